What follows belongs to an exercise in optimizing a design on an open flow for small area; a production flow would make more cautious choices.
At most, simulation tests tie the RTL to the original design; equivalence was not proved.
Order is by start time. A run may have started before the one above it ended, and the first run may already hold edits.
Some runs may be left out. An edit can pass the tests and still lose a function that they never use.
For runs 6 and 7, only the layout was checked, not whether the RTL still works.
No activity file was given, so power comes from the tool's default toggle rates.

<file path="flow/config.mk">
export PLATFORM = sky130hd
export DESIGN_NAME = platformer_top
export DESIGN_NICKNAME = platformer_top
export VERILOG_FILES = /design/flow/design.v
export SDC_FILE = /design/flow/constraint.sdc
export NUM_CORES = 4
export LEC_CHECK = 0
export CAP_MARGIN = 20
export CORE_MARGIN = 2
export CORE_UTILIZATION = 40
export SLEW_MARGIN = 20
</file>
<file path="flow/constraint.sdc">
create_clock -name core_clock -period 20.0 [get_ports {CLOCK_50}]
set_input_delay 4.0000 -clock core_clock [delete_from_list [all_inputs] [get_ports {CLOCK_50}]]
set_output_delay 4.0000 -clock core_clock [all_outputs]
set_load 0.01 [all_outputs]
</file>
<file path="flow/design.v">
module vga_driver(
    input  clk,
    input  rst,
    output reg vga_clk,
    output reg hsync,
    output reg vsync,
    output reg active_pixels,
    output reg [9:0] xPixel,
    output reg [9:0] yPixel,
    output reg VGA_BLANK_N,
    output reg VGA_SYNC_N
);
parameter HA_END = 10'd639;            
parameter HS_STA = HA_END + 10'd16;    
parameter HS_END = HS_STA + 10'd96;    
parameter WIDTH  = 10'd799;            
parameter VA_END = 10'd479;            
parameter VS_STA = VA_END + 10'd10;    
parameter VS_END = VS_STA + 10'd2;     
parameter HEIGHT = 10'd524;            
always @(*) begin
    hsync         = ~((xPixel >= HS_STA) && (xPixel < HS_END));
    vsync         = ~((yPixel >= VS_STA) && (yPixel < VS_END));
    active_pixels = (xPixel <= HA_END && yPixel <= VA_END);
    VGA_BLANK_N   = active_pixels;
    VGA_SYNC_N    = 1'b1;
end
always @(posedge clk or negedge rst) begin
    if (!rst) begin
        vga_clk <= 1'b0;
        xPixel  <= 10'd0;
        yPixel  <= 10'd0;
    end else begin
        vga_clk <= ~vga_clk;
        if (vga_clk) begin
            if (xPixel == WIDTH) begin
                xPixel <= 10'd0;
                if (yPixel == HEIGHT)
                    yPixel <= 10'd0;
                else
                    yPixel <= yPixel + 10'd1;
            end else begin
                xPixel <= xPixel + 10'd1;
            end
        end
    end
end
endmodule
module platform_collision (
    input  wire [9:0] player_x,
    input  wire [9:0] player_y,
    input  wire [1:0] level,
    input  wire [9:0] lava_height,
	 input  wire 		 hit_lava_wall,
    output wire       on_ground,
    output wire [9:0] support_y,
    output wire       hit_ceiling,
    output wire       hit_left_wall,
    output wire       hit_right_wall,
    output wire       at_goal_region,
    output wire       in_lava
);
    localparam PLAYER_W = 10'd16;
    localparam PLAYER_H = 10'd16;
    localparam LAVA_Y   = 10'd380;
    localparam LANDING_TOL = 10'd8;
    localparam CEILING_TOL = 10'd12;
    localparam SCREEN_HEIGHT = 10'd480;
    localparam LAVA_X_START  = 270;
    localparam LAVA_WIDTH    = 40;
    reg [9:0] PX_MIN [0:11];
    reg [9:0] PX_MAX [0:11];
    reg [9:0] PY_TOP [0:11];
    reg [9:0] PY_BOT [0:11];
    reg [9:0] PG_X_MIN, PG_X_MAX, PG_Y_TOP, PG_Y_BOT;
    integer i;
    always @(*) begin
        for (i = 0; i < 12; i = i + 1) begin
            PX_MIN[i] = 10'd0;
            PX_MAX[i] = 10'd0;
            PY_TOP[i] = 10'd0;
            PY_BOT[i] = 10'd0;
        end
        if (level == 2'd0) begin
            PX_MIN[0]  = 0;   PX_MAX[0]  = 60;  PY_TOP[0]  = 360; PY_BOT[0]  = 380;
            PX_MIN[1]  = 90;  PX_MAX[1]  = 270; PY_TOP[1]  = 360; PY_BOT[1]  = 380;
            PX_MIN[2]  = 130; PX_MAX[2]  = 200; PY_TOP[2]  = 295; PY_BOT[2]  = 310;
            PX_MIN[3]  = 175; PX_MAX[3]  = 210; PY_TOP[3]  = 240; PY_BOT[3]  = 255;
            PX_MIN[4]  = 240; PX_MAX[4]  = 270; PY_TOP[4]  = 220; PY_BOT[4]  = 380;
            PX_MIN[5]  = 330; PX_MAX[5]  = 380; PY_TOP[5]  = 360; PY_BOT[5]  = 380;
            PX_MIN[6]  = 380; PX_MAX[6]  = 430; PY_TOP[6]  = 295; PY_BOT[6]  = 310;
            PX_MIN[7]  = 345; PX_MAX[7]  = 380; PY_TOP[7]  = 230; PY_BOT[7]  = 245;
            PX_MIN[8]  = 370; PX_MAX[8]  = 430; PY_TOP[8]  = 165; PY_BOT[8]  = 180;
            PX_MIN[9]  = 475; PX_MAX[9]  = 550; PY_TOP[9]  = 190; PY_BOT[9]  = 240;
            PX_MIN[10] = 540; PX_MAX[10] = 639; PY_TOP[10] = 360; PY_BOT[10] = 380;
            PG_X_MIN = 580; PG_X_MAX = 630; PG_Y_TOP = 355; PG_Y_BOT = 360;
        end else begin
            PX_MIN[0] = 0;   PX_MAX[0] = 100; PY_TOP[0] = 400; PY_BOT[0] = 480;
            PX_MIN[1] = 200; PX_MAX[1] = 300; PY_TOP[1] = 400; PY_BOT[1] = 480;
            PX_MIN[2] = 400; PX_MAX[2] = 500; PY_TOP[2] = 400; PY_BOT[2] = 480;
            PX_MIN[3] = 550; PX_MAX[3] = 639; PY_TOP[3] = 400; PY_BOT[3] = 480;
            PX_MIN[4] = 120; PX_MAX[4] = 180; PY_TOP[4] = 370; PY_BOT[4] = 385;
            PX_MIN[5] = 350; PX_MAX[5] = 400; PY_TOP[5] = 350; PY_BOT[5] = 365;
            PX_MIN[6] = 550; PX_MAX[6] = 639; PY_TOP[6] = 50;  PY_BOT[6] = 65;
            PG_X_MIN = 10; PG_X_MAX = 60; PG_Y_TOP = 395; PG_Y_BOT = 400;
        end
    end
    wire [9:0] feet_y   = player_y + PLAYER_H;
    wire [9:0] head_y   = player_y;
    wire [9:0] px_left  = player_x;
    wire [9:0] px_right = player_x + PLAYER_W - 1;
    wire [9:0] lava_band_y_min = SCREEN_HEIGHT - lava_height;
    wire [9:0] lava_band_y_max = SCREEN_HEIGHT - 1;
    reg       r_has_support;
    reg [9:0] r_support_y;
    reg       r_hit_left;
    reg       r_hit_right;
    reg       r_hit_ceiling;
    function overlap_x;
        input [9:0] a_min, a_max, b_min, b_max;
        begin
            overlap_x = (a_max >= b_min) && (a_min <= b_max);
        end
    endfunction
    function overlap_y;
        input [9:0] a_min, a_max, b_min, b_max;
        begin
            overlap_y = (a_max >= b_min) && (a_min <= b_max);
        end
    endfunction
    always @(*) begin
        r_has_support = 1'b0;
        r_support_y   = 10'd0;
        r_hit_left    = 1'b0;
        r_hit_right   = 1'b0;
        r_hit_ceiling = 1'b0;
        for (i = 0; i < 12; i = i + 1) begin
            if (overlap_x(px_left, px_right, PX_MIN[i], PX_MAX[i])) begin
                if (feet_y >= PY_TOP[i] && feet_y <= PY_TOP[i] + LANDING_TOL) begin
                    if (!r_has_support || (PY_TOP[i] > r_support_y)) begin
                        r_has_support = 1'b1;
                        r_support_y   = PY_TOP[i];
                    end
                end
                if ( head_y <= PY_BOT[i] &&
                     head_y >= (PY_BOT[i] - CEILING_TOL) &&
                     overlap_y(head_y, feet_y, PY_TOP[i], PY_BOT[i]) ) begin
                    r_hit_ceiling = 1'b1;
                end
            end
            if (overlap_y(head_y, feet_y, PY_TOP[i], PY_BOT[i])) begin
                if (px_left  <= PX_MAX[i] && px_left  >= PX_MAX[i] - 2) r_hit_left  = 1'b1;
                if (px_right >= PX_MIN[i] && px_right <= PX_MIN[i] + 2) r_hit_right = 1'b1;
            end
        end
    end
    assign support_y = r_support_y;
    assign on_ground =
        r_has_support &&
        (feet_y >= r_support_y) &&
        (feet_y <= r_support_y + LANDING_TOL);
    assign hit_ceiling   = r_hit_ceiling;
    assign hit_left_wall = r_hit_left;
    assign hit_right_wall= r_hit_right;
    assign at_goal_region =
        overlap_x(px_left, px_right, PG_X_MIN, PG_X_MAX) &&
        overlap_y(head_y, feet_y, PG_Y_TOP, PG_Y_BOT);
    wire rising_lava_hit =
        (level == 2'd0) && (lava_height != 10'd0) &&
        overlap_x(px_left, px_right, LAVA_X_START, LAVA_X_START + LAVA_WIDTH - 1) &&
        overlap_y(head_y, feet_y, lava_band_y_min, lava_band_y_max);
    wire in_water_l2 =
        (feet_y >= 10'd400) && (
            (px_left >= 10'd101 && px_right < 10'd200) ||
            (px_left >= 10'd301 && px_right < 10'd400) ||
            (px_left >= 10'd501 && px_right < 10'd550)
        );
    reg r_in_lava;
    always @(*) begin
        case (level)
            2'd0: r_in_lava = ((feet_y >= LAVA_Y) && !on_ground) || rising_lava_hit || hit_lava_wall;
            2'd1: r_in_lava = in_water_l2;
            default: r_in_lava = 1'b0;
        endcase
    end
    assign in_lava = r_in_lava;
endmodule
module player_physics (
    input  wire       clk,
    input  wire       rst,
    input  wire       game_tick,
    input  wire       move_left,
    input  wire       move_right,
    input  wire       jump,
    input  wire       on_ground,
    input  wire [9:0] support_y,
    input  wire       hit_ceiling,
    input  wire       hit_left_wall,
    input  wire       hit_right_wall,
    input  wire       freeze,
    input  wire [9:0] reset_x,    
    input  wire [9:0] reset_y,    
    input  wire       reset_player,  
    output reg  [9:0] player_x,
    output reg  [9:0] player_y,
    output reg        jump_landed_pulse
);
    localparam SCREEN_W = 10'd640;
    localparam PLAYER_W = 10'd16;
    localparam PLAYER_H = 10'd16;
    localparam H_SPEED    = 10'd3;
    localparam signed [7:0] GRAVITY      = 8'sd1;
    localparam signed [7:0] JUMP_VEL     = -8'sd11;
    localparam signed [7:0] MAX_FALL_VEL = 8'sd8;
    localparam START_X  = 10'd20;
    localparam START_Y  = 10'd360 - PLAYER_H;
    reg signed [7:0] vy;
    reg signed [7:0] vy_next;
    reg        was_in_air;
    reg [9:0] next_x;
    reg [9:0] next_y;
    always @(posedge clk or negedge rst) begin
        if (!rst) begin
            player_x          <= START_X;
            player_y          <= START_Y;
            vy                <= 8'sd0;
            vy_next           <= 8'sd0;
            was_in_air        <= 1'b0;
            jump_landed_pulse <= 1'b0;
        end else if (game_tick) begin
            jump_landed_pulse <= 1'b0;
            if (!freeze) begin
                if (reset_player) begin
                    player_x <= reset_x;
                    player_y <= reset_y;
                    vy       <= 8'sd0;
                    vy_next  <= 8'sd0;
                    was_in_air <= 1'b0;
                end else begin
                    next_x = player_x;
                    if (move_left && !move_right) begin
                        if (!hit_left_wall && player_x > H_SPEED)
                            next_x = player_x - H_SPEED;
                    end
                    else if (move_right && !move_left) begin
                        if (!hit_right_wall && player_x < SCREEN_W - PLAYER_W - H_SPEED)
                            next_x = player_x + H_SPEED;
                    end
                    player_x <= next_x;
                    next_y  = player_y;
                    vy_next = vy;
                    if (jump && on_ground) begin
                        vy_next   = JUMP_VEL;
                        next_y    = player_y + {{2{vy_next[7]}}, vy_next};
                        was_in_air <= 1'b1;
                    end
                    else begin
                        if (!on_ground) begin
                            vy_next = vy + GRAVITY;
                            if (vy_next > MAX_FALL_VEL) vy_next = MAX_FALL_VEL;
                            next_y = player_y + {{2{vy_next[7]}}, vy_next};
                            if (hit_ceiling && vy_next < 0) begin
                                vy_next = 0;
                                next_y  = player_y;
                            end
                        end
                        else begin
                            next_y  = support_y - PLAYER_H;
                            vy_next = 0;
                            if (was_in_air) begin
                                jump_landed_pulse <= 1'b1;
                                was_in_air        <= 1'b0;
                            end
                        end
                    end
                    player_y <= next_y;
                    vy       <= vy_next;
                end
            end
        end
    end
endmodule
module lava_controller (
    input  wire       clk,
    input  wire       rst,
    input  wire       game_tick,
    input  wire       any_input_level,
    input  wire       speed_boost_pulse,
    input  wire       freeze,
    input  wire [9:0] player_x,
    input  wire [1:0] level,
    output reg  [9:0] lava_wall_x,
    output reg        hit_lava_wall
);
    localparam SCREEN_W       = 10'd640;
    localparam LAVA_WALL_WIDTH= 10'd10;
    localparam LAVA_DELAY_TICKS = 9'd120;
    reg [7:0] lava_speed;
    reg       lava_enabled;
    reg       first_move_done;
    reg [8:0] delay_cnt;
    always @(posedge clk or negedge rst) begin
        if (!rst) begin
            lava_wall_x     <= 10'd0;
            lava_speed      <= 8'd1; 
            lava_enabled    <= 1'b0;
            first_move_done <= 1'b0;
            delay_cnt       <= 9'd0;
            hit_lava_wall   <= 1'b0;
        end else if (game_tick) begin
            hit_lava_wall <= 1'b0;
            if (level == 2'd0) begin
                if (freeze) begin
                end else begin
                    if (!first_move_done && any_input_level)
                        first_move_done <= 1'b1;
                    if (first_move_done && !lava_enabled) begin
                        if (delay_cnt < LAVA_DELAY_TICKS)
                            delay_cnt <= delay_cnt + 1'b1;
                        else
                            lava_enabled <= 1'b1;
                    end
                    if (speed_boost_pulse)
                        lava_speed <= lava_speed;
                    if (lava_enabled) begin
                        if (lava_wall_x + LAVA_WALL_WIDTH < SCREEN_W)
                            lava_wall_x <= lava_wall_x + lava_speed;
                    end
                    if (lava_wall_x + LAVA_WALL_WIDTH >= player_x)
                        hit_lava_wall <= 1'b1;
                end
            end else begin
                lava_wall_x   <= 10'd0;
                hit_lava_wall <= 1'b0;
            end
        end
    end
endmodule
module enemy_controller (
    input  wire       clk,
    input  wire       rst,
    input  wire       game_tick,
    input  wire       freeze,
    input  wire [1:0] level,
    input  wire [9:0] player_x,
    input  wire [9:0] player_y,
    output reg  [9:0] enemy_x,
    output reg  [9:0] enemy_y,
    output reg  [9:0] proj0_x,
    output reg  [9:0] proj0_y,
    output reg        proj0_active,
    output reg  [9:0] proj1_x,
    output reg  [9:0] proj1_y,
    output reg        proj1_active,
    output reg  [9:0] proj2_x,
    output reg  [9:0] proj2_y,
    output reg        proj2_active,
    output reg  [9:0] proj3_x,
    output reg  [9:0] proj3_y,
    output reg        proj3_active,
    output wire       hit_enemy
);
    localparam SCREEN_H  = 10'd480;
    localparam PLAYER_W  = 10'd16;
    localparam PLAYER_H  = 10'd16;
    localparam ENEMY_W   = 10'd16;
    localparam ENEMY_H   = 10'd16;
    localparam PROJ_W    = 10'd5;  
    localparam PROJ_H    = 10'd12;  
    localparam NUM_PROJ  = 4;
    localparam ENEMY_Y_CONST    = 10'd120;
    localparam PATROL_X_MIN     = 10'd120;
    localparam PATROL_X_MAX     = 10'd580;
    localparam ENEMY_SPEED      = 10'd3;
    localparam PROJ_SPEED       = 10'd6;
    localparam SHOOT_PERIOD_TCK = 8'd20;
    reg        dir_left;
    reg [7:0]  shoot_timer;
    reg [9:0] proj_x   [0:NUM_PROJ-1];
    reg [9:0] proj_y   [0:NUM_PROJ-1];
    reg       proj_act [0:NUM_PROJ-1];
    integer i;
    always @(posedge clk or negedge rst) begin
        if (!rst) begin
            enemy_x     <= PATROL_X_MIN;
            enemy_y     <= ENEMY_Y_CONST;
            dir_left    <= 1'b0;
            for (i = 0; i < NUM_PROJ; i = i + 1) begin
                proj_x[i]   <= 10'd0;
                proj_y[i]   <= 10'd0;
                proj_act[i] <= 1'b0;
            end
            shoot_timer <= SHOOT_PERIOD_TCK;
        end else if (game_tick) begin
            if (level != 2'd1) begin
                enemy_x     <= PATROL_X_MIN;
                enemy_y     <= ENEMY_Y_CONST;
                dir_left    <= 1'b0;
                for (i = 0; i < NUM_PROJ; i = i + 1) begin
                    proj_x[i]   <= 10'd0;
                    proj_y[i]   <= 10'd0;
                    proj_act[i] <= 1'b0;
                end
                shoot_timer <= SHOOT_PERIOD_TCK;
            end else if (!freeze) begin
                if (!dir_left) begin
                    if (enemy_x + ENEMY_W + ENEMY_SPEED <= PATROL_X_MAX)
                        enemy_x <= enemy_x + ENEMY_SPEED;
                    else begin
                        enemy_x  <= PATROL_X_MAX - ENEMY_W;
                        dir_left <= 1'b1;
                    end
                end else begin
                    if (enemy_x >= PATROL_X_MIN + ENEMY_SPEED)
                        enemy_x <= enemy_x - ENEMY_SPEED;
                    else begin
                        enemy_x  <= PATROL_X_MIN;
                        dir_left <= 1'b0;
                    end
                end
                enemy_y <= ENEMY_Y_CONST;
                if (shoot_timer > 0) begin
                    shoot_timer <= shoot_timer - 1'b1;
                end else begin
                    integer slot;
                    slot = -1;
                    for (i = 0; i < NUM_PROJ; i = i + 1) begin
                        if (!proj_act[i] && slot == -1)
                            slot = i;
                    end
                    if (slot != -1) begin
                        proj_act[slot] <= 1'b1;
                        proj_x[slot]   <= enemy_x + (ENEMY_W >> 1) - (PROJ_W >> 1);
                        proj_y[slot]   <= enemy_y + ENEMY_H;
                    end
                    shoot_timer <= SHOOT_PERIOD_TCK;
                end
                for (i = 0; i < NUM_PROJ; i = i + 1) begin
                    if (proj_act[i]) begin
                        if (proj_y[i] + PROJ_H + PROJ_SPEED < SCREEN_H) begin
                            proj_y[i] <= proj_y[i] + PROJ_SPEED;
                        end else begin
                            proj_act[i] <= 1'b0;  
                        end
                    end
                end
            end
        end
    end
    always @(*) begin
        proj0_x      = proj_x[0];
        proj0_y      = proj_y[0];
        proj0_active = proj_act[0];
        proj1_x      = proj_x[1];
        proj1_y      = proj_y[1];
        proj1_active = proj_act[1];
        proj2_x      = proj_x[2];
        proj2_y      = proj_y[2];
        proj2_active = proj_act[2];
        proj3_x      = proj_x[3];
        proj3_y      = proj_y[3];
        proj3_active = proj_act[3];
    end
    function automatic overlap_1d;
        input [9:0] a_min, a_max, b_min, b_max;
        begin
            overlap_1d = (a_max >= b_min) && (a_min <= b_max);
        end
    endfunction
    wire [9:0] player_x_min = player_x;
    wire [9:0] player_x_max = player_x + PLAYER_W - 1;
    wire [9:0] player_y_min = player_y;
    wire [9:0] player_y_max = player_y + PLAYER_H - 1;
    wire [9:0] enemy_x_min  = enemy_x;
    wire [9:0] enemy_x_max  = enemy_x + ENEMY_W - 1;
    wire [9:0] enemy_y_min  = enemy_y;
    wire [9:0] enemy_y_max  = enemy_y + ENEMY_H - 1;
    wire enemy_overlap =
        overlap_1d(player_x_min, player_x_max, enemy_x_min, enemy_x_max) &&
        overlap_1d(player_y_min, player_y_max, enemy_y_min, enemy_y_max);
    reg proj_overlap_any;
    always @(*) begin
        proj_overlap_any = 1'b0;
        for (i = 0; i < NUM_PROJ; i = i + 1) begin
            if (proj_act[i]) begin
                if ( overlap_1d(player_x_min, player_x_max,
                                proj_x[i], proj_x[i] + PROJ_W - 1) &&
                     overlap_1d(player_y_min, player_y_max,
                                proj_y[i], proj_y[i] + PROJ_H - 1) ) begin
                    proj_overlap_any = 1'b1;
                end
            end
        end
    end
    assign hit_enemy = (level == 2'd1) && (enemy_overlap || proj_overlap_any);
endmodule
module vga_driver_memory (
    input  wire [9:0] x,
    input  wire [9:0] y,
    input  wire       active_pixels,
    input  wire [9:0] player_x,
    input  wire [9:0] player_y,
    input  wire [9:0] lava_wall_x,
    input  wire [9:0] lava_height,
    input  wire [2:0] game_state,
    input  wire [1:0] level,
    input  wire [9:0] enemy_x,
    input  wire [9:0] enemy_y,
    input  wire [9:0] proj0_x,
    input  wire [9:0] proj0_y,
    input  wire       proj0_active,
    input  wire [9:0] proj1_x,
    input  wire [9:0] proj1_y,
    input  wire       proj1_active,
    input  wire [9:0] proj2_x,
    input  wire [9:0] proj2_y,
    input  wire       proj2_active,
    input  wire [9:0] proj3_x,
    input  wire [9:0] proj3_y,
    input  wire       proj3_active,
    output reg  [7:0] VGA_R,
    output reg  [7:0] VGA_G,
    output reg  [7:0] VGA_B
);
    localparam S_RUNNING   = 3'd0;
    localparam S_GAME_OVER = 3'd1;
    localparam S_WIN       = 3'd2;
    localparam LIGHT_GRAY      = 24'hC0C0C0;
    localparam DARK_GRAY       = 24'h505050;
    localparam LAVA_RED        = 24'hFF4500;
    localparam GOLD            = 24'hFFD700;
    localparam PLAYER_COLOR    = 24'h0000FF;
    localparam LAVA_WALL_COLOR = 24'hFF6600;
    localparam BROWN           = 24'h964B00;
    localparam GRASS_GREEN     = 24'h3CB043;
    localparam WATER_BLUE      = 24'h00AFFF;
    localparam ENEMY_COLOR     = 24'hFF00FF;
    localparam PROJ_COLOR      = 24'hFFFFFF;
    localparam SCREEN_HEIGHT = 10'd480;
    localparam LAVA_Y        = 10'd380;
    localparam LAVA_X_START  = 270;
    localparam LAVA_WIDTH    = 40;
    reg [23:0] base_color;
    reg [23:0] vga_color;
    reg        draw_player;
    always @(*) begin : render
        integer px;
        integer py;
        px = 0;
        py = 0;
        draw_player = 1'b0;
        base_color = LIGHT_GRAY;
        if (y < 75)
            base_color = DARK_GRAY;
        if (level == 2'd0 && y >= LAVA_Y)
            base_color = LAVA_RED;
        if (level == 2'd0 &&
            (x >= LAVA_X_START && x < LAVA_X_START + LAVA_WIDTH) &&
            (y >= (SCREEN_HEIGHT - lava_height)))
            base_color = LAVA_RED;
        case (level)
            2'd0: begin
                if (x >= 0   && x <= 60  && y >= 360 && y <= 380) base_color = DARK_GRAY;
                if (x >= 90  && x <= 270 && y >= 360 && y <= 380) base_color = DARK_GRAY;
                if (x >= 130 && x <= 200 && y >= 295 && y <= 310) base_color = DARK_GRAY;
                if (x >= 175 && x <= 210 && y >= 240 && y <= 255) base_color = DARK_GRAY;
                if (x >= 240 && x <= 270 && y >= 220 && y <= 380) base_color = DARK_GRAY;
                if (x >= 330 && x <= 380 && y >= 360 && y <= 380) base_color = DARK_GRAY;
                if (x >= 380 && x <= 430 && y >= 295 && y <= 310) base_color = DARK_GRAY;
                if (x >= 345 && x <= 380 && y >= 230 && y <= 245) base_color = DARK_GRAY;
                if (x >= 370 && x <= 430 && y >= 165 && y <= 180) base_color = DARK_GRAY;
                if (x >= 475 && x <= 550 && y >= 190 && y <= 240) base_color = DARK_GRAY;
                if (x >= 540 &&          y >= 360 && y <= 380)     base_color = DARK_GRAY;
            end
            2'd1: begin
                if (x >= 0   && x <= 100 && y >= 400) base_color = GRASS_GREEN;
                if (x >= 200 && x <= 300 && y >= 400) base_color = GRASS_GREEN;
                if (x >= 400 && x <= 500 && y >= 400) base_color = GRASS_GREEN;
                if (x >= 550 && x <= 639 && y >= 400) base_color = GRASS_GREEN;
                if (x >= 120 && x <= 180 && y >= 370 && y <= 385) base_color = BROWN;
                if (x >= 350 && x <= 400 && y >= 350 && y <= 365) base_color = BROWN;
                if (y >= 400) begin
                    if (x > 100 && x < 200) base_color = WATER_BLUE;
                    if (x > 300 && x < 400) base_color = WATER_BLUE;
                    if (x > 500 && x < 550) base_color = WATER_BLUE;
                end
                if (x >= enemy_x && x < enemy_x + 16 &&
                    y >= enemy_y && y < enemy_y + 16)
                    base_color = ENEMY_COLOR;
                if (proj0_active &&
                    x >= proj0_x && x < proj0_x + 5 &&
                    y >= proj0_y && y < proj0_y + 12)
                    base_color = PROJ_COLOR;
                if (proj1_active &&
                    x >= proj1_x && x < proj1_x + 5 &&
                    y >= proj1_y && y < proj1_y + 12)
                    base_color = PROJ_COLOR;
                if (proj2_active &&
                    x >= proj2_x && x < proj2_x + 5 &&
                    y >= proj2_y && y < proj2_y + 12)
                    base_color = PROJ_COLOR;
                if (proj3_active &&
                    x >= proj3_x && x < proj3_x + 5 &&
                    y >= proj3_y && y < proj3_y + 12)
                    base_color = PROJ_COLOR;
            end
        endcase
        if (level == 2'd0 && x >= 580 && x <= 630 && y >= 355 && y <= 360)
            base_color = GOLD;
        if (level == 2'd1 && x >= 10 && x <= 60 && y >= 395 && y <= 400)
            base_color = GOLD;
        if (level == 2'd0 && x >= lava_wall_x && x < lava_wall_x + 10)
            base_color = LAVA_WALL_COLOR;
        if (x >= player_x && x < player_x + 16 &&
            y >= player_y && y < player_y + 16) begin
            px = x - player_x;
            py = y - player_y;
            draw_player = 1'b0;
            if (px >= 5 && px <= 10 && py <= 5) draw_player = 1'b1;
            if (px >= 7 && px <= 8 && py >= 6 && py <= 12) draw_player = 1'b1;
            if ((py >= 8 && py <= 12) && (px == 7 - (py - 8))) draw_player = 1'b1;
            if ((py >= 8 && py <= 12) && (px == 8 + (py - 8))) draw_player = 1'b1;
            if ((py >= 13 && py <= 15) && (px == 7 - (py - 13))) draw_player = 1'b1;
            if ((py >= 13 && py <= 15) && (px == 8 + (py - 13))) draw_player = 1'b1;
            if (draw_player)
                base_color = PLAYER_COLOR;
        end
        vga_color = base_color;
        if (active_pixels) begin
            if (game_state == S_GAME_OVER) begin
                vga_color[23:16] = base_color[23:16] | 8'h60;
                vga_color[15:8]  = base_color[15:8]  >> 1;
                vga_color[7:0]   = base_color[7:0]   >> 1;
            end else if (game_state == S_WIN) begin
                vga_color = base_color | 24'h302000;
            end
        end
    end
    always @(*) begin
        VGA_R = vga_color[23:16];
        VGA_G = vga_color[15:8];
        VGA_B = vga_color[7:0];
    end
endmodule
module platformer_top (
    input        CLOCK_50,
    input  [3:0] KEY,
    input  [9:0] SW,
    output [9:0] LEDR,
    output [6:0] HEX0,
    output [6:0] HEX1,
    output [6:0] HEX2,
    output [6:0] HEX3,
    output       VGA_BLANK_N,
    output [7:0] VGA_R,
    output [7:0] VGA_G,
    output [7:0] VGA_B,
    output       VGA_CLK,
    output       VGA_HS,
    output       VGA_VS,
    output       VGA_SYNC_N
);
    wire clk = CLOCK_50;
    wire rst = SW[0]; 
    wire       active_pixels;
    wire [9:0] x;
    wire [9:0] y;
    vga_driver the_vga(
        .clk          (clk),
        .rst          (rst),
        .vga_clk      (VGA_CLK),
        .hsync        (VGA_HS),
        .vsync        (VGA_VS),
        .active_pixels(active_pixels),
        .xPixel       (x),
        .yPixel       (y),
        .VGA_BLANK_N  (VGA_BLANK_N),
        .VGA_SYNC_N   (VGA_SYNC_N)
    );
    localparam TICK_DIV_MAX = 20'd1023;
    reg [19:0] tick_counter;
    reg        game_tick;
    always @(posedge clk or negedge rst) begin
        if (!rst) begin
            tick_counter <= 20'd0;
            game_tick    <= 1'b0;
        end else begin
            if (tick_counter == TICK_DIV_MAX) begin
                tick_counter <= 20'd0;
                game_tick    <= 1'b1;
            end else begin
                tick_counter <= tick_counter + 1'b1;
                game_tick    <= 1'b0;
            end
        end
    end
    wire raw_move_right = ~KEY[0];
    wire raw_jump       = ~KEY[1];
    wire raw_move_left  = ~KEY[2];
    wire move_left  = raw_move_left;
    wire move_right = raw_move_right;
    wire jump       = raw_jump;
    wire any_input_level = raw_move_left | raw_move_right | raw_jump;
    wire level_skip = SW[1];
    wire [9:0] player_x;
    wire [9:0] player_y;
    wire       on_ground;
    wire [9:0] support_y;
    wire       hit_ceiling;
    wire       hit_left_wall;
    wire       hit_right_wall;
    wire       at_goal_region;
    wire       in_lava;
	reg [1:0] level;  
    reg [9:0] lava_height;
    reg       lava_rise;
    platform_collision collision (
        .player_x     (player_x),
        .player_y     (player_y),
        .level        (level),
        .lava_height  (lava_height),
		  .hit_lava_wall(hit_lava_wall),
        .on_ground    (on_ground),
        .support_y    (support_y),
        .hit_ceiling  (hit_ceiling),
        .hit_left_wall(hit_left_wall),
        .hit_right_wall(hit_right_wall),
        .at_goal_region(at_goal_region),
        .in_lava      (in_lava)
    );
    localparam S_RUNNING   = 3'd0;
    localparam S_GAME_OVER = 3'd1;
    localparam S_WIN       = 3'd2;
    reg [2:0] game_state;
    reg       freeze;
    reg [15:0] score;
    reg        lava_speed_boost_pulse;
    reg [9:0] player_x_reset;
    reg [9:0] player_y_reset;
    localparam LAVA_TOP    = 10'd380;
    localparam LAVA_BOTTOM = 10'd0;
    localparam LAVA_SPEED  = 3;
    wire jump_landed_pulse;
    wire hit_enemy;
    always @(posedge clk or negedge rst) begin
        if (!rst) begin
            game_state  <= S_RUNNING;
            freeze      <= 1'b0;
            score       <= 16'd0;
            level       <= 2'd0;
            lava_height <= 10'd0;
            lava_rise   <= 1'b1;
            player_x_reset <= 10'd20;
            player_y_reset <= 10'd360 - 10'd16;
        end else if (game_tick) begin
            lava_speed_boost_pulse <= 1'b0;
            case (game_state)
                S_RUNNING: begin
                    freeze <= 1'b0;
                    if (jump_landed_pulse) begin
                        score <= score + 1;
                        lava_speed_boost_pulse <= 1'b1;
                    end
                    if (in_lava || hit_enemy) begin
                        game_state <= S_GAME_OVER;
                        freeze     <= 1'b1;
                    end else if (at_goal_region || level_skip) begin
                        game_state <= S_WIN;
                        freeze     <= 1'b1;
                    end
                    if (level == 2'd0) begin
                        if (lava_rise) begin
                            if (lava_height + LAVA_SPEED < LAVA_TOP)
                                lava_height <= lava_height + LAVA_SPEED;
                            else begin
                                lava_height <= LAVA_TOP;
                                lava_rise   <= 1'b0;
                            end
                        end else begin
                            if (lava_height >= LAVA_SPEED)
                                lava_height <= lava_height - LAVA_SPEED;
                            else begin
                                lava_height <= LAVA_BOTTOM;
                                lava_rise   <= 1'b1;
                            end
                        end
                    end else begin
                        lava_height <= LAVA_BOTTOM;
                        lava_rise   <= 1'b1;
                    end
                end
                S_GAME_OVER: begin
                    freeze     <= 1'b1;
                    game_state <= S_GAME_OVER;
                    if (level == 2'd0) begin
                        player_x_reset <= 10'd20;
                        player_y_reset <= 10'd360 - 10'd16;
                    end else begin
                        player_x_reset <= 10'd20;
                        player_y_reset <= 10'd380 - 10'd16;
                    end
                end
                S_WIN: begin
                    if (level < 2'd1) begin
                        player_x_reset <= 10'd20;
                        player_y_reset <= 10'd380 - 10'd16;
                        lava_height <= 10'd0;
                        lava_rise   <= 1'b1;
                        game_state  <= S_RUNNING;
                        freeze      <= 1'b0;
                        level       <= level + 1'b1;
                    end else begin
                        level      <= 2'd1;
                        game_state <= S_WIN;
                        freeze     <= 1'b1;
                    end
                end
            endcase
        end
    end
    wire reset_player = 1'b0; 
    player_physics player (
        .clk              (clk),
        .rst              (rst),
        .game_tick        (game_tick),
        .move_left        (move_left),
        .move_right       (move_right),
        .jump             (jump),
        .on_ground        (on_ground),
        .support_y        (support_y),
        .hit_ceiling      (hit_ceiling),
        .hit_left_wall    (hit_left_wall),
        .hit_right_wall   (hit_right_wall),
        .freeze           (freeze),
        .reset_x          (player_x_reset),
        .reset_y          (player_y_reset),
        .reset_player     (reset_player),
        .player_x         (player_x),
        .player_y         (player_y),
        .jump_landed_pulse(jump_landed_pulse)
    );
    wire [9:0] lava_wall_x;
    wire       hit_lava_wall;
    lava_controller lava (
        .clk              (clk),
        .rst              (rst),
        .game_tick        (game_tick),
        .any_input_level  (any_input_level),
        .speed_boost_pulse(lava_speed_boost_pulse),
        .freeze           (freeze),
        .player_x         (player_x),
        .level            (level),
        .lava_wall_x      (lava_wall_x),
        .hit_lava_wall    (hit_lava_wall)
    );
    wire [9:0] enemy_x;
    wire [9:0] enemy_y;
    wire [9:0] proj0_x, proj0_y;
    wire       proj0_active;
    wire [9:0] proj1_x, proj1_y;
    wire       proj1_active;
    wire [9:0] proj2_x, proj2_y;
    wire       proj2_active;
    wire [9:0] proj3_x, proj3_y;
    wire       proj3_active;
    enemy_controller enemy_ctrl (
        .clk         (clk),
        .rst         (rst),
        .game_tick   (game_tick),
        .freeze      (freeze),
        .level       (level),
        .player_x    (player_x),
        .player_y    (player_y),
        .enemy_x     (enemy_x),
        .enemy_y     (enemy_y),
        .proj0_x     (proj0_x),
        .proj0_y     (proj0_y),
        .proj0_active(proj0_active),
        .proj1_x     (proj1_x),
        .proj1_y     (proj1_y),
        .proj1_active(proj1_active),
        .proj2_x     (proj2_x),
        .proj2_y     (proj2_y),
        .proj2_active(proj2_active),
        .proj3_x     (proj3_x),
        .proj3_y     (proj3_y),
        .proj3_active(proj3_active),
        .hit_enemy   (hit_enemy)
    );
    vga_driver_memory the_renderer(
        .x             (x),
        .y             (y),
        .active_pixels (active_pixels),
        .player_x      (player_x),
        .player_y      (player_y),
        .lava_wall_x   (lava_wall_x),
        .lava_height   (lava_height),
        .game_state    (game_state),
        .level         (level),
        .enemy_x       (enemy_x),
        .enemy_y       (enemy_y),
        .proj0_x       (proj0_x),
        .proj0_y       (proj0_y),
        .proj0_active  (proj0_active),
        .proj1_x       (proj1_x),
        .proj1_y       (proj1_y),
        .proj1_active  (proj1_active),
        .proj2_x       (proj2_x),
        .proj2_y       (proj2_y),
        .proj2_active  (proj2_active),
        .proj3_x       (proj3_x),
        .proj3_y       (proj3_y),
        .proj3_active  (proj3_active),
        .VGA_R         (VGA_R),
        .VGA_G         (VGA_G),
        .VGA_B         (VGA_B)
    );
    function [6:0] seg7;
        input [3:0] d;
        begin
            case (d)
                4'h0: seg7 = 7'b1000000;
                4'h1: seg7 = 7'b1111001;
                4'h2: seg7 = 7'b0100100;
                4'h3: seg7 = 7'b0110000;
                4'h4: seg7 = 7'b0011001;
                4'h5: seg7 = 7'b0010010;
                4'h6: seg7 = 7'b0000010;
                4'h7: seg7 = 7'b1111000;
                4'h8: seg7 = 7'b0000000;
                4'h9: seg7 = 7'b0010000;
                4'hA: seg7 = 7'b0001000;
                4'hB: seg7 = 7'b0000011;
                4'hC: seg7 = 7'b1000110;
                4'hD: seg7 = 7'b0100001;
                4'hE: seg7 = 7'b0000110;
                default: seg7 = 7'b0001110;
            endcase
        end
    endfunction
    assign HEX0 = seg7(score[3:0]);
    assign HEX1 = seg7(score[7:4]);
    assign HEX2 = seg7(score[11:8]);
    assign HEX3 = seg7(score[15:12]);
    assign LEDR = player_x;
endmodule
</file>
<file path="flow/run.sh">
#!/bin/bash
# synth_recipe.tcl (not shown) runs the flow's synth.tcl, then flattens the netlist and writes it again
# the make line also repeats each setting of config.mk as NAME=value (left out here)
make -C /OpenROAD-flow-scripts/flow DESIGN_CONFIG=/design/flow/config.mk WORK_HOME=/design/flow/orfs CLKGATE_MAP_FILE= SYNTH_SCRIPT=/design/flow/synth_recipe.tcl finish
</file>
==> results.json, run 1 <==
{
  "firstDrtPassIters": 5,
  "root_buffer": "clkbuf_16",
  "critPathMaxFanout": 32,
  "crit_start": "player.player_x[3]$_DFFE_PN0P_",
  "yosysSeqAreaShare": 0.1466,
  "die_h_um": 317.1,
  "clock.fmax_ghz": 0.05945,
  "postCtsHoldBufs": 0,
  "drv_cap": 0,
  "drv_slew": 0,
  "synthCells": 5303,
  "wl_met1_um": 62810,
  "grt_pass1_wl_um": 220800,
  "layout-drive-gt1-share": 0.05423,
  "cts.path.max_buffers": 3,
  "r2r-start": "player.player_x[3]$_DFFE_PN0P_",
  "row_count": 114,
  "post-route-period-util": 0.8411,
  "slew_headroom": 0.1949,
  "via_count": 40470,
  "yosys_register_bits": 229,
  "clk_latency_ns": 0.62,
  "dieArea_mm2": 0.1006,
  "wl_met3_um": 11040,
  "avgSynthCellArea_um2": 7.394,
  "outcome": "no timing/DRC/antenna violations",
  "async_reset_ff_frac": 1.000,
  "clock_skew_ns": 0.01969,
  "viasPerCell": 6.178,
  "hp-start": "lava.delay_cnt[8]$_DFFE_PN0P_",
  "yosysTopAreaCell": "ha_1",
  "remaining_drc_errors": 0,
  "finalHoldViolations": 0,
  "grt_pass1_vias": 37480,
  "required_ns": 20.51,
  "start_util": 0.4043,
  "finalNonFillerCells": 6550,
  "synth_flop_cell": "dfrtp_1",
  "route.met2.wl_um": 62660,
  "fin_crit_ns": 16.82,
  "nets": 5934,
  "die_width_um": 317.1,
  "antenna_found_initial": 1,
  "cts_buffers": 30,
  "grt_overflow": 0,
  "synth_warnings": 14,
  "antenna_left": 0,
  "post-place-cells": 6494,
  "final_util": 0.4368,
  "fillers": 9869,
  "fin_setup_tns_ns": 0,
  "gr-usage-all-layers": 0.2768,
  "cts_resized": 0,
  "antenna_cells": 0,
  "core_mm2": 0.09699,
  "min_path_cells": 0,
  "synth_fp_nets": 5987,
  "area_growth_pct": 8.044,
  "htreeDepth": 1,
  "cts_setup_buffers": 0,
  "cp-start-kind": "flip-flop",
  "synth_top_area_frac": 0.2125,
  "setup_viol": 0,
  "cp.arrival_ns": 17.33,
  "ios": 82,
  "worst_pin_slew_ns": 1.199,
  "io_buffers": 71,
  "grt_max_degree": 86,
  "top_layer": "met5",
  "slowest_stage": "nor2_1",
  "worstHoldPathType": "reg -> reg",
  "cp_slowest_stage_delay_ns": 0.69,
  "cts.clk_slew.worst_paths_ns": 0.08,
  "cpMostUsedCell": "ha_1",
  "drtIter0Drc": 4198,
  "synth_edf_count": 0,
  "syn_area_mm2": 0.03921,
  "ys_types": 112,
  "clock-sinks": 229,
  "synth_area_leaders": "ha_1, dfrtp_1, xnor2_1, o21ai_0, a21oi_1",
  "rrSetupSlack_ns": 3.18,
  "dpl.hpwl_um": 104700,
  "path_class": "reg -> reg",
  "cts_tree": "yes",
  "drt_wl_total_um": 143500,
  "wire_per_inst_um": 21.91,
  "critPathCaptureType": "flip-flop",
  "rsz0062_at_grt": "no",
  "place_congestion": 1.024,
  "r2r_cells": 65
}
[through the flow]
stage	hold slack [ns]	setup slack [ns]	area, um2
final	0.3799	3.178	42370
after global routing	0.3903	1.958	42370
after CTS	0.3838	3.517	42370
after detailed placement	0.3670	3.587	41280
after global placement	0.3679	3.636	41280
after floorplan	0.4301	5.554	39210
[cell usage in the layout, fill, tap and decap left out, types with 39 or more instances in the layout]
cell | Yosys | final
a21o_1 | 81 | 81
a21oi_1 | 433 | 432
a31oi_1 | 90 | 90
and2_1 | 40 | 40
and3_1 | 45 | 45
buf_4 | 4 | 90
clkdlybuf4s50_1 | 0 | 70
dfrtp_1 | 216 | 215
ha_1 | 666 | 664
inv_1 | 265 | 263
mux2_2 | 42 | 42
nand2_1 | 468 | 468
nand2b_1 | 158 | 158
nand3_1 | 176 | 176
nand4_1 | 88 | 88
nor2_1 | 424 | 424
nor2b_1 | 156 | 156
nor3_1 | 155 | 154
nor4_1 | 78 | 78
o21ai_0 | 439 | 439
or3_1 | 39 | 39
xnor2_1 | 275 | 274
xor2_1 | 66 | 66
[worst paths after layout]
check	endpoint
max in group asynchronous	player.player_x[9]$_DFFE_PN0P_
min	lava.delay_cnt[8]$_DFFE_PN0P_
max reg2reg	freeze$_DFFE_PN0P_
min in group asynchronous	tick_counter[5]$_DFF_PN0_
min reg2reg	lava.delay_cnt[8]$_DFFE_PN0P_
max	freeze$_DFFE_PN0P_
[layout make-up]
| class | count | area, um2 | area share |
|---|---|---|---|
| Sequential cell | 229 | 5748 | 0.1357 |
| Multi-Input combinational cell | 4544 | 31480 | 0.7429 |
| Inverter | 284 | 1069 | 0.02522 |
| Clock inverter | 15 | 245.2 | 0.005788 |
| Clock buffer | 41 | 842.1 | 0.01988 |
| Timing Repair Buffer | 161 | 1391 | 0.03284 |
| Tap cell | 1276 | 1597 | 0.03768 |
[cell usage after synthesis, drive strengths merged, types with 45 or more instances]
cell,count
inv,275
xor2,67
nor2b,156
buf,50
nor4,79
dfrtp,216
ha,666
a21o,81
clkbuf,196
nand3,177
nand4,88
o21ai,458
a21oi,435
a31oi,90
nor2,426
and3,45
nand2,469
nor3,157
nand2b,158
xnor2,275
[sequential cells by signal (all words and copies together), names as in the netlist, 8 cells and up]
signal                  count
score                      16
player.player_y            10
player.player_x            10
lava_height                10
enemy_ctrl.enemy_x         10
tick_counter               20
the_vga.yPixel             10
enemy_ctrl.proj_y          40
player.vy                   8
the_vga.xPixel             10
lava.delay_cnt              9
enemy_ctrl.proj_x          40
lava.lava_wall_x           10
enemy_ctrl.shoot_timer      8
[cell families (layout without fill, tap and decap cells)]
| kind of cell | count (synthesis) | after routing | share of synthesized area |
|---|---|---|---|
| flops | 229 | 229 | 0.1466 |
| compound gates | 1496 | 1496 | 0.2366 |
| buf+inv | 530 | 501 | 0.05217 |
| xor+xnor | 344 | 344 | 0.07773 |
| mux | 69 | 69 | 0.01991 |
| simple gates | 1965 | 1965 | 0.2529 |
| fa+ha+maj | 669 | 669 | 0.2140 |
| other cells | 1 | 1 | 0.00009563 |
[routing by layer]
metal  vias up  global-route usage
li1      19170                   -
met1     19120              0.3811
met2      1853              0.4396
met3       324             0.02876
met4         2              0.1174
met5         -                   0
[critical path, delay by kind of cell (launching register included)]
family / cells / cell delay, ns
AOI/OAI and AO/OA: 28 / 6.28
and+or+nand+nor: 22 / 5.62
adders and majority gates: 7 / 2.26
buffers and inverters: 5 / 1.16
xor gates and xnor gates: 1 / 0.54
muxes: 2 / 0.44
DFF: 1 / 0.36
Power of run 1 is not shown: the default activity estimate is doubtful for this run.
==> inputs of run 2 (changes only) <==
==> flow/design.v (replaced) <==
module vga_driver(
    input            clk,
    input            rst,
    input            vga_clk,
    output reg [9:0] xPixel,
    output reg [9:0] yPixel,
    output           hsync,
    output           vsync,
    output           active_pixels
);
    function ge;
        input [9:0] a, b;
        integer i;
        reg r;
        begin
            r = 1'b1;
            for (i = 0; i < 10; i = i + 1)
                r = (a[i] & ~b[i]) | (~(a[i] ^ b[i]) & r);
            ge = r;
        end
    endfunction
    function [9:0] inc10;
        input [9:0] a;
        integer i;
        reg c;
        begin
            c = 1'b1;
            for (i = 0; i < 10; i = i + 1) begin
                inc10[i] = a[i] ^ c;
                c = a[i] & c;
            end
        end
    endfunction
    wire x_end = (xPixel == 10'd799);
    wire y_end = (yPixel == 10'd524);
    assign hsync = ~(ge(xPixel, 10'd655) && !ge(xPixel, 10'd751));
    assign vsync = ~(yPixel == 10'd489 || yPixel == 10'd490);
    assign active_pixels = !ge(xPixel, 10'd640) && !ge(yPixel, 10'd480);
    always @(posedge clk or negedge rst) begin
        if (!rst) begin
            xPixel <= 10'd0;
            yPixel <= 10'd0;
        end else if (vga_clk) begin
            if (x_end) begin
                xPixel <= 10'd0;
                yPixel <= y_end ? 10'd0 : inc10(yPixel);
            end else begin
                xPixel <= inc10(xPixel);
            end
        end
    end
endmodule
module platform_collision (
    input  wire [9:0] player_x,
    input  wire [9:0] player_y,
    input  wire       level,
    input  wire [9:0] lava_top,       
    input  wire       lava_on,        
    input  wire       hit_lava_wall,
    output wire       on_ground,
    output wire [9:0] land_y,         
    output wire       hit_ceiling,
    output wire       hit_left_wall,
    output wire       hit_right_wall,
    output wire       at_goal_region,
    output wire       in_lava
);
    function ge;
        input [9:0] a, b;
        integer i;
        reg r;
        begin
            r = 1'b1;
            for (i = 0; i < 10; i = i + 1)
                r = (a[i] & ~b[i]) | (~(a[i] ^ b[i]) & r);
            ge = r;
        end
    endfunction
    function inr;
        input [9:0] v, lo, hi;
        begin
            inr = ge(v, lo) && ge(hi, v);
        end
    endfunction
    wire [9:0] x = player_x;
    wire [9:0] y = player_y;
    function [4:0] plat;  
        input [9:0] x, y;
        input integer xmin, xmax, ytop, ybot;
        reg ox, oy;
        begin
            ox = inr(x, (xmin >= 15) ? xmin - 15 : 0, xmax);
            oy = inr(y, ytop - 16, ybot);
            plat[4] = ox && inr(y, ytop - 16, ytop - 8);
            plat[3] = ox && inr(y, ybot - 12, ybot);
            plat[2] = oy && (xmax < 639) && inr(x, xmax - 2, xmax);
            plat[1] = oy && (xmin > 0) && inr(x, (xmin >= 15) ? xmin - 15 : 0, (xmin >= 13) ? xmin - 13 : 0);
            plat[0] = ox;
        end
    endfunction
    wire [4:0] a0  = plat(x, y,   0,  60, 360, 380);
    wire [4:0] a1  = plat(x, y,  90, 270, 360, 380);
    wire [4:0] a2  = plat(x, y, 130, 200, 295, 310);
    wire [4:0] a3  = plat(x, y, 175, 210, 240, 255);
    wire [4:0] a4  = plat(x, y, 240, 270, 220, 380);
    wire [4:0] a5  = plat(x, y, 330, 380, 360, 380);
    wire [4:0] a6  = plat(x, y, 380, 430, 295, 310);
    wire [4:0] a7  = plat(x, y, 345, 380, 230, 245);
    wire [4:0] a8  = plat(x, y, 370, 430, 165, 180);
    wire [4:0] a9  = plat(x, y, 475, 550, 190, 240);
    wire [4:0] a10 = plat(x, y, 540, 639, 360, 380);
    wire [4:0] b0  = plat(x, y,   0, 100, 400, 480);
    wire [4:0] b1  = plat(x, y, 200, 300, 400, 480);
    wire [4:0] b2  = plat(x, y, 400, 500, 400, 480);
    wire [4:0] b3  = plat(x, y, 550, 639, 400, 480);
    wire [4:0] b4  = plat(x, y, 120, 180, 370, 385);
    wire [4:0] b5  = plat(x, y, 350, 400, 350, 365);
    wire [4:0] b6  = plat(x, y, 550, 639,  50,  65);
    wire [4:0] oa = a0 | a1 | a2 | a3 | a4 | a5 | a6 | a7 | a8 | a9 | a10;
    wire [4:0] ob = b0 | b1 | b2 | b3 | b4 | b5 | b6;
    wire [4:0] o  = level ? ob : oa;
    assign on_ground      = o[4];
    assign hit_ceiling    = o[3];
    assign hit_left_wall  = o[2];
    assign hit_right_wall = o[1];
    reg [9:0] ly;
    always @(*) begin
        ly = 10'd0;
        if (!level) begin
            if (inr(y, 344, 352)) ly = ly | 10'd344;
            if (inr(y, 279, 287)) ly = ly | 10'd279;
            if (inr(y, 224, 232)) ly = ly | 10'd224;
            if (inr(y, 204, 212)) ly = ly | 10'd204;
            if (inr(y, 214, 222)) ly = ly | 10'd214;
            if (inr(y, 149, 157)) ly = ly | 10'd149;
            if (inr(y, 174, 182)) ly = ly | 10'd174;
        end else begin
            if (inr(y, 384, 392)) ly = ly | 10'd384;
            if (inr(y, 354, 362)) ly = ly | 10'd354;
            if (inr(y, 334, 342)) ly = ly | 10'd334;
            if (inr(y,  34,  42)) ly = ly | 10'd34;
        end
    end
    assign land_y = ly;
    assign at_goal_region = level ? (ge(10'd60, x) && inr(y, 379, 400))
                                  : (inr(x, 565, 630) && inr(y, 339, 360));
    function [5:0] inc6;
        input [5:0] a;
        integer i;
        reg c;
        begin
            c = 1'b1;
            for (i = 0; i < 6; i = i + 1) begin
                inc6[i] = a[i] ^ c;
                c = a[i] & c;
            end
        end
    endfunction
    wire [9:0] feet = {inc6(y[9:4]), y[3:0]};
    wire rising_lava_hit = lava_on && inr(x, 255, 309) &&
                           ge(feet, lava_top) && ge(10'd479, y);
    wire in_water = ge(y, 10'd384) &&
                    (inr(x, 101, 184) || inr(x, 301, 384) || inr(x, 501, 534));
    assign in_lava = level ? in_water
                           : ((ge(y, 10'd364) && !on_ground) || rising_lava_hit || hit_lava_wall);
endmodule
module player_physics (
    input  wire       clk,
    input  wire       rst,
    input  wire       game_tick,
    input  wire       freeze,
    input  wire       move_left,
    input  wire       move_right,
    input  wire       jump,
    input  wire       on_ground,
    input  wire [9:0] land_y,
    input  wire       hit_ceiling,
    input  wire       hit_left_wall,
    input  wire       hit_right_wall,
    output reg  [9:0] player_x,
    output reg  [9:0] player_y,
    output reg        jump_landed_pulse
);
    function ge;
        input [9:0] a, b;
        integer i;
        reg r;
        begin
            r = 1'b1;
            for (i = 0; i < 10; i = i + 1)
                r = (a[i] & ~b[i]) | (~(a[i] ^ b[i]) & r);
            ge = r;
        end
    endfunction
    function [9:0] add10;
        input [9:0] a, b;
        integer i;
        reg c;
        begin
            c = 1'b0;
            for (i = 0; i < 10; i = i + 1) begin
                add10[i] = a[i] ^ b[i] ^ c;
                c = (a[i] & b[i]) | (c & (a[i] ^ b[i]));
            end
        end
    endfunction
    reg [4:0] vy;           
    reg       was_in_air;
    wire go_left  = move_left && !move_right && !hit_left_wall && ge(player_x, 10'd4);
    wire go_right = move_right && !move_left && !hit_right_wall && !ge(player_x, 10'd621);
    wire [9:0] x_step = go_left ? 10'h3FD : 10'd3;
    wire       jumping = jump && on_ground;
    wire [4:0] vy_inc  = vy + 5'd1;
    wire [4:0] vy_fall = (vy_inc == 5'd9) ? 5'd8 : vy_inc;
    wire       stop_up = hit_ceiling && vy_fall[4];
    wire [4:0] dy      = jumping ? 5'b10101 : vy_fall;    
    wire [9:0] y_move  = add10(player_y, {{5{dy[4]}}, dy});
    always @(posedge clk or negedge rst) begin
        if (!rst) begin
            player_x          <= 10'd20;
            player_y          <= 10'd344;
            vy                <= 5'd0;
            was_in_air        <= 1'b0;
            jump_landed_pulse <= 1'b0;
        end else if (game_tick) begin
            jump_landed_pulse <= 1'b0;
            if (!freeze) begin
                if (go_left || go_right)
                    player_x <= add10(player_x, x_step);
                if (jumping) begin
                    vy         <= 5'b10101;
                    player_y   <= y_move;
                    was_in_air <= 1'b1;
                end else if (!on_ground) begin
                    if (stop_up) begin
                        vy <= 5'd0;
                    end else begin
                        vy       <= vy_fall;
                        player_y <= y_move;
                    end
                end else begin
                    player_y <= land_y;
                    vy       <= 5'd0;
                    if (was_in_air) begin
                        jump_landed_pulse <= 1'b1;
                        was_in_air        <= 1'b0;
                    end
                end
            end
        end
    end
endmodule
module lava_controller (
    input  wire       clk,
    input  wire       rst,
    input  wire       game_tick,
    input  wire       freeze,
    input  wire       any_input_level,
    input  wire [9:0] player_x,
    output wire [9:0] lava_wall_x,
    output reg        hit_lava_wall
);
    function ge;
        input [9:0] a, b;
        integer i;
        reg r;
        begin
            r = 1'b1;
            for (i = 0; i < 10; i = i + 1)
                r = (a[i] & ~b[i]) | (~(a[i] ^ b[i]) & r);
            ge = r;
        end
    endfunction
    function [9:0] add10;
        input [9:0] a, b;
        integer i;
        reg c;
        begin
            c = 1'b0;
            for (i = 0; i < 10; i = i + 1) begin
                add10[i] = a[i] ^ b[i] ^ c;
                c = (a[i] & b[i]) | (c & (a[i] ^ b[i]));
            end
        end
    endfunction
    reg [9:0] w;
    wire waiting = &w[9:7];
    assign lava_wall_x = waiting ? 10'd0 : w;
    wire step = (w != 10'd630) && ((w != 10'd902) || any_input_level);
    always @(posedge clk or negedge rst) begin
        if (!rst) begin
            w             <= 10'd902;
            hit_lava_wall <= 1'b0;
        end else if (game_tick) begin
            hit_lava_wall <= ge(add10(lava_wall_x, 10'd10), player_x);
            if (!freeze && step)
                w <= add10(w, 10'd1);
        end
    end
endmodule
module enemy_controller (
    input  wire       clk,
    input  wire       rst,
    input  wire       game_tick,
    input  wire       freeze,
    input  wire       level,
    input  wire [9:0] player_x,
    input  wire [9:0] player_y,
    output reg  [9:0] enemy_x,
    output reg  [9:0] proj0_x,      
    output reg  [9:0] proj1_x,
    output reg  [9:0] proj2_x,      
    output wire       proj0_active,
    output wire       proj1_active,
    output wire       proj2_active,
    output reg  [5:0] q3,           
    output wire       hit_enemy
);
    function ge;
        input [9:0] a, b;
        integer i;
        reg r;
        begin
            r = 1'b1;
            for (i = 0; i < 10; i = i + 1)
                r = (a[i] & ~b[i]) | (~(a[i] ^ b[i]) & r);
            ge = r;
        end
    endfunction
    function [9:0] addc;
        input [9:0] a, b;
        input       cin;
        integer i;
        reg c;
        begin
            c = cin;
            for (i = 0; i < 10; i = i + 1) begin
                addc[i] = a[i] ^ b[i] ^ c;
                c = (a[i] & b[i]) | (c & (a[i] ^ b[i]));
            end
        end
    endfunction
    reg       dir_left;
    reg [1:0] fired;    
    wire fire = (q3 == 6'd60);
    assign proj0_active = (fired != 2'd0);
    assign proj1_active = fired[1];
    assign proj2_active = (fired == 2'd3) && !ge({4'd0, q3}, 10'd40);
    wire at_right = ge(enemy_x, 10'd562);
    wire at_left  = !ge(enemy_x, 10'd123);
    wire [9:0] ex_step = addc(enemy_x, dir_left ? 10'h3FD : 10'd3, 1'b0);
    always @(posedge clk or negedge rst) begin
        if (!rst) begin
            enemy_x  <= 10'd120;
            dir_left <= 1'b0;
            q3       <= 6'd0;
            fired    <= 2'd0;
        end else if (game_tick) begin
            if (!level) begin
                enemy_x  <= 10'd120;
                dir_left <= 1'b0;
                q3       <= 6'd0;
                fired    <= 2'd0;
            end else if (!freeze) begin
                if (!dir_left) begin
                    if (!at_right)
                        enemy_x <= ex_step;
                    else begin
                        enemy_x  <= 10'd564;
                        dir_left <= 1'b1;
                    end
                end else begin
                    if (!at_left)
                        enemy_x <= ex_step;
                    else begin
                        enemy_x  <= 10'd120;
                        dir_left <= 1'b0;
                    end
                end
                if (fire) begin
                    q3 <= 6'd0;
                    if (fired != 2'd3)
                        fired <= fired + 2'd1;
                end else begin
                    q3 <= q3 + 6'd3;
                end
            end
        end
    end
    always @(posedge clk) begin
        if (game_tick && level && !freeze && fire) begin
            proj2_x <= proj1_x;
            proj1_x <= proj0_x;
            proj0_x <= addc(enemy_x, 10'd6, 1'b0);
        end
    end
    wire [9:0] px15 = addc(player_x, 10'd15, 1'b0);
    wire [9:0] te = addc(px15, ~enemy_x, 1'b1);    
    wire [9:0] t0 = addc(px15, ~proj0_x, 1'b1);
    wire [9:0] t1 = addc(px15, ~proj1_x, 1'b1);
    wire [9:0] t2 = addc(px15, ~proj2_x, 1'b1);
    wire [9:0] u  = addc(addc(player_y, 10'd903, 1'b0), ~{3'd0, q3, 1'b0}, 1'b1);
    wire enemy_overlap = ge(10'd30, te) && ge(player_y, 10'd105) && ge(10'd135, player_y);
    wire h0 = proj0_active && ge(10'd19, t0) && ge(10'd26, u);
    wire h1 = proj1_active && ge(10'd19, t1) && ge(u, 10'd126) && ge(10'd152, u);
    wire h2 = proj2_active && ge(10'd19, t2) && ge(u, 10'd252) && ge(10'd278, u);
    assign hit_enemy = level && (enemy_overlap || h0 || h1 || h2);
endmodule
module vga_driver_memory (
    input  wire [9:0] x,
    input  wire [9:0] y,
    input  wire [9:0] player_x,
    input  wire [9:0] player_y,
    input  wire [9:0] lava_wall_x,
    input  wire [9:0] lava_top,      
    input  wire       game_over,
    input  wire       game_win,
    input  wire       level,
    input  wire [9:0] enemy_x,
    input  wire [9:0] proj0_x,
    input  wire [9:0] proj1_x,
    input  wire [9:0] proj2_x,
    input  wire       proj0_active,
    input  wire       proj1_active,
    input  wire       proj2_active,
    input  wire [5:0] q3,
    output wire [7:0] VGA_R,
    output wire [7:0] VGA_G,
    output wire [7:0] VGA_B
);
    function ge;
        input [9:0] a, b;
        integer i;
        reg r;
        begin
            r = 1'b1;
            for (i = 0; i < 10; i = i + 1)
                r = (a[i] & ~b[i]) | (~(a[i] ^ b[i]) & r);
            ge = r;
        end
    endfunction
    function inr;
        input [9:0] v, lo, hi;
        begin
            inr = ge(v, lo) && ge(hi, v);
        end
    endfunction
    function [9:0] addc;
        input [9:0] a, b;
        input       cin;
        integer i;
        reg c;
        begin
            c = cin;
            for (i = 0; i < 10; i = i + 1) begin
                addc[i] = a[i] ^ b[i] ^ c;
                c = (a[i] & b[i]) | (c & (a[i] ^ b[i]));
            end
        end
    endfunction
    localparam LIGHT_GRAY      = 24'hC0C0C0;
    localparam DARK_GRAY       = 24'h505050;
    localparam LAVA_RED        = 24'hFF4500;
    localparam GOLD            = 24'hFFD700;
    localparam PLAYER_COLOR    = 24'h0000FF;
    localparam LAVA_WALL_COLOR = 24'hFF6600;
    localparam BROWN           = 24'h964B00;
    localparam GRASS_GREEN     = 24'h3CB043;
    localparam WATER_BLUE      = 24'h00AFFF;
    localparam ENEMY_COLOR     = 24'hFF00FF;
    localparam PROJ_COLOR      = 24'hFFFFFF;
    wire [9:0] dpx = addc(x, ~player_x, 1'b1);
    wire [9:0] dpy = addc(y, ~player_y, 1'b1);
    wire [9:0] dwx = addc(x, ~lava_wall_x, 1'b1);
    wire [9:0] dex = addc(x, ~enemy_x, 1'b1);
    wire [9:0] d0x = addc(x, ~proj0_x, 1'b1);
    wire [9:0] d1x = addc(x, ~proj1_x, 1'b1);
    wire [9:0] d2x = addc(x, ~proj2_x, 1'b1);
    wire [9:0] dqy = addc(addc(y, 10'd888, 1'b0), ~{3'd0, q3, 1'b0}, 1'b1);
    wire in_player = (dpx[9:4] == 6'd0) && (dpy[9:4] == 6'd0);
    wire [3:0] sx = dpx[3:0];
    wire [3:0] sy = dpy[3:0];
    wire figure =
        (sx >= 4'd5 && sx <= 4'd10 && sy <= 4'd5) ||
        (sx >= 4'd7 && sx <= 4'd8 && sy >= 4'd6 && sy <= 4'd12) ||
        (sy >= 4'd8 && sy <= 4'd12 && (sx == 4'd15 - sy || sx == sy)) ||
        (sy >= 4'd13 && (sx == 4'd4 - sy || sx == sy - 4'd5));
    wire in_wall  = ge(10'd9, dwx);
    wire in_enemy = (dex[9:4] == 6'd0) && inr(y, 10'd120, 10'd135);
    wire in_proj  = (proj0_active && ge(10'd4, d0x) && ge(10'd11, dqy)) ||
                    (proj1_active && ge(10'd4, d1x) && inr(dqy, 10'd126, 10'd137)) ||
                    (proj2_active && ge(10'd4, d2x) && inr(dqy, 10'd252, 10'd263));
    reg [23:0] c;
    reg [23:0] t;
    always @(*) begin
        c = LIGHT_GRAY;
        if (!ge(y, 10'd75)) c = DARK_GRAY;
        if (!level) begin
            if (ge(y, 10'd380)) c = LAVA_RED;
            if (inr(x, 10'd270, 10'd309) && ge(y, lava_top)) c = LAVA_RED;
            if ((inr(x,   0,  60) && inr(y, 360, 380)) ||
                (inr(x,  90, 270) && inr(y, 360, 380)) ||
                (inr(x, 130, 200) && inr(y, 295, 310)) ||
                (inr(x, 175, 210) && inr(y, 240, 255)) ||
                (inr(x, 240, 270) && inr(y, 220, 380)) ||
                (inr(x, 330, 380) && inr(y, 360, 380)) ||
                (inr(x, 380, 430) && inr(y, 295, 310)) ||
                (inr(x, 345, 380) && inr(y, 230, 245)) ||
                (inr(x, 370, 430) && inr(y, 165, 180)) ||
                (inr(x, 475, 550) && inr(y, 190, 240)) ||
                (ge(x, 540)       && inr(y, 360, 380)))
                c = DARK_GRAY;
            if (inr(x, 580, 630) && inr(y, 355, 360)) c = GOLD;
            if (in_wall) c = LAVA_WALL_COLOR;
        end else begin
            if (ge(y, 400) && (ge(10'd100, x) || inr(x, 200, 300) || inr(x, 400, 500) || ge(x, 550)))
                c = GRASS_GREEN;
            if ((inr(x, 120, 180) && inr(y, 370, 385)) ||
                (inr(x, 350, 400) && inr(y, 350, 365)))
                c = BROWN;
            if (ge(y, 400) && (inr(x, 101, 199) || inr(x, 301, 399) || inr(x, 501, 549)))
                c = WATER_BLUE;
            if (in_enemy) c = ENEMY_COLOR;
            if (in_proj) c = PROJ_COLOR;
            if (inr(x, 10, 60) && inr(y, 395, 400)) c = GOLD;
        end
        if (in_player && figure) c = PLAYER_COLOR;
        t = c;
        if (game_over) begin
            t[23:16] = c[23:16] | 8'h60;
            t[15:8]  = c[15:8] >> 1;
            t[7:0]   = c[7:0] >> 1;
        end else if (game_win) begin
            t = c | 24'h302000;
        end
    end
    assign VGA_R = t[23:16];
    assign VGA_G = t[15:8];
    assign VGA_B = t[7:0];
endmodule
module platformer_top (
    input        CLOCK_50,
    input  [3:0] KEY,
    input  [9:0] SW,
    output [9:0] LEDR,
    output [6:0] HEX0,
    output [6:0] HEX1,
    output [6:0] HEX2,
    output [6:0] HEX3,
    output       VGA_BLANK_N,
    output [7:0] VGA_R,
    output [7:0] VGA_G,
    output [7:0] VGA_B,
    output       VGA_CLK,
    output       VGA_HS,
    output       VGA_VS,
    output       VGA_SYNC_N
);
    wire clk = CLOCK_50;
    wire rst = SW[0];
    function ge;
        input [9:0] a, b;
        integer i;
        reg r;
        begin
            r = 1'b1;
            for (i = 0; i < 10; i = i + 1)
                r = (a[i] & ~b[i]) | (~(a[i] ^ b[i]) & r);
            ge = r;
        end
    endfunction
    function [9:0] addc;
        input [9:0] a, b;
        input       cin;
        integer i;
        reg c;
        begin
            c = cin;
            for (i = 0; i < 10; i = i + 1) begin
                addc[i] = a[i] ^ b[i] ^ c;
                c = (a[i] & b[i]) | (c & (a[i] ^ b[i]));
            end
        end
    endfunction
    reg [9:0] tick_counter;
    reg       game_tick;
    always @(posedge clk or negedge rst) begin
        if (!rst) begin
            tick_counter <= 10'd0;
            game_tick    <= 1'b0;
        end else begin
            tick_counter <= addc(tick_counter, 10'd0, 1'b1);
            game_tick    <= &tick_counter;
        end
    end
    assign VGA_CLK    = tick_counter[0];
    assign VGA_SYNC_N = 1'b1;
    wire [9:0] x;
    wire [9:0] y;
    wire       active_pixels;
    vga_driver the_vga (
        .clk          (clk),
        .rst          (rst),
        .vga_clk      (tick_counter[0]),
        .xPixel       (x),
        .yPixel       (y),
        .hsync        (VGA_HS),
        .vsync        (VGA_VS),
        .active_pixels(active_pixels)
    );
    assign VGA_BLANK_N = active_pixels;
    wire move_right = ~KEY[0];
    wire jump       = ~KEY[1];
    wire move_left  = ~KEY[2];
    wire any_input  = move_right | jump | move_left;
    wire level_skip = SW[1];
    reg game_over;
    reg game_win;
    reg level;            
    wire freeze = game_over | game_win;
    reg [15:0] score;
    reg  [9:0] lava_top;    
    reg        lava_rise;
    wire [9:0] player_x;
    wire [9:0] player_y;
    wire       on_ground;
    wire [9:0] land_y;
    wire       hit_ceiling;
    wire       hit_left_wall;
    wire       hit_right_wall;
    wire       at_goal_region;
    wire       in_lava;
    wire       hit_lava_wall;
    wire       hit_enemy;
    wire       jump_landed_pulse;
    platform_collision collision (
        .player_x      (player_x),
        .player_y      (player_y),
        .level         (level),
        .lava_top      (lava_top),
        .lava_on       (lava_top != 10'd480),
        .hit_lava_wall (hit_lava_wall),
        .on_ground     (on_ground),
        .land_y        (land_y),
        .hit_ceiling   (hit_ceiling),
        .hit_left_wall (hit_left_wall),
        .hit_right_wall(hit_right_wall),
        .at_goal_region(at_goal_region),
        .in_lava       (in_lava)
    );
    always @(posedge clk or negedge rst) begin
        if (!rst) begin
            game_over <= 1'b0;
            game_win  <= 1'b0;
            level     <= 1'b0;
            score     <= 16'd0;
            lava_top  <= 10'd480;
            lava_rise <= 1'b1;
        end else if (game_tick) begin
            if (!freeze) begin
                if (jump_landed_pulse)
                    score <= score + 16'd1;
                if (in_lava || hit_enemy)
                    game_over <= 1'b1;
                else if (at_goal_region || level_skip)
                    game_win <= 1'b1;
                if (!level) begin
                    if (lava_rise) begin
                        if (ge(lava_top, 10'd104))
                            lava_top <= addc(lava_top, 10'h3FD, 1'b0);
                        else begin
                            lava_top  <= 10'd100;
                            lava_rise <= 1'b0;
                        end
                    end else begin
                        if (ge(10'd477, lava_top))
                            lava_top <= addc(lava_top, 10'd3, 1'b0);
                        else begin
                            lava_top  <= 10'd480;
                            lava_rise <= 1'b1;
                        end
                    end
                end
            end else if (game_win && !level) begin
                game_win <= 1'b0;
                level    <= 1'b1;
            end
        end
    end
    player_physics player (
        .clk              (clk),
        .rst              (rst),
        .game_tick        (game_tick),
        .freeze           (freeze),
        .move_left        (move_left),
        .move_right       (move_right),
        .jump             (jump),
        .on_ground        (on_ground),
        .land_y           (land_y),
        .hit_ceiling      (hit_ceiling),
        .hit_left_wall    (hit_left_wall),
        .hit_right_wall   (hit_right_wall),
        .player_x         (player_x),
        .player_y         (player_y),
        .jump_landed_pulse(jump_landed_pulse)
    );
    wire [9:0] lava_wall_x;
    lava_controller lava (
        .clk            (clk),
        .rst            (rst),
        .game_tick      (game_tick),
        .freeze         (freeze),
        .any_input_level(any_input),
        .player_x       (player_x),
        .lava_wall_x    (lava_wall_x),
        .hit_lava_wall  (hit_lava_wall)
    );
    wire [9:0] enemy_x;
    wire [9:0] proj0_x, proj1_x, proj2_x;
    wire       proj0_active, proj1_active, proj2_active;
    wire [5:0] q3;
    enemy_controller enemy_ctrl (
        .clk         (clk),
        .rst         (rst),
        .game_tick   (game_tick),
        .freeze      (freeze),
        .level       (level),
        .player_x    (player_x),
        .player_y    (player_y),
        .enemy_x     (enemy_x),
        .proj0_x     (proj0_x),
        .proj1_x     (proj1_x),
        .proj2_x     (proj2_x),
        .proj0_active(proj0_active),
        .proj1_active(proj1_active),
        .proj2_active(proj2_active),
        .q3          (q3),
        .hit_enemy   (hit_enemy)
    );
    vga_driver_memory the_renderer (
        .x           (x),
        .y           (y),
        .player_x    (player_x),
        .player_y    (player_y),
        .lava_wall_x (lava_wall_x),
        .lava_top    (lava_top),
        .game_over   (game_over),
        .game_win    (game_win),
        .level       (level),
        .enemy_x     (enemy_x),
        .proj0_x     (proj0_x),
        .proj1_x     (proj1_x),
        .proj2_x     (proj2_x),
        .proj0_active(proj0_active),
        .proj1_active(proj1_active),
        .proj2_active(proj2_active),
        .q3          (q3),
        .VGA_R       (VGA_R),
        .VGA_G       (VGA_G),
        .VGA_B       (VGA_B)
    );
    function [6:0] seg7;
        input [3:0] d;
        begin
            case (d)
                4'h0: seg7 = 7'b1000000;
                4'h1: seg7 = 7'b1111001;
                4'h2: seg7 = 7'b0100100;
                4'h3: seg7 = 7'b0110000;
                4'h4: seg7 = 7'b0011001;
                4'h5: seg7 = 7'b0010010;
                4'h6: seg7 = 7'b0000010;
                4'h7: seg7 = 7'b1111000;
                4'h8: seg7 = 7'b0000000;
                4'h9: seg7 = 7'b0010000;
                4'hA: seg7 = 7'b0001000;
                4'hB: seg7 = 7'b0000011;
                4'hC: seg7 = 7'b1000110;
                4'hD: seg7 = 7'b0100001;
                4'hE: seg7 = 7'b0000110;
                default: seg7 = 7'b0001110;
            endcase
        end
    endfunction
    assign HEX0 = seg7(score[3:0]);
    assign HEX1 = seg7(score[7:4]);
    assign HEX2 = seg7(score[11:8]);
    assign HEX3 = seg7(score[15:12]);
    assign LEDR = player_x;
endmodule
==> run 2 against run 1 <==
Effect of this change: still clean on timing, DRC and antenna; synthesized cell count shrank 64%; maximum frequency is 38% higher; sequential cell count down 81; clock skew fell by 0.0064 ns; wire length down 64%; design area shrank 55%; die area decreased by 56%; synthesized area fell by 56%; register-to-register slack better by 9.4 ns; setup slack gained 4.6 ns; core utilization is 0.57 points higher; critical endpoint is now VGA_G[0].
==> results.json, run 2 <==
{
  "outcome": "no timing/DRC/antenna violations",
  "grt_pass1_wl_um": 82580,
  "slew_headroom": 0.2314,
  "antenna_cells": 0,
  "wire_per_inst_um": 20.71,
  "finalNonFillerCells": 2493,
  "clock_skew_ns": 0.01333,
  "cp.arrival_ns": 8.19,
  "clock-sinks": 148,
  "cts_buffers": 17,
  "power_density_mw_per_mm2": 35.17,
  "die_h_um": 211.5,
  "grt_overflow": 0,
  "setup_viol": 0,
  "synth_flop_cell": "dfrtp_1",
  "internal_power_w": 0.0004851,
  "fin_setup_tns_ns": 0,
  "p_switching_w": 0.0001809,
  "crit_start": "the_vga.xPixel[1]$_DFFE_PN0P_",
  "synth_top_family_by_area": "adder cells",
  "worst_pin_slew_ns": 1.142,
  "synth_edf_count": 30,
  "worstHoldPathType": "reg -> reg",
  "nets": 2261,
  "r2r_cells": 26,
  "ys_types": 101,
  "drt_wl_total_um": 51640,
  "root_buffer": "clkbuf_16",
  "cts_tree": "yes",
  "mostFrequentLayoutCells": "ha_1, inv_1, nand2_1, nor2_1, fa_1",
  "start_util": 0.4025,
  "r2r-start": "player.player_x[1]$_DFFE_PN0P_",
  "synth_top_area_frac": 0.1424,
  "fillers": 4155,
  "netlist_top_cells_count": "ha_1, inv_1, nand2_1",
  "top_register": "score",
  "rsz0062_at_grt": "no",
  "endpoint": "VGA_G[0]",
  "finalHoldViolations": 0,
  "via_count": 14960,
  "place_congestion": 0.9822,
  "drv_slew": 0,
  "cts.clk_slew.worst_paths_ns": 0.07,
  "dpl.hpwl_um": 38960,
  "clk_latency_ns": 0.45,
  "rrSetupSlack_ns": 12.54,
  "seqPwrFrac": 0.469,
  "critPathCaptureType": "output port",
  "viasPerCell": 6.000,
  "ios": 82,
  "path_class": "reg -> out",
  "layout_commonest_cell": "ha_1",
  "seqCellArea_mm2": 0.003879,
  "drtIter0Drc": 1520,
  "dieArea_mm2": 0.04474,
  "vdd_drop_max_mv": 0.06208,
  "cp_slowest_stage_delay_ns": 0.82,
  "avgSynthCellArea_um2": 8.999,
  "synth_fp_nets": 2241,
  "post-place-cells": 2461,
  "yosys.area_share.simple": 0.1828,
  "firstDrtPassIters": 5,
  "gr-usage-all-layers": 0.2362,
  "multi_input_area_mm2": 0.01228,
  "synth_compound_area_frac": 0.1881,
  "path_cells": "inv_1 > fa_1 > fa_1 > fa_1 > fa_1 > fa_1 > fa_1 > fa_1 > fa_1 > and4_1 > nand4_1 > a2111o_1 > a31oi_1 > nand3b_1 > o31ai_1 > a311oi_1 > clkdlybuf4s50_1",
  "htreeDepth": 4,
  "yosysMostFrequentCell": "ha_1",
  "syn_area_mm2": 0.01722,
  "synth_warnings": 7,
  "comb_power_share": 0.066,
  "leakage_nw": 7.959,
  "slowest_stage": "a31oi_1",
  "die_width_um": 211.5,
  "critPathMaxFanout": 10,
  "synth_xor_xnor_area_share": 0.03247,
  "min_path_cells": 1,
  "cts_setup_buffers": 0,
  "postCtsHoldBufs": 0,
  "area_growth_pct": 9.930,
  "largest_reg_flops": 16,
  "cpMostUsedCell": "fa_1",
  "post-route-period-util": 0.6094,
  "io_buffers": 71,
  "synth_area_leaders": "dfrtp_1, ha_1, fa_1, edfxtp_1, inv_1",
  "fin_crit_ns": 12.19,
  "synthAdderAreaFrac": 0.2772,
  "yosys_register_bits": 148,
  "synthCells": 1914,
  "antenna_left": 0,
  "layout-drive-gt1-share": 0.06934,
  "yosysTopAreaCell": "dfrtp_1",
  "clock.fmax_ghz": 0.08205,
  "async_reset_ff_frac": 0.7973,
  "remaining_drc_errors": 0,
  "grt_max_degree": 44,
  "yosysSeqAreaShare": 0.2252,
  "grt_pass1_vias": 14590,
  "synth_mux_area_frac": 0.03131,
  "antenna_found_initial": 0,
  "p_clk_frac": 0.465,
  "cts_resized": 0,
  "drv_cap": 0,
  "swShare": 0.2716,
  "row_count": 76,
  "cp-start-kind": "flip-flop",
  "cts.path.max_buffers": 2,
  "required_ns": 16.00,
  "timing.rr.end": "player.player_y[9]$_DFFE_PN0P_",
  "core_mm2": 0.04279
}
[run 2: cell count changes in the layout (fill, tap and decap cells not counted), sizes merged, moves of 118 or more]
cell and delta:
a21oi -349, dfrtp -118, ha -470, nand2 -331
nand2b -132, nand3 -128, nor2 -309, nor2b -134
o21ai -351, xnor2 -229
[run 2: layer usage]
metal | wire length (um) | up-vias | GRT usage | part of all wire
met5 | 0 | - | 0 | 0
met3 | 2905 | 100 | 0.03026 | 0.056
met2 | 23830 | 542 | 0.3748 | 0.46
met1 | 23380 | 7339 | 0.3320 | 0.45
li1 | - | 6976 | - | -
met4 | 1522 | 0 | 0.08208 | 0.029
[run 2: final cells by class]
cell class / instances / area share
multi-input cells: 1493 / 0.6487
flip-flops and latches: 148 / 0.2049
repair buffers: 91 / 0.04533
inverters: 183 / 0.03628
well taps: 546 / 0.03608
clock buffers: 17 / 0.02247
clock inverters: 15 / 0.006278
[run 2: how the worst min path moves through the flow]
stage	startpoint	to	slack (ns)
5_1_grt	enemy_ctrl.proj0_x[0]$_DFFE_PP_	enemy_ctrl.proj1_x[0]$_DFFE_PP_	0.50
3_5_place_dp	tick_counter[1]$_DFF_PN0_	tick_counter[1]$_DFF_PN0_	0.46
4_1_cts	tick_counter[1]$_DFF_PN0_	tick_counter[1]$_DFF_PN0_	0.47
3_3_place_gp	tick_counter[1]$_DFF_PN0_	tick_counter[1]$_DFF_PN0_	0.45
2_1_floorplan	tick_counter[9]$_DFF_PN0_	tick_counter[9]$_DFF_PN0_	0.44
6_report	tick_counter[1]$_DFF_PN0_	tick_counter[1]$_DFF_PN0_	0.47
[run 2: cells by family after synthesis]
family,count (synthesis)
adders and majority gates,312
and+or+nand+nor,598
xor gates and xnor gates,63
other,1
DFF,148
buffers and inverters,273
muxes,47
AOI/OAI and AO/OA,472
[run 2: through the flow]
| step | power, W | hold slack, ns | instance area, um2 | setup slack (ns) | utilization |
|---|---|---|---|---|---|
| 2_1_floorplan | 0.0003439 | 0.4415 | 17220 | 9.964 | - |
| 3_3_place_gp | 0.0003612 | 0.4533 | 18380 | 8.364 | 0.4296 |
| 3_5_place_dp | 0.0003622 | 0.4611 | 18380 | 8.311 | 0.4296 |
| 4_1_cts | 0.0006746 | 0.4745 | 18930 | 7.824 | 0.4423 |
| 5_1_grt | 0.0006920 | 0.5032 | 18930 | 7.567 | 0.4425 |
| 6_report | 0.0006660 | 0.4747 | 18930 | 7.813 | 0.4425 |
[run 2: critical path: cells and delay by family, from the launching register on]
kind | cells | cell delay, ns
adder cells (fa/ha/maj) | 8 | 3.83
AO/OA/AOI/OAI | 4 | 1.62
AND/OR/NAND/NOR | 3 | 0.60
flip-flops | 1 | 0.71
buffers and inverters | 2 | 1.00
[run 2: power groups by stage]
| stage | sequential (W) | clock [W] | combinational [W] |
|---|---|---|---|
| 2_1_floorplan | 0.000315 | 0 | 0.0000287 |
| 3_3_place_gp | 0.000318 | 0 | 0.0000433 |
| 3_5_place_dp | 0.000318 | 0 | 0.0000444 |
| 4_1_cts | 0.000312 | 0.000318 | 0.0000446 |
| 5_1_grt | 0.000312 | 0.000329 | 0.0000505 |
| 6_report | 0.000312 | 0.000310 | 0.0000441 |
==> inputs of run 3 (changes only) <==
--- a/flow/design.v
+++ b/flow/design.v
@@ -21,18 +21,19 @@
     endfunction
     function [9:0] inc10;
         input [9:0] a;
+        input       c;
         integer i;
-        reg c;
+        reg k;
         begin
-            c = 1'b1;
+            k = c;
             for (i = 0; i < 10; i = i + 1) begin
-                inc10[i] = a[i] ^ c;
-                c = a[i] & c;
+                inc10[i] = a[i] ^ k;
+                k = a[i] & k;
             end
         end
     endfunction
-    wire x_end = (xPixel == 10'd799);
-    wire y_end = (yPixel == 10'd524);
+    wire x_wrap = vga_clk && (xPixel == 10'd799);
+    wire y_wrap = x_wrap && (yPixel == 10'd524);
     assign hsync = ~(ge(xPixel, 10'd655) && !ge(xPixel, 10'd751));
     assign vsync = ~(yPixel == 10'd489 || yPixel == 10'd490);
     assign active_pixels = !ge(xPixel, 10'd640) && !ge(yPixel, 10'd480);
@@ -40,13 +41,9 @@
         if (!rst) begin
             xPixel <= 10'd0;
             yPixel <= 10'd0;
-        end else if (vga_clk) begin
-            if (x_end) begin
-                xPixel <= 10'd0;
-                yPixel <= y_end ? 10'd0 : inc10(yPixel);
-            end else begin
-                xPixel <= inc10(xPixel);
-            end
+        end else begin
+            xPixel <= inc10(xPixel, vga_clk) & {10{~x_wrap}};
+            yPixel <= inc10(yPixel, x_wrap) & {10{~y_wrap}};
         end
     end
 endmodule
@@ -84,38 +81,50 @@
     endfunction
     wire [9:0] x = player_x;
     wire [9:0] y = player_y;
+    function gei;
+        input [9:0] x;
+        input integer t;
+        begin
+            if (t <= 0)
+                gei = 1'b1;
+            else if (t >= 1024)
+                gei = 1'b0;
+            else
+                gei = ge(x, t);
+        end
+    endfunction
     function [4:0] plat;  
         input [9:0] x, y;
-        input integer xmin, xmax, ytop, ybot;
+        input integer ox0, ox1, lw0, lw1, rw0, rw1, ytop, ybot;
         reg ox, oy;
         begin
-            ox = inr(x, (xmin >= 15) ? xmin - 15 : 0, xmax);
+            ox = gei(x, ox0) && !gei(x, ox1);
             oy = inr(y, ytop - 16, ybot);
             plat[4] = ox && inr(y, ytop - 16, ytop - 8);
             plat[3] = ox && inr(y, ybot - 12, ybot);
-            plat[2] = oy && (xmax < 639) && inr(x, xmax - 2, xmax);
-            plat[1] = oy && (xmin > 0) && inr(x, (xmin >= 15) ? xmin - 15 : 0, (xmin >= 13) ? xmin - 13 : 0);
+            plat[2] = oy && gei(x, lw0) && !gei(x, lw1);
+            plat[1] = oy && gei(x, rw0) && !gei(x, rw1);
             plat[0] = ox;
         end
     endfunction
-    wire [4:0] a0  = plat(x, y,   0,  60, 360, 380);
-    wire [4:0] a1  = plat(x, y,  90, 270, 360, 380);
-    wire [4:0] a2  = plat(x, y, 130, 200, 295, 310);
-    wire [4:0] a3  = plat(x, y, 175, 210, 240, 255);
-    wire [4:0] a4  = plat(x, y, 240, 270, 220, 380);
-    wire [4:0] a5  = plat(x, y, 330, 380, 360, 380);
-    wire [4:0] a6  = plat(x, y, 380, 430, 295, 310);
-    wire [4:0] a7  = plat(x, y, 345, 380, 230, 245);
-    wire [4:0] a8  = plat(x, y, 370, 430, 165, 180);
-    wire [4:0] a9  = plat(x, y, 475, 550, 190, 240);
-    wire [4:0] a10 = plat(x, y, 540, 639, 360, 380);
-    wire [4:0] b0  = plat(x, y,   0, 100, 400, 480);
-    wire [4:0] b1  = plat(x, y, 200, 300, 400, 480);
-    wire [4:0] b2  = plat(x, y, 400, 500, 400, 480);
-    wire [4:0] b3  = plat(x, y, 550, 639, 400, 480);
-    wire [4:0] b4  = plat(x, y, 120, 180, 370, 385);
-    wire [4:0] b5  = plat(x, y, 350, 400, 350, 365);
-    wire [4:0] b6  = plat(x, y, 550, 639,  50,  65);
+    wire [4:0] a0  = plat(x, y,   0,   60,   58,   60,   0,   0, 360, 380);   
+    wire [4:0] a1  = plat(x, y,  76,  272,  268,  272,  76,  80, 360, 380);   
+    wire [4:0] a2  = plat(x, y, 116,  202,  200,  202, 116, 118, 295, 310);   
+    wire [4:0] a3  = plat(x, y, 160,  212,  208,  212, 160, 164, 240, 255);   
+    wire [4:0] a4  = plat(x, y, 226,  272,  268,  272, 226, 228, 220, 380);   
+    wire [4:0] a5  = plat(x, y, 316,  382,  380,  382, 316, 320, 360, 380);   
+    wire [4:0] a6  = plat(x, y, 364,  430,  428,  430, 364, 368, 295, 310);   
+    wire [4:0] a7  = plat(x, y, 332,  382,  380,  382, 332, 334, 230, 245);   
+    wire [4:0] a8  = plat(x, y, 356,  430,  428,  430, 356, 358, 165, 180);   
+    wire [4:0] a9  = plat(x, y, 460,  550,  548,  550, 460, 464, 190, 240);   
+    wire [4:0] a10 = plat(x, y, 526, 1024, 1024, 1024, 526, 528, 360, 380);   
+    wire [4:0] b0  = plat(x, y,   0,  100,   96,  100,   0,   0, 400, 480);   
+    wire [4:0] b1  = plat(x, y, 184,  300,  298,  300, 184, 188, 400, 480);   
+    wire [4:0] b2  = plat(x, y, 384,  502,  500,  502, 384, 388, 400, 480);   
+    wire [4:0] b3  = plat(x, y, 536, 1024, 1024, 1024, 536, 538, 400, 480);   
+    wire [4:0] b4  = plat(x, y, 106,  180,  178,  180, 106, 108, 370, 385);   
+    wire [4:0] b5  = plat(x, y, 334,  400,  396,  400, 334, 336, 350, 365);   
+    wire [4:0] b6  = plat(x, y, 536, 1024, 1024, 1024, 536, 538,  50,  65);   
     wire [4:0] oa = a0 | a1 | a2 | a3 | a4 | a5 | a6 | a7 | a8 | a9 | a10;
     wire [4:0] ob = b0 | b1 | b2 | b3 | b4 | b5 | b6;
     wire [4:0] o  = level ? ob : oa;
@@ -142,8 +151,8 @@
         end
     end
     assign land_y = ly;
-    assign at_goal_region = level ? (ge(10'd60, x) && inr(y, 379, 400))
-                                  : (inr(x, 565, 630) && inr(y, 339, 360));
+    assign at_goal_region = level ? (!ge(x, 10'd60) && inr(y, 379, 400))
+                                  : (ge(x, 10'd564) && inr(y, 339, 360));
     function [5:0] inc6;
         input [5:0] a;
         integer i;
@@ -157,10 +166,10 @@
         end
     endfunction
     wire [9:0] feet = {inc6(y[9:4]), y[3:0]};
-    wire rising_lava_hit = lava_on && inr(x, 255, 309) &&
+    wire rising_lava_hit = lava_on && ge(x, 10'd256) && !ge(x, 10'd310) &&
                            ge(feet, lava_top) && ge(10'd479, y);
     wire in_water = ge(y, 10'd384) &&
-                    (inr(x, 101, 184) || inr(x, 301, 384) || inr(x, 501, 534));
+                    ((ge(x, 10'd100) && !ge(x, 10'd184)) || (ge(x, 10'd300) && !ge(x, 10'd384)) || (ge(x, 10'd502) && !ge(x, 10'd536)));
     assign in_lava = level ? in_water
                            : ((ge(y, 10'd364) && !on_ground) || rising_lava_hit || hit_lava_wall);
 endmodule
@@ -206,15 +215,18 @@
     endfunction
     reg [4:0] vy;           
     reg       was_in_air;
+    wire run      = game_tick && !freeze;
     wire go_left  = move_left && !move_right && !hit_left_wall && ge(player_x, 10'd4);
-    wire go_right = move_right && !move_left && !hit_right_wall && !ge(player_x, 10'd621);
-    wire [9:0] x_step = go_left ? 10'h3FD : 10'd3;
+    wire go_right = move_right && !move_left && !hit_right_wall && !ge(player_x, 10'd622);
+    wire [9:0] x_step = (run && go_left) ? 10'h3FD : (run && go_right) ? 10'd3 : 10'd0;
     wire       jumping = jump && on_ground;
-    wire [4:0] vy_inc  = vy + 5'd1;
+    wire       landing = on_ground && !jumping;
+    wire [4:0] vy_inc  = {vy[4] ^ (&vy[3:0]), vy[3] ^ (&vy[2:0]), vy[2] ^ (&vy[1:0]), vy[1] ^ vy[0], ~vy[0]};
     wire [4:0] vy_fall = (vy_inc == 5'd9) ? 5'd8 : vy_inc;
-    wire       stop_up = hit_ceiling && vy_fall[4];
+    wire       stop_up = !on_ground && hit_ceiling && vy_fall[4];
     wire [4:0] dy      = jumping ? 5'b10101 : vy_fall;    
-    wire [9:0] y_move  = add10(player_y, {{5{dy[4]}}, dy});
+    wire       y_moves = run && !landing && !stop_up;
+    wire [9:0] y_move  = add10(player_y, y_moves ? {{5{dy[4]}}, dy} : 10'd0);
     always @(posedge clk or negedge rst) begin
         if (!rst) begin
             player_x          <= 10'd20;
@@ -222,29 +234,17 @@
             vy                <= 5'd0;
             was_in_air        <= 1'b0;
             jump_landed_pulse <= 1'b0;
-        end else if (game_tick) begin
-            jump_landed_pulse <= 1'b0;
-            if (!freeze) begin
-                if (go_left || go_right)
-                    player_x <= add10(player_x, x_step);
-                if (jumping) begin
-                    vy         <= 5'b10101;
-                    player_y   <= y_move;
-                    was_in_air <= 1'b1;
-                end else if (!on_ground) begin
-                    if (stop_up) begin
-                        vy <= 5'd0;
-                    end else begin
-                        vy       <= vy_fall;
-                        player_y <= y_move;
-                    end
-                end else begin
-                    player_y <= land_y;
-                    vy       <= 5'd0;
-                    if (was_in_air) begin
-                        jump_landed_pulse <= 1'b1;
-                        was_in_air        <= 1'b0;
-                    end
+        end else begin
+            player_x <= add10(player_x, x_step);
+            player_y <= (run && landing) ? land_y : y_move;
+            if (game_tick) begin
+                jump_landed_pulse <= run && landing && was_in_air;
+                if (!freeze) begin
+                    vy <= y_moves ? dy : 5'd0;
+                    if (jumping)
+                        was_in_air <= 1'b1;
+                    else if (landing)
+                        was_in_air <= 1'b0;
                 end
             end
         end
@@ -256,46 +256,31 @@
     input  wire       game_tick,
     input  wire       freeze,
     input  wire       any_input_level,
-    input  wire [9:0] player_x,
-    output wire [9:0] lava_wall_x,
-    output reg        hit_lava_wall
+    output wire [9:0] lava_wall_x
 );
-    function ge;
-        input [9:0] a, b;
-        integer i;
-        reg r;
-        begin
-            r = 1'b1;
-            for (i = 0; i < 10; i = i + 1)
-                r = (a[i] & ~b[i]) | (~(a[i] ^ b[i]) & r);
-            ge = r;
-        end
-    endfunction
-    function [9:0] add10;
-        input [9:0] a, b;
+    function [9:0] inc10;
+        input [9:0] a;
+        input       c;
         integer i;
-        reg c;
+        reg k;
         begin
-            c = 1'b0;
+            k = c;
             for (i = 0; i < 10; i = i + 1) begin
-                add10[i] = a[i] ^ b[i] ^ c;
-                c = (a[i] & b[i]) | (c & (a[i] ^ b[i]));
+                inc10[i] = a[i] ^ k;
+                k = a[i] & k;
             end
         end
     endfunction
     reg [9:0] w;
     wire waiting = &w[9:7];
     assign lava_wall_x = waiting ? 10'd0 : w;
-    wire step = (w != 10'd630) && ((w != 10'd902) || any_input_level);
+    wire step = game_tick && !freeze && (w != 10'd630) &&
+                ((w != 10'd902) || any_input_level);
     always @(posedge clk or negedge rst) begin
-        if (!rst) begin
-            w             <= 10'd902;
-            hit_lava_wall <= 1'b0;
-        end else if (game_tick) begin
-            hit_lava_wall <= ge(add10(lava_wall_x, 10'd10), player_x);
-            if (!freeze && step)
-                w <= add10(w, 10'd1);
-        end
+        if (!rst)
+            w <= 10'd902;
+        else
+            w <= inc10(w, step);
     end
 endmodule
 module enemy_controller (
@@ -306,6 +291,7 @@
     input  wire       level,
     input  wire [9:0] player_x,
     input  wire [9:0] player_y,
+    input  wire [9:0] lava_wall_x,
     output reg  [9:0] enemy_x,
     output reg  [9:0] proj0_x,      
     output reg  [9:0] proj1_x,
@@ -314,7 +300,8 @@
     output wire       proj1_active,
     output wire       proj2_active,
     output reg  [5:0] q3,           
-    output wire       hit_enemy
+    output wire       hit_enemy,
+    output wire       near_lava_wall   
 );
     function ge;
         input [9:0] a, b;
@@ -327,7 +314,7 @@
             ge = r;
         end
     endfunction
-    function [9:0] addc;
+    function [10:0] addc;
         input [9:0] a, b;
         input       cin;
         integer i;
@@ -338,6 +325,7 @@
                 addc[i] = a[i] ^ b[i] ^ c;
                 c = (a[i] & b[i]) | (c & (a[i] ^ b[i]));
             end
+            addc[10] = c;
         end
     endfunction
     reg       dir_left;
@@ -346,65 +334,63 @@
     assign proj0_active = (fired != 2'd0);
     assign proj1_active = fired[1];
     assign proj2_active = (fired == 2'd3) && !ge({4'd0, q3}, 10'd40);
-    wire at_right = ge(enemy_x, 10'd562);
-    wire at_left  = !ge(enemy_x, 10'd123);
-    wire [9:0] ex_step = addc(enemy_x, dir_left ? 10'h3FD : 10'd3, 1'b0);
+    wire run   = game_tick && level && !freeze;
+    wire clear = game_tick && !level;
+    wire at_end = dir_left ? !ge(enemy_x, 10'd123) : ge(enemy_x, 10'd562);
+    wire move   = run && !at_end;
+    wire [9:0] ex_next = addc(enemy_x, move ? (dir_left ? 10'h3FD : 10'd3) : 10'd0, 1'b0);
+    wire [9:0] q3_sum = addc({4'd0, q3}, 10'd3, 1'b0);
+    wire [5:0] q3_next = q3_sum[5:0];
     always @(posedge clk or negedge rst) begin
         if (!rst) begin
             enemy_x  <= 10'd120;
             dir_left <= 1'b0;
             q3       <= 6'd0;
             fired    <= 2'd0;
-        end else if (game_tick) begin
-            if (!level) begin
-                enemy_x  <= 10'd120;
+        end else begin
+            enemy_x  <= clear ? 10'd120 : ex_next;
+            if (clear)
                 dir_left <= 1'b0;
-                q3       <= 6'd0;
-                fired    <= 2'd0;
-            end else if (!freeze) begin
-                if (!dir_left) begin
-                    if (!at_right)
-                        enemy_x <= ex_step;
-                    else begin
-                        enemy_x  <= 10'd564;
-                        dir_left <= 1'b1;
-                    end
-                end else begin
-                    if (!at_left)
-                        enemy_x <= ex_step;
-                    else begin
-                        enemy_x  <= 10'd120;
-                        dir_left <= 1'b0;
-                    end
-                end
-                if (fire) begin
-                    q3 <= 6'd0;
-                    if (fired != 2'd3)
-                        fired <= fired + 2'd1;
-                end else begin
-                    q3 <= q3 + 6'd3;
-                end
-            end
+            else if (run && at_end)
+                dir_left <= !dir_left;
+            if (clear || (run && fire))
+                q3 <= 6'd0;
+            else if (run)
+                q3 <= q3_next;
+            if (clear)
+                fired <= 2'd0;
+            else if (run && fire && fired != 2'd3)
+                fired <= {fired[1] | fired[0], ~fired[0]};
         end
     end
     always @(posedge clk) begin
-        if (game_tick && level && !freeze && fire) begin
+        if (run && fire) begin
             proj2_x <= proj1_x;
             proj1_x <= proj0_x;
-            proj0_x <= addc(enemy_x, 10'd6, 1'b0);
+            proj0_x <= enemy_x;
         end
     end
-    wire [9:0] px15 = addc(player_x, 10'd15, 1'b0);
-    wire [9:0] te = addc(px15, ~enemy_x, 1'b1);    
-    wire [9:0] t0 = addc(px15, ~proj0_x, 1'b1);
-    wire [9:0] t1 = addc(px15, ~proj1_x, 1'b1);
-    wire [9:0] t2 = addc(px15, ~proj2_x, 1'b1);
-    wire [9:0] u  = addc(addc(player_y, 10'd903, 1'b0), ~{3'd0, q3, 1'b0}, 1'b1);
-    wire enemy_overlap = ge(10'd30, te) && ge(player_y, 10'd105) && ge(10'd135, player_y);
-    wire h0 = proj0_active && ge(10'd19, t0) && ge(10'd26, u);
-    wire h1 = proj1_active && ge(10'd19, t1) && ge(u, 10'd126) && ge(10'd152, u);
-    wire h2 = proj2_active && ge(10'd19, t2) && ge(u, 10'd252) && ge(10'd278, u);
-    assign hit_enemy = level && (enemy_overlap || h0 || h1 || h2);
+    wire [9:0] npx = ~player_x;
+    wire [9:0] npy = ~player_y;
+    wire [9:0] nu = addc({3'd0, q3, 1'b0}, npy, 1'b0);    
+    wire yh0 = inr(nu, 10'd876, 10'd902);    
+    wire yh1 = inr(nu, 10'd750, 10'd776);    
+    wire yh2 = inr(nu, 10'd624, 10'd650);    
+    wire [9:0] pxs = yh0 ? proj0_x : (yh1 ? proj1_x : proj2_x);
+    wire [9:0] n2  = addc(pxs, npx, 1'b0);     
+    wire proj_hit = ((yh0 && proj0_active) || (yh1 && proj1_active) || (yh2 && proj2_active)) &&
+                    (ge(10'd8, n2) || ge(n2, 10'd1013));
+    wire [10:0] n1 = addc(level ? enemy_x : lava_wall_x, npx, 1'b0);
+    wire enemy_overlap = (ge(10'd14, n1[9:0]) || ge(n1[9:0], 10'd1008)) &&
+                         ge(player_y, 10'd105) && ge(10'd135, player_y);
+    assign near_lava_wall = n1[10] || ge(n1[9:0], 10'd1013);
+    assign hit_enemy = level && (enemy_overlap || proj_hit);
+    function inr;
+        input [9:0] v, lo, hi;
+        begin
+            inr = ge(v, lo) && ge(hi, v);
+        end
+    endfunction
 endmodule
 module vga_driver_memory (
     input  wire [9:0] x,
@@ -469,35 +455,52 @@
     localparam WATER_BLUE      = 24'h00AFFF;
     localparam ENEMY_COLOR     = 24'hFF00FF;
     localparam PROJ_COLOR      = 24'hFFFFFF;
-    wire [9:0] dpx = addc(x, ~player_x, 1'b1);
-    wire [9:0] dpy = addc(y, ~player_y, 1'b1);
-    wire [9:0] dwx = addc(x, ~lava_wall_x, 1'b1);
-    wire [9:0] dex = addc(x, ~enemy_x, 1'b1);
-    wire [9:0] d0x = addc(x, ~proj0_x, 1'b1);
-    wire [9:0] d1x = addc(x, ~proj1_x, 1'b1);
-    wire [9:0] d2x = addc(x, ~proj2_x, 1'b1);
-    wire [9:0] dqy = addc(addc(y, 10'd888, 1'b0), ~{3'd0, q3, 1'b0}, 1'b1);
-    wire in_player = (dpx[9:4] == 6'd0) && (dpy[9:4] == 6'd0);
-    wire [3:0] sx = dpx[3:0];
-    wire [3:0] sy = dpy[3:0];
-    wire figure =
-        (sx >= 4'd5 && sx <= 4'd10 && sy <= 4'd5) ||
-        (sx >= 4'd7 && sx <= 4'd8 && sy >= 4'd6 && sy <= 4'd12) ||
-        (sy >= 4'd8 && sy <= 4'd12 && (sx == 4'd15 - sy || sx == sy)) ||
-        (sy >= 4'd13 && (sx == 4'd4 - sy || sx == sy - 4'd5));
-    wire in_wall  = ge(10'd9, dwx);
-    wire in_enemy = (dex[9:4] == 6'd0) && inr(y, 10'd120, 10'd135);
-    wire in_proj  = (proj0_active && ge(10'd4, d0x) && ge(10'd11, dqy)) ||
-                    (proj1_active && ge(10'd4, d1x) && inr(dqy, 10'd126, 10'd137)) ||
-                    (proj2_active && ge(10'd4, d2x) && inr(dqy, 10'd252, 10'd263));
-    reg [23:0] c;
-    reg [23:0] t;
+    wire [9:0] nx = ~x;
+    wire [9:0] ny = ~y;
+    wire [9:0] npx = addc(player_x, nx, 1'b0);    
+    wire [9:0] npy = addc(player_y, ny, 1'b0);    
+    wire in_player = (&npx[9:4]) && (&npy[9:4]);
+    wire [3:0] sx = ~npx[3:0];
+    wire [3:0] sy = ~npy[3:0];
+    wire [2:0] h = sx[3] ? ~sx[2:0] : sx[2:0];
+    reg figure;
     always @(*) begin
-        c = LIGHT_GRAY;
-        if (!ge(y, 10'd75)) c = DARK_GRAY;
+        case (sy)
+            4'd0, 4'd1, 4'd2, 4'd3, 4'd4, 4'd5:
+                     figure = (h == 3'd5) || (h == 3'd6) || (h == 3'd7);
+            4'd9:    figure = (h == 3'd6) || (h == 3'd7);
+            4'd10:   figure = (h == 3'd5) || (h == 3'd7);
+            4'd11:   figure = (h == 3'd4) || (h == 3'd7);
+            4'd12:   figure = (h == 3'd3) || (h == 3'd7);
+            4'd14:   figure = (h == 3'd6);
+            4'd15:   figure = (h == 3'd5);
+            default: figure = (h == 3'd7);    
+        endcase
+    end
+    wire [9:0] nqy = addc({3'd0, q3, 1'b0}, ny, 1'b0);    
+    wire row0 = inr(nqy, 10'd876, 10'd887);
+    wire row1 = inr(nqy, 10'd750, 10'd761);
+    wire row2 = inr(nqy, 10'd624, 10'd635);
+    wire erow = inr(y, 10'd120, 10'd135);
+    wire [9:0] ob = !level ? lava_wall_x :
+                    erow   ? enemy_x :
+                    row0   ? proj0_x :
+                    row1   ? proj1_x : proj2_x;
+    wire [9:0] nob = addc(ob, nx, 1'b0);          
+    wire in_wall  = ge(nob, 10'd1014);
+    wire in_enemy = erow && (&nob[9:4]);
+    wire in_proj  = ((row0 && proj0_active) || (row1 && proj1_active) || (row2 && proj2_active)) &&
+                    inr(nob, 10'd1013, 10'd1017);
+    localparam C_LIGHT = 4'd0, C_DARK = 4'd1, C_LAVA = 4'd2, C_GOLD = 4'd3,
+               C_PLAYER = 4'd4, C_WALL = 4'd5, C_BROWN = 4'd6, C_GRASS = 4'd7,
+               C_WATER = 4'd8, C_ENEMY = 4'd9, C_PROJ = 4'd10;
+    reg [3:0] c;
+    always @(*) begin
+        c = C_LIGHT;
+        if (!ge(y, 10'd75)) c = C_DARK;
         if (!level) begin
-            if (ge(y, 10'd380)) c = LAVA_RED;
-            if (inr(x, 10'd270, 10'd309) && ge(y, lava_top)) c = LAVA_RED;
+            if (ge(y, 10'd380)) c = C_LAVA;
+            if (inr(x, 10'd270, 10'd309) && ge(y, lava_top)) c = C_LAVA;
             if ((inr(x,   0,  60) && inr(y, 360, 380)) ||
                 (inr(x,  90, 270) && inr(y, 360, 380)) ||
                 (inr(x, 130, 200) && inr(y, 295, 310)) ||
@@ -509,30 +512,59 @@
                 (inr(x, 370, 430) && inr(y, 165, 180)) ||
                 (inr(x, 475, 550) && inr(y, 190, 240)) ||
                 (ge(x, 540)       && inr(y, 360, 380)))
-                c = DARK_GRAY;
-            if (inr(x, 580, 630) && inr(y, 355, 360)) c = GOLD;
-            if (in_wall) c = LAVA_WALL_COLOR;
+                c = C_DARK;
+            if (inr(x, 580, 630) && inr(y, 355, 360)) c = C_GOLD;
+            if (in_wall) c = C_WALL;
         end else begin
-            if (ge(y, 400) && (ge(10'd100, x) || inr(x, 200, 300) || inr(x, 400, 500) || ge(x, 550)))
-                c = GRASS_GREEN;
+            if (ge(y, 400))
+                c = (inr(x, 101, 199) || inr(x, 301, 399) || inr(x, 501, 549)) ? C_WATER : C_GRASS;
             if ((inr(x, 120, 180) && inr(y, 370, 385)) ||
                 (inr(x, 350, 400) && inr(y, 350, 365)))
-                c = BROWN;
-            if (ge(y, 400) && (inr(x, 101, 199) || inr(x, 301, 399) || inr(x, 501, 549)))
-                c = WATER_BLUE;
-            if (in_enemy) c = ENEMY_COLOR;
-            if (in_proj) c = PROJ_COLOR;
-            if (inr(x, 10, 60) && inr(y, 395, 400)) c = GOLD;
-        end
-        if (in_player && figure) c = PLAYER_COLOR;
-        t = c;
-        if (game_over) begin
-            t[23:16] = c[23:16] | 8'h60;
-            t[15:8]  = c[15:8] >> 1;
-            t[7:0]   = c[7:0] >> 1;
-        end else if (game_win) begin
-            t = c | 24'h302000;
+                c = C_BROWN;
+            if (in_enemy) c = C_ENEMY;
+            if (in_proj) c = C_PROJ;
+            if (inr(x, 10, 60) && inr(y, 395, 400)) c = C_GOLD;
         end
+        if (in_player && figure) c = C_PLAYER;
+    end
+    reg [23:0] t;
+    always @(*) begin
+        case ({game_over ? 2'd1 : game_win ? 2'd2 : 2'd0, c})
+            {2'd0, 4'd0}: t = 24'hC0C0C0;    
+            {2'd0, 4'd1}: t = 24'h505050;    
+            {2'd0, 4'd2}: t = 24'hFF4500;    
+            {2'd0, 4'd3}: t = 24'hFFD700;    
+            {2'd0, 4'd4}: t = 24'h0000FF;    
+            {2'd0, 4'd5}: t = 24'hFF6600;    
+            {2'd0, 4'd6}: t = 24'h964B00;    
+            {2'd0, 4'd7}: t = 24'h3CB043;    
+            {2'd0, 4'd8}: t = 24'h00AFFF;    
+            {2'd0, 4'd9}: t = 24'hFF00FF;    
+            {2'd0, 4'd10}: t = 24'hFFFFFF;    
+            {2'd1, 4'd0}: t = 24'hE06060;    
+            {2'd1, 4'd1}: t = 24'h702828;    
+            {2'd1, 4'd2}: t = 24'hFF2200;    
+            {2'd1, 4'd3}: t = 24'hFF6B00;    
+            {2'd1, 4'd4}: t = 24'h60007F;    
+            {2'd1, 4'd5}: t = 24'hFF3300;    
+            {2'd1, 4'd6}: t = 24'hF62500;    
+            {2'd1, 4'd7}: t = 24'h7C5821;    
+            {2'd1, 4'd8}: t = 24'h60577F;    
+            {2'd1, 4'd9}: t = 24'hFF007F;    
+            {2'd1, 4'd10}: t = 24'hFF7F7F;    
+            {2'd2, 4'd0}: t = 24'hF0E0C0;    
+            {2'd2, 4'd1}: t = 24'h707050;    
+            {2'd2, 4'd2}: t = 24'hFF6500;    
+            {2'd2, 4'd3}: t = 24'hFFF700;    
+            {2'd2, 4'd4}: t = 24'h3020FF;    
+            {2'd2, 4'd5}: t = 24'hFF6600;    
+            {2'd2, 4'd6}: t = 24'hB66B00;    
+            {2'd2, 4'd7}: t = 24'h3CB043;    
+            {2'd2, 4'd8}: t = 24'h30AFFF;    
+            {2'd2, 4'd9}: t = 24'hFF20FF;    
+            {2'd2, 4'd10}: t = 24'hFFFFFF;    
+            default: t = 24'bx;
+        endcase
     end
     assign VGA_R = t[23:16];
     assign VGA_G = t[15:8];
@@ -569,6 +601,19 @@
             ge = r;
         end
     endfunction
+    function [15:0] inc16;
+        input [15:0] a;
+        input        c;
+        integer i;
+        reg k;
+        begin
+            k = c;
+            for (i = 0; i < 16; i = i + 1) begin
+                inc16[i] = a[i] ^ k;
+                k = a[i] & k;
+            end
+        end
+    endfunction
     function [9:0] addc;
         input [9:0] a, b;
         input       cin;
@@ -633,6 +678,7 @@
     wire       hit_lava_wall;
     wire       hit_enemy;
     wire       jump_landed_pulse;
+    wire       near_lava_wall;
     platform_collision collision (
         .player_x      (player_x),
         .player_y      (player_y),
@@ -648,42 +694,40 @@
         .at_goal_region(at_goal_region),
         .in_lava       (in_lava)
     );
+    wire run      = game_tick && !freeze;
+    wire lava_en  = run && !level;
+    wire lava_end = lava_rise ? !ge(lava_top, 10'd104) : !ge(10'd477, lava_top);
+    wire [9:0] lava_step = addc(lava_top, lava_en ? (lava_rise ? 10'h3FD : 10'd3) : 10'd0, 1'b0);
+    reg hit_lava_wall_r;
+    assign hit_lava_wall = hit_lava_wall_r;
     always @(posedge clk or negedge rst) begin
         if (!rst) begin
-            game_over <= 1'b0;
-            game_win  <= 1'b0;
-            level     <= 1'b0;
-            score     <= 16'd0;
-            lava_top  <= 10'd480;
-            lava_rise <= 1'b1;
-        end else if (game_tick) begin
-            if (!freeze) begin
-                if (jump_landed_pulse)
-                    score <= score + 16'd1;
-                if (in_lava || hit_enemy)
-                    game_over <= 1'b1;
-                else if (at_goal_region || level_skip)
-                    game_win <= 1'b1;
-                if (!level) begin
-                    if (lava_rise) begin
-                        if (ge(lava_top, 10'd104))
-                            lava_top <= addc(lava_top, 10'h3FD, 1'b0);
-                        else begin
-                            lava_top  <= 10'd100;
-                            lava_rise <= 1'b0;
-                        end
-                    end else begin
-                        if (ge(10'd477, lava_top))
-                            lava_top <= addc(lava_top, 10'd3, 1'b0);
-                        else begin
-                            lava_top  <= 10'd480;
-                            lava_rise <= 1'b1;
-                        end
-                    end
+            game_over       <= 1'b0;
+            game_win        <= 1'b0;
+            level           <= 1'b0;
+            score           <= 16'd0;
+            lava_top        <= 10'd480;
+            lava_rise       <= 1'b1;
+            hit_lava_wall_r <= 1'b0;
+        end else begin
+            score <= inc16(score, run && jump_landed_pulse);
+            if (lava_en && lava_end) begin
+                lava_top  <= lava_rise ? 10'd100 : 10'd480;
+                lava_rise <= !lava_rise;
+            end else begin
+                lava_top  <= lava_step;
+            end
+            if (game_tick) begin
+                hit_lava_wall_r <= near_lava_wall;
+                if (!freeze) begin
+                    if (in_lava || hit_enemy)
+                        game_over <= 1'b1;
+                    else if (at_goal_region || level_skip)
+                        game_win <= 1'b1;
+                end else if (game_win && !level) begin
+                    game_win <= 1'b0;
+                    level    <= 1'b1;
                 end
-            end else if (game_win && !level) begin
-                game_win <= 1'b0;
-                level    <= 1'b1;
             end
         end
     end
@@ -711,9 +755,7 @@
         .game_tick      (game_tick),
         .freeze         (freeze),
         .any_input_level(any_input),
-        .player_x       (player_x),
-        .lava_wall_x    (lava_wall_x),
-        .hit_lava_wall  (hit_lava_wall)
+        .lava_wall_x    (lava_wall_x)
     );
     wire [9:0] enemy_x;
     wire [9:0] proj0_x, proj1_x, proj2_x;
@@ -727,6 +769,7 @@
         .level       (level),
         .player_x    (player_x),
         .player_y    (player_y),
+        .lava_wall_x (lava_wall_x),
         .enemy_x     (enemy_x),
         .proj0_x     (proj0_x),
         .proj1_x     (proj1_x),
@@ -735,7 +778,8 @@
         .proj1_active(proj1_active),
         .proj2_active(proj2_active),
         .q3          (q3),
-        .hit_enemy   (hit_enemy)
+        .hit_enemy   (hit_enemy),
+        .near_lava_wall(near_lava_wall)
     );
     vga_driver_memory the_renderer (
         .x           (x),
==> run 3 against run 2 <==
Effect of this change: still clean; die area down 16%; synthesized area down 16%; core utilization increased by 1.1 points; count of clock-buffer cells in the layout grew 3; critical path depth increased by 21; non-clock buffer count is 4 higher; final cell count fell by 16%; critical endpoint is now VGA_B[5].
==> results.json, run 3 <==
{
  "outcome": "no timing/DRC/antenna violations",
  "syn_area_mm2": 0.01447,
  "crit_start": "the_vga.yPixel[1]$_DFF_PN0_",
  "root_buffer": "clkbuf_16",
  "fin_setup_tns_ns": 0,
  "postCtsHoldBufs": 0,
  "wire_per_inst_um": 20.06,
  "mostFrequentLayoutCells": "nor2_1, ha_1, inv_1, nand2_1, dfrtp_1",
  "row_count": 69,
  "ios": 82,
  "slew_headroom": 0.3218,
  "nets": 1838,
  "yosysMostFrequentCell": "nor2_1",
  "viasPerCell": 6.050,
  "clock.fmax_ghz": 0.06386,
  "drv_slew": 0,
  "area_growth_pct": 11.62,
  "drv_cap": 0,
  "firstDrtPassIters": 7,
  "path_class": "reg -> out",
  "timing.rr.end": "game_win$_DFFE_PN0P_",
  "final_util": 0.4539,
  "clock-sinks": 148,
  "antenna_left": 0,
  "cp-start-kind": "flip-flop",
  "r2r_cells": 35,
  "yosys_register_bits": 148,
  "die_h_um": 194.2,
  "synth_top_area_frac": 0.1695,
  "place_congestion": 0.9096,
  "antenna_cells": 0,
  "cts_setup_buffers": 0,
  "required_ns": 16.00,
  "antenna_found_initial": 0,
  "finalHoldViolations": 0,
  "cts.path.max_buffers": 2,
  "via_count": 12670,
  "rrSetupSlack_ns": 10.95,
  "drtIter0Drc": 1326,
  "worst_pin_slew_ns": 1.004,
  "grt_pass1_wl_um": 68170,
  "top_register": "score",
  "cts_buffers": 17,
  "slowest_stage": "a311oi_4",
  "clk_latency_ns": 0.44,
  "die_width_um": 194.2,
  "dieArea_mm2": 0.03770,
  "cp_slowest_stage_delay_ns": 0.75,
  "clock_skew_ns": 0.01040,
  "endpoint": "VGA_B[5]",
  "remaining_drc_errors": 0,
  "critPathCaptureType": "output port",
  "io_buffers": 71,
  "grt_pass1_vias": 12210,
  "htreeDepth": 4,
  "cp.arrival_ns": 11.66,
  "worstHoldPathType": "reg -> reg",
  "synthCells": 1596,
  "async_reset_ff_frac": 0.7973,
  "layout_commonest_cell": "nor2_1",
  "netlist_top_cells_count": "nor2_1, ha_1, inv_1",
  "gr-usage-all-layers": 0.2259,
  "cts_resized": 0,
  "avgSynthCellArea_um2": 9.063,
  "synth_area_leaders": "dfrtp_1, fa_1, ha_1, edfxtp_1, dfstp_2",
  "fin_crit_ns": 15.66,
  "setup_viol": 0,
  "layout-drive-gt1-share": 0.08022,
  "cpMostUsedCell": "fa_1",
  "largest_reg_flops": 16,
  "core_mm2": 0.03557,
  "cts.clk_slew.worst_paths_ns": 0.06,
  "grt_overflow": 0,
  "synth_warnings": 7,
  "post-route-period-util": 0.7830,
  "yosysSeqAreaShare": 0.2681,
  "start_util": 0.4067,
  "rsz0062_at_grt": "no",
  "drt_wl_total_um": 42020,
  "ys_types": 103,
  "critPathMaxFanout": 17,
  "synth_fp_nets": 1814,
  "r2r-start": "player.player_y[1]$_DFF_PN0_",
  "cts_tree": "yes",
  "synth_flop_cell": "dfrtp_1",
  "grt_max_degree": 61,
  "dpl.hpwl_um": 31210,
  "yosysTopAreaCell": "dfrtp_1",
  "synth_edf_count": 30
}
==> run 3: cell count changes in the layout (fill, tap and decap cells not counted), moves of 23 or more <==
| cell | before | now |
|---|---|---|
| ha_1 | 196 | 120 |
| fa_1 | 116 | 83 |
| nor2b_1 | 22 | 45 |
| nand2_1 | 138 | 100 |
| inv_1 | 175 | 113 |
| xnor2_1 | 46 | 18 |
| o21ai_0 | 107 | 84 |
==> run 3: cells by family after synthesis <==
group                      after synthesis  share of synthesized area
DFF                                    148                     0.2681
AOI/OAI and AO/OA                      428                     0.2098
and+or+nand+nor                        530                     0.1895
xor gates and xnor gates                33                    0.02050
adders and majority gates              203                     0.2187
muxes                                   44                    0.03443
other                                    1                  0.0002592
buffers and inverters                  209                    0.05873
==> run 3: per-stage QoR <==
stage	area (um2)	setup WS, ns	hold WS, ns	cells
finish	16150	4.341	0.4655	2094
global route	16150	3.546	0.4829	2094
CTS	16150	4.281	0.4749	2094
detailed placement	15530	4.788	0.4611	2062
global placement	15530	4.890	0.4527	2062
floorplan	14470	6.032	0.4394	1596
==> run 3: layout make-up <==
| class | instances | area, um2 |
|---|---|---|
| clock buffers | 20 | 489.2 |
| clock inverters | 12 | 121.4 |
| fillers | 3429 | 19420 |
| inverters | 119 | 446.7 |
| multi-input cells | 1239 | 9744 |
| flip-flops and latches | 148 | 3879 |
| well taps | 461 | 576.8 |
| repair buffers | 95 | 888.4 |
==> run 3: worst min path at each step <==
| stage | startpoint | endpoint | slack, ns | cells past startpoint |
|---|---|---|---|---|
| finish | tick_counter[9]$_DFF_PN0_ | tick_counter[9]$_DFF_PN0_ | 0.47 | 1 |
| global placement | enemy_ctrl.proj1_x[4]$_DFFE_PP_ | enemy_ctrl.proj2_x[4]$_DFFE_PP_ | 0.45 | 0 |
| CTS | tick_counter[1]$_DFF_PN0_ | tick_counter[1]$_DFF_PN0_ | 0.47 | 1 |
| detailed placement | tick_counter[1]$_DFF_PN0_ | tick_counter[1]$_DFF_PN0_ | 0.46 | 1 |
| global route | enemy_ctrl.proj1_x[3]$_DFFE_PP_ | enemy_ctrl.proj2_x[3]$_DFFE_PP_ | 0.48 | 0 |
| floorplan | enemy_ctrl.proj1_x[9]$_DFFE_PP_ | enemy_ctrl.proj2_x[9]$_DFFE_PP_ | 0.44 | 0 |
==> run 3: layer usage <==
metal,GRT usage,part of all wire,vias up
met5,0,0,-
met3,0.04175,0.069,36
li1,-,-,5916
met1,0.3203,0.46,6244
met2,0.3580,0.46,472
met4,0.05219,0.014,0
==> run 3: critical path, delay by kind of cell, from the launching register on <==
kind / cells / cell delay, ns
adders and majority gates: 17 / 5.98
AOI/OAI and AO/OA: 6 / 1.59
buffers and inverters: 7 / 1.28
and+or+nand+nor: 5 / 0.95
DFF: 1 / 0.63
muxes: 2 / 0.52
xor gates and xnor gates: 1 / 0.26
Power of run 3 is not shown: the default activity estimate is doubtful for this run.
==> inputs of run 4 (changes only) <==
==> flow/flow/run.sh (new file) <==
#!/bin/bash
# Own flow: the standard layout, except that synthesis maps the logic
# with an area-oriented ABC script (see synth.tcl).  Each tool's output goes
# to a log file of its own in this folder.
set -euo pipefail
WORK=$(pwd)
export OWN_ABC_SCRIPT="$WORK/flow/abc_area.script"

# synthesis: the standard synthesis script with the ABC script swapped
make -C "$FLOW_HOME" DESIGN_CONFIG="$WORK/config.mk" WORK_HOME="$WORK/orfs" \
    CLKGATE_MAP_FILE= SYNTH_SCRIPT="$WORK/flow/synth.tcl" synth > "$WORK/own_synth.log" 2>&1

# floorplan to the final layout: the standard flow, which reuses the
# synthesised netlist above
bash "$WORK/standard.sh" finish > "$WORK/standard_finish.log" 2>&1
==> flow/flow/abc_area.script (new file) <==
&get -n
&st
&dch -f
&nf
&st
&dch -f
&nf
&st
&dch -f
&nf
&st
&dch -f
&nf
&st
&dch -f
&nf
&put
==> flow/flow/synth.tcl (new file) <==
# The standard synthesis (synth_recipe.tcl), with one change: ABC maps the
# combinational logic with the script in flow/abc_area.script instead of ORFS's
# speed script.  Everything before ABC, and so every register, its name and
# its cell, is the standard synthesis's.
proc synth {args} { yosys synth -nofsm -noshare {*}$args }
proc abc {args} {
  set i [lsearch $args -script]
  if {$i >= 0} {
    set args [lreplace $args [expr {$i + 1}] [expr {$i + 1}] $::env(OWN_ABC_SCRIPT)]
  }
  yosys abc {*}$args
}
source $::env(SCRIPTS_DIR)/synth.tcl
# left out here: clear keep_hierarchy, flatten, clean up, hide names made inside functions, write 1_2_yosys.v
==> flow/standard.sh (new file) <==
#!/bin/bash
# synth_recipe.tcl (not shown) runs the flow's synth.tcl, then flattens the netlist and writes it again
# the make line also repeats each setting of config.mk as NAME=value (left out here)
make -C /OpenROAD-flow-scripts/flow DESIGN_CONFIG=/design/flow/config.mk WORK_HOME=/design/flow/orfs CLKGATE_MAP_FILE= SYNTH_SCRIPT=/design/flow/synth_recipe.tcl "${@:-finish}"
removed: flow/run.sh
==> run 4 against run 3 <==
Effect of this change: highest routed layer is now met5; synthesized cell count shrank 7.1%; wire length shrank 5.8%; synthesized area shrank 8.2%; register-to-register slack lost 0.53 ns; still clean on timing, DRC and antenna; clock skew grew 0.0024 ns; maximum frequency shrank 5.3%; setup slack lost 0.88 ns; critical path type unchanged.
==> results.json, run 4 <==
{
  "fin_setup_tns_ns": 0,
  "dpl.hpwl_um": 30000,
  "cp-start-kind": "flip-flop",
  "path_class": "reg -> out",
  "nets": 1807,
  "root_buffer": "clkbuf_16",
  "cpMostUsedCell": "fa_1",
  "required_ns": 16.00,
  "synthCells": 1482,
  "yosys_register_bits": 148,
  "async_reset_ff_frac": 0.7973,
  "viasPerCell": 5.859,
  "yosysTopAreaCell": "dfrtp_1",
  "layout-drive-gt1-share": 0.04619,
  "drv_cap": 0,
  "grt_overflow": 0,
  "worst_pin_slew_ns": 0.9239,
  "multi_input_area_mm2": 0.008959,
  "synth_area_leaders": "dfrtp_1, fa_1, ha_1, edfxtp_1, a21oi_1",
  "core_mm2": 0.03262,
  "syn_area_mm2": 0.01328,
  "rsz0062_at_grt": "no",
  "crit_family": "adder cells",
  "wire_per_inst_um": 19.36,
  "top_register": "score",
  "slowest_stage": "or4_1",
  "die_width_um": 186.2,
  "row_count": 66,
  "io_buffers": 71,
  "grt_pass1_wl_um": 63350,
  "fillers": 3187,
  "outcome": "no timing/DRC/antenna violations",
  "start_util": 0.4071,
  "gr-usage-all-layers": 0.2371,
  "antenna_cells": 0,
  "cts.clk_slew.worst_paths_ns": 0.07,
  "grt_max_degree": 72,
  "crit_buf_inv": 8,
  "remaining_drc_errors": 0,
  "critPathMaxFanout": 18,
  "clock_skew_ns": 0.01281,
  "cp_slowest_stage_delay_ns": 0.62,
  "area_growth_pct": 15.17,
  "antenna_left": 0,
  "drtIter0Drc": 1325,
  "netlist_top_cells_count": "nand2_1, nor2_1, ha_1",
  "cts_setup_buffers": 0,
  "mostFrequentLayoutCells": "nand2_1, nor2_1, ha_1, clkinv_1, a21oi_1",
  "die_h_um": 186.2,
  "ios": 82,
  "post-route-period-util": 0.8269,
  "ys_types": 65,
  "cts_buffers": 17,
  "antenna_found_initial": 1,
  "synth_fp_nets": 1700,
  "finalHoldViolations": 0,
  "synth_flop_cell": "dfrtp_1",
  "cts.path.max_buffers": 2,
  "cts_tree": "yes",
  "cts_resized": 0,
  "setup_viol": 0,
  "avgSynthCellArea_um2": 8.961,
  "drt_wl_total_um": 39570,
  "place_congestion": 0.9681,
  "firstDrtPassIters": 5,
  "fin_crit_ns": 16.54,
  "clock-sinks": 148,
  "largest_reg_flops": 16,
  "dieArea_mm2": 0.03467,
  "synth_edf_count": 30,
  "worstHoldPathType": "reg -> reg",
  "synth_warnings": 7,
  "clock.fmax_ghz": 0.06047,
  "yosysSeqAreaShare": 0.2921,
  "seqCellArea_mm2": 0.003880,
  "htreeDepth": 4,
  "via_count": 11980,
  "cp.arrival_ns": 12.54,
  "synth_top_area_frac": 0.1847,
  "critPathCaptureType": "output port",
  "clk_latency_ns": 0.45,
  "postCtsHoldBufs": 0,
  "drv_slew": 0,
  "grt_pass1_vias": 11610,
  "slew_headroom": 0.3818
}
## run 4: cell count changes in the layout (fill, tap and decap cells not counted), moves of 13 or more
cell	change
nand2b_1	+15
mux2i_1	-13
a21oi_1	+45
o21ai_0	+15
or2_2	-14
inv_1	-113
and2_0	+14
nand2_1	+32
a21o_1	+20
clkinv_1	+117
## run 4: metal layers
layer  wire length [um]  GRT usage  part of all wire  vias up
li1                   -          -                 -     5638
met1              17350     0.3149              0.44     5779
met2              18860     0.3948              0.48      471
met3               2402    0.04206             0.061       86
met4                949    0.07402             0.024        2
met5                 13          0           0.00033        -
## run 4: metrics by stage
step | hold WS [ns] | instance area, um2 | setup WS [ns] | util | cells
2_1_floorplan | 0.4424 | 13280 | 4.801 | - | 1482
3_3_place_gp | 0.4497 | 14680 | 4.218 | 0.4501 | 2012
3_5_place_dp | 0.4594 | 14680 | 4.014 | 0.4501 | 2012
4_1_cts | 0.4764 | 15290 | 3.510 | 0.4689 | 2044
5_1_grt | 0.4848 | 15290 | 2.682 | 0.4689 | 2044
6_report | 0.4722 | 15290 | 3.463 | 0.4689 | 2044
## run 4: cells by family (layout without fill, tap and decap cells)
group / count (synthesis) / after routing / share of synthesized area
adder cells (fa/ha/maj): 203 / 203 / 0.2382
multiplexers: 27 / 27 / 0.02063
AND/OR/NAND/NOR: 539 / 539 / 0.1992
XOR/XNOR: 29 / 29 / 0.01913
flip-flops: 148 / 148 / 0.2921
AO/OA/AOI/OAI: 415 / 415 / 0.1963
other: 1 / 1 / 0.0002824
buffers and inverters: 120 / 240 / 0.03420
## run 4: path summary, 6_finish.rpt
path	startpoint	endpoint	slack, ns	depth (start not counted)
setup / recovery	the_vga.yPixel[1]$_DFF_PN0_	VGA_G[1]	3.46	40
hold / removal	tick_counter[1]$_DFF_PN0_	tick_counter[1]$_DFF_PN0_	0.47	1
setup reg to reg	player.player_y[1]$_DFF_PN0_	game_win$_DFFE_PN0P_	10.42	38
hold reg to reg	tick_counter[1]$_DFF_PN0_	tick_counter[1]$_DFF_PN0_	0.47	1
max in group asynchronous	SW[0]	player.player_x[0]$_DFF_PN0_	15.05	2
min in group asynchronous	SW[0]	the_vga.xPixel[4]$_DFF_PN0_	3.58	1
## run 4: layout make-up
cell class / count / area share
multi-input combinational: 1214 / 0.5857
sequential: 148 / 0.2537
timing repair buffer: 89 / 0.05514
tap: 442 / 0.03616
inverter: 119 / 0.02920
clock buffer: 17 / 0.02781
clock inverter: 15 / 0.01227
## run 4: worst register-to-register path: cells and delay by family, from the launching register on
| kind | cells | cell delay, ns |
|---|---|---|
| AO/OA/AOI/OAI | 6 | 1.14 |
| buffers and inverters | 9 | 1.00 |
| flip-flops | 1 | 0.58 |
| XOR/XNOR | 1 | 0.31 |
| AND/OR/NAND/NOR | 4 | 0.79 |
| multiplexers | 1 | 0.15 |
| adder cells (fa/ha/maj) | 17 | 5.52 |
Power of run 4 is not shown: the default activity estimate is doubtful for this run.
==> inputs of run 5 (changes only) <==
==> flow/flow/run.sh (replaced) <==
#!/bin/bash
# Own flow: the standard layout, except that synthesis maps the logic
# for area (see synth.tcl) and the port buffers are the smallest buffers.  Each tool's output goes
# to a log file of its own in this folder.
set -euo pipefail
WORK=$(pwd)
export OWN_ABC_SCRIPT="$WORK/flow/abc_area.script"

# synthesis: the standard synthesis script with the ABC script swapped
make -C "$FLOW_HOME" DESIGN_CONFIG="$WORK/config.mk" WORK_HOME="$WORK/orfs" \
    CLKGATE_MAP_FILE= SYNTH_SCRIPT="$WORK/flow/synth.tcl" synth > "$WORK/own_synth.log" 2>&1

# floorplan to the final layout: the standard flow, which reuses the
# synthesised netlist above.  Every input and output port still gets a
# buffer, but the smallest buffer cell rather than the default choice.
bash "$WORK/standard.sh" "BUFFER_PORTS_ARGS=-buffer_cell sky130_fd_sc_hd__buf_1" finish \
    > "$WORK/standard_finish.log" 2>&1
==> flow/flow/abc_area.script (replaced) <==
&get -n
&st
&dch -f
&nf -R 1000
&st
&dch -f
&nf -R 1000
&st
&dch -f
&nf -R 1000
&st
&dch -f
&nf -R 1000
&st
&dch -f
&nf -R 1000
&put
==> flow/flow/synth.tcl (replaced) <==
# The standard synthesis (synth_recipe.tcl), with two changes to how the
# combinational logic is mapped:
#  - extract_fa extracts full adders only, not half adders: half-adder
#    extraction also grabs XOR/AND pairs out of decoders and comparisons,
#    which ABC then cannot optimise;
#  - ABC maps with the area-oriented script in flow/abc_area.script instead
#    of ORFS's speed script (which also buffers and upsizes for timing).
# Everything before, and so every register, its name and its cell, is the
# standard synthesis's.
proc synth {args} { yosys synth -nofsm -noshare {*}$args }
proc abc {args} {
  set i [lsearch $args -script]
  if {$i >= 0} {
    set args [lreplace $args [expr {$i + 1}] [expr {$i + 1}] $::env(OWN_ABC_SCRIPT)]
  }
  yosys abc {*}$args
}
proc extract_fa {args} { yosys extract_fa -fa {*}$args }
source $::env(SCRIPTS_DIR)/synth.tcl
# left out here: clear keep_hierarchy, flatten, clean up, hide names made inside functions, write 1_2_yosys.v
==> run 5 against run 4 <==
Effect of this change: via count grew 2.4%; synthesized cell count up 2.1%; global-route usage rose by 1.1 points; synthesized area fell by 5.2%; critical path type unchanged; critical endpoint unchanged; highest routed layer is now met4.
==> results.json, run 5 <==
{
  "seqPwrFrac": 0.473,
  "drv_cap": 0,
  "required_ns": 16.00,
  "yosys.area_share.simple": 0.2558,
  "root_buffer": "clkbuf_16",
  "synth_top_family_by_area": "simple AND/OR/NAND/NOR gates",
  "critPathMaxFanout": 21,
  "synth_compound_area_frac": 0.2125,
  "clock-sinks": 148,
  "remaining_drc_errors": 0,
  "synth_top_area_frac": 0.1948,
  "yosysSeqAreaShare": 0.3081,
  "internal_power_w": 0.0004835,
  "gr-usage-all-layers": 0.2476,
  "hp-start": "tick_counter[6]$_DFF_PN0_",
  "synthAdderAreaFrac": 0.1320,
  "grtUsageMet3": 0.03690,
  "multi_input_area_mm2": 0.008363,
  "htreeDepth": 4,
  "layout_commonest_cell": "nand2_1",
  "power_density_mw_per_mm2": 46.78,
  "p_switching_w": 0.0001747,
  "wire_per_inst_um": 19.66,
  "cts_buffers": 17,
  "start_util": 0.4084,
  "ys_types": 64,
  "avgSynthCellArea_um2": 8.321,
  "outcome": "no timing/DRC/antenna violations",
  "cp.arrival_ns": 11.63,
  "grt_overflow": 0,
  "synth_xor_xnor_area_share": 0.04383,
  "place_area_mm2": 0.01350,
  "die_h_um": 181.4,
  "dieArea_mm2": 0.03291,
  "critPathCaptureType": "output port",
  "nets": 1717,
  "cp_slowest_stage_delay_ns": 0.84,
  "drt_wl_total_um": 39860,
  "finish.instance_area_mm2": 0.01407,
  "synth_warnings": 7,
  "async_reset_ff_frac": 0.7973,
  "post-route-period-util": 0.7813,
  "fin_setup_tns_ns": 0,
  "cp-start-kind": "flip-flop",
  "final_util": 0.4564,
  "synth_area_leaders": "dfrtp_1, fa_1, edfxtp_1, nand2_1, nor2_1",
  "leakage_nw": 5.235,
  "layout-drive-gt1-share": 0.04596,
  "antenna_cells": 0,
  "yosys_register_bits": 148,
  "synthCells": 1513,
  "grt_use_met2": 0.3870,
  "r2r_cells": 32,
  "worstHoldPathType": "reg -> reg",
  "slew_headroom": 0.3822,
  "ios": 82,
  "yosysMostFrequentCell": "nand2_1",
  "largest_reg_flops": 16,
  "netlist_top_cells_count": "nand2_1, nor2_1, a21oi_1",
  "setup_viol": 0,
  "synth_edf_count": 30,
  "worstHoldEndpoint": "tick_counter[6]$_DFF_PN0_",
  "clock.fmax_ghz": 0.06400,
  "viasPerCell": 6.050,
  "cts_setup_buffers": 0,
  "swShare": 0.2654,
  "finalHoldViolations": 0,
  "path_class": "reg -> out",
  "synth_fp_nets": 1611,
  "io_buffers": 71,
  "seqCellArea_mm2": 0.003880,
  "busiest_layer": "met2",
  "fin_crit_ns": 15.63,
  "synth_mux_area_frac": 0.01829,
  "mostFrequentLayoutCells": "nand2_1, nor2_1, a21oi_1, dfrtp_1, clkinv_1",
  "firstDrtPassIters": 6,
  "comb_power_share": 0.041,
  "place_congestion": 0.9420,
  "top_register": "score",
  "grt_pass1_vias": 11610,
  "rrSetupSlack_ns": 10.09,
  "worst_pin_slew_ns": 0.9034,
  "cts_tree": "yes",
  "synth_flop_cell": "dfrtp_1",
  "grt_pass1_wl_um": 64870,
  "core_mm2": 0.03083,
  "p_clk_frac": 0.486,
  "holdWs_ns": 0.4759,
  "yosysTopAreaCell": "dfrtp_1",
  "fillers": 3070,
  "postCtsHoldBufs": 0,
  "via_count": 12270,
  "cts.clk_slew.worst_paths_ns": 0.07,
  "use_met1": 0.3544,
  "dpl.hpwl_um": 29570,
  "antenna_left": 0,
  "syn_area_mm2": 0.01259,
  "min_path_cells": 1,
  "rsz0062_at_grt": "no",
  "die_width_um": 181.4,
  "slowest_stage": "or4_1",
  "r2r-start": "player.player_y[1]$_DFF_PN0_",
  "clock_skew_ns": 0.01351,
  "row_count": 64,
  "area_growth_pct": 11.76,
  "timing.rr.end": "game_win$_DFFE_PN0P_",
  "cts.path.max_buffers": 2,
  "clk_latency_ns": 0.46,
  "cpMostUsedCell": "fa_1",
  "drtIter0Drc": 1328,
  "drv_slew": 0,
  "grt_max_degree": 65,
  "vdd_drop_max_mv": 0.06026,
  "cts_resized": 0,
  "antenna_found_initial": 0
}
run 5: changes by cell type after synthesis, moves of 8 or more:
cell | before | now
nor3_1 | 47 | 62
xnor2_1 | 18 | 40
and3_1 | 10 | 20
xor2_1 | 11 | 23
ha_1 | 120 | 0
nor2b_1 | 35 | 27
clkinv_1 | 119 | 96
nand3_1 | 49 | 59
nor2_1 | 132 | 191
nand2_1 | 132 | 193
a21o_1 | 45 | 20
o21ai_0 | 99 | 90
run 5: power groups by stage:
stage | Combinational (W) | Clock (W) | Sequential, W
after global routing | 0.0000304 | 0.000340 | 0.000312
after detailed placement | 0.0000269 | 0 | 0.000317
final | 0.0000270 | 0.000320 | 0.000312
after floorplan | 0.0000146 | 0 | 0.000316
after global placement | 0.0000270 | 0 | 0.000317
after CTS | 0.0000270 | 0.000327 | 0.000311
run 5: worst max-delay path: cells and delay by family (launching register included):
kind,cells,cell delay [ns]
compound gates,6,1.27
xor+xnor,2,0.25
fa+ha+maj,13,5.37
buf+inv,6,0.98
flops,1,0.51
simple gates,11,2.74
run 5: metrics by stage:
step	power (W)	worst slack, ns	instances
6_report	0.0006582	4.375	2028
5_1_grt	0.0006817	3.602	2028
4_1_cts	0.0006653	4.381	2028
3_5_place_dp	0.0003441	4.894	1996
3_3_place_gp	0.0003442	5.076	1996
2_1_floorplan	0.0003309	4.958	1513
run 5: worst max-delay path by stage:
stage | startpoint | to | slack, ns | depth (start not counted)
after floorplan | enemy_ctrl.q3[0]$_DFFE_PN0P_ | VGA_G[0] | 4.96 | 34
after global placement | the_vga.yPixel[2]$_DFF_PN0_ | VGA_G[1] | 5.08 | 38
after detailed placement | the_vga.yPixel[2]$_DFF_PN0_ | VGA_G[1] | 4.89 | 38
after CTS | the_vga.yPixel[2]$_DFF_PN0_ | VGA_G[1] | 4.38 | 38
after global routing | the_vga.yPixel[2]$_DFF_PN0_ | VGA_G[1] | 3.60 | 38
final | the_vga.yPixel[2]$_DFF_PN0_ | VGA_G[1] | 4.37 | 38
run 5: kinds of logic after synthesis:
| kind of cell | count (synthesis) |
|---|---|
| xor+xnor | 63 |
| simple gates | 684 |
| mux | 23 |
| buf+inv | 97 |
| other cells | 1 |
| flops | 148 |
| compound gates | 414 |
| fa+ha+maj | 83 |
run 5: cell type report:
class                      count  area share
tap                          396     0.03522
clock inverter                14    0.009515
multi-input combinational   1268      0.5944
inverter                      96     0.02561
clock buffer                  18     0.03121
sequential                   148      0.2758
timing repair buffer          88     0.02828
run 5: layer usage:
layer / up-vias / part of all wire / wire length, um
met5: - / 0 / 0
met4: 0 / 0.022 / 869
met3: 67 / 0.070 / 2779
met2: 525 / 0.46 / 18170
met1: 5919 / 0.45 / 18040
li1: 5758 / - / -
==> inputs of run 6 (changes only) <==
--- a/flow/design.v
+++ b/flow/design.v
@@ -251,49 +251,54 @@
     end
 endmodule
 module lava_controller (
-    input  wire       clk,
-    input  wire       rst,
-    input  wire       game_tick,
-    input  wire       freeze,
-    input  wire       any_input_level,
-    output wire [9:0] lava_wall_x
+    input  wire       lava_en,        
+    input  wire [9:0] lava_top,
+    input  wire       lava_rise,
+    output wire [9:0] lava_top_next,
+    output wire       lava_turn       
 );
-    function [9:0] inc10;
-        input [9:0] a;
-        input       c;
+    function ge;
+        input [9:0] a, b;
         integer i;
-        reg k;
+        reg r;
         begin
-            k = c;
+            r = 1'b1;
+            for (i = 0; i < 10; i = i + 1)
+                r = (a[i] & ~b[i]) | (~(a[i] ^ b[i]) & r);
+            ge = r;
+        end
+    endfunction
+    function [9:0] addc;
+        input [9:0] a, b;
+        input       cin;
+        integer i;
+        reg c;
+        begin
+            c = cin;
             for (i = 0; i < 10; i = i + 1) begin
-                inc10[i] = a[i] ^ k;
-                k = a[i] & k;
+                addc[i] = a[i] ^ b[i] ^ c;
+                c = (a[i] & b[i]) | (c & (a[i] ^ b[i]));
             end
         end
     endfunction
-    reg [9:0] w;
-    wire waiting = &w[9:7];
-    assign lava_wall_x = waiting ? 10'd0 : w;
-    wire step = game_tick && !freeze && (w != 10'd630) &&
-                ((w != 10'd902) || any_input_level);
-    always @(posedge clk or negedge rst) begin
-        if (!rst)
-            w <= 10'd902;
-        else
-            w <= inc10(w, step);
-    end
+    wire lava_end = lava_rise ? !ge(lava_top, 10'd104) : !ge(10'd477, lava_top);
+    wire [9:0] lava_step = addc(lava_top, lava_en ? (lava_rise ? 10'h3FD : 10'd3) : 10'd0, 1'b0);
+    assign lava_turn     = lava_en && lava_end;
+    assign lava_top_next = lava_turn ? (lava_rise ? 10'd100 : 10'd480) : lava_step;
 endmodule
 module enemy_controller (
     input  wire       clk,
     input  wire       rst,
     input  wire       game_tick,
     input  wire       freeze,
+    input  wire       game_win,
     input  wire       level,
     input  wire [9:0] player_x,
     input  wire [9:0] player_y,
-    input  wire [9:0] lava_wall_x,
-    output reg  [9:0] enemy_x,
-    output reg  [9:0] proj0_x,      
+    input  wire       any_input,
+    output wire [9:0] wall_or_enemy_x,   
+    output wire [9:0] lava_top,          
+    output wire [9:0] proj0_x,      
     output reg  [9:0] proj1_x,
     output reg  [9:0] proj2_x,      
     output wire       proj0_active,
@@ -314,6 +319,12 @@
             ge = r;
         end
     endfunction
+    function inr;
+        input [9:0] v, lo, hi;
+        begin
+            inr = ge(v, lo) && ge(hi, v);
+        end
+    endfunction
     function [10:0] addc;
         input [9:0] a, b;
         input       cin;
@@ -328,81 +339,96 @@
             addc[10] = c;
         end
     endfunction
-    reg       dir_left;
+    reg [9:0] r;        
+    reg       dir_left;   
     reg [1:0] fired;    
+    wire run     = game_tick && !freeze;
+    wire run2    = run && level;
+    wire clear   = game_tick && !level;
+    wire begin2  = game_tick && !level && game_win;    
+    wire waiting = &r[9:7];
+    wire w_step  = (r != 10'd630) && ((r != 10'd902) || any_input);
+    wire at_end  = dir_left ? !ge(r, 10'd123) : ge(r, 10'd562);
+    wire [9:0] r_delta = level ? ((run && !at_end) ? (dir_left ? 10'h3FD : 10'd3) : 10'd0)
+                               : {9'd0, run && w_step};
+    wire [9:0] r_next  = addc(r, r_delta, 1'b0);
+    assign wall_or_enemy_x = waiting ? 10'd0 : r;
     wire fire = (q3 == 6'd60);
     assign proj0_active = (fired != 2'd0);
     assign proj1_active = fired[1];
     assign proj2_active = (fired == 2'd3) && !ge({4'd0, q3}, 10'd40);
-    wire run   = game_tick && level && !freeze;
-    wire clear = game_tick && !level;
-    wire at_end = dir_left ? !ge(enemy_x, 10'd123) : ge(enemy_x, 10'd562);
-    wire move   = run && !at_end;
-    wire [9:0] ex_next = addc(enemy_x, move ? (dir_left ? 10'h3FD : 10'd3) : 10'd0, 1'b0);
-    wire [9:0] q3_sum = addc({4'd0, q3}, 10'd3, 1'b0);
-    wire [5:0] q3_next = q3_sum[5:0];
+    wire [10:0] q3_sum  = addc({4'd0, q3}, 10'd3, 1'b0);
+    reg  [9:0] p0;      
+    assign lava_top = p0;
+    assign proj0_x  = p0;
+    wire [9:0] lava_top_next;
+    wire       lava_turn;
+    lava_controller lava (
+        .lava_en      (run && !level),
+        .lava_top     (p0),
+        .lava_rise    (dir_left),
+        .lava_top_next(lava_top_next),
+        .lava_turn    (lava_turn)
+    );
     always @(posedge clk or negedge rst) begin
         if (!rst) begin
-            enemy_x  <= 10'd120;
-            dir_left <= 1'b0;
+            r        <= 10'd902;
+            dir_left <= 1'b1;
+            p0       <= 10'd480;
             q3       <= 6'd0;
             fired    <= 2'd0;
         end else begin
-            enemy_x  <= clear ? 10'd120 : ex_next;
-            if (clear)
+            r <= begin2 ? 10'd120 : r_next;
+            if (begin2)
                 dir_left <= 1'b0;
-            else if (run && at_end)
+            else if (level ? (run2 && at_end) : lava_turn)
                 dir_left <= !dir_left;
-            if (clear || (run && fire))
+            if (!level)
+                p0 <= lava_top_next;
+            else if (run2 && fire)
+                p0 <= r;
+            if (clear || (run2 && fire))
                 q3 <= 6'd0;
-            else if (run)
-                q3 <= q3_next;
+            else if (run2)
+                q3 <= q3_sum[5:0];
             if (clear)
                 fired <= 2'd0;
-            else if (run && fire && fired != 2'd3)
+            else if (run2 && fire && fired != 2'd3)
                 fired <= {fired[1] | fired[0], ~fired[0]};
         end
     end
     always @(posedge clk) begin
-        if (run && fire) begin
+        if (run2 && fire) begin
             proj2_x <= proj1_x;
-            proj1_x <= proj0_x;
-            proj0_x <= enemy_x;
+            proj1_x <= p0;
         end
     end
     wire [9:0] npx = ~player_x;
     wire [9:0] npy = ~player_y;
-    wire [9:0] nu = addc({3'd0, q3, 1'b0}, npy, 1'b0);    
-    wire yh0 = inr(nu, 10'd876, 10'd902);    
-    wire yh1 = inr(nu, 10'd750, 10'd776);    
-    wire yh2 = inr(nu, 10'd624, 10'd650);    
+    wire [10:0] nu = addc({3'd0, q3, 1'b0}, npy, 1'b0);    
+    wire yh0 = inr(nu[9:0], 10'd876, 10'd902);    
+    wire yh1 = inr(nu[9:0], 10'd750, 10'd776);    
+    wire yh2 = inr(nu[9:0], 10'd624, 10'd650);    
     wire [9:0] pxs = yh0 ? proj0_x : (yh1 ? proj1_x : proj2_x);
-    wire [9:0] n2  = addc(pxs, npx, 1'b0);     
+    wire [10:0] n2 = addc(pxs, npx, 1'b0);     
     wire proj_hit = ((yh0 && proj0_active) || (yh1 && proj1_active) || (yh2 && proj2_active)) &&
-                    (ge(10'd8, n2) || ge(n2, 10'd1013));
-    wire [10:0] n1 = addc(level ? enemy_x : lava_wall_x, npx, 1'b0);
+                    (ge(10'd8, n2[9:0]) || ge(n2[9:0], 10'd1013));
+    wire [10:0] n1 = addc(wall_or_enemy_x, npx, 1'b0);
     wire enemy_overlap = (ge(10'd14, n1[9:0]) || ge(n1[9:0], 10'd1008)) &&
                          ge(player_y, 10'd105) && ge(10'd135, player_y);
     assign near_lava_wall = n1[10] || ge(n1[9:0], 10'd1013);
     assign hit_enemy = level && (enemy_overlap || proj_hit);
-    function inr;
-        input [9:0] v, lo, hi;
-        begin
-            inr = ge(v, lo) && ge(hi, v);
-        end
-    endfunction
 endmodule
 module vga_driver_memory (
     input  wire [9:0] x,
     input  wire [9:0] y,
     input  wire [9:0] player_x,
     input  wire [9:0] player_y,
-    input  wire [9:0] lava_wall_x,
     input  wire [9:0] lava_top,      
     input  wire       game_over,
     input  wire       game_win,
     input  wire       level,
-    input  wire [9:0] enemy_x,
+    input  wire [9:0] wall_or_enemy_x,    
     input  wire [9:0] proj0_x,
     input  wire [9:0] proj1_x,
     input  wire [9:0] proj2_x,
@@ -482,10 +508,9 @@
     wire row1 = inr(nqy, 10'd750, 10'd761);
     wire row2 = inr(nqy, 10'd624, 10'd635);
     wire erow = inr(y, 10'd120, 10'd135);
-    wire [9:0] ob = !level ? lava_wall_x :
-                    erow   ? enemy_x :
-                    row0   ? proj0_x :
-                    row1   ? proj1_x : proj2_x;
+    wire [9:0] ob = (!level || erow) ? wall_or_enemy_x :
+                    row0 ? proj0_x :
+                    row1 ? proj1_x : proj2_x;
     wire [9:0] nob = addc(ob, nx, 1'b0);          
     wire in_wall  = ge(nob, 10'd1014);
     wire in_enemy = erow && (&nob[9:4]);
@@ -664,8 +689,7 @@
     reg level;            
     wire freeze = game_over | game_win;
     reg [15:0] score;
-    reg  [9:0] lava_top;    
-    reg        lava_rise;
+    wire [9:0] lava_top;    
     wire [9:0] player_x;
     wire [9:0] player_y;
     wire       on_ground;
@@ -694,10 +718,7 @@
         .at_goal_region(at_goal_region),
         .in_lava       (in_lava)
     );
-    wire run      = game_tick && !freeze;
-    wire lava_en  = run && !level;
-    wire lava_end = lava_rise ? !ge(lava_top, 10'd104) : !ge(10'd477, lava_top);
-    wire [9:0] lava_step = addc(lava_top, lava_en ? (lava_rise ? 10'h3FD : 10'd3) : 10'd0, 1'b0);
+    wire run = game_tick && !freeze;
     reg hit_lava_wall_r;
     assign hit_lava_wall = hit_lava_wall_r;
     always @(posedge clk or negedge rst) begin
@@ -706,17 +727,9 @@
             game_win        <= 1'b0;
             level           <= 1'b0;
             score           <= 16'd0;
-            lava_top        <= 10'd480;
-            lava_rise       <= 1'b1;
             hit_lava_wall_r <= 1'b0;
         end else begin
             score <= inc16(score, run && jump_landed_pulse);
-            if (lava_en && lava_end) begin
-                lava_top  <= lava_rise ? 10'd100 : 10'd480;
-                lava_rise <= !lava_rise;
-            end else begin
-                lava_top  <= lava_step;
-            end
             if (game_tick) begin
                 hit_lava_wall_r <= near_lava_wall;
                 if (!freeze) begin
@@ -748,16 +761,7 @@
         .player_y         (player_y),
         .jump_landed_pulse(jump_landed_pulse)
     );
-    wire [9:0] lava_wall_x;
-    lava_controller lava (
-        .clk            (clk),
-        .rst            (rst),
-        .game_tick      (game_tick),
-        .freeze         (freeze),
-        .any_input_level(any_input),
-        .lava_wall_x    (lava_wall_x)
-    );
-    wire [9:0] enemy_x;
+    wire [9:0] wall_or_enemy_x;
     wire [9:0] proj0_x, proj1_x, proj2_x;
     wire       proj0_active, proj1_active, proj2_active;
     wire [5:0] q3;
@@ -766,11 +770,13 @@
         .rst         (rst),
         .game_tick   (game_tick),
         .freeze      (freeze),
+        .game_win    (game_win),
+        .lava_top    (lava_top),
         .level       (level),
         .player_x    (player_x),
         .player_y    (player_y),
-        .lava_wall_x (lava_wall_x),
-        .enemy_x     (enemy_x),
+        .any_input   (any_input),
+        .wall_or_enemy_x(wall_or_enemy_x),
         .proj0_x     (proj0_x),
         .proj1_x     (proj1_x),
         .proj2_x     (proj2_x),
@@ -786,12 +792,11 @@
         .y           (y),
         .player_x    (player_x),
         .player_y    (player_y),
-        .lava_wall_x (lava_wall_x),
         .lava_top    (lava_top),
         .game_over   (game_over),
         .game_win    (game_win),
         .level       (level),
-        .enemy_x     (enemy_x),
+        .wall_or_enemy_x(wall_or_enemy_x),
         .proj0_x     (proj0_x),
         .proj1_x     (proj1_x),
         .proj2_x     (proj2_x),
==> run 6 against run 5 <==
Effect of this change: synthesized area down 5.4%; sequential share of layout area down 3.0 points; critical endpoint is now VGA_G[0]; worst hold slack worse by 0.0048 ns; highest routed layer unchanged; critical path depth up 1; maximum frequency down 2.1%; clock skew up 0.0015 ns; synthesized cell count down 0.93%; first-iteration DRC count down 4.3%; core utilization down 0.10 points; register-to-register slack better by 0.60 ns; final cell count down 0.89%; design area down 4.6%.
==> results.json, run 6 <==
{
  "outcome": "no timing/DRC/antenna violations",
  "gr-usage-all-layers": 0.2735,
  "syn_area_mm2": 0.01191,
  "ys_types": 63,
  "timing.rr.end": "game_over$_DFFE_PN0P_",
  "yosysMostFrequentCell": "nand2_1",
  "yosysTopAreaCell": "dfrtp_1",
  "row_count": 63,
  "antenna_found_initial": 0,
  "largest_reg_flops": 16,
  "r2r-start": "player.player_y[1]$_DFF_PN0_",
  "drt_wl_total_um": 41630,
  "drtIter0Drc": 1271,
  "synth_fp_nets": 1597,
  "synth_warnings": 7,
  "remaining_drc_errors": 0,
  "holdWs_ns": 0.4711,
  "postCtsHoldBufs": 0,
  "synth_area_leaders": "dfrtp_1, fa_1, nand2_1, a21oi_1, nor2_1",
  "fillers": 3037,
  "layout-drive-gt1-share": 0.04259,
  "antenna_left": 0,
  "synth_top_area_frac": 0.1912,
  "rsz0062_at_grt": "no",
  "grt_pass1_wl_um": 66190,
  "io_buffers": 71,
  "drv_cap": 0,
  "critPathCaptureType": "output port",
  "cpMostUsedCell": "fa_1",
  "netlist_top_cells_count": "nand2_1, nor2_1, a21oi_1",
  "clk_latency_ns": 0.44,
  "finalHoldViolations": 0,
  "ios": 82,
  "wire_per_inst_um": 20.71,
  "rrSetupSlack_ns": 10.69,
  "viasPerCell": 6.171,
  "fin_setup_tns_ns": 0,
  "antenna_cells": 0,
  "cp-start-kind": "flip-flop",
  "clock.fmax_ghz": 0.06267,
  "drv_slew": 0,
  "grt_overflow": 0,
  "fin_crit_ns": 15.96,
  "async_reset_ff_frac": 0.8425,
  "firstDrtPassIters": 6,
  "seqCellArea_mm2": 0.003298,
  "cts_resized": 0,
  "cts_setup_buffers": 0,
  "area_growth_pct": 12.73,
  "yosys_register_bits": 127,
  "path_class": "reg -> out",
  "critPathMaxFanout": 11,
  "slowest_stage": "nor3b_1",
  "cp.arrival_ns": 11.96,
  "top_register": "score",
  "synth_flop_cell": "dfrtp_1",
  "root_buffer": "clkbuf_16",
  "worstHoldPathType": "reg -> reg",
  "via_count": 12400,
  "grt_pass1_vias": 11510,
  "synth_edf_count": 20,
  "cp_slowest_stage_delay_ns": 0.77,
  "required_ns": 16.00,
  "cts.clk_slew.worst_paths_ns": 0.07,
  "crit_start": "the_vga.yPixel[2]$_DFF_PN0_",
  "layout_commonest_cell": "nand2_1",
  "die_h_um": 176.5,
  "cts_buffers": 17,
  "start_util": 0.4039,
  "cts.path.max_buffers": 2,
  "multi_input_area_mm2": 0.008308,
  "mostFrequentLayoutCells": "nand2_1, nor2_1, a21oi_1, o21ai_0, dfrtp_1",
  "cts_tree": "yes",
  "clock-sinks": 127,
  "yosysSeqAreaShare": 0.2770,
  "dpl.hpwl_um": 31020,
  "setup_viol": 0,
  "grt_max_degree": 60,
  "clock_skew_ns": 0.01501,
  "worst_pin_slew_ns": 0.9407,
  "place_congestion": 0.9444,
  "nets": 1705,
  "r2r_cells": 34,
  "avgSynthCellArea_um2": 7.944,
  "dieArea_mm2": 0.03116,
  "synthCells": 1499,
  "slew_headroom": 0.3729,
  "post-route-period-util": 0.7978,
  "htreeDepth": 4,
  "core_mm2": 0.02948,
  "endpoint": "VGA_G[0]",
  "die_width_um": 176.5
}
## run 6: final cells by class
class,count,area share
timing repair buffer,90,0.03076
inverter,80,0.02237
tap,390,0.03635
clock buffer,18,0.03355
sequential,127,0.2457
clock inverter,14,0.01240
multi-input combinational,1291,0.6189
## run 6: worst min-delay path by stage
stage                                          startpoint                         endpoint  cells past startpoint
after detailed placement        tick_counter[6]$_DFF_PN0_        tick_counter[6]$_DFF_PN0_                      1
after global routing            tick_counter[1]$_DFF_PN0_        tick_counter[1]$_DFF_PN0_                      1
after floorplan                 tick_counter[6]$_DFF_PN0_        tick_counter[6]$_DFF_PN0_                      1
after CTS                       tick_counter[6]$_DFF_PN0_        tick_counter[6]$_DFF_PN0_                      1
after global placement    enemy_ctrl.proj1_x[1]$_DFFE_PP_  enemy_ctrl.proj2_x[1]$_DFFE_PP_                      0
final                           tick_counter[6]$_DFF_PN0_        tick_counter[6]$_DFF_PN0_                      1
## run 6: worst max-delay path, delay by kind of cell, from the launching register on
family	cells	cell delay, ns
AO/OA/AOI/OAI	7	1.25
XOR/XNOR	1	0.07
adder cells (fa/ha/maj)	13	5.00
buffers and inverters	6	1.12
flip-flops	1	0.63
AND/OR/NAND/NOR	12	3.45
## run 6: kinds of logic (layout without fill, tap and decap cells)
group	count (synthesis)	count (layout)	synth area share
other	1	1	0.0003149
and+or+nand+nor	689	689	0.2693
muxes	14	14	0.01177
DFF	127	127	0.2770
buffers and inverters	81	202	0.02585
xor gates and xnor gates	60	60	0.04413
adders and majority gates	83	83	0.1395
AOI/OAI and AO/OA	444	444	0.2321
## run 6: per-stage QoR
stage	area (um2)	instances	util	setup slack, ns
CTS	13420	2010	0.4554	4.191
floorplan	11910	1499	-	6.322
detailed placement	12810	1978	0.4344	4.698
finish	13420	2010	0.4554	4.044
global placement	12810	1978	0.4344	4.810
global route	13420	2010	0.4554	3.368
## run 6: routing by layer
metal	vias up	global-route usage	wire [um]
li1	5713	-	-
met1	5974	0.3858	18040
met2	625	0.4222	18820
met3	91	0.05146	3662
met4	0	0.09194	1110
met5	-	0	0
Power of run 6 is not shown: the default activity estimate is doubtful for this run.
==> inputs of run 7 (changes only) <==
--- a/flow/config.mk
+++ b/flow/config.mk
@@ -8,4 +8,7 @@
 export CAP_MARGIN = 20
 export CORE_MARGIN = 2
 export CORE_UTILIZATION = 40
+export CTS_BUF_LIST = sky130_fd_sc_hd__clkbuf_8
+export CTS_CLUSTER_DIAMETER = 200
+export CTS_CLUSTER_SIZE = 40
 export SLEW_MARGIN = 20
==> run 7 against run 6 <==
Effect of this change: largest cell class unchanged; sequential cell count unchanged; still clean; core utilization fell by 0.63 points; clock skew is 0.0076 ns higher; critical path depth unchanged; count of clock-buffer cells in the layout fell by 1.
==> results.json, run 7 <==
{
  "synth_fp_nets": 1597,
  "drv_slew": 0,
  "fin_setup_tns_ns": 0,
  "setup_viol": 0,
  "avgSynthCellArea_um2": 7.944,
  "clock-sinks": 127,
  "cp-start-kind": "flip-flop",
  "syn_area_mm2": 0.01191,
  "viasPerCell": 6.164,
  "die_width_um": 176.5,
  "finalNonFillerCells": 2010,
  "cts_resized": 0,
  "io_buffers": 71,
  "row_count": 63,
  "fillers": 3066,
  "yosys_register_bits": 127,
  "drt_wl_total_um": 41670,
  "min_path_cells": 1,
  "required_ns": 16.00,
  "clock.fmax_ghz": 0.06255,
  "cts.path.max_buffers": 2,
  "largest_reg_flops": 16,
  "post-route-period-util": 0.7994,
  "cts.clk_slew.worst_paths_ns": 0.10,
  "wire_per_inst_um": 20.73,
  "cts_tree": "yes",
  "top_layer": "met5",
  "antenna_cells": 0,
  "clk_latency_ns": 0.47,
  "root_buffer": "clkbuf_8",
  "ys_types": 63,
  "grt_pass1_vias": 11500,
  "seqCellArea_mm2": 0.003298,
  "path_class": "reg -> out",
  "core_mm2": 0.02948,
  "yosysTopAreaCell": "dfrtp_1",
  "dieArea_mm2": 0.03116,
  "synthCells": 1499,
  "drtIter0Drc": 1270,
  "outcome": "no timing/DRC/antenna violations",
  "rsz0062_at_grt": "no",
  "cpMostUsedCell": "fa_1",
  "wl_met3_um": 3410,
  "worstHoldPathType": "reg -> reg",
  "worst_pin_slew_ns": 0.9416,
  "antenna_found_initial": 1,
  "clock_skew_ns": 0.02265,
  "wl_met1_um": 18310,
  "cts_setup_buffers": 0,
  "top_register": "score",
  "layout-drive-gt1-share": 0.04259,
  "antenna_left": 0,
  "postCtsHoldBufs": 0,
  "slew_headroom": 0.3723,
  "grt_overflow": 0,
  "cts_buffers": 17,
  "die_h_um": 176.5,
  "async_reset_ff_frac": 0.8425,
  "netlist_top_cells_count": "nand2_1, nor2_1, a21oi_1",
  "area_growth_pct": 11.17,
  "mostFrequentLayoutCells": "nand2_1, nor2_1, a21oi_1, o21ai_0, dfrtp_1",
  "fin_crit_ns": 15.99,
  "place_congestion": 0.9444,
  "start_util": 0.4039,
  "via_count": 12390,
  "synth_warnings": 7,
  "yosysSeqAreaShare": 0.2770,
  "critPathMaxFanout": 11,
  "ios": 82,
  "nets": 1705,
  "slowest_stage": "nor3b_1",
  "synth_edf_count": 20,
  "synth_top_area_frac": 0.1912,
  "firstDrtPassIters": 7,
  "critPathCaptureType": "output port",
  "cp_slowest_stage_delay_ns": 0.77,
  "synth_area_leaders": "dfrtp_1, fa_1, nand2_1, a21oi_1, nor2_1",
  "layout_commonest_cell": "nand2_1",
  "yosysMostFrequentCell": "nand2_1",
  "grt_pass1_wl_um": 66070,
  "post-place-cells": 1978,
  "finalHoldViolations": 0,
  "grt_max_degree": 60,
  "drv_cap": 0,
  "gr-usage-all-layers": 0.2728,
  "route.met2.wl_um": 18740,
  "cp.arrival_ns": 11.99,
  "htreeDepth": 4,
  "remaining_drc_errors": 0,
  "dpl.hpwl_um": 31020,
  "synth_flop_cell": "dfrtp_1",
  "r2r_cells": 34,
  "multi_input_area_mm2": 0.008308
}
[run 7: cell type report]
type,instances,area share
clock buffer,17,0.01767
tap,390,0.03686
clock inverter,15,0.01484
inverter,80,0.02268
timing repair buffer,90,0.03119
multi-input combinational,1291,0.6276
sequential,127,0.2491
[run 7: logic make-up after synthesis]
kind of cell               count (synthesis)  share of synthesized area
and+or+nand+nor                          689                     0.2693
AOI/OAI and AO/OA                        444                     0.2321
DFF                                      127                     0.2770
adders and majority gates                 83                     0.1395
buffers and inverters                     81                    0.02585
xor gates and xnor gates                  60                    0.04413
muxes                                     14                    0.01177
other                                      1                  0.0003149
[run 7: worst max-delay path, delay by kind of cell (launching register included)]
| family | cells | cell delay [ns] |
|---|---|---|
| compound gates | 7 | 1.26 |
| xor+xnor | 1 | 0.07 |
| fa+ha+maj | 13 | 5.00 |
| buf+inv | 6 | 1.11 |
| flops | 1 | 0.64 |
| simple gates | 12 | 3.44 |
[run 7: metal layers]
metal  global-route usage  vias up
met5                    0        -
li1                     -     5710
met4              0.09504        2
met1               0.3863     5950
met3              0.04931      104
met2               0.4194      624
[run 7: per-stage QoR]
stage,utilization,hold slack (ns),setup slack [ns],instance area [um2]
after floorplan,-,0.4457,6.322,11910
after global placement,0.4344,0.4581,4.810,12810
after detailed placement,0.4344,0.4642,4.698,12810
after CTS,0.4490,0.4794,4.144,13240
after global routing,0.4490,0.5013,3.328,13240
final,0.4490,0.4749,4.012,13240
[run 7: final timing paths]
kind / slack, ns / start / end
worst max-delay path: 4.01 / the_vga.yPixel[2]$_DFF_PN0_ / VGA_G[0]
worst min-delay path: 0.47 / tick_counter[6]$_DFF_PN0_ / tick_counter[6]$_DFF_PN0_
worst max register to register: 10.72 / player.player_y[1]$_DFF_PN0_ / game_over$_DFFE_PN0P_
worst min register to register: 0.47 / tick_counter[6]$_DFF_PN0_ / tick_counter[6]$_DFF_PN0_
max in group asynchronous: 15.10 / SW[0] / enemy_ctrl.r[0]$_DFF_PN0_
min in group asynchronous: 3.61 / SW[0] / player.player_x[3]$_DFF_PN0_
Power of run 7 is not shown: the default activity estimate is doubtful for this run.
==> inputs of run 8 (changes only) <==
--- a/flow/design.v
+++ b/flow/design.v
@@ -95,38 +95,37 @@
     endfunction
     function [4:0] plat;  
         input [9:0] x, y;
-        input integer ox0, ox1, lw0, lw1, rw0, rw1, ytop, ybot;
+        input integer ox0, ox1, lw0, lw1, rw0, rw1, ytop, ybot, ceil;
         reg ox, oy;
         begin
             ox = gei(x, ox0) && !gei(x, ox1);
             oy = inr(y, ytop - 16, ybot);
             plat[4] = ox && inr(y, ytop - 16, ytop - 8);
-            plat[3] = ox && inr(y, ybot - 12, ybot);
+            plat[3] = (ceil != 0) && ox && inr(y, ybot - 12, ybot);
             plat[2] = oy && gei(x, lw0) && !gei(x, lw1);
             plat[1] = oy && gei(x, rw0) && !gei(x, rw1);
             plat[0] = ox;
         end
     endfunction
-    wire [4:0] a0  = plat(x, y,   0,   60,   58,   60,   0,   0, 360, 380);   
-    wire [4:0] a1  = plat(x, y,  76,  272,  268,  272,  76,  80, 360, 380);   
-    wire [4:0] a2  = plat(x, y, 116,  202,  200,  202, 116, 118, 295, 310);   
-    wire [4:0] a3  = plat(x, y, 160,  212,  208,  212, 160, 164, 240, 255);   
-    wire [4:0] a4  = plat(x, y, 226,  272,  268,  272, 226, 228, 220, 380);   
-    wire [4:0] a5  = plat(x, y, 316,  382,  380,  382, 316, 320, 360, 380);   
-    wire [4:0] a6  = plat(x, y, 364,  430,  428,  430, 364, 368, 295, 310);   
-    wire [4:0] a7  = plat(x, y, 332,  382,  380,  382, 332, 334, 230, 245);   
-    wire [4:0] a8  = plat(x, y, 356,  430,  428,  430, 356, 358, 165, 180);   
-    wire [4:0] a9  = plat(x, y, 460,  550,  548,  550, 460, 464, 190, 240);   
-    wire [4:0] a10 = plat(x, y, 526, 1024, 1024, 1024, 526, 528, 360, 380);   
-    wire [4:0] b0  = plat(x, y,   0,  100,   96,  100,   0,   0, 400, 480);   
-    wire [4:0] b1  = plat(x, y, 184,  300,  298,  300, 184, 188, 400, 480);   
-    wire [4:0] b2  = plat(x, y, 384,  502,  500,  502, 384, 388, 400, 480);   
-    wire [4:0] b3  = plat(x, y, 536, 1024, 1024, 1024, 536, 538, 400, 480);   
-    wire [4:0] b4  = plat(x, y, 106,  180,  178,  180, 106, 108, 370, 385);   
-    wire [4:0] b5  = plat(x, y, 334,  400,  396,  400, 334, 336, 350, 365);   
-    wire [4:0] b6  = plat(x, y, 536, 1024, 1024, 1024, 536, 538,  50,  65);   
+    wire [4:0] a0  = plat(x, y,   0,   60,   58,   60,   0,   0, 360, 380, 0);   
+    wire [4:0] a1  = plat(x, y,  76,  272,  268,  272,  76,  80, 360, 380, 0);   
+    wire [4:0] a2  = plat(x, y, 116,  202,  200,  202, 116, 118, 295, 310, 1);   
+    wire [4:0] a3  = plat(x, y, 160,  212,  208,  212, 160, 164, 240, 255, 1);   
+    wire [4:0] a4  = plat(x, y, 226,  272,  268,  272, 226, 228, 220, 380, 0);   
+    wire [4:0] a5  = plat(x, y, 316,  382,  380,  382, 316, 320, 360, 380, 0);   
+    wire [4:0] a6  = plat(x, y, 364,  430,  428,  430, 364, 368, 295, 310, 1);   
+    wire [4:0] a7  = plat(x, y, 332,  382,  380,  382, 332, 334, 230, 245, 1);   
+    wire [4:0] a8  = plat(x, y, 356,  430,  428,  430, 356, 358, 165, 180, 1);   
+    wire [4:0] a9  = plat(x, y, 460,  550,  548,  550, 460, 464, 190, 240, 1);   
+    wire [4:0] a10 = plat(x, y, 526, 1024, 1024, 1024, 526, 528, 360, 380, 0);   
+    wire [4:0] b0  = plat(x, y,   0,  100,   96,  100,   0,   0, 400, 480, 0);   
+    wire [4:0] b1  = plat(x, y, 184,  300,  298,  300, 184, 188, 400, 480, 0);   
+    wire [4:0] b2  = plat(x, y, 384,  502,  500,  502, 384, 388, 400, 480, 0);   
+    wire [4:0] b3  = plat(x, y, 536, 1024, 1024, 1024, 536, 538, 400, 480, 0);   
+    wire [4:0] b4  = plat(x, y, 106,  180,  178,  180, 106, 108, 370, 385, 1);   
+    wire [4:0] b5  = plat(x, y, 334,  400,  396,  400, 334, 336, 350, 365, 1);   
     wire [4:0] oa = a0 | a1 | a2 | a3 | a4 | a5 | a6 | a7 | a8 | a9 | a10;
-    wire [4:0] ob = b0 | b1 | b2 | b3 | b4 | b5 | b6;
+    wire [4:0] ob = b0 | b1 | b2 | b3 | b4 | b5;
     wire [4:0] o  = level ? ob : oa;
     assign on_ground      = o[4];
     assign hit_ceiling    = o[3];
@@ -147,7 +146,6 @@
             if (inr(y, 384, 392)) ly = ly | 10'd384;
             if (inr(y, 354, 362)) ly = ly | 10'd354;
             if (inr(y, 334, 342)) ly = ly | 10'd334;
-            if (inr(y,  34,  42)) ly = ly | 10'd34;
         end
     end
     assign land_y = ly;
@@ -652,18 +650,22 @@
             end
         end
     endfunction
-    reg [9:0] tick_counter;
+    reg [9:0] tick_lfsr;
     reg       game_tick;
+    reg       vga_clk;
+    wire tick_fb = tick_lfsr[9] ^ tick_lfsr[6] ^ (tick_lfsr[8:0] == 9'd0);
     always @(posedge clk or negedge rst) begin
         if (!rst) begin
-            tick_counter <= 10'd0;
-            game_tick    <= 1'b0;
+            tick_lfsr <= 10'd0;
+            game_tick <= 1'b0;
+            vga_clk   <= 1'b0;
         end else begin
-            tick_counter <= addc(tick_counter, 10'd0, 1'b1);
-            game_tick    <= &tick_counter;
+            tick_lfsr <= {tick_lfsr[8:0], tick_fb};
+            game_tick <= (tick_lfsr == 10'd512);
+            vga_clk   <= ~vga_clk;
         end
     end
-    assign VGA_CLK    = tick_counter[0];
+    assign VGA_CLK    = vga_clk;
     assign VGA_SYNC_N = 1'b1;
     wire [9:0] x;
     wire [9:0] y;
@@ -671,7 +673,7 @@
     vga_driver the_vga (
         .clk          (clk),
         .rst          (rst),
-        .vga_clk      (tick_counter[0]),
+        .vga_clk      (vga_clk),
         .xPixel       (x),
         .yPixel       (y),
         .hsync        (VGA_HS),
--- a/flow/config.mk
+++ b/flow/config.mk
@@ -8,7 +8,4 @@
 export CAP_MARGIN = 20
 export CORE_MARGIN = 2
 export CORE_UTILIZATION = 40
-export CTS_BUF_LIST = sky130_fd_sc_hd__clkbuf_8
-export CTS_CLUSTER_DIAMETER = 200
-export CTS_CLUSTER_SIZE = 40
 export SLEW_MARGIN = 20
==> run 8 against run 7 <==
Effect of this change: still clean on timing, DRC and antenna; non-clock buffer count grew 4; final cell count shrank 1.5%; core utilization grew 1.3 points; maximum frequency grew 1.5%; via count shrank 2.1%; sequential cell count grew 1; synthesized area shrank 1.3%; largest cell class unchanged.
==> results.json, run 8 <==
{
  "outcome": "no timing/DRC/antenna violations",
  "grt_pass1_vias": 11440,
  "dieArea_mm2": 0.03076,
  "timing.rr.end": "game_win$_DFFE_PN0P_",
  "r2r-start": "player.player_y[1]$_DFF_PN0_",
  "dpl.hpwl_um": 30580,
  "layout-drive-gt1-share": 0.04702,
  "cts_tree": "yes",
  "cts_setup_buffers": 0,
  "crit_family": "adder cells",
  "io_buffers": 71,
  "postCtsHoldBufs": 0,
  "slew_headroom": 0.3546,
  "synth_flop_cell": "dfrtp_1",
  "fin_crit_ns": 15.75,
  "root_buffer": "clkbuf_16",
  "grt_overflow": 0,
  "clk_latency_ns": 0.44,
  "critPathMaxFanout": 11,
  "worstHoldPathType": "reg -> reg",
  "cpMostUsedCell": "fa_1",
  "yosysSeqAreaShare": 0.2829,
  "worstHoldEndpoint": "tick_lfsr[3]$_DFF_PN0_",
  "drt_wl_total_um": 40660,
  "rsz0062_at_grt": "no",
  "synth_area_leaders": "dfrtp_1, fa_1, nor2_1, a21oi_1, nand2_1",
  "drtIter0Drc": 1645,
  "post-route-period-util": 0.7875,
  "yosysMostFrequentCell": "nor2_1",
  "area_growth_pct": 13.25,
  "clock-sinks": 128,
  "grt_pass1_wl_um": 65120,
  "mostFrequentLayoutCells": "nor2_1, nand2_1, a21oi_1, o21ai_0",
  "cts.path.max_buffers": 2,
  "via_count": 12130,
  "netlist_top_cells_count": "nor2_1, nand2_1, a21oi_1",
  "largest_reg_flops": 16,
  "required_ns": 16.00,
  "nets": 1680,
  "row_count": 62,
  "htreeDepth": 4,
  "min_path_cells": 0,
  "path_depth": 39,
  "async_reset_ff_frac": 0.8438,
  "start_util": 0.4082,
  "gr-usage-all-layers": 0.2696,
  "r2r_cells": 33,
  "synth_top_area_frac": 0.1960,
  "cp_slowest_stage_delay_ns": 0.59,
  "crit_buf_inv": 5,
  "avgSynthCellArea_um2": 7.992,
  "cp-start-kind": "flip-flop",
  "setup_viol": 0,
  "syn_area_mm2": 0.01175,
  "antenna_left": 0,
  "cp.arrival_ns": 11.75,
  "firstDrtPassIters": 8,
  "clock.fmax_ghz": 0.06349,
  "cts_resized": 0,
  "ys_types": 64,
  "synth_fp_nets": 1568,
  "top_register": "score",
  "hp-start": "tick_lfsr[2]$_DFF_PN0_",
  "remaining_drc_errors": 0,
  "critPathCaptureType": "output port",
  "path_class": "reg -> out",
  "worst_pin_slew_ns": 0.9628,
  "viasPerCell": 6.124,
  "wire_per_inst_um": 20.53,
  "cts.clk_slew.worst_paths_ns": 0.06,
  "antenna_found_initial": 1,
  "rrSetupSlack_ns": 10.84,
  "die_width_um": 175.4,
  "synthCells": 1470,
  "cts_buffers": 17,
  "drv_cap": 0,
  "post-place-cells": 1947,
  "yosys_register_bits": 128,
  "finalHoldViolations": 0,
  "ios": 82,
  "place_congestion": 1.004,
  "slowest_stage": "dfrtp_1",
  "die_h_um": 175.4,
  "synth_warnings": 7,
  "core_mm2": 0.02878,
  "clock_skew_ns": 0.01496,
  "layout_commonest_cell": "nor2_1",
  "yosysTopAreaCell": "dfrtp_1",
  "drv_slew": 0,
  "synth_edf_count": 20,
  "fin_setup_tns_ns": 0,
  "finalNonFillerCells": 1980,
  "grt_max_degree": 56
}
==> run 8: worst max-delay path by stage <==
| stage | start | to | slack (ns) |
|---|---|---|---|
| final | the_vga.yPixel[2]$_DFF_PN0_ | VGA_G[1] | 4.25 |
| after global routing | the_vga.yPixel[2]$_DFF_PN0_ | VGA_G[1] | 3.52 |
| after detailed placement | the_vga.yPixel[2]$_DFF_PN0_ | VGA_G[1] | 4.78 |
| after global placement | the_vga.yPixel[2]$_DFF_PN0_ | VGA_G[1] | 4.99 |
| after floorplan | the_vga.yPixel[2]$_DFF_PN0_ | VGA_G[1] | 5.54 |
| after CTS | the_vga.yPixel[2]$_DFF_PN0_ | VGA_G[1] | 4.32 |
==> run 8: layout make-up <==
class | instances | area, um2
Antenna cell | 1 | 2.502
Clock buffer | 19 | 442.9
Clock inverter | 13 | 172.7
Fill cell | 2922 | 15470
Inverter | 92 | 345.3
Multi-Input combinational cell | 1249 | 8095
Sequential cell | 128 | 3323
Tap cell | 384 | 480.5
Timing Repair Buffer | 94 | 442.9
==> run 8: cells by family (layout without fill, tap and decap cells) <==
logic type | Yosys count | after routing | share of synthesized area
compound gates | 413 | 413 | 0.2162
xor+xnor | 54 | 54 | 0.04026
fa+ha+maj | 85 | 85 | 0.1431
buf+inv | 93 | 218 | 0.03003
flops | 128 | 128 | 0.2829
mux | 24 | 24 | 0.02066
other cells | 1 | 2 | 0.0003192
simple gates | 672 | 672 | 0.2666
==> run 8: metrics by stage <==
step	area, um2	util	worst slack (ns)	hold slack, ns
6_report	13310	0.4623	4.250	0.3767
5_1_grt	13300	0.4622	3.517	0.3822
4_1_cts	13300	0.4622	4.325	0.3764
3_5_place_dp	12690	0.4408	4.781	0.3612
3_3_place_gp	12690	0.4408	4.990	0.3570
2_1_floorplan	11750	-	5.536	0.3540
==> run 8: per-layer routing <==
metal	wire length, um	track usage	vias up
li1	-	-	5606
met1	17720	0.3823	5780
met2	18110	0.4134	633
met3	3609	0.04848	106
met4	1216	0.09618	0
met5	0	0	-
Power of run 8 is not shown: the default activity estimate is doubtful for this run.
==> inputs of run 9 (changes only) <==
--- a/flow/config.mk
+++ b/flow/config.mk
@@ -8,4 +8,8 @@
 export CAP_MARGIN = 20
 export CORE_MARGIN = 2
 export CORE_UTILIZATION = 40
+export CTS_BUF_LIST = sky130_fd_sc_hd__clkbuf_8
+export CTS_CLUSTER_DIAMETER = 200
+export CTS_CLUSTER_SIZE = 40
+export GPL_TIMING_DRIVEN = 0
 export SLEW_MARGIN = 20
==> run 9 against run 8 <==
Effect of this change: setup slack lost 0.11 ns; synthesized cell count is the same; critical path depth is the same; clock skew grew 0.0052 ns; critical path type unchanged.
==> results.json, run 9 <==
{
  "slew_headroom": 0.2417,
  "yosysTopAreaCell": "dfrtp_1",
  "grt_max_degree": 36,
  "viasPerCell": 6.141,
  "gr-usage-all-layers": 0.2701,
  "synth_area_leaders": "dfrtp_1, fa_1, nor2_1, a21oi_1, nand2_1",
  "core_mm2": 0.02878,
  "top_register": "score",
  "grt_pass1_vias": 11460,
  "start_util": 0.4082,
  "largest_reg_flops": 16,
  "remaining_drc_errors": 0,
  "synth_warnings": 7,
  "htreeDepth": 4,
  "netlist_top_cells_count": "nor2_1, nand2_1, a21oi_1",
  "cts_setup_buffers": 0,
  "dpl.hpwl_um": 30850,
  "required_ns": 16.00,
  "worst_pin_slew_ns": 1.137,
  "layout_commonest_cell": "nor2_1",
  "clock_skew_ns": 0.02016,
  "clk_latency_ns": 0.48,
  "rrSetupSlack_ns": 10.69,
  "dp_slack_ns": 4.712,
  "cp.arrival_ns": 11.86,
  "mostFrequentLayoutCells": "nor2_1, nand2_1, a21oi_1, o21ai_0, clkinv_1",
  "finalNonFillerCells": 1969,
  "syn_area_mm2": 0.01175,
  "cp_slowest_stage_delay_ns": 0.58,
  "rsz0062_at_grt": "no",
  "drt_wl_total_um": 40680,
  "critPathCaptureType": "output port",
  "ys_types": 64,
  "drv_cap": 0,
  "post-place-cells": 1937,
  "clock.fmax_ghz": 0.06305,
  "worstHoldPathType": "reg -> reg",
  "hp-start": "tick_lfsr[3]$_DFF_PN0_",
  "outcome": "no timing/DRC/antenna violations",
  "yosysSeqAreaShare": 0.2829,
  "wire_per_inst_um": 20.66,
  "die_width_um": 175.4,
  "cts.path.max_buffers": 2,
  "slowest_stage": "dfrtp_1",
  "yosys_register_bits": 128,
  "min_path_cells": 0,
  "nets": 1670,
  "avgSynthCellArea_um2": 7.992,
  "r2r-start": "player.player_y[1]$_DFF_PN0_",
  "via_count": 12090,
  "yosysMostFrequentCell": "nor2_1",
  "setup_ws_ns": 4.140,
  "synth_fp_nets": 1568,
  "cts_buffers": 17,
  "ios": 82,
  "grt_pass1_wl_um": 65000,
  "cts_resized": 0,
  "async_reset_ff_frac": 0.8438,
  "dieArea_mm2": 0.03076,
  "io_buffers": 71,
  "synth_edf_count": 20,
  "antenna_found_initial": 0,
  "finalHoldViolations": 0,
  "fin_crit_ns": 15.86,
  "clock-sinks": 128,
  "worstHoldEndpoint": "tick_lfsr[4]$_DFF_PN0_",
  "synthCells": 1470,
  "r2r_cells": 33,
  "critPathMaxFanout": 11,
  "timing.rr.end": "game_win$_DFFE_PN0P_",
  "cts_tree": "yes",
  "path_class": "reg -> out",
  "cts.clk_slew.worst_paths_ns": 0.08,
  "area_growth_pct": 11.01,
  "grt_overflow": 0,
  "setup_viol": 0,
  "die_h_um": 175.4,
  "cpMostUsedCell": "fa_1",
  "post-route-period-util": 0.7930,
  "root_buffer": "clkbuf_8",
  "antenna_cells": 0,
  "place_congestion": 0.9675,
  "fin_setup_tns_ns": 0,
  "synth_top_area_frac": 0.1960,
  "postCtsHoldBufs": 0,
  "layout-drive-gt1-share": 0.04353,
  "drtIter0Drc": 1343,
  "holdWs_ns": 0.3803,
  "synth_flop_cell": "dfrtp_1",
  "row_count": 62,
  "firstDrtPassIters": 8,
  "antenna_left": 0,
  "drv_slew": 0,
  "cp-start-kind": "flip-flop"
}
==> run 9: cell types whose count changed in the layout (fill, tap and decap cells not counted), sizes merged <==
cell	previous run	this run
buf	93	84
bufinv	3	1
clkbuf	20	18
clkinv	95	97
clkinvlp	0	1
diode	1	0
==> run 9: cells by family after synthesis <==
| family | share of synthesized area |
|---|---|
| buffers and inverters | 0.03003 |
| multiplexers | 0.02066 |
| other | 0.0003192 |
| flip-flops | 0.2829 |
| adder cells (fa/ha/maj) | 0.1431 |
| AND/OR/NAND/NOR | 0.2666 |
| XOR/XNOR | 0.04026 |
| AO/OA/AOI/OAI | 0.2162 |
==> run 9: final cells by class <==
type	instances	area (um2)
clock inverter	14	128.9
timing repair buffer	83	401.6
tap	384	480.5
clock buffer	18	247.7
multi-input combinational	1249	8105
inverter	92	345.3
sequential	128	3326
buffer	1	7.507
fill	2913	15740
==> run 9: metal layers <==
| metal | part of all wire | global-route usage | vias up |
|---|---|---|---|
| met5 | 0 | 0 | - |
| li1 | - | - | 5569 |
| met2 | 0.45 | 0.4145 | 627 |
| met1 | 0.43 | 0.3805 | 5806 |
| met4 | 0.022 | 0.07986 | 0 |
| met3 | 0.094 | 0.06190 | 89 |
==> run 9: how the worst max path moves through the flow <==
stage | startpoint | to | slack (ns) | depth (start not counted)
6_report | the_vga.yPixel[2]$_DFF_PN0_ | VGA_G[0] | 4.14 | 39
5_1_grt | the_vga.yPixel[2]$_DFF_PN0_ | VGA_G[0] | 3.33 | 39
4_1_cts | the_vga.yPixel[2]$_DFF_PN0_ | VGA_G[0] | 4.19 | 39
3_5_place_dp | the_vga.yPixel[2]$_DFF_PN0_ | VGA_G[0] | 4.71 | 39
3_3_place_gp | the_vga.yPixel[2]$_DFF_PN0_ | VGA_G[1] | 3.48 | 36
2_1_floorplan | the_vga.yPixel[2]$_DFF_PN0_ | VGA_G[1] | 5.54 | 35
==> run 9: worst max-delay path, delay by kind of cell, from the launching register on <==
family / cells / cell delay (ns)
mux: 1 / 0.27
xor+xnor: 2 / 0.28
fa+ha+maj: 13 / 5.31
flops: 1 / 0.58
simple gates: 10 / 2.68
buf+inv: 5 / 0.73
compound gates: 8 / 1.51
==> run 9: metrics by stage <==
stage,cell area (um2),utilization
after CTS,13040,0.4531
after global routing,13040,0.4532
final,13040,0.4532
after detailed placement,12660,0.4400
after global placement,12500,0.4342
after floorplan,11750,-
Power of run 9 is not shown: the default activity estimate is doubtful for this run.
==> inputs of run 10 (changes only) <==
--- a/flow/design.v
+++ b/flow/design.v
@@ -118,10 +118,10 @@
     wire [4:0] a8  = plat(x, y, 356,  430,  428,  430, 356, 358, 165, 180, 1);   
     wire [4:0] a9  = plat(x, y, 460,  550,  548,  550, 460, 464, 190, 240, 1);   
     wire [4:0] a10 = plat(x, y, 526, 1024, 1024, 1024, 526, 528, 360, 380, 0);   
-    wire [4:0] b0  = plat(x, y,   0,  100,   96,  100,   0,   0, 400, 480, 0);   
-    wire [4:0] b1  = plat(x, y, 184,  300,  298,  300, 184, 188, 400, 480, 0);   
-    wire [4:0] b2  = plat(x, y, 384,  502,  500,  502, 384, 388, 400, 480, 0);   
-    wire [4:0] b3  = plat(x, y, 536, 1024, 1024, 1024, 536, 538, 400, 480, 0);   
+    wire [4:0] b0  = plat(x, y,   0,  100,   96,  100,   0,   0, 400, 511, 0);   
+    wire [4:0] b1  = plat(x, y, 184,  300,  298,  300, 184, 188, 400, 511, 0);   
+    wire [4:0] b2  = plat(x, y, 384,  502,  500,  502, 384, 388, 400, 511, 0);   
+    wire [4:0] b3  = plat(x, y, 536, 1024, 1024, 1024, 536, 538, 400, 511, 0);   
     wire [4:0] b4  = plat(x, y, 106,  180,  178,  180, 106, 108, 370, 385, 1);   
     wire [4:0] b5  = plat(x, y, 334,  400,  396,  400, 334, 336, 350, 365, 1);   
     wire [4:0] oa = a0 | a1 | a2 | a3 | a4 | a5 | a6 | a7 | a8 | a9 | a10;
@@ -165,7 +165,7 @@
     endfunction
     wire [9:0] feet = {inc6(y[9:4]), y[3:0]};
     wire rising_lava_hit = lava_on && ge(x, 10'd256) && !ge(x, 10'd310) &&
-                           ge(feet, lava_top) && ge(10'd479, y);
+                           ge(feet, lava_top);
     wire in_water = ge(y, 10'd384) &&
                     ((ge(x, 10'd100) && !ge(x, 10'd184)) || (ge(x, 10'd300) && !ge(x, 10'd384)) || (ge(x, 10'd502) && !ge(x, 10'd536)));
     assign in_lava = level ? in_water
@@ -185,7 +185,7 @@
     input  wire       hit_left_wall,
     input  wire       hit_right_wall,
     output reg  [9:0] player_x,
-    output reg  [9:0] player_y,
+    output wire [9:0] player_y,
     output reg        jump_landed_pulse
 );
     function ge;
@@ -211,6 +211,8 @@
             end
         end
     endfunction
+    reg [8:0] py;
+    assign player_y = {1'b0, py};
     reg [4:0] vy;           
     reg       was_in_air;
     wire run      = game_tick && !freeze;
@@ -228,13 +230,13 @@
     always @(posedge clk or negedge rst) begin
         if (!rst) begin
             player_x          <= 10'd20;
-            player_y          <= 10'd344;
+            py                <= 9'd344;
             vy                <= 5'd0;
             was_in_air        <= 1'b0;
             jump_landed_pulse <= 1'b0;
         end else begin
             player_x <= add10(player_x, x_step);
-            player_y <= (run && landing) ? land_y : y_move;
+            py       <= (run && landing) ? land_y[8:0] : y_move[8:0];
             if (game_tick) begin
                 jump_landed_pulse <= run && landing && was_in_air;
                 if (!freeze) begin
@@ -550,45 +552,25 @@
         end
         if (in_player && figure) c = C_PLAYER;
     end
-    reg [23:0] t;
+    reg [23:0] p;
     always @(*) begin
-        case ({game_over ? 2'd1 : game_win ? 2'd2 : 2'd0, c})
-            {2'd0, 4'd0}: t = 24'hC0C0C0;    
-            {2'd0, 4'd1}: t = 24'h505050;    
-            {2'd0, 4'd2}: t = 24'hFF4500;    
-            {2'd0, 4'd3}: t = 24'hFFD700;    
-            {2'd0, 4'd4}: t = 24'h0000FF;    
-            {2'd0, 4'd5}: t = 24'hFF6600;    
-            {2'd0, 4'd6}: t = 24'h964B00;    
-            {2'd0, 4'd7}: t = 24'h3CB043;    
-            {2'd0, 4'd8}: t = 24'h00AFFF;    
-            {2'd0, 4'd9}: t = 24'hFF00FF;    
-            {2'd0, 4'd10}: t = 24'hFFFFFF;    
-            {2'd1, 4'd0}: t = 24'hE06060;    
-            {2'd1, 4'd1}: t = 24'h702828;    
-            {2'd1, 4'd2}: t = 24'hFF2200;    
-            {2'd1, 4'd3}: t = 24'hFF6B00;    
-            {2'd1, 4'd4}: t = 24'h60007F;    
-            {2'd1, 4'd5}: t = 24'hFF3300;    
-            {2'd1, 4'd6}: t = 24'hF62500;    
-            {2'd1, 4'd7}: t = 24'h7C5821;    
-            {2'd1, 4'd8}: t = 24'h60577F;    
-            {2'd1, 4'd9}: t = 24'hFF007F;    
-            {2'd1, 4'd10}: t = 24'hFF7F7F;    
-            {2'd2, 4'd0}: t = 24'hF0E0C0;    
-            {2'd2, 4'd1}: t = 24'h707050;    
-            {2'd2, 4'd2}: t = 24'hFF6500;    
-            {2'd2, 4'd3}: t = 24'hFFF700;    
-            {2'd2, 4'd4}: t = 24'h3020FF;    
-            {2'd2, 4'd5}: t = 24'hFF6600;    
-            {2'd2, 4'd6}: t = 24'hB66B00;    
-            {2'd2, 4'd7}: t = 24'h3CB043;    
-            {2'd2, 4'd8}: t = 24'h30AFFF;    
-            {2'd2, 4'd9}: t = 24'hFF20FF;    
-            {2'd2, 4'd10}: t = 24'hFFFFFF;    
-            default: t = 24'bx;
+        case (c)
+            C_LIGHT: p = 24'hC0C0C0;
+            C_DARK: p = 24'h505050;
+            C_LAVA: p = 24'hFF4500;
+            C_GOLD: p = 24'hFFD700;
+            C_PLAYER: p = 24'h0000FF;
+            C_WALL: p = 24'hFF6600;
+            C_BROWN: p = 24'h964B00;
+            C_GRASS: p = 24'h3CB043;
+            C_WATER: p = 24'h00AFFF;
+            C_ENEMY: p = 24'hFF00FF;
+            C_PROJ: p = 24'hFFFFFF;
+            default: p = 24'bx;
         endcase
     end
+    wire [23:0] t = game_over ? {p[23:16] | 8'h60, 1'b0, p[15:9], 1'b0, p[7:1]} :
+                    game_win  ? (p | 24'h302000) : p;
     assign VGA_R = t[23:16];
     assign VGA_G = t[15:8];
     assign VGA_B = t[7:0];
==> flow/flow/abc_area.script (replaced) <==
&get -n
&st
&dc2
&dch -f
&nf -R 1000
&st
&dc2
&dch -f
&nf -R 1000
&st
&dc2
&dch -f
&nf -R 1000
&st
&dc2
&dch -f
&nf -R 1000
&st
&dc2
&dch -f
&nf -R 1000
&put
--- a/flow/config.mk
+++ b/flow/config.mk
@@ -11,5 +11,4 @@
 export CTS_BUF_LIST = sky130_fd_sc_hd__clkbuf_8
 export CTS_CLUSTER_DIAMETER = 200
 export CTS_CLUSTER_SIZE = 40
-export GPL_TIMING_DRIVEN = 0
 export SLEW_MARGIN = 20
==> run 10 against run 9 <==
Effect of this change: still clean on timing, DRC and antenna; synthesized cell count fell by 4.6%; clock skew fell by 0.0060 ns; worst hold slack improved by 0.0017 ns; first-iteration DRC count rose by 17%; wire length fell by 7.5%; synthesized area fell by 2.5%; critical endpoint is now VGA_B[6].
==> results.json, run 10 <==
{
  "dpl.hpwl_um": 27830,
  "cts.clk_slew.worst_paths_ns": 0.09,
  "crit_family": "adder cells",
  "post-route-period-util": 0.8147,
  "hp-start": "tick_lfsr[4]$_DFF_PN0_",
  "synthCells": 1403,
  "r2r_cells": 31,
  "timing.rr.end": "game_win$_DFFE_PN0P_",
  "synth_area_leaders": "dfrtp_1, fa_1, nor2_1, nand2_1, edfxtp_1",
  "cts_setup_buffers": 0,
  "io_buffers": 71,
  "antenna_left": 0,
  "yosysMostFrequentCell": "nor2_1",
  "worst_pin_slew_ns": 0.9650,
  "cp-start-kind": "flip-flop",
  "grt_max_degree": 56,
  "cts.path.max_buffers": 2,
  "rsz0062_at_grt": "no",
  "grt_pass1_vias": 10970,
  "start_util": 0.4091,
  "die_width_um": 173.3,
  "layout_commonest_cell": "nor2_1",
  "rrSetupSlack_ns": 10.65,
  "slowest_stage": "nand4b_1",
  "cp_slowest_stage_delay_ns": 0.85,
  "mostFrequentLayoutCells": "nor2_1, nand2_1, a21oi_1, o21ai_0, dfrtp_1",
  "synth_flop_cell": "dfrtp_1",
  "yosysTopAreaCell": "dfrtp_1",
  "holdWs_ns": 0.3820,
  "finalHoldViolations": 0,
  "remaining_drc_errors": 0,
  "grt_overflow": 0,
  "grt_pass1_wl_um": 60250,
  "path_class": "reg -> out",
  "wire_per_inst_um": 19.82,
  "drt_wl_total_um": 37640,
  "clock.fmax_ghz": 0.06137,
  "cpMostUsedCell": "fa_1",
  "postCtsHoldBufs": 0,
  "fin_crit_ns": 16.29,
  "path_depth": 36,
  "core_mm2": 0.02801,
  "final_util": 0.4552,
  "ys_types": 63,
  "area_growth_pct": 11.27,
  "drtIter0Drc": 1578,
  "antenna_found_initial": 0,
  "top_register": "score",
  "critPathMaxFanout": 20,
  "root_buffer": "clkbuf_8",
  "cp.arrival_ns": 12.29,
  "yosys_register_bits": 127,
  "endpoint": "VGA_B[6]",
  "avgSynthCellArea_um2": 8.168,
  "clk_latency_ns": 0.49,
  "antenna_cells": 0,
  "cts_tree": "yes",
  "largest_reg_flops": 16,
  "htreeDepth": 4,
  "viasPerCell": 6.141,
  "slew_headroom": 0.3532,
  "firstDrtPassIters": 6,
  "place_congestion": 0.9851,
  "clock_skew_ns": 0.01412,
  "crit_start": "the_vga.yPixel[2]$_DFF_PN0_",
  "crit_buf_inv": 5,
  "gr-usage-all-layers": 0.2518,
  "synth_fp_nets": 1500,
  "netlist_top_cells_count": "nor2_1, nand2_1, a21oi_1",
  "yosysSeqAreaShare": 0.2878,
  "critPathCaptureType": "output port",
  "outcome": "no timing/DRC/antenna violations",
  "fillers": 2813,
  "drv_cap": 0,
  "cts_resized": 0,
  "r2r-start": "player.py[1]$_DFF_PN0_",
  "via_count": 11660,
  "dieArea_mm2": 0.03002,
  "worstHoldPathType": "reg -> reg",
  "die_h_um": 173.3,
  "row_count": 61,
  "synth_edf_count": 20,
  "required_ns": 16.00,
  "layout-drive-gt1-share": 0.04405,
  "nets": 1605,
  "drv_slew": 0,
  "setup_viol": 0,
  "syn_area_mm2": 0.01146,
  "cts_buffers": 17,
  "fin_setup_tns_ns": 0,
  "synth_top_area_frac": 0.1987,
  "synth_warnings": 7,
  "clock-sinks": 127,
  "ios": 82,
  "async_reset_ff_frac": 0.8425
}
==> run 10: metrics by stage <==
stage               worst slack (ns)  instance area, um2  std cells
global placement               4.523               12330       1867
global route                   2.834               12750       1899
finish                         3.707               12750       1899
detailed placement             4.321               12330       1867
CTS                            3.764               12750       1899
floorplan                      4.974               11460       1403
==> run 10: logic make-up after synthesis <==
group | Yosys count | synth area share
simple gates | 618 | 0.2519
compound gates | 411 | 0.2250
flops | 127 | 0.2878
fa+ha+maj | 85 | 0.1459
buf+inv | 84 | 0.02784
xor+xnor | 55 | 0.04203
mux | 22 | 0.01922
other cells | 1 | 0.0003272
==> run 10: how the worst min path moves through the flow <==
stage | end | cells past startpoint
2_1_floorplan | tick_lfsr[4]$_DFF_PN0_ | 0
3_3_place_gp | tick_lfsr[9]$_DFF_PN0_ | 0
3_5_place_dp | tick_lfsr[5]$_DFF_PN0_ | 0
4_1_cts | tick_lfsr[5]$_DFF_PN0_ | 0
5_1_grt | tick_lfsr[8]$_DFF_PN0_ | 0
6_report | tick_lfsr[5]$_DFF_PN0_ | 0
==> run 10: cell type report <==
| cell class | count | area (um2) | share of cell area |
|---|---|---|---|
| Sequential cell | 127 | 3298 | 0.2587 |
| Multi-Input combinational cell | 1192 | 7855 | 0.6160 |
| Timing Repair Buffer | 87 | 390.4 | 0.03062 |
| Inverter | 83 | 311.5 | 0.02443 |
| Clock inverter | 15 | 188.9 | 0.01482 |
| Tap cell | 378 | 473.0 | 0.03709 |
| Clock buffer | 17 | 234.0 | 0.01835 |
==> run 10: per-layer routing <==
| layer | part of all wire | up-vias | track usage |
|---|---|---|---|
| met5 | 0 | - | 0 |
| met2 | 0.46 | 607 | 0.3965 |
| met1 | 0.43 | 5577 | 0.3534 |
| li1 | - | 5381 | - |
| met4 | 0.031 | 0 | 0.09251 |
| met3 | 0.078 | 96 | 0.03596 |
Power of run 10 is not shown: the default activity estimate is doubtful for this run.
==> inputs of run 11 (changes only) <==
--- a/flow/config.mk
+++ b/flow/config.mk
@@ -9,6 +9,7 @@
 export CORE_MARGIN = 2
 export CORE_UTILIZATION = 40
 export CTS_BUF_LIST = sky130_fd_sc_hd__clkbuf_8
-export CTS_CLUSTER_DIAMETER = 200
-export CTS_CLUSTER_SIZE = 40
+export CTS_CLUSTER_DIAMETER = 250
+export CTS_CLUSTER_SIZE = 60
+export GPL_TIMING_DRIVEN = 0
 export SLEW_MARGIN = 20
==> run 11 against run 10 <==
Effect of this change: sequential share of layout area grew 0.071 points; wire length shrank 0.58%; register-to-register slack got worse by 0.07 ns; synthesized area did not move; design area down 0.20%; worst hold slack better by 0.0036 ns.
==> results.json, run 11 <==
{
  "synth_area_leaders": "dfrtp_1, fa_1, nor2_1, nand2_1, edfxtp_1",
  "multi_input_area_mm2": 0.007863,
  "yosys_register_bits": 127,
  "antenna_found_initial": 0,
  "firstDrtPassIters": 8,
  "synth_fp_nets": 1500,
  "drtIter0Drc": 1065,
  "die_width_um": 173.3,
  "grt_overflow": 0,
  "synth_warnings": 7,
  "setup_ws_ns": 3.806,
  "nets": 1600,
  "finalHoldViolations": 0,
  "critPathCaptureType": "output port",
  "via_count": 11530,
  "ys_types": 63,
  "cts_buffers": 17,
  "largest_reg_flops": 16,
  "required_ns": 16.00,
  "grt_pass1_vias": 10930,
  "cts.path.max_buffers": 2,
  "dpl.hpwl_um": 27940,
  "grt_pass1_wl_um": 60150,
  "cpMostUsedCell": "fa_1",
  "post-place-cells": 1862,
  "antenna_left": 0,
  "mostFrequentLayoutCells": "nor2_1, nand2_1, a21oi_1, o21ai_0, dfrtp_1",
  "netlist_top_cells_count": "nor2_1, nand2_1, a21oi_1",
  "holdWs_ns": 0.3856,
  "layout-drive-gt1-share": 0.04354,
  "viasPerCell": 6.088,
  "row_count": 61,
  "slowest_stage": "nand4b_1",
  "cp-start-kind": "flip-flop",
  "synth_flop_cell": "dfrtp_1",
  "cts_resized": 0,
  "cts_tree": "yes",
  "drt_wl_total_um": 37430,
  "drv_cap": 0,
  "worst_pin_slew_ns": 0.9474,
  "antenna_cells": 0,
  "drv_slew": 0,
  "remaining_drc_errors": 0,
  "fillers": 2843,
  "cp.arrival_ns": 12.19,
  "die_h_um": 173.3,
  "gr-usage-all-layers": 0.2516,
  "clk_latency_ns": 0.49,
  "cts.clk_slew.worst_paths_ns": 0.09,
  "finalNonFillerCells": 1894,
  "wire_per_inst_um": 19.76,
  "yosysSeqAreaShare": 0.2878,
  "path_class": "reg -> out",
  "io_buffers": 71,
  "clock.fmax_ghz": 0.06175,
  "worstHoldPathType": "reg -> reg",
  "synthCells": 1403,
  "seqCellArea_mm2": 0.003301,
  "async_reset_ff_frac": 0.8425,
  "avgSynthCellArea_um2": 8.168,
  "rsz0062_at_grt": "no",
  "yosysTopAreaCell": "dfrtp_1",
  "postCtsHoldBufs": 0,
  "ios": 82,
  "cts_setup_buffers": 0,
  "yosysMostFrequentCell": "nor2_1",
  "synth_edf_count": 20,
  "syn_area_mm2": 0.01146,
  "top_register": "score",
  "clock_skew_ns": 0.02301,
  "setup_viol": 0,
  "area_growth_pct": 11.05,
  "post-route-period-util": 0.8097,
  "clock-sinks": 127,
  "fin_setup_tns_ns": 0,
  "core_mm2": 0.02801,
  "layout_commonest_cell": "nor2_1",
  "fin_crit_ns": 16.19,
  "dieArea_mm2": 0.03002,
  "htreeDepth": 4,
  "root_buffer": "clkbuf_8",
  "outcome": "no timing/DRC/antenna violations",
  "place_congestion": 0.9497,
  "grt_max_degree": 33,
  "slew_headroom": 0.3684,
  "synth_top_area_frac": 0.1987,
  "start_util": 0.4091,
  "cp_slowest_stage_delay_ns": 0.82,
  "critPathMaxFanout": 20,
  "dp_slack_ns": 4.237
}
## run 11: cell counts after synthesis
No cell type changed its count.
## run 11: cells by family after synthesis
| kind of cell | synth area share |
|---|---|
| AND/OR/NAND/NOR | 0.2519 |
| AO/OA/AOI/OAI | 0.2250 |
| flip-flops | 0.2878 |
| adder cells (fa/ha/maj) | 0.1459 |
| buffers and inverters | 0.02784 |
| XOR/XNOR | 0.04203 |
| multiplexers | 0.01922 |
| other | 0.0003272 |
## run 11: area by class of cell
cell class	instances	area share
timing repair buffer	81	0.02900
sequential	127	0.2594
tap	378	0.03716
clock inverter	15	0.01317
inverter	83	0.02448
multi-input combinational	1192	0.6178
buffer	1	0.0005899
clock buffer	17	0.01839
## run 11: worst paths after layout
| kind | start | end | slack (ns) | cells after the start |
|---|---|---|---|---|
| setup / recovery | the_vga.yPixel[2]$_DFF_PN0_ | VGA_B[5] | 3.81 | 36 |
| hold / removal | tick_lfsr[7]$_DFF_PN0_ | tick_lfsr[8]$_DFF_PN0_ | 0.39 | 0 |
| setup reg to reg | player.py[1]$_DFF_PN0_ | game_win$_DFFE_PN0P_ | 10.58 | 32 |
| hold reg to reg | tick_lfsr[7]$_DFF_PN0_ | tick_lfsr[8]$_DFF_PN0_ | 0.39 | 0 |
| max in group asynchronous | SW[0] | enemy_ctrl.r[7]$_DFF_PN1_ | 15.36 | 4 |
| min in group asynchronous | SW[0] | vga_clk$_DFF_PN0_ | 3.50 | 1 |
## run 11: through the flow
stage	util	area [um2]
detailed placement	0.4399	12320
finish	0.4543	12730
floorplan	-	11460
global placement	0.4355	12200
CTS	0.4542	12720
global route	0.4543	12730
## run 11: worst max-delay path: cells and delay by family (launching register included)
family                   cells  cell delay, ns
adder cells (fa/ha/maj)     13            5.30
AND/OR/NAND/NOR             10            3.47
buffers and inverters        6            1.01
AO/OA/AOI/OAI                5            0.99
flip-flops                   1            0.67
XOR/XNOR                     2            0.27
## run 11: routing by layer
layer	share of wire	GRT usage	wire length (um)	up-vias
met2	0.46	0.4010	17180	530
met5	0	0	0	-
met3	0.068	0.04254	2536	94
met1	0.44	0.3456	16480	5530
li1	-	-	-	5376
met4	0.033	0.09110	1229	0
Power of run 11 is not shown: the default activity estimate is doubtful for this run.
==> inputs of run 12 (changes only) <==
--- a/flow/config.mk
+++ b/flow/config.mk
@@ -8,8 +8,8 @@
 export CAP_MARGIN = 20
 export CORE_MARGIN = 2
 export CORE_UTILIZATION = 40
-export CTS_BUF_LIST = sky130_fd_sc_hd__clkbuf_8
-export CTS_CLUSTER_DIAMETER = 250
+export CTS_BUF_LIST = sky130_fd_sc_hd__clkbuf_16
+export CTS_CLUSTER_DIAMETER = 300
 export CTS_CLUSTER_SIZE = 60
 export GPL_TIMING_DRIVEN = 0
 export SLEW_MARGIN = 20
==> run 12 against run 11 <==
Effect of this change: still clean on timing, DRC and antenna; setup slack lost 0.058 ns; global-route usage is essentially flat; sequential cell count is the same; register-to-register slack is essentially flat; final cell count is essentially flat; non-clock buffer count is the same; synthesized area is the same; count of clock-buffer cells in the layout is the same; critical path type unchanged; largest cell class unchanged.
==> results.json, run 12 <==
{
  "cts_buffers": 17,
  "cts.clk_slew.worst_paths_ns": 0.07,
  "required_ns": 16.00,
  "critPathCaptureType": "output port",
  "grt_pass1_wl_um": 60350,
  "setup_viol": 0,
  "postCtsHoldBufs": 0,
  "drv_cap": 0,
  "yosysTopAreaCell": "dfrtp_1",
  "drtIter0Drc": 1105,
  "yosysMostFrequentCell": "nor2_1",
  "place_congestion": 0.9497,
  "hp-start": "tick_lfsr[7]$_DFF_PN0_",
  "die_h_um": 173.3,
  "firstDrtPassIters": 6,
  "clock_skew_ns": 0.01361,
  "path_class": "reg -> out",
  "layout-drive-gt1-share": 0.04354,
  "die_width_um": 173.3,
  "syn_area_mm2": 0.01146,
  "clk_latency_ns": 0.44,
  "drv_slew": 0,
  "post-route-period-util": 0.8126,
  "worstHoldEndpoint": "tick_lfsr[8]$_DFF_PN0_",
  "root_buffer": "clkbuf_16",
  "grt_pass1_vias": 10960,
  "critPathMaxFanout": 20,
  "remaining_drc_errors": 0,
  "synth_area_leaders": "dfrtp_1, fa_1, nor2_1, nand2_1, edfxtp_1",
  "slew_headroom": 0.3665,
  "core_mm2": 0.02801,
  "synth_top_family_by_area": "simple AND/OR/NAND/NOR gates",
  "synthAdderAreaFrac": 0.1459,
  "largest_reg_flops": 16,
  "cpMostUsedCell": "fa_1",
  "synth_mux_area_frac": 0.01922,
  "yosysSeqAreaShare": 0.2878,
  "gr-usage-all-layers": 0.2519,
  "ys_types": 63,
  "start_util": 0.4091,
  "worst_pin_slew_ns": 0.9452,
  "cp_slowest_stage_delay_ns": 0.84,
  "netlist_top_cells_count": "nor2_1, nand2_1, a21oi_1",
  "synthCells": 1403,
  "cp.arrival_ns": 12.25,
  "rrSetupSlack_ns": 10.57,
  "r2r-start": "player.py[1]$_DFF_PN0_",
  "grt_overflow": 0,
  "cp-start-kind": "flip-flop",
  "timing.rr.end": "game_win$_DFFE_PN0P_",
  "outcome": "no timing/DRC/antenna violations",
  "fin_crit_ns": 16.25,
  "area_growth_pct": 12.74,
  "cts_tree": "yes",
  "yosys_register_bits": 127,
  "cts_resized": 0,
  "layout_commonest_cell": "nor2_1",
  "fin_setup_tns_ns": 0,
  "r2r_cells": 31,
  "top_register": "score",
  "synth_top_area_frac": 0.1987,
  "mostFrequentLayoutCells": "nor2_1, nand2_1, a21oi_1, o21ai_0, dfrtp_1",
  "ios": 82,
  "dpl.hpwl_um": 27940,
  "cts_setup_buffers": 0,
  "synth_compound_area_frac": 0.2250,
  "synth_flop_cell": "dfrtp_1",
  "avgSynthCellArea_um2": 8.168,
  "finalHoldViolations": 0,
  "min_path_cells": 0,
  "slowest_stage": "nand4b_1",
  "antenna_found_initial": 0,
  "io_buffers": 71,
  "htreeDepth": 4,
  "synth_xor_xnor_area_share": 0.04204,
  "synth_fp_nets": 1500,
  "row_count": 61,
  "clock.fmax_ghz": 0.06153,
  "async_reset_ff_frac": 0.8425,
  "worstHoldPathType": "reg -> reg",
  "nets": 1600,
  "clock-sinks": 127,
  "synth_warnings": 7,
  "drt_wl_total_um": 37580,
  "yosys.area_share.simple": 0.2519,
  "rsz0062_at_grt": "no",
  "synth_edf_count": 20,
  "grt_max_degree": 33,
  "cts.path.max_buffers": 2,
  "viasPerCell": 6.107,
  "via_count": 11570,
  "wire_per_inst_um": 19.83,
  "antenna_left": 0,
  "dieArea_mm2": 0.03002
}
==> run 12: cell counts after synthesis <==
Identical to the previous run, type by type.
==> run 12: critical path: cells and delay by family, from the launching register on <==
kind | cells | cell delay (ns)
adders and majority gates | 13 | 5.29
and+or+nand+nor | 10 | 3.52
buffers and inverters | 6 | 1.02
AOI/OAI and AO/OA | 5 | 0.98
DFF | 1 | 0.67
xor gates and xnor gates | 2 | 0.28
==> run 12: cells by family after synthesis <==
logic type / after synthesis
flip-flops: 127
AO/OA/AOI/OAI: 411
AND/OR/NAND/NOR: 618
buffers and inverters: 84
XOR/XNOR: 55
adder cells (fa/ha/maj): 85
multiplexers: 22
other: 1
==> run 12: worst max path at each step <==
| stage | startpoint | slack [ns] | cells after the start | end |
|---|---|---|---|---|
| 6_report | the_vga.yPixel[2]$_DFF_PN0_ | 3.75 | 36 | VGA_B[5] |
| 5_1_grt | the_vga.yPixel[2]$_DFF_PN0_ | 2.76 | 38 | VGA_B[6] |
| 4_1_cts | the_vga.yPixel[2]$_DFF_PN0_ | 3.74 | 36 | VGA_B[5] |
| 3_5_place_dp | the_vga.yPixel[2]$_DFF_PN0_ | 4.24 | 36 | VGA_B[5] |
| 3_3_place_gp | the_vga.yPixel[2]$_DFF_PN0_ | 2.41 | 35 | VGA_B[5] |
| 2_1_floorplan | the_vga.yPixel[2]$_DFF_PN0_ | 4.97 | 31 | VGA_R[5] |
==> run 12: per-layer routing <==
| metal | up-vias | part of all wire | GRT usage |
|---|---|---|---|
| li1 | 5375 | - | - |
| met1 | 5594 | 0.44 | 0.3450 |
| met2 | 520 | 0.47 | 0.4037 |
| met3 | 83 | 0.067 | 0.03925 |
| met4 | 0 | 0.027 | 0.09463 |
| met5 | - | 0 | 0 |
==> run 12: final cells by class <==
type                       count  area, um2
sequential                   127       3301
clock buffer                  17      425.4
clock inverter                15      167.7
buffer                         1      7.507
tap                          378      473.0
multi-input combinational   1192       7863
inverter                      83      311.5
timing repair buffer          81      369.1
antenna                        1      2.502
fill                        2819      15090
==> run 12: metrics by stage <==
step / util / worst slack [ns] / instances / area [um2] / hold WS (ns)
finish: 0.4613 / 3.748 / 1895 / 12920 / 0.3781
global route: 0.4612 / 2.764 / 1894 / 12920 / 0.3948
CTS: 0.4611 / 3.736 / 1894 / 12910 / 0.3815
detailed placement: 0.4399 / 4.237 / 1862 / 12320 / 0.3634
global placement: 0.4355 / 2.415 / 1852 / 12200 / 0.3609
floorplan: - / 4.974 / 1403 / 11460 / 0.3540
Power of run 12 is not shown: the default activity estimate is doubtful for this run.
==> inputs of run 13 (changes only) <==
--- a/flow/config.mk
+++ b/flow/config.mk
@@ -7,9 +7,9 @@
 export LEC_CHECK = 0
 export CAP_MARGIN = 20
 export CORE_MARGIN = 2
-export CORE_UTILIZATION = 40
-export CTS_BUF_LIST = sky130_fd_sc_hd__clkbuf_16
-export CTS_CLUSTER_DIAMETER = 300
+export CORE_UTILIZATION = 65
+export CTS_BUF_LIST = sky130_fd_sc_hd__clkbuf_8
+export CTS_CLUSTER_DIAMETER = 250
 export CTS_CLUSTER_SIZE = 60
 export GPL_TIMING_DRIVEN = 0
 export SLEW_MARGIN = 20
==> run 13 against run 12 <==
Effect of this change: still clean; final cell count down 8.2%; setup slack better by 0.15 ns; sequential share of layout area up 0.80 points; via count up 4.0%; worst hold slack better by 0.0072 ns; maximum frequency up 0.92%; synthesized cell count unchanged; global-route usage up 14 points; die area down 38%; design area down 3.1%; wire length down 3.6%; register-to-register slack worse by 0.28 ns; critical path type unchanged; largest cell class unchanged; highest routed layer unchanged.
==> results.json, run 13 <==
{
  "final_util": 0.7240,
  "wl_met3_um": 3965,
  "cts_setup_buffers": 0,
  "antenna_found_initial": 0,
  "synthAdderAreaFrac": 0.1459,
  "path_class": "reg -> out",
  "die_width_um": 136.8,
  "core_mm2": 0.01730,
  "required_ns": 16.00,
  "cts_buffers": 17,
  "firstDrtPassIters": 6,
  "cts_tree": "yes",
  "dieArea_mm2": 0.01871,
  "viasPerCell": 6.917,
  "gr-usage-all-layers": 0.3920,
  "slowest_stage": "nand4b_1",
  "holdWs_ns": 0.3853,
  "outcome": "no timing/DRC/antenna violations",
  "cp.arrival_ns": 12.10,
  "cpMostUsedCell": "fa_1",
  "ios": 82,
  "synth_mux_area_frac": 0.01922,
  "drv_slew": 0,
  "layout_commonest_cell": "nor2_1",
  "post-route-period-util": 0.8052,
  "largest_reg_flops": 16,
  "wl_met1_um": 13500,
  "synth_top_area_frac": 0.1987,
  "grt_overflow": 0,
  "yosys.area_share.simple": 0.2519,
  "place_congestion": 1.011,
  "via_count": 12040,
  "synth_warnings": 7,
  "synth_edf_count": 20,
  "rsz0062_at_grt": "no",
  "fin_setup_tns_ns": 0,
  "route.met2.wl_um": 16800,
  "grt_pass1_wl_um": 56840,
  "critPathCaptureType": "output port",
  "cp_slowest_stage_delay_ns": 0.80,
  "top_register": "score",
  "finalHoldViolations": 0,
  "worst_pin_slew_ns": 1.038,
  "clock.fmax_ghz": 0.06210,
  "synth_flop_cell": "dfrtp_1",
  "synthCells": 1403,
  "yosysMostFrequentCell": "nor2_1",
  "fin_crit_ns": 16.10,
  "area_growth_pct": 9.281,
  "root_buffer": "clkbuf_8",
  "netlist_top_cells_count": "nor2_1, nand2_1, a21oi_1",
  "mostFrequentLayoutCells": "nor2_1, nand2_1, a21oi_1, o21ai_0, dfrtp_1",
  "antenna_left": 0,
  "htreeDepth": 4,
  "slew_headroom": 0.3082,
  "drv_cap": 0,
  "clock_skew_ns": 0.01806,
  "synth_compound_area_frac": 0.2250,
  "drt_wl_total_um": 36230,
  "yosysSeqAreaShare": 0.2878,
  "yosys_register_bits": 127,
  "cp-start-kind": "flip-flop",
  "worstHoldPathType": "reg -> reg",
  "syn_area_mm2": 0.01146,
  "synth_xor_xnor_area_share": 0.04204,
  "cts.clk_slew.worst_paths_ns": 0.10,
  "drtIter0Drc": 1527,
  "io_buffers": 71,
  "layout-drive-gt1-share": 0.04224,
  "postCtsHoldBufs": 0,
  "synth_top_family_by_area": "simple AND/OR/NAND/NOR gates",
  "nets": 1599,
  "die_h_um": 136.8,
  "synth_fp_nets": 1500,
  "wire_per_inst_um": 20.82,
  "async_reset_ff_frac": 0.8425,
  "cts_resized": 0,
  "ys_types": 63,
  "remaining_drc_errors": 0,
  "start_util": 0.6625,
  "clock-sinks": 127,
  "critPathMaxFanout": 20,
  "cts.path.max_buffers": 2,
  "avgSynthCellArea_um2": 8.168,
  "grt_max_degree": 35,
  "synth_area_leaders": "dfrtp_1, fa_1, nor2_1, nand2_1, edfxtp_1",
  "setup_viol": 0,
  "row_count": 48,
  "dpl.hpwl_um": 26770,
  "top_layer": "met4",
  "grt_pass1_vias": 11180,
  "yosysTopAreaCell": "dfrtp_1",
  "antenna_cells": 0,
  "clk_latency_ns": 0.48
}
[run 13: changes by cell type in the layout (fill, tap and decap cells not counted)]
cell / delta
buf_6: -1
inv_6: +2
diode_2: -1
buf_4: +1
buf_2: -1
dfrtp_2: -1
clkbuf_16: -17
clkinvlp_4: +1
dfrtp_1: +1
clkinv_4: -3
clkbuf_8: +17
[run 13: final cells by class]
| cell class | count | area [um2] |
|---|---|---|
| Tap cell | 225 | 281.5 |
| Buffer | 1 | 7.507 |
| Multi-Input combinational cell | 1192 | 7863 |
| Clock inverter | 15 | 166.4 |
| Sequential cell | 127 | 3299 |
| Fill cell | 1337 | 4773 |
| Clock buffer | 17 | 234.0 |
| Inverter | 83 | 311.5 |
| Timing Repair Buffer | 80 | 360.3 |
[run 13: kinds of logic after synthesis]
logic type,count (synthesis)
XOR/XNOR,55
adder cells (fa/ha/maj),85
AND/OR/NAND/NOR,618
buffers and inverters,84
flip-flops,127
AO/OA/AOI/OAI,411
multiplexers,22
other,1
[run 13: final timing paths]
check	from	end	slack, ns	depth (start not counted)
max	the_vga.yPixel[2]$_DFF_PN0_	VGA_B[6]	3.90	38
min	tick_lfsr[5]$_DFF_PN0_	tick_lfsr[6]$_DFF_PN0_	0.39	0
max reg2reg	player.py[1]$_DFF_PN0_	game_win$_DFFE_PN0P_	10.29	31
min reg2reg	tick_lfsr[5]$_DFF_PN0_	tick_lfsr[6]$_DFF_PN0_	0.39	0
max in group asynchronous	SW[0]	enemy_ctrl.p0[7]$_DFFE_PN1P_	15.63	3
min in group asynchronous	SW[0]	the_vga.xPixel[7]$_DFF_PN0_	3.49	1
[run 13: metrics by stage]
stage               setup slack (ns)  cell area, um2  cells
floorplan                      4.974           11460   1403
global placement               3.481           12010   1699
detailed placement             4.587           12120   1708
CTS                            4.093           12520   1740
global route                   3.354           12520   1740
finish                         3.896           12520   1740
[run 13: per-layer routing]
layer  global-route usage  vias up
met4               0.2211        0
li1                     -     5355
met3              0.08704      190
met5                    0        -
met1               0.4990     5646
met2               0.6211      845
[run 13: critical path: cells and delay by family, from the launching register on]
kind	cells	cell delay (ns)
xor+xnor	2	0.32
buf+inv	6	1.08
compound gates	7	1.34
fa+ha+maj	13	5.35
flops	1	0.71
simple gates	10	2.81
Power of run 13 is not shown: the default activity estimate is doubtful for this run.
==> inputs of run 14 (changes only) <==
--- a/flow/flow/run.sh
+++ b/flow/flow/run.sh
@@ -13,5 +13,9 @@
 # floorplan to the final layout: the standard flow, which reuses the
 # synthesised netlist above.  Every input and output port still gets a
 # buffer, but the smallest buffer cell rather than the default choice.
+# Clock tree: the standard flow's options (sink clustering, repair of the clock nets),
+# with 8x clock buffers and without the dummy loads CTS would add to
+# balance the leaf nets.
+export CTS_ARGS="-repair_clock_nets -dont_use_dummy_load -buf_list sky130_fd_sc_hd__clkbuf_8"
 bash "$WORK/standard.sh" "BUFFER_PORTS_ARGS=-buffer_cell sky130_fd_sc_hd__buf_1" finish \
     > "$WORK/standard_finish.log" 2>&1
--- a/flow/config.mk
+++ b/flow/config.mk
@@ -7,9 +7,6 @@
 export LEC_CHECK = 0
 export CAP_MARGIN = 20
 export CORE_MARGIN = 2
-export CORE_UTILIZATION = 65
-export CTS_BUF_LIST = sky130_fd_sc_hd__clkbuf_8
-export CTS_CLUSTER_DIAMETER = 250
-export CTS_CLUSTER_SIZE = 60
+export CORE_UTILIZATION = 40
 export GPL_TIMING_DRIVEN = 0
 export SLEW_MARGIN = 20
==> run 14 against run 13 <==
Effect of this change: final cell count grew 8.0%; non-clock buffer count rose by 1; setup slack got worse by 0.19 ns; via count down 4.8%; maximum frequency is 1.2% lower; critical path type unchanged; critical endpoint is now VGA_B[5]; highest routed layer unchanged.
==> results.json, run 14 <==
{
  "outcome": "no timing/DRC/antenna violations",
  "antenna_found_initial": 0,
  "grt_overflow": 0,
  "syn_area_mm2": 0.01146,
  "antenna_cells": 0,
  "start_util": 0.4091,
  "postCtsHoldBufs": 0,
  "ios": 82,
  "grt_pass1_vias": 10890,
  "mostFrequentLayoutCells": "nor2_1, nand2_1, a21oi_1, o21ai_0, dfrtp_1",
  "worst_pin_slew_ns": 0.9888,
  "cp.arrival_ns": 12.29,
  "drv_cap": 0,
  "yosys_register_bits": 127,
  "row_count": 61,
  "yosysTopAreaCell": "dfrtp_1",
  "async_reset_ff_frac": 0.8425,
  "ys_types": 63,
  "cp-start-kind": "flip-flop",
  "cts_buffers": 17,
  "wire_per_inst_um": 19.88,
  "rsz0062_at_grt": "no",
  "synth_warnings": 7,
  "cts_setup_buffers": 0,
  "dp_slack_ns": 4.237,
  "synth_top_area_frac": 0.1987,
  "final_util": 0.4483,
  "dieArea_mm2": 0.03002,
  "avgSynthCellArea_um2": 8.168,
  "remaining_drc_errors": 0,
  "clock.fmax_ghz": 0.06138,
  "drtIter0Drc": 1089,
  "required_ns": 16.00,
  "cts.clk_slew.worst_paths_ns": 0.10,
  "clk_latency_ns": 0.47,
  "holdWs_ns": 0.3853,
  "area_growth_pct": 9.586,
  "path_class": "reg -> out",
  "crit_family": "adder cells",
  "viasPerCell": 6.098,
  "critPathCaptureType": "output port",
  "slowest_stage": "nand4b_1",
  "cts.path.max_buffers": 2,
  "fin_setup_tns_ns": 0,
  "clock_skew_ns": 0.04078,
  "layout-drive-gt1-share": 0.03398,
  "slew_headroom": 0.3315,
  "via_count": 11460,
  "yosysSeqAreaShare": 0.2878,
  "synth_edf_count": 20,
  "io_buffers": 71,
  "critPathMaxFanout": 20,
  "grt_max_degree": 33,
  "cts_resized": 0,
  "drt_wl_total_um": 37360,
  "cpMostUsedCell": "fa_1",
  "gr-usage-all-layers": 0.2500,
  "synth_flop_cell": "dfrtp_1",
  "layout_commonest_cell": "nor2_1",
  "largest_reg_flops": 16,
  "htreeDepth": 4,
  "dpl.hpwl_um": 27940,
  "core_mm2": 0.02801,
  "root_buffer": "clkbuf_8",
  "drv_slew": 0,
  "worstHoldPathType": "reg -> reg",
  "fin_crit_ns": 16.29,
  "yosysMostFrequentCell": "nor2_1",
  "setup_ws_ns": 3.708,
  "synthCells": 1403,
  "nets": 1600,
  "clock-sinks": 127,
  "cts_tree": "yes",
  "firstDrtPassIters": 6,
  "synth_fp_nets": 1500,
  "place_congestion": 0.9497,
  "cp_slowest_stage_delay_ns": 0.83,
  "die_width_um": 173.3,
  "top_register": "score",
  "synth_area_leaders": "dfrtp_1, fa_1, nor2_1, nand2_1, edfxtp_1",
  "die_h_um": 173.3,
  "netlist_top_cells_count": "nor2_1, nand2_1, a21oi_1",
  "post-route-period-util": 0.8146,
  "setup_viol": 0,
  "grt_pass1_wl_um": 59860,
  "crit_buf_inv": 6,
  "finalHoldViolations": 0,
  "antenna_left": 0
}
## run 14: cell counts after synthesis
No cell type changed its count.
## run 14: area by class of cell
cell class                      instances  area, um2
Clock buffer                           17      234.0
Buffer                                  1      7.507
Tap cell                              378      473.0
Multi-Input combinational cell       1192       7863
Fill cell                            2858      15450
Sequential cell                       127       3301
Inverter                               83      311.5
Timing Repair Buffer                   81      369.1
## run 14: kinds of logic (layout without fill, tap and decap cells)
family / Yosys count / count (layout) / share of synthesized area
AOI/OAI and AO/OA: 411 / 411 / 0.2250
xor gates and xnor gates: 55 / 55 / 0.04203
adders and majority gates: 85 / 85 / 0.1459
buffers and inverters: 84 / 182 / 0.02784
DFF: 127 / 127 / 0.2878
muxes: 22 / 22 / 0.01922
other: 1 / 1 / 0.0003272
and+or+nand+nor: 618 / 618 / 0.2519
## run 14: metrics by stage
| stage | cell area [um2] | instances |
|---|---|---|
| floorplan | 11460 | 1403 |
| global placement | 12200 | 1852 |
| detailed placement | 12320 | 1862 |
| CTS | 12560 | 1879 |
| global route | 12560 | 1879 |
| finish | 12560 | 1879 |
## run 14: path summary, 6_finish.rpt
kind,start,end,slack (ns),cells past startpoint
setup / recovery,the_vga.yPixel[2]$_DFF_PN0_,VGA_B[5],3.71,36
hold / removal,tick_lfsr[7]$_DFF_PN0_,tick_lfsr[8]$_DFF_PN0_,0.39,0
setup reg to reg,player.py[1]$_DFF_PN0_,game_win$_DFFE_PN0P_,10.59,32
hold reg to reg,tick_lfsr[7]$_DFF_PN0_,tick_lfsr[8]$_DFF_PN0_,0.39,0
max in group asynchronous,SW[0],enemy_ctrl.r[7]$_DFF_PN1_,15.32,4
min in group asynchronous,SW[0],vga_clk$_DFF_PN0_,3.54,1
## run 14: per-layer routing
metal  GRT usage  vias up  routed length (um)
met5           0        -                   0
met2      0.4012      513               17190
met3     0.03399       96                2312
met4     0.09534        0                1229
met1      0.3445     5494               16620
li1            -     5356                   -
Power of run 14 is not shown: the default activity estimate is doubtful for this run.
==> inputs of run 15 (changes only) <==
--- a/flow/flow/run.sh
+++ b/flow/flow/run.sh
@@ -16,6 +16,6 @@
 # Clock tree: the standard flow's options (sink clustering, repair of the clock nets),
 # with 8x clock buffers and without the dummy loads CTS would add to
 # balance the leaf nets.
-export CTS_ARGS="-repair_clock_nets -dont_use_dummy_load -buf_list sky130_fd_sc_hd__clkbuf_8"
+export CTS_ARGS="-sink_clustering_enable -repair_clock_nets -dont_use_dummy_load -buf_list sky130_fd_sc_hd__clkbuf_8 -sink_clustering_size 30 -sink_clustering_max_diameter 100"
 bash "$WORK/standard.sh" "BUFFER_PORTS_ARGS=-buffer_cell sky130_fd_sc_hd__buf_1" finish \
     > "$WORK/standard_finish.log" 2>&1
==> run 15 against run 14 <==
Effect of this change: die area did not move; non-clock buffer count did not move; worst hold slack did not move; synthesized cell count did not move; via count did not move; setup slack did not move.
==> results.json, run 15 <==
{
  "antenna_left": 0,
  "antenna_cells": 0,
  "start_util": 0.4091,
  "gr-usage-all-layers": 0.2500,
  "yosysMostFrequentCell": "nor2_1",
  "htreeDepth": 4,
  "area_growth_pct": 9.586,
  "synth_fp_nets": 1500,
  "firstDrtPassIters": 6,
  "path_class": "reg -> out",
  "ios": 82,
  "crit_buf_inv": 6,
  "synth_warnings": 7,
  "r2r_cells": 32,
  "hp-start": "tick_lfsr[7]$_DFF_PN0_",
  "rsz0062_at_grt": "no",
  "root_buffer": "clkbuf_8",
  "r2r-start": "player.py[1]$_DFF_PN0_",
  "avgSynthCellArea_um2": 8.168,
  "layout_commonest_cell": "nor2_1",
  "grt_max_degree": 33,
  "postCtsHoldBufs": 0,
  "worstHoldPathType": "reg -> reg",
  "worstHoldEndpoint": "tick_lfsr[8]$_DFF_PN0_",
  "grt_pass1_vias": 10890,
  "cts_resized": 0,
  "cts.clk_slew.worst_paths_ns": 0.10,
  "synth_area_leaders": "dfrtp_1, fa_1, nor2_1, nand2_1, edfxtp_1",
  "clk_latency_ns": 0.47,
  "synth_edf_count": 20,
  "row_count": 61,
  "core_mm2": 0.02801,
  "dpl.hpwl_um": 27940,
  "yosys_register_bits": 127,
  "rrSetupSlack_ns": 10.59,
  "die_h_um": 173.3,
  "crit_family": "adder cells",
  "min_path_cells": 0,
  "top_register": "score",
  "cts.path.max_buffers": 2,
  "die_width_um": 173.3,
  "clock_skew_ns": 0.04078,
  "setup_viol": 0,
  "via_count": 11460,
  "cts_tree": "yes",
  "required_ns": 16.00,
  "synth_top_area_frac": 0.1987,
  "timing.rr.end": "game_win$_DFFE_PN0P_",
  "ys_types": 63,
  "drtIter0Drc": 1089,
  "place_congestion": 0.9497,
  "dieArea_mm2": 0.03002,
  "worst_pin_slew_ns": 0.9888,
  "io_buffers": 71,
  "grt_pass1_wl_um": 59860,
  "antenna_found_initial": 0,
  "remaining_drc_errors": 0,
  "cpMostUsedCell": "fa_1",
  "layout-drive-gt1-share": 0.03398,
  "critPathCaptureType": "output port",
  "critPathMaxFanout": 20,
  "drt_wl_total_um": 37360,
  "netlist_top_cells_count": "nor2_1, nand2_1, a21oi_1",
  "nets": 1600,
  "slowest_stage": "nand4b_1",
  "viasPerCell": 6.098,
  "outcome": "no timing/DRC/antenna violations",
  "yosysTopAreaCell": "dfrtp_1",
  "fin_crit_ns": 16.29,
  "syn_area_mm2": 0.01146,
  "async_reset_ff_frac": 0.8425,
  "wire_per_inst_um": 19.88,
  "cp-start-kind": "flip-flop",
  "drv_slew": 0,
  "synth_flop_cell": "dfrtp_1",
  "finalHoldViolations": 0,
  "cp_slowest_stage_delay_ns": 0.83,
  "fin_setup_tns_ns": 0,
  "grt_overflow": 0,
  "slew_headroom": 0.3315,
  "mostFrequentLayoutCells": "nor2_1, nand2_1, a21oi_1, o21ai_0, dfrtp_1",
  "clock-sinks": 127,
  "yosysSeqAreaShare": 0.2878,
  "cts_buffers": 17,
  "largest_reg_flops": 16,
  "post-route-period-util": 0.8146,
  "path_depth": 36,
  "cp.arrival_ns": 12.29,
  "drv_cap": 0,
  "cts_setup_buffers": 0,
  "clock.fmax_ghz": 0.06138,
  "synthCells": 1403
}
run 15: cell counts in the layout (fill, tap and decap cells not counted):
No cell type changed its count.
run 15: worst max-delay path by stage:
stage	from	endpoint	slack, ns
after floorplan	the_vga.yPixel[2]$_DFF_PN0_	VGA_R[5]	4.97
after global placement	the_vga.yPixel[2]$_DFF_PN0_	VGA_B[5]	2.41
after detailed placement	the_vga.yPixel[2]$_DFF_PN0_	VGA_B[5]	4.24
after CTS	the_vga.yPixel[2]$_DFF_PN0_	VGA_B[5]	3.72
after global routing	the_vga.yPixel[2]$_DFF_PN0_	VGA_B[6]	2.78
final	the_vga.yPixel[2]$_DFF_PN0_	VGA_B[5]	3.71
run 15: cell families after synthesis:
group                    Yosys count  synth area share
AND/OR/NAND/NOR                  618            0.2519
AO/OA/AOI/OAI                    411            0.2250
flip-flops                       127            0.2878
adder cells (fa/ha/maj)           85            0.1459
buffers and inverters             84           0.02784
XOR/XNOR                          55           0.04203
multiplexers                      22           0.01922
other                              1         0.0003272
run 15: layout make-up:
| cell class | instances | area, um2 |
|---|---|---|
| multi-input combinational | 1192 | 7863 |
| inverter | 83 | 311.5 |
| sequential | 127 | 3301 |
| fill | 2858 | 15450 |
| clock buffer | 17 | 234.0 |
| tap | 378 | 473.0 |
| timing repair buffer | 81 | 369.1 |
| buffer | 1 | 7.507 |
run 15: per-stage QoR:
step / util / hold WS, ns / cells / area (um2) / setup WS [ns]
after CTS: 0.4483 / 0.3884 / 1879 / 12560 / 3.715
after global routing: 0.4483 / 0.4033 / 1879 / 12560 / 2.780
after detailed placement: 0.4399 / 0.3634 / 1862 / 12320 / 4.237
after floorplan: - / 0.3540 / 1403 / 11460 / 4.974
after global placement: 0.4355 / 0.3609 / 1852 / 12200 / 2.415
final: 0.4483 / 0.3853 / 1879 / 12560 / 3.708
run 15: worst register-to-register path, delay by kind of cell, from the launching register on:
family          cells  cell delay [ns]
mux                 1             0.24
simple gates        8             1.50
fa+ha+maj          13             4.90
flops               1             0.63
buf+inv             4             0.68
compound gates      6             1.35
run 15: routing by layer:
| metal | part of all wire | track usage | routed length (um) | vias to the layer above |
|---|---|---|---|---|
| li1 | - | - | - | 5356 |
| met5 | 0 | 0 | 0 | - |
| met3 | 0.062 | 0.03399 | 2312 | 96 |
| met4 | 0.033 | 0.09534 | 1229 | 0 |
| met1 | 0.44 | 0.3445 | 16620 | 5494 |
| met2 | 0.46 | 0.4012 | 17190 | 513 |
Power of run 15 is not shown: the default activity estimate is doubtful for this run.
==> inputs of run 16 (changes only) <==
--- a/flow/flow/run.sh
+++ b/flow/flow/run.sh
@@ -16,6 +16,6 @@
 # Clock tree: the standard flow's options (sink clustering, repair of the clock nets),
 # with 8x clock buffers and without the dummy loads CTS would add to
 # balance the leaf nets.
-export CTS_ARGS="-sink_clustering_enable -repair_clock_nets -dont_use_dummy_load -buf_list sky130_fd_sc_hd__clkbuf_8 -sink_clustering_size 30 -sink_clustering_max_diameter 100"
+export CTS_ARGS="-sink_clustering_enable -repair_clock_nets -dont_use_dummy_load -buf_list {sky130_fd_sc_hd__clkbuf_4 sky130_fd_sc_hd__clkbuf_8}"
 bash "$WORK/standard.sh" "BUFFER_PORTS_ARGS=-buffer_cell sky130_fd_sc_hd__buf_1" finish \
     > "$WORK/standard_finish.log" 2>&1
==> run 16 against run 15 <==
Effect of this change: via count unchanged; register-to-register slack barely moved; core utilization unchanged; global-route usage did not move; synthesized area did not move.
==> results.json, run 16 <==
{
  "rsz0062_at_grt": "no",
  "drt_wl_total_um": 37360,
  "clk_latency_ns": 0.47,
  "largest_reg_flops": 16,
  "timing.rr.end": "game_win$_DFFE_PN0P_",
  "cp.arrival_ns": 12.29,
  "antenna_found_initial": 0,
  "clock-sinks": 127,
  "top_register": "score",
  "drv_cap": 0,
  "min_path_cells": 0,
  "yosysTopAreaCell": "dfrtp_1",
  "layout-drive-gt1-share": 0.03398,
  "critPathMaxFanout": 20,
  "setup_viol": 0,
  "r2r_cells": 32,
  "yosysSeqAreaShare": 0.2878,
  "critPathCaptureType": "output port",
  "cpMostUsedCell": "fa_1",
  "firstDrtPassIters": 6,
  "post-route-period-util": 0.8146,
  "mostFrequentLayoutCells": "nor2_1, nand2_1, a21oi_1, o21ai_0, dfrtp_1",
  "htreeDepth": 4,
  "required_ns": 16.00,
  "fillers": 2858,
  "grt_pass1_wl_um": 59860,
  "core_mm2": 0.02801,
  "dpl.hpwl_um": 27940,
  "cts_tree": "yes",
  "clock_skew_ns": 0.04078,
  "synthCells": 1403,
  "synth_warnings": 7,
  "root_buffer": "clkbuf_8",
  "cp_slowest_stage_delay_ns": 0.83,
  "avgSynthCellArea_um2": 8.168,
  "r2r-start": "player.py[1]$_DFF_PN0_",
  "slowest_stage": "nand4b_1",
  "async_reset_ff_frac": 0.8425,
  "antenna_cells": 0,
  "synth_flop_cell": "dfrtp_1",
  "row_count": 61,
  "via_count": 11460,
  "ios": 82,
  "fin_setup_tns_ns": 0,
  "die_h_um": 173.3,
  "worstHoldPathType": "reg -> reg",
  "worstHoldEndpoint": "tick_lfsr[8]$_DFF_PN0_",
  "grt_pass1_vias": 10890,
  "cts_resized": 0,
  "cts_setup_buffers": 0,
  "wire_per_inst_um": 19.88,
  "layout_commonest_cell": "nor2_1",
  "rrSetupSlack_ns": 10.59,
  "drv_slew": 0,
  "synth_area_leaders": "dfrtp_1, fa_1, nor2_1, nand2_1, edfxtp_1",
  "synth_fp_nets": 1500,
  "die_width_um": 173.3,
  "worst_pin_slew_ns": 0.9888,
  "outcome": "no timing/DRC/antenna violations",
  "path_class": "reg -> out",
  "cts.path.max_buffers": 2,
  "io_buffers": 71,
  "fin_crit_ns": 16.29,
  "slew_headroom": 0.3315,
  "area_growth_pct": 9.586,
  "viasPerCell": 6.098,
  "drtIter0Drc": 1089,
  "yosysMostFrequentCell": "nor2_1",
  "remaining_drc_errors": 0,
  "nets": 1600,
  "grt_max_degree": 33,
  "yosys_register_bits": 127,
  "dieArea_mm2": 0.03002,
  "place_congestion": 0.9497,
  "synth_top_area_frac": 0.1987,
  "finalHoldViolations": 0,
  "cp-start-kind": "flip-flop",
  "netlist_top_cells_count": "nor2_1, nand2_1, a21oi_1",
  "gr-usage-all-layers": 0.2500,
  "cts_buffers": 17,
  "antenna_left": 0,
  "synth_edf_count": 20,
  "ys_types": 63,
  "hp-start": "tick_lfsr[7]$_DFF_PN0_",
  "clock.fmax_ghz": 0.06138,
  "cts.clk_slew.worst_paths_ns": 0.10,
  "grt_overflow": 0,
  "start_util": 0.4091,
  "syn_area_mm2": 0.01146,
  "postCtsHoldBufs": 0
}
[run 16: area by class of cell]
type,count,area (um2),share of cell area
Clock buffer,17,234.0,0.01863
Multi-Input combinational cell,1192,7863,0.6261
Sequential cell,127,3301,0.2628
Inverter,83,311.5,0.02481
Tap cell,378,473.0,0.03766
Buffer,1,7.507,0.0005978
Timing Repair Buffer,81,369.1,0.02939
[run 16: metal layers]
metal | global-route usage | part of all wire
met1 | 0.3445 | 0.44
met2 | 0.4012 | 0.46
met3 | 0.03399 | 0.062
met4 | 0.09534 | 0.033
met5 | 0 | 0
[run 16: worst max-delay path: cells and delay by family (launching register included)]
family                   cells  cell delay [ns]
adder cells (fa/ha/maj)     13             5.30
AO/OA/AOI/OAI                5             0.98
AND/OR/NAND/NOR             10             3.57
buffers and inverters        6             1.00
flip-flops                   1             0.67
XOR/XNOR                     2             0.28
[run 16: how the worst max path moves through the flow]
| stage | from | end | depth (start not counted) |
|---|---|---|---|
| after detailed placement | the_vga.yPixel[2]$_DFF_PN0_ | VGA_B[5] | 36 |
| after global placement | the_vga.yPixel[2]$_DFF_PN0_ | VGA_B[5] | 35 |
| after CTS | the_vga.yPixel[2]$_DFF_PN0_ | VGA_B[5] | 36 |
| after global routing | the_vga.yPixel[2]$_DFF_PN0_ | VGA_B[6] | 38 |
| final | the_vga.yPixel[2]$_DFF_PN0_ | VGA_B[5] | 36 |
| after floorplan | the_vga.yPixel[2]$_DFF_PN0_ | VGA_R[5] | 31 |
[run 16: kinds of logic after synthesis]
logic type	share of synthesized area
simple gates	0.2519
compound gates	0.2250
flops	0.2878
fa+ha+maj	0.1459
buf+inv	0.02784
xor+xnor	0.04203
mux	0.01922
other cells	0.0003272
[run 16: per-stage QoR]
| step | std cells | hold WS [ns] | cell area [um2] | utilization | setup WS, ns |
|---|---|---|---|---|---|
| after floorplan | 1403 | 0.3540 | 11460 | - | 4.974 |
| after global placement | 1852 | 0.3609 | 12200 | 0.4355 | 2.415 |
| after detailed placement | 1862 | 0.3634 | 12320 | 0.4399 | 4.237 |
| after CTS | 1879 | 0.3884 | 12560 | 0.4483 | 3.715 |
| after global routing | 1879 | 0.4033 | 12560 | 0.4483 | 2.780 |
| final | 1879 | 0.3853 | 12560 | 0.4483 | 3.708 |
Power of run 16 is not shown: the default activity estimate is doubtful for this run.
==> inputs of run 17 (changes only) <==
--- a/flow/flow/run.sh
+++ b/flow/flow/run.sh
@@ -16,6 +16,6 @@
 # Clock tree: the standard flow's options (sink clustering, repair of the clock nets),
 # with 8x clock buffers and without the dummy loads CTS would add to
 # balance the leaf nets.
-export CTS_ARGS="-sink_clustering_enable -repair_clock_nets -dont_use_dummy_load -buf_list {sky130_fd_sc_hd__clkbuf_4 sky130_fd_sc_hd__clkbuf_8}"
+export CTS_ARGS="-sink_clustering_enable -repair_clock_nets -dont_use_dummy_load -buf_list sky130_fd_sc_hd__clkbuf_8 -sink_clustering_size 40 -sink_clustering_max_diameter 200"
 bash "$WORK/standard.sh" "BUFFER_PORTS_ARGS=-buffer_cell sky130_fd_sc_hd__buf_1" finish \
     > "$WORK/standard_finish.log" 2>&1
==> run 17 against run 16 <==
Effect of this change: still clean on timing, DRC and antenna; worst hold slack is the same; synthesized cell count unchanged; via count did not move; count of clock-buffer cells in the layout unchanged; design area did not move; final cell count unchanged; sequential share of layout area unchanged; critical path type unchanged; largest cell class unchanged.
==> results.json, run 17 <==
{
  "worst_pin_slew_ns": 0.9888,
  "clock-sinks": 127,
  "finish.instance_area_mm2": 0.01256,
  "dpl.hpwl_um": 27940,
  "layout_commonest_cell": "nor2_1",
  "worstHoldPathType": "reg -> reg",
  "top_register": "score",
  "postCtsHoldBufs": 0,
  "remaining_drc_errors": 0,
  "synth_fp_nets": 1500,
  "antenna_left": 0,
  "drt_wl_total_um": 37360,
  "cts_tree": "yes",
  "synth_area_leaders": "dfrtp_1, fa_1, nor2_1, nand2_1, edfxtp_1",
  "synthCells": 1403,
  "io_buffers": 71,
  "synth_flop_cell": "dfrtp_1",
  "outcome": "no timing/DRC/antenna violations",
  "cp.arrival_ns": 12.29,
  "firstDrtPassIters": 6,
  "drv_slew": 0,
  "area_growth_pct": 9.586,
  "avgSynthCellArea_um2": 8.168,
  "fin_setup_tns_ns": 0,
  "antenna_cells": 0,
  "antenna_found_initial": 0,
  "grt_max_degree": 33,
  "grt_overflow": 0,
  "start_util": 0.4091,
  "dieArea_mm2": 0.03002,
  "yosys_register_bits": 127,
  "busiest_layer": "met2",
  "finalHoldViolations": 0,
  "cp_slowest_stage_delay_ns": 0.83,
  "synth_top_area_frac": 0.1987,
  "cts.path.max_buffers": 2,
  "cts_resized": 0,
  "largest_reg_flops": 16,
  "root_buffer": "clkbuf_8",
  "row_count": 61,
  "syn_area_mm2": 0.01146,
  "mostFrequentLayoutCells": "nor2_1, nand2_1, a21oi_1, o21ai_0, dfrtp_1",
  "grt_pass1_vias": 10890,
  "setup_viol": 0,
  "viasPerCell": 6.098,
  "place_area_mm2": 0.01232,
  "yosysMostFrequentCell": "nor2_1",
  "async_reset_ff_frac": 0.8425,
  "nets": 1600,
  "place_congestion": 0.9497,
  "htreeDepth": 4,
  "slew_headroom": 0.3315,
  "wire_per_inst_um": 19.88,
  "cts.clk_slew.worst_paths_ns": 0.10,
  "drtIter0Drc": 1089,
  "fin_crit_ns": 16.29,
  "critPathCaptureType": "output port",
  "netlist_top_cells_count": "nor2_1, nand2_1, a21oi_1",
  "critPathMaxFanout": 20,
  "cts_buffers": 17,
  "ios": 82,
  "cpMostUsedCell": "fa_1",
  "grtUsageMet3": 0.03399,
  "via_count": 11460,
  "seqCellArea_mm2": 0.003301,
  "clk_latency_ns": 0.47,
  "required_ns": 16.00,
  "use_met1": 0.3445,
  "fillers": 2858,
  "slowest_stage": "nand4b_1",
  "ys_types": 63,
  "synth_edf_count": 20,
  "yosysTopAreaCell": "dfrtp_1",
  "cts_setup_buffers": 0,
  "grt_pass1_wl_um": 59860,
  "layout-drive-gt1-share": 0.03398,
  "multi_input_area_mm2": 0.007863,
  "post-route-period-util": 0.8146,
  "synth_warnings": 7,
  "cp-start-kind": "flip-flop",
  "rsz0062_at_grt": "no",
  "core_mm2": 0.02801,
  "path_class": "reg -> out",
  "die_h_um": 173.3,
  "clock.fmax_ghz": 0.06138,
  "yosysSeqAreaShare": 0.2878,
  "clock_skew_ns": 0.04078,
  "drv_cap": 0,
  "die_width_um": 173.3,
  "gr-usage-all-layers": 0.2500,
  "grt_use_met2": 0.4012
}
run 17: cell counts after synthesis:
No cell type changed its count.
run 17: worst max-delay path: cells and delay by family (launching register included):
| family | cells | cell delay, ns |
|---|---|---|
| adders and majority gates | 13 | 5.30 |
| and+or+nand+nor | 10 | 3.57 |
| buffers and inverters | 6 | 1.00 |
| AOI/OAI and AO/OA | 5 | 0.98 |
| DFF | 1 | 0.67 |
| xor gates and xnor gates | 2 | 0.28 |
run 17: cell families (layout without fill, tap and decap cells):
kind of cell	after synthesis	count (layout)	share of synthesized area
other	1	1	0.0003272
adders and majority gates	85	85	0.1459
muxes	22	22	0.01922
xor gates and xnor gates	55	55	0.04203
AOI/OAI and AO/OA	411	411	0.2250
buffers and inverters	84	182	0.02784
DFF	127	127	0.2878
and+or+nand+nor	618	618	0.2519
run 17: cell type report:
cell class,count,area share
clock buffers,17,0.01863
plain buffers,1,0.0005978
multi-input cells,1192,0.6261
inverters,83,0.02481
flip-flops and latches,127,0.2628
well taps,378,0.03766
repair buffers,81,0.02939
run 17: path summary, 6_finish.rpt:
path	cells past startpoint	start	to	slack, ns
min	0	tick_lfsr[7]$_DFF_PN0_	tick_lfsr[8]$_DFF_PN0_	0.39
max	36	the_vga.yPixel[2]$_DFF_PN0_	VGA_B[5]	3.71
max reg2reg	32	player.py[1]$_DFF_PN0_	game_win$_DFFE_PN0P_	10.59
min in group asynchronous	1	SW[0]	vga_clk$_DFF_PN0_	3.54
min reg2reg	0	tick_lfsr[7]$_DFF_PN0_	tick_lfsr[8]$_DFF_PN0_	0.39
max in group asynchronous	4	SW[0]	enemy_ctrl.r[7]$_DFF_PN1_	15.32
run 17: per-layer routing:
metal  vias up  part of all wire
met5         -                 0
met2       513              0.46
met3        96             0.062
li1       5356                 -
met4         0             0.033
met1      5494              0.44
run 17: per-stage QoR:
stage          hold WS, ns  setup WS [ns]  utilization  instances
2_1_floorplan       0.3540          4.974            -       1403
3_3_place_gp        0.3609          2.415       0.4355       1852
3_5_place_dp        0.3634          4.237       0.4399       1862
4_1_cts             0.3884          3.715       0.4483       1879
5_1_grt             0.4033          2.780       0.4483       1879
6_report            0.3853          3.708       0.4483       1879
Power of run 17 is not shown: the default activity estimate is doubtful for this run.
==> inputs of run 18 (changes only) <==
--- a/flow/config.mk
+++ b/flow/config.mk
@@ -5,8 +5,8 @@
 export SDC_FILE = /design/flow/constraint.sdc
 export NUM_CORES = 4
 export LEC_CHECK = 0
-export CAP_MARGIN = 20
+export CAP_MARGIN = 5
 export CORE_MARGIN = 2
 export CORE_UTILIZATION = 40
 export GPL_TIMING_DRIVEN = 0
-export SLEW_MARGIN = 20
+export SLEW_MARGIN = 5
==> run 18 against run 17 <==
Effect of this change: synthesized area did not move; global-route usage about the same; wire length down 0.20%; first-iteration DRC count up 15%; sequential cell count did not move; die area stayed put; maximum frequency is 0.35% higher; non-clock buffer count fell by 2; synthesized cell count unchanged; design area barely moved; worst hold slack worse by 0.0016 ns; highest routed layer unchanged.
==> results.json, run 18 <==
{
  "worst_pin_slew_ns": 1.276,
  "yosys_register_bits": 127,
  "cts.clk_slew.worst_paths_ns": 0.09,
  "grt_pass1_vias": 10850,
  "antenna_found_initial": 0,
  "antenna_cells": 0,
  "synth_edf_count": 20,
  "ios": 82,
  "grt_pass1_wl_um": 59830,
  "fillers": 2879,
  "dpl.hpwl_um": 27860,
  "drt_wl_total_um": 37280,
  "path_class": "reg -> out",
  "post-route-period-util": 0.8118,
  "slew_headroom": 0.1493,
  "yosysTopAreaCell": "dfrtp_1",
  "yosysSeqAreaShare": 0.2878,
  "die_width_um": 173.3,
  "finish.instance_area_mm2": 0.01256,
  "cp_slowest_stage_delay_ns": 0.79,
  "mostFrequentLayoutCells": "nor2_1, nand2_1, a21oi_1, o21ai_0, dfrtp_1",
  "top_register": "score",
  "clock-sinks": 127,
  "synth_fp_nets": 1500,
  "place_congestion": 0.9497,
  "synth_flop_cell": "dfrtp_1",
  "io_buffers": 71,
  "worstHoldPathType": "reg -> reg",
  "wire_per_inst_um": 19.86,
  "fin_crit_ns": 16.24,
  "dieArea_mm2": 0.03002,
  "cts_setup_buffers": 0,
  "synth_top_area_frac": 0.1987,
  "grt_overflow": 0,
  "layout_commonest_cell": "nor2_1",
  "critPathCaptureType": "output port",
  "firstDrtPassIters": 6,
  "grt_max_degree": 39,
  "finalNonFillerCells": 1877,
  "fin_setup_tns_ns": 0,
  "antenna_left": 0,
  "htreeDepth": 4,
  "core_mm2": 0.02801,
  "root_buffer": "clkbuf_8",
  "layout-drive-gt1-share": 0.03135,
  "ys_types": 63,
  "cts_resized": 0,
  "row_count": 61,
  "die_h_um": 173.3,
  "cts.path.max_buffers": 2,
  "cpMostUsedCell": "fa_1",
  "clock.fmax_ghz": 0.06159,
  "rsz0062_at_grt": "no",
  "nets": 1598,
  "start_util": 0.4091,
  "outcome": "no timing/DRC/antenna violations",
  "critPathMaxFanout": 20,
  "avgSynthCellArea_um2": 8.168,
  "finalHoldViolations": 0,
  "drv_cap": 0,
  "area_growth_pct": 9.597,
  "min_path_cells": 0,
  "syn_area_mm2": 0.01146,
  "clock_skew_ns": 0.03424,
  "synth_area_leaders": "dfrtp_1, fa_1, nor2_1, nand2_1, edfxtp_1",
  "yosysMostFrequentCell": "nor2_1",
  "synthCells": 1403,
  "netlist_top_cells_count": "nor2_1, nand2_1, a21oi_1",
  "synth_warnings": 7,
  "postCtsHoldBufs": 0,
  "async_reset_ff_frac": 0.8425,
  "post-place-cells": 1860,
  "cts_tree": "yes",
  "setup_viol": 0,
  "remaining_drc_errors": 0,
  "place_area_mm2": 0.01232,
  "cp-start-kind": "flip-flop",
  "via_count": 11490,
  "cp.arrival_ns": 12.24,
  "required_ns": 16.00,
  "clk_latency_ns": 0.47,
  "r2r_cells": 31,
  "drv_slew": 0,
  "viasPerCell": 6.123,
  "drtIter0Drc": 1256,
  "cts_buffers": 17,
  "slowest_stage": "nand4b_1",
  "largest_reg_flops": 16,
  "gr-usage-all-layers": 0.2504
}
[run 18: cell counts after synthesis]
No cell type changed its count.
[run 18: worst paths after layout]
path / startpoint / end / slack [ns]
worst min register to register: tick_lfsr[7]$_DFF_PN0_ / tick_lfsr[8]$_DFF_PN0_ / 0.38
worst min-delay path: tick_lfsr[7]$_DFF_PN0_ / tick_lfsr[8]$_DFF_PN0_ / 0.38
worst max register to register: player.py[1]$_DFF_PN0_ / game_win$_DFFE_PN0P_ / 10.60
worst max-delay path: the_vga.yPixel[2]$_DFF_PN0_ / VGA_B[6] / 3.76
max in group asynchronous: SW[0] / enemy_ctrl.dir_left$_DFFE_PN1P_ / 15.57
min in group asynchronous: SW[0] / player.player_x[3]$_DFF_PN0_ / 3.52
[run 18: per-layer routing]
metal | wire length, um | global-route usage | vias to the layer above
met3 | 2671 | 0.04013 | 95
met2 | 17020 | 0.3995 | 535
li1 | - | - | 5334
met4 | 1235 | 0.09075 | 0
met1 | 16350 | 0.3449 | 5529
met5 | 0 | 0 | -
[run 18: critical path, delay by kind of cell (launching register included)]
| family | cells | cell delay [ns] |
|---|---|---|
| flip-flops | 1 | 0.67 |
| XOR/XNOR | 2 | 0.26 |
| AND/OR/NAND/NOR | 10 | 3.09 |
| adder cells (fa/ha/maj) | 13 | 5.33 |
| AO/OA/AOI/OAI | 7 | 1.29 |
| buffers and inverters | 6 | 1.12 |
[run 18: kinds of logic after synthesis]
logic type / share of synthesized area
and+or+nand+nor: 0.2519
xor gates and xnor gates: 0.04203
buffers and inverters: 0.02784
muxes: 0.01922
other: 0.0003272
DFF: 0.2878
AOI/OAI and AO/OA: 0.2250
adders and majority gates: 0.1459
[run 18: cell type report]
class | count | area, um2 | area share
buffer | 1 | 7.507 | 0.0005977
clock buffer | 17 | 234.0 | 0.01863
inverter | 83 | 311.5 | 0.02481
multi-input combinational | 1192 | 7863 | 0.6260
sequential | 127 | 3298 | 0.2626
tap | 378 | 473.0 | 0.03766
timing repair buffer | 79 | 372.9 | 0.02969
[run 18: metrics by stage]
| step | worst slack (ns) | util | hold slack, ns |
|---|---|---|---|
| floorplan | 4.974 | - | 0.3540 |
| global placement | 2.415 | 0.4355 | 0.3609 |
| detailed placement | 4.246 | 0.4399 | 0.3634 |
| CTS | 3.751 | 0.4483 | 0.3872 |
| global route | 2.803 | 0.4484 | 0.4019 |
| finish | 3.764 | 0.4484 | 0.3837 |
Power of run 18 is not shown: the default activity estimate is doubtful for this run.
==> inputs of run 19 (changes only) <==
--- a/flow/flow/run.sh
+++ b/flow/flow/run.sh
@@ -16,6 +16,6 @@
 # Clock tree: the standard flow's options (sink clustering, repair of the clock nets),
 # with 8x clock buffers and without the dummy loads CTS would add to
 # balance the leaf nets.
-export CTS_ARGS="-sink_clustering_enable -repair_clock_nets -dont_use_dummy_load -buf_list sky130_fd_sc_hd__clkbuf_8 -sink_clustering_size 40 -sink_clustering_max_diameter 200"
+export CTS_ARGS="-sink_clustering_enable -repair_clock_nets -dont_use_dummy_load -buf_list sky130_fd_sc_hd__clkbuf_8 -sink_clustering_size 40 -sink_clustering_max_diameter 200 -sink_buffer_max_cap_derate 0.05"
 bash "$WORK/standard.sh" "BUFFER_PORTS_ARGS=-buffer_cell sky130_fd_sc_hd__buf_1" finish \
     > "$WORK/standard_finish.log" 2>&1
--- a/flow/config.mk
+++ b/flow/config.mk
@@ -5,8 +5,8 @@
 export SDC_FILE = /design/flow/constraint.sdc
 export NUM_CORES = 4
 export LEC_CHECK = 0
-export CAP_MARGIN = 5
+export CAP_MARGIN = 20
 export CORE_MARGIN = 2
 export CORE_UTILIZATION = 40
 export GPL_TIMING_DRIVEN = 0
-export SLEW_MARGIN = 5
+export SLEW_MARGIN = 20
==> run 19 against run 18 <==
Effect of this change: setup slack worse by 0.056 ns; first-iteration DRC count is 13% lower; critical path depth is 2 lower; clock skew is 0.0065 ns higher; global-route usage hardly changed; sequential share of layout area hardly changed.
==> results.json, run 19 <==
{
  "outcome": "no timing/DRC/antenna violations",
  "synthCells": 1403,
  "finalHoldViolations": 0,
  "remaining_drc_errors": 0,
  "fin_crit_ns": 16.29,
  "antenna_left": 0,
  "post-route-period-util": 0.8146,
  "die_width_um": 173.3,
  "firstDrtPassIters": 6,
  "top_register": "score",
  "finalNonFillerCells": 1879,
  "yosysTopAreaCell": "dfrtp_1",
  "worst_pin_slew_ns": 0.9888,
  "timing.rr.end": "game_win$_DFFE_PN0P_",
  "setup_viol": 0,
  "crit_start": "the_vga.yPixel[2]$_DFF_PN0_",
  "largest_reg_flops": 16,
  "grt_pass1_wl_um": 59860,
  "htreeDepth": 4,
  "cts.path.max_buffers": 2,
  "grt_overflow": 0,
  "synth_warnings": 7,
  "ios": 82,
  "ys_types": 63,
  "io_buffers": 71,
  "drv_slew": 0,
  "layout-drive-gt1-share": 0.03398,
  "area_growth_pct": 9.586,
  "fillers": 2858,
  "seqCellArea_mm2": 0.003301,
  "setup_ws_ns": 3.708,
  "dieArea_mm2": 0.03002,
  "synth_edf_count": 20,
  "grt_max_degree": 33,
  "syn_area_mm2": 0.01146,
  "cts_resized": 0,
  "antenna_cells": 0,
  "cp.arrival_ns": 12.29,
  "cts_setup_buffers": 0,
  "wire_per_inst_um": 19.88,
  "grt_pass1_vias": 10890,
  "yosys_register_bits": 127,
  "root_buffer": "clkbuf_8",
  "finish.instance_area_mm2": 0.01256,
  "start_util": 0.4091,
  "cts.clk_slew.worst_paths_ns": 0.10,
  "antenna_found_initial": 0,
  "worstHoldPathType": "reg -> reg",
  "clock.fmax_ghz": 0.06138,
  "cts_buffers": 17,
  "die_h_um": 173.3,
  "yosysSeqAreaShare": 0.2878,
  "row_count": 61,
  "place_area_mm2": 0.01232,
  "cp_slowest_stage_delay_ns": 0.83,
  "post-place-cells": 1862,
  "slowest_stage": "nand4b_1",
  "yosysMostFrequentCell": "nor2_1",
  "clock-sinks": 127,
  "rsz0062_at_grt": "no",
  "fin_setup_tns_ns": 0,
  "r2r-start": "player.py[1]$_DFF_PN0_",
  "cpMostUsedCell": "fa_1",
  "worstHoldEndpoint": "tick_lfsr[8]$_DFF_PN0_",
  "layout_commonest_cell": "nor2_1",
  "core_mm2": 0.02801,
  "dpl.hpwl_um": 27940,
  "postCtsHoldBufs": 0,
  "viasPerCell": 6.098,
  "place_congestion": 0.9497,
  "min_path_cells": 0,
  "rrSetupSlack_ns": 10.59,
  "cts_tree": "yes",
  "synth_fp_nets": 1500,
  "drtIter0Drc": 1089,
  "dp_slack_ns": 4.237,
  "avgSynthCellArea_um2": 8.168,
  "async_reset_ff_frac": 0.8425,
  "clock_skew_ns": 0.04078,
  "critPathCaptureType": "output port",
  "slew_headroom": 0.3315,
  "clk_latency_ns": 0.47,
  "required_ns": 16.00,
  "mostFrequentLayoutCells": "nor2_1, nand2_1, a21oi_1, o21ai_0, dfrtp_1",
  "via_count": 11460,
  "r2r_cells": 32,
  "synth_top_area_frac": 0.1987,
  "netlist_top_cells_count": "nor2_1, nand2_1, a21oi_1",
  "drt_wl_total_um": 37360,
  "drv_cap": 0,
  "nets": 1600,
  "cp-start-kind": "flip-flop",
  "path_class": "reg -> out",
  "gr-usage-all-layers": 0.2500,
  "critPathMaxFanout": 20,
  "synth_flop_cell": "dfrtp_1",
  "hp-start": "tick_lfsr[7]$_DFF_PN0_",
  "synth_area_leaders": "dfrtp_1, fa_1, nor2_1, nand2_1, edfxtp_1",
  "multi_input_area_mm2": 0.007863
}
## run 19: cell counts after synthesis
Identical to the previous run, type by type.
## run 19: cells by family after synthesis
group           synth area share
compound gates            0.2250
xor+xnor                 0.04203
fa+ha+maj                 0.1459
buf+inv                  0.02784
flops                     0.2878
mux                      0.01922
other cells            0.0003272
simple gates              0.2519
## run 19: through the flow
stage	hold WS (ns)	utilization
finish	0.3853	0.4483
global route	0.4033	0.4483
CTS	0.3884	0.4483
detailed placement	0.3634	0.4399
global placement	0.3609	0.4355
floorplan	0.3540	-
## run 19: worst max-delay path, delay by kind of cell, from the launching register on
kind / cells / cell delay (ns)
AO/OA/AOI/OAI: 5 / 0.98
XOR/XNOR: 2 / 0.28
adder cells (fa/ha/maj): 13 / 5.30
buffers and inverters: 6 / 1.00
flip-flops: 1 / 0.67
AND/OR/NAND/NOR: 10 / 3.57
## run 19: how the worst max path moves through the flow
stage	end	slack [ns]	cells after the start
after detailed placement	VGA_B[5]	4.24	36
after floorplan	VGA_R[5]	4.97	31
after global routing	VGA_B[6]	2.78	38
after global placement	VGA_B[5]	2.41	35
after CTS	VGA_B[5]	3.72	36
final	VGA_B[5]	3.71	36
## run 19: layer usage
metal  vias up  global-route usage  wire, um
li1       5356                   -         -
met2       513              0.4012     17190
met5         -                   0         0
met4         0             0.09534      1229
met1      5494              0.3445     16620
met3        96             0.03399      2312
## run 19: cell type report
cell class | instances | area share
Timing Repair Buffer | 81 | 0.02939
Clock buffer | 17 | 0.01863
Tap cell | 378 | 0.03766
Buffer | 1 | 0.0005978
Sequential cell | 127 | 0.2628
Multi-Input combinational cell | 1192 | 0.6261
Inverter | 83 | 0.02481
Power of run 19 is not shown: the default activity estimate is doubtful for this run.
==> inputs of run 20 (changes only) <==
--- a/flow/flow/run.sh
+++ b/flow/flow/run.sh
@@ -16,6 +16,6 @@
 # Clock tree: the standard flow's options (sink clustering, repair of the clock nets),
 # with 8x clock buffers and without the dummy loads CTS would add to
 # balance the leaf nets.
-export CTS_ARGS="-sink_clustering_enable -repair_clock_nets -dont_use_dummy_load -buf_list sky130_fd_sc_hd__clkbuf_8 -sink_clustering_size 40 -sink_clustering_max_diameter 200 -sink_buffer_max_cap_derate 0.05"
+export CTS_ARGS="-sink_clustering_enable -repair_clock_nets -dont_use_dummy_load -buf_list sky130_fd_sc_hd__clkbuf_8 -sink_clustering_size 40 -sink_clustering_max_diameter 200 -sink_buffer_max_cap_derate 1.0"
 bash "$WORK/standard.sh" "BUFFER_PORTS_ARGS=-buffer_cell sky130_fd_sc_hd__buf_1" finish \
     > "$WORK/standard_finish.log" 2>&1
==> run 20 against run 19 <==
Effect of this change: critical path type unchanged; first-iteration DRC count stayed put; still clean; sequential share of layout area stayed put; clock skew did not move; largest cell class unchanged; final cell count stayed put; global-route usage is the same; register-to-register slack about the same; maximum frequency unchanged; die area unchanged; wire length unchanged; highest routed layer unchanged.
==> results.json, run 20 <==
{
  "finish.instance_area_mm2": 0.01256,
  "netlist_top_cells_count": "nor2_1, nand2_1, a21oi_1",
  "path_class": "reg -> out",
  "nets": 1600,
  "clock_skew_ns": 0.04078,
  "layout_commonest_cell": "nor2_1",
  "fin_crit_ns": 16.29,
  "start_util": 0.4091,
  "postCtsHoldBufs": 0,
  "via_count": 11460,
  "synth_top_area_frac": 0.1987,
  "critPathCaptureType": "output port",
  "fin_setup_tns_ns": 0,
  "avgSynthCellArea_um2": 8.168,
  "synth_edf_count": 20,
  "root_buffer": "clkbuf_8",
  "finalHoldViolations": 0,
  "grt_pass1_wl_um": 59860,
  "synth_fp_nets": 1500,
  "viasPerCell": 6.098,
  "slowest_stage": "nand4b_1",
  "drt_wl_total_um": 37360,
  "cts_setup_buffers": 0,
  "io_buffers": 71,
  "core_mm2": 0.02801,
  "grt_overflow": 0,
  "outcome": "no timing/DRC/antenna violations",
  "layout-drive-gt1-share": 0.03398,
  "mostFrequentLayoutCells": "nor2_1, nand2_1, a21oi_1, o21ai_0, dfrtp_1",
  "clk_latency_ns": 0.47,
  "place_area_mm2": 0.01232,
  "place_congestion": 0.9497,
  "cts_tree": "yes",
  "yosysMostFrequentCell": "nor2_1",
  "post-route-period-util": 0.8146,
  "row_count": 61,
  "rsz0062_at_grt": "no",
  "wl_met3_um": 2312,
  "largest_reg_flops": 16,
  "slew_headroom": 0.3315,
  "yosysSeqAreaShare": 0.2878,
  "route.met2.wl_um": 17190,
  "area_growth_pct": 9.586,
  "htreeDepth": 4,
  "cts.clk_slew.worst_paths_ns": 0.10,
  "top_register": "score",
  "syn_area_mm2": 0.01146,
  "dieArea_mm2": 0.03002,
  "worstHoldPathType": "reg -> reg",
  "drv_cap": 0,
  "dpl.hpwl_um": 27940,
  "fillers": 2858,
  "clock.fmax_ghz": 0.06138,
  "synth_warnings": 7,
  "yosys_register_bits": 127,
  "drtIter0Drc": 1089,
  "worst_pin_slew_ns": 0.9888,
  "die_h_um": 173.3,
  "firstDrtPassIters": 6,
  "holdWs_ns": 0.3853,
  "die_width_um": 173.3,
  "top_layer": "met4",
  "synth_area_leaders": "dfrtp_1, fa_1, nor2_1, nand2_1, edfxtp_1",
  "cp.arrival_ns": 12.29,
  "ys_types": 63,
  "drv_slew": 0,
  "cp_slowest_stage_delay_ns": 0.83,
  "wl_met1_um": 16620,
  "cp-start-kind": "flip-flop",
  "antenna_cells": 0,
  "setup_viol": 0,
  "async_reset_ff_frac": 0.8425,
  "antenna_found_initial": 0,
  "cts_resized": 0,
  "grt_pass1_vias": 10890,
  "cts.path.max_buffers": 2,
  "final_util": 0.4483,
  "ios": 82,
  "cts_buffers": 17,
  "synth_flop_cell": "dfrtp_1",
  "gr-usage-all-layers": 0.2500,
  "cpMostUsedCell": "fa_1",
  "yosysTopAreaCell": "dfrtp_1",
  "required_ns": 16.00,
  "clock-sinks": 127,
  "synthCells": 1403,
  "critPathMaxFanout": 20,
  "wire_per_inst_um": 19.88,
  "antenna_left": 0,
  "remaining_drc_errors": 0,
  "grt_max_degree": 33
}
## run 20: area by class of cell
type | instances | area, um2 | area share
clock buffer | 17 | 234.0 | 0.01863
sequential | 127 | 3301 | 0.2628
multi-input combinational | 1192 | 7863 | 0.6261
buffer | 1 | 7.507 | 0.0005978
tap | 378 | 473.0 | 0.03766
inverter | 83 | 311.5 | 0.02481
timing repair buffer | 81 | 369.1 | 0.02939
## run 20: worst max-delay path: cells and delay by family, from the launching register on
family	cells	cell delay [ns]
AOI/OAI and AO/OA	5	0.98
xor gates and xnor gates	2	0.28
adders and majority gates	13	5.30
buffers and inverters	6	1.00
DFF	1	0.67
and+or+nand+nor	10	3.57
## run 20: path summary, 6_finish.rpt
kind | startpoint | slack [ns] | cells past startpoint | endpoint
min in group asynchronous | SW[0] | 3.54 | 1 | vga_clk$_DFF_PN0_
worst max register to register | player.py[1]$_DFF_PN0_ | 10.59 | 32 | game_win$_DFFE_PN0P_
worst min-delay path | tick_lfsr[7]$_DFF_PN0_ | 0.39 | 0 | tick_lfsr[8]$_DFF_PN0_
max in group asynchronous | SW[0] | 15.32 | 4 | enemy_ctrl.r[7]$_DFF_PN1_
worst max-delay path | the_vga.yPixel[2]$_DFF_PN0_ | 3.71 | 36 | VGA_B[5]
worst min register to register | tick_lfsr[7]$_DFF_PN0_ | 0.39 | 0 | tick_lfsr[8]$_DFF_PN0_
## run 20: layer usage
layer  up-vias  GRT usage
met5         -          0
met4         0    0.09534
met3        96    0.03399
met2       513     0.4012
met1      5494     0.3445
li1       5356          -
## run 20: cell families (layout without fill, tap and decap cells)
| group | after synthesis | in the layout | synth area share |
|---|---|---|---|
| XOR/XNOR | 55 | 55 | 0.04203 |
| flip-flops | 127 | 127 | 0.2878 |
| adder cells (fa/ha/maj) | 85 | 85 | 0.1459 |
| AO/OA/AOI/OAI | 411 | 411 | 0.2250 |
| AND/OR/NAND/NOR | 618 | 618 | 0.2519 |
| multiplexers | 22 | 22 | 0.01922 |
| buffers and inverters | 84 | 182 | 0.02784 |
| other | 1 | 1 | 0.0003272 |
## run 20: through the flow
step | std cells | setup WS (ns)
6_report | 1879 | 3.708
5_1_grt | 1879 | 2.780
4_1_cts | 1879 | 3.715
3_5_place_dp | 1862 | 4.237
3_3_place_gp | 1852 | 2.415
2_1_floorplan | 1403 | 4.974
Power of run 20 is not shown: the default activity estimate is doubtful for this run.
==> inputs of run 21 (changes only) <==
==> flow/run.sh (new file) <==
#!/bin/bash
# synth_recipe.tcl (not shown) runs the flow's synth.tcl, then flattens the netlist and writes it again
# the make line also repeats each setting of config.mk as NAME=value (left out here)
make -C /OpenROAD-flow-scripts/flow DESIGN_CONFIG=/design/flow/config.mk WORK_HOME=/design/flow/orfs CLKGATE_MAP_FILE= SYNTH_SCRIPT=/design/flow/synth_recipe.tcl finish
--- a/flow/config.mk
+++ b/flow/config.mk
@@ -8,5 +8,8 @@
 export CAP_MARGIN = 20
 export CORE_MARGIN = 2
 export CORE_UTILIZATION = 40
+export CTS_BUF_LIST = sky130_fd_sc_hd__clkbuf_8
+export CTS_CLUSTER_DIAMETER = 200
+export CTS_CLUSTER_SIZE = 40
 export GPL_TIMING_DRIVEN = 0
 export SLEW_MARGIN = 20
removed: flow/flow/run.sh
removed: flow/flow/abc_area.script
removed: flow/flow/synth.tcl
removed: flow/standard.sh
==> run 21 against run 20 <==
Effect of this change: synthesized area up 20%; non-clock buffer count is 77 higher; clock skew down 0.018 ns; critical path depth increased by 8; final cell count is 14% higher; register-to-register slack lost 0.26 ns; via count rose by 14%; sequential share of layout area is 4.9 points lower; first-iteration DRC count rose by 15%; setup slack worse by 1.0 ns; die area rose by 19%; global-route usage increased by 0.67 points; critical path type unchanged.
==> results.json, run 21 <==
{
  "outcome": "no timing/DRC/antenna violations",
  "ys_types": 94,
  "cts_tree": "yes",
  "grt_overflow": 0,
  "postCtsHoldBufs": 0,
  "synth_edf_count": 20,
  "fin_crit_ns": 17.29,
  "netlist_top_cells_count": "inv_1, nor2_1, ha_1",
  "synth_area_leaders": "dfrtp_1, fa_1, ha_1, edfxtp_1, a21oi_1",
  "fin_setup_tns_ns": 0,
  "yosysSeqAreaShare": 0.2406,
  "slowest_stage": "a2111oi_0",
  "path_class": "reg -> out",
  "hp-start": "tick_lfsr[7]$_DFF_PN0_",
  "clock-sinks": 127,
  "critPathCaptureType": "output port",
  "cts.clk_slew.worst_paths_ns": 0.09,
  "root_buffer": "clkbuf_8",
  "start_util": 0.4078,
  "yosysMostFrequentCell": "inv_1",
  "finalHoldViolations": 0,
  "drt_wl_total_um": 45560,
  "worstHoldPathType": "reg -> reg",
  "setup_ws_ns": 2.708,
  "fillers": 3298,
  "row_count": 67,
  "dieArea_mm2": 0.03577,
  "synth_fp_nets": 1784,
  "drtIter0Drc": 1248,
  "via_count": 13080,
  "synthCells": 1580,
  "crit_start": "the_vga.yPixel[1]$_DFF_PN0_",
  "grt_pass1_wl_um": 71770,
  "synth_warnings": 7,
  "largest_reg_flops": 16,
  "slew_headroom": 0.2579,
  "cp_slowest_stage_delay_ns": 0.86,
  "yosys_register_bits": 127,
  "antenna_left": 0,
  "required_ns": 16.00,
  "grt_max_degree": 61,
  "critPathMaxFanout": 9,
  "rsz0062_at_grt": "no",
  "core_mm2": 0.03362,
  "finish.instance_area_mm2": 0.01541,
  "async_reset_ff_frac": 0.8425,
  "synth_flop_cell": "dfrtp_1",
  "top_register": "score",
  "cts_resized": 0,
  "cp.arrival_ns": 13.29,
  "place_congestion": 0.9684,
  "post-route-period-util": 0.8646,
  "cpMostUsedCell": "fa_1",
  "gr-usage-all-layers": 0.2567,
  "viasPerCell": 6.131,
  "clock.fmax_ghz": 0.05783,
  "place_area_mm2": 0.01502,
  "cts_buffers": 17,
  "avgSynthCellArea_um2": 8.677,
  "wire_per_inst_um": 21.36,
  "drv_slew": 0,
  "clk_latency_ns": 0.46,
  "cp-start-kind": "flip-flop",
  "antenna_cells": 0,
  "setup_viol": 0,
  "syn_area_mm2": 0.01371,
  "htreeDepth": 4,
  "nets": 1876,
  "synth_top_area_frac": 0.1661,
  "ios": 82,
  "layout_commonest_cell": "inv_1",
  "yosysTopAreaCell": "dfrtp_1",
  "cts_setup_buffers": 0,
  "dpl.hpwl_um": 35770,
  "grt_pass1_vias": 12530,
  "area_growth_pct": 12.42,
  "remaining_drc_errors": 0,
  "clock_skew_ns": 0.02284,
  "layout-drive-gt1-share": 0.05816,
  "die_h_um": 189.1,
  "r2r-start": "player.py[1]$_DFF_PN0_",
  "cts.path.max_buffers": 2,
  "worst_pin_slew_ns": 1.109,
  "mostFrequentLayoutCells": "inv_1, nor2_1, ha_1, nand2_1, a21oi_1",
  "antenna_found_initial": 0,
  "dp_slack_ns": 3.275,
  "drv_cap": 0,
  "die_width_um": 189.1,
  "firstDrtPassIters": 5,
  "holdWs_ns": 0.3785,
  "io_buffers": 71
}
==> run 21: critical path, delay by kind of cell (launching register included) <==
family	cells	cell delay, ns
fa+ha+maj	18	6.34
xor+xnor	1	0.25
mux	1	0.18
compound gates	6	1.58
buf+inv	8	1.23
flops	1	0.53
simple gates	10	2.75
==> run 21: per-layer routing <==
layer,up-vias,share of wire,GRT usage
li1,5995,-,-
met5,-,0,0
met1,6330,0.45,0.3607
met4,0,0.021,0.06550
met3,77,0.082,0.04745
met2,675,0.45,0.4073
==> run 21: stage by stage <==
step | util | cells
after floorplan | - | 1580
after global placement | 0.4456 | 2099
after detailed placement | 0.4469 | 2101
after CTS | 0.4585 | 2133
after global routing | 0.4585 | 2133
final | 0.4585 | 2133
==> run 21: kinds of logic (layout without fill, tap and decap cells) <==
family                     after synthesis  in the layout  synth area share
adders and majority gates              189            189            0.2174
other                                    1              1         0.0002735
xor gates and xnor gates                31             31           0.01980
buffers and inverters                  216            321           0.06142
DFF                                    127            127            0.2406
and+or+nand+nor                        541            541            0.2101
muxes                                   46             46           0.03833
AOI/OAI and AO/OA                      429            429            0.2121
==> run 21: final cells by class <==
| cell class | instances | area (um2) | share of cell area |
|---|---|---|---|
| clock buffer | 18 | 247.7 | 0.01607 |
| sequential | 127 | 3298 | 0.2140 |
| tap | 448 | 560.5 | 0.03637 |
| inverter | 130 | 488.0 | 0.03166 |
| clock inverter | 14 | 142.6 | 0.009255 |
| multi-input combinational | 1237 | 9577 | 0.6214 |
| buffer | 86 | 354.1 | 0.02297 |
| timing repair buffer | 73 | 744.5 | 0.04830 |
==> run 21: final timing paths <==
| check | end | slack (ns) | cells past startpoint |
|---|---|---|---|
| worst max register to register | game_win$_DFFE_PN0P_ | 10.33 | 36 |
| worst min register to register | tick_lfsr[8]$_DFF_PN0_ | 0.38 | 0 |
| min in group asynchronous | the_vga.xPixel[5]$_DFF_PN0_ | 3.45 | 1 |
| worst max-delay path | VGA_G[4] | 2.71 | 44 |
| worst min-delay path | tick_lfsr[8]$_DFF_PN0_ | 0.38 | 0 |
| max in group asynchronous | enemy_ctrl.p0[5]$_DFFE_PN1P_ | 15.81 | 2 |
Power of run 21 is not shown: the default activity estimate is doubtful for this run.

==> static timing again, ports no longer ideal <==
The flow's constraints put no driver on any port. The routed layouts listed below were extracted and timed again, unchanged, in two steps.
Step 1 assumes that a clkbuf_16 drives the clock port and a buf_2 every other input.
Step 2 moves the port delays by t, midway between the first and last clock arrival at a register: inputs arrive t later, outputs are due t later. That takes back most of the time a late clock gives input paths.
Three values: ideal ports, drivers, drivers and shift; two values: the first two.
| run | t, ns | setup slack, ns | latest minus earliest clock arrival (ns) | worst data-port slew with drivers (ns) |
|---|---|---|---|---|
| run 1 | 0.673 | 3.178 / 3.178 / 3.178 | 0.019 / 0.019 | 0.06 |
| run 2 | 0.493 | 7.813 / 7.762 / 8.255 | 0.014 / 0.014 | 0.05 |
| run 3 | 0.494 | 4.341 / 4.286 / 4.780 | 0.012 / 0.012 | 0.03 |
| run 4 | 0.499 | 3.463 / 3.409 / 3.909 | 0.013 / 0.013 | 0.03 |
| run 5 | 0.498 | 4.375 / 4.326 / 4.825 | 0.017 / 0.017 | 0.05 |
| run 6 | 0.478 | 4.044 / 3.996 / 4.474 | 0.016 / 0.016 | 0.03 |
| run 7 | 0.502 | 4.012 / 3.968 / 4.471 | 0.025 / 0.025 | 0.03 |
| run 8 | 0.482 | 4.250 / 4.202 / 4.685 | 0.015 / 0.015 | 0.03 |
| run 9 | 0.512 | 4.140 / 4.095 / 4.606 | 0.023 / 0.023 | 0.03 |
| run 10 | 0.524 | 3.707 / 3.662 / 4.185 | 0.019 / 0.019 | 0.03 |
| run 11 | 0.524 | 3.806 / 3.761 / 4.286 | 0.024 / 0.023 | 0.03 |
| run 12 | 0.483 | 3.748 / 3.701 / 4.184 | 0.014 / 0.014 | 0.03 |
| run 13 | 0.513 | 3.896 / 3.855 / 4.368 | 0.018 / 0.018 | 0.03 |
| run 14 | 0.497 | 3.708 / 3.662 / 4.159 | 0.049 / 0.048 | 0.03 |
| run 15 | 0.497 | 3.708 / 3.662 / 4.159 | 0.049 / 0.048 | 0.03 |
| run 16 | 0.497 | 3.708 / 3.662 / 4.159 | 0.049 / 0.048 | 0.03 |
| run 17 | 0.497 | 3.708 / 3.662 / 4.159 | 0.049 / 0.048 | 0.03 |
| run 18 | 0.503 | 3.764 / 3.720 / 4.223 | 0.048 / 0.048 | 0.03 |
| run 19 | 0.497 | 3.708 / 3.662 / 4.159 | 0.049 / 0.048 | 0.03 |
| run 20 | 0.497 | 3.708 / 3.662 / 4.159 | 0.049 / 0.048 | 0.03 |
| run 21 | 0.500 | 2.708 / 2.659 / 3.160 | 0.024 / 0.025 | 0.04 |
After both steps every run listed still meets setup and hold.
